Background: an optimization exercise with open tools, aiming at small area. Do not read the settings as production practice. Function was checked by simulation only, so behaviour that the tests miss may differ from the original. The runs stand in the order in which they began. Some may have run side by side, so a run need not build on the results above it, and the first need not be the original design. The series may have gaps, and a smaller design here may also do less where the tests do not look. Power and IR drop assume default switching activity.

==> run.sh <==
#!/bin/bash
# synth_recipe.tcl (not shown) runs the flow's synth.tcl, then flattens the netlist and writes it again
# the make line also repeats each setting of config.mk as NAME=value (left out here)
make -C /OpenROAD-flow-scripts/flow DESIGN_CONFIG=/design/flow/config.mk WORK_HOME=/design/flow/orfs CLKGATE_MAP_FILE= SYNTH_SCRIPT=/design/flow/synth_recipe.tcl finish
==> config.mk <==
export PLATFORM = sky130hd
export DESIGN_NAME = pdp11
export DESIGN_NICKNAME = pdp11
export VERILOG_FILES = /design/flow/design.v
export SDC_FILE = /design/flow/constraint.sdc
export NUM_CORES = 4
export LEC_CHECK = 0
export CAP_MARGIN = 35
export CORE_MARGIN = 2
export CORE_UTILIZATION = 30
export SLEW_MARGIN = 35
==> constraint.sdc <==
create_clock -name core_clock -period 14.0 [get_ports {clk}]
set_input_delay 2.8000 -clock core_clock [delete_from_list [all_inputs] [get_ports {clk}]]
set_output_delay 2.8000 -clock core_clock [all_outputs]
set_load 0.01 [all_outputs]
==> design.v <==
module pdp11(clk, reset, initial_pc, halted, waited, trapped, soft_reset,
	     bus_addr, bus_data_out, bus_data_in,
	     bus_rd, bus_wr, bus_byte_op,
	     bus_arbitrate, bus_ack, bus_error,
	     bus_i_access, bus_d_access, bus_cpu_cm,
	     mmu_fetch_va, mmu_valid_incdec,
	     mmu_trap_odd, mmu_abort, mmu_trap, mmu_wr_inhibit, mmu_incdec,
	     bus_int, bus_int_ipl, bus_int_vector, interrupt_ack_ipl, 
	     pc, psw, psw_io_wr);
   input clk, reset;
   input [15:0] initial_pc;
   output 	halted;
   output 	waited;
   output 	trapped;
   output 	soft_reset;
   output [15:0] bus_addr;
   reg [15:0] 	 bus_addr;
   input [15:0]  bus_data_in;
   output [15:0] bus_data_out;
   reg [15:0] 	 bus_data_out;
   output 	 bus_rd, bus_wr, bus_byte_op;
   reg 		 bus_rd, bus_wr, bus_byte_op;
   output 	 bus_arbitrate;
   input 	 bus_ack, bus_error;
   input 	 bus_int;
   input [7:0] 	 bus_int_ipl, bus_int_vector;
   output [7:0]  interrupt_ack_ipl;
   reg [7:0] 	 interrupt_ack_ipl;
   output [15:0] psw;
   output [15:0] pc;
   input 	 psw_io_wr;
   output 	 bus_i_access;
   output 	 bus_d_access;
   output [1:0]  bus_cpu_cm;
   output 	 mmu_fetch_va;
   output 	 mmu_valid_incdec;
   output 	 mmu_trap_odd;
   output 	 mmu_wr_inhibit;
   output [15:0] mmu_incdec;
   input 	 mmu_abort;
   input 	 mmu_trap;
   reg 		 interrupt;
   wire [15:0] 	 bus_addr_mux;
   wire [15:0] 	 bus_data_out_mux;
   wire 	 bus_rd_r, bus_wr_r, bus_byte_op_r;
   reg 		halted;
   reg 		waited;
   wire 	trap;
   reg 		trap_bpt;
   reg 		trap_iot;
   reg 		trap_emt;
   reg 		trap_trap;
   reg 		trap_odd;
   reg 		trap_oflo;
   reg 		trap_bus;
   reg 		trap_ill;
   reg 		trap_res;
   reg 		trap_priv;
   reg 		trap_abort;
   reg 		trace_inhibit;
   reg [7:0] 	vector;
   wire 	trace;
   wire 	odd_fetch;
   wire 	odd_pc;
   wire 	waiting;
   wire 	bus_req;
   reg [15:0] 	psw;
   wire 	cc_n, cc_z, cc_v, cc_c;
   wire [2:0] 	ipl;
   reg [15:0] 	r0, r1, r2, r3, r4, r5;
   reg [15:0] 	r6[0:3];
   reg [15:0] 	pc;
   reg [15:0] 	trap_pc;
   reg [15:0] 	trap_psw;
   wire [15:0] 	sp;
   wire 	assert_wait;
   wire 	assert_halt;
   wire 	assert_reset;
   wire 	assert_bpt;
   wire 	assert_iot;
   wire 	assert_trap_odd;
   wire 	assert_trap_oflo;
   wire 	assert_trap_ill;
   wire 	assert_trap_res;
   wire 	assert_trap_priv;
   wire 	assert_trap_emt;
   wire 	assert_trap_trap;
   wire 	assert_trap_bus;
   wire 	assert_trap_abort;
   wire 	assert_trace_inhibit;
   wire 	deassert_wait;
   wire [3:0] 	isn_15_12;
   wire [6:0] 	isn_15_9;
   wire [9:0] 	isn_15_6;
   wire [8:0] 	isn_14_6;
   wire [5:0] 	isn_11_6;
   wire [2:0] 	isn_11_9;
   wire [5:0] 	isn_5_0;
   wire 	is_isn_rss;
   wire 	is_isn_rdd;
   wire 	is_isn_rxx;
   wire 	is_isn_r32;
   wire 	is_isn_byte;
   wire 	is_isn_mfpx;
   wire 	is_isn_mtpx;
   wire 	is_isn_mfps;
   wire 	is_illegal;
   wire 	is_reserved;
   wire 	no_operand;
   wire 	store_result;
   wire 	store_result32;
   wire 	store_ss_reg;
   wire 	need_srcspec_dd_word,
		need_srcspec_dd_byte,
		need_srcspec_dd;
   wire 	need_destspec_dd_word,
		need_destspec_dd_byte,
		need_destspec_dd,
		need_pop_reg,
		need_pop_pc_psw,
		need_push_state,
		need_dest_data,
		need_src_data;
   wire 	need_s1,
		need_s2,
		need_s4,
		need_d1,
		need_d2,
		need_d4;
   wire [15:0] 	dd_ea_mux;
   wire [15:0] 	ss_ea_mux;
   wire [15:0] 	new_pc;
   wire 	latch_pc;
   wire 	latch_sp;
   wire 	new_cc_n, new_cc_z, new_cc_v, new_cc_c;
   wire 	latch_cc;
   wire [3:0] 	new_psw_cc;
   wire [2:0] 	new_psw_prio;
   wire 	latch_psw_prio;
   wire [15:0] 	new_psw_rti_kernel;
   wire [15:0] 	new_psw_rti_user;
   reg [15:0] 	isn;
   reg [15:0] 	dd_ea;
   reg [15:0] 	ss_ea;
   wire [2:0] 	dd_mode, dd_reg;
   wire 	dd_dest_mem,
		dd_dest_reg,
		dd_ea_ind,
		dd_post_incr,
		dd_pre_dec;
   wire [15:0] 	new_dd_reg_post_incr;
   wire [15:0] 	new_dd_reg_pre_decr;
   wire [15:0] 	new_dd_reg_incdec;
   wire [15:0] 	new_ss_reg_post_incr;
   wire [15:0] 	new_ss_reg_pre_decr;
   wire [15:0] 	new_ss_reg_incdec;
   wire [2:0] 	ss_mode, ss_reg;
   wire [15:0] 	ss_reg_value;	 
   wire [15:0] 	ss_rego1_value;	 
   wire [15:0] 	dd_reg_value;	 
   reg [15:0] 	ss_data;	 
   reg [15:0] 	dd_data;	 
   reg [15:0] 	e1_data;	 
   reg [15:0] 	e32_data;	 
   wire 	ss_ea_ind,
		ss_post_incr,
		ss_pre_dec;
   wire [15:0] 	pc_mux;
   wire [15:0] 	sp_mux;
   wire [15:0] 	ss_data_mux;
   wire [15:0] 	dd_data_mux;
   wire [15:0] 	e1_data_mux;
   wire [15:0] 	e1_result;
   wire [15:0] 	e32_result;
   wire 	e1_advance;
   wire 	ok_to_assert_trap;
   wire 	ok_to_reset_trap;
   wire 	ok_to_reset_trace_inhibit;
   parameter 	mode_kernel = 2'b00;
   parameter 	mode_super  = 2'b01;
   parameter 	mode_undef  = 2'b10;
   parameter 	mode_user   = 2'b11;
   wire [1:0] 	current_mode;
   wire [1:0] 	previous_mode;
   parameter
       h1 = 5'b00000,
       f1 = 5'b00001,
       c1 = 5'b00010,
       s1 = 5'b00011,
       s2 = 5'b00100,
       s3 = 5'b00101,
       s4 = 5'b00110,
       d1 = 5'b00111,
       d2 = 5'b01000,
       d3 = 5'b01001,
       d4 = 5'b01010,
       e1 = 5'b01011,
       w1 = 5'b01100,
       o1 = 5'b01101,
       o2 = 5'b01110,
       o3 = 5'b01111,
       p1 = 5'b10001,
       t0 = 5'b10010,
       t1 = 5'b10011,
       t2 = 5'b10100,
       t3 = 5'b10101,
       t4 = 5'b10110,
       i1 = 5'b10111;
   wire [4:0] 	new_istate;
   reg [4:0] 	istate;
   wire        enable_execute;
   assign      enable_execute = istate == e1 &&
				~is_illegal && ~is_reserved &&
				~trap_odd && ~trap_abort 
&& ~trap_bus;
wire        enable_d1;
assign      enable_d1 = istate == d1 && ~trap_abort && ~trap_bus;
wire        enable_s1;
assign      enable_s1 = istate == s1 && ~trap_abort && ~trap_bus;
   execute exec(.clk(clk), .reset(reset),
		 .enable(enable_execute),
		 .pc(pc), .psw(psw),
		 .ss_data(ss_data), .dd_data(dd_data),
		 .cc_n(cc_n), .cc_z(cc_z), .cc_v(cc_v), .cc_c(cc_c),
		 .current_mode(current_mode),
		 .dd_ea(dd_ea),
		 .ss_reg(ss_reg),
		 .ss_reg_value(ss_reg_value),
		 .ss_rego1_value(ss_rego1_value),
		 .isn(isn),  .r5(r5),
		 .assert_halt(assert_halt),
		 .assert_wait(assert_wait),
		 .assert_trap_priv(assert_trap_priv),
		 .assert_trap_emt(assert_trap_emt), 
		 .assert_trap_trap(assert_trap_trap),
		 .assert_bpt(assert_bpt),
		 .assert_iot(assert_iot),
		 .assert_reset(assert_reset),
		 .assert_trace_inhibit(assert_trace_inhibit),
		 .e1_result(e1_result), .e32_result(e32_result),
		 .e1_advance(e1_advance),
		 .new_pc(new_pc), .latch_pc(latch_pc), .latch_sp(latch_sp),
		 .new_cc_n(new_cc_n), .new_cc_z(new_cc_z), 
		 .new_cc_v(new_cc_v), .new_cc_c(new_cc_c),
		 .latch_cc(latch_cc),
		 .latch_psw_prio(latch_psw_prio),
		 .new_psw_prio(new_psw_prio));
   assign ss_ea_mux =
     (istate == c1 || istate == s1) ?
		     (ss_mode == 0 ? ss_reg_value :
		      ss_mode == 1 ? ss_reg_value :
		      ss_mode == 2 ? ss_reg_value :
		      ss_mode == 3 ? ss_reg_value :
		      ss_mode == 4 ? (ss_reg_value -
      		       		((is_isn_byte && ss_reg < 6) ? 16'd1 : 16'd2)) :
		      ss_mode == 5 ? (ss_reg_value -
      		       		((is_isn_byte && ss_reg < 6) ? 16'd1 : 16'd2)) :
		      ss_mode == 6 ? pc :
		      ss_mode == 7 ? pc :
		      16'b0) :
     istate == s2 ?
		     (ss_mode == 3 ? bus_data_in :
		      ss_mode == 5 ? bus_data_in :
		      ss_mode == 6 ? (bus_data_in + ss_reg_value) :
		      ss_mode == 7 ? (bus_data_in + ss_reg_value) :
		      ss_ea) :
     istate == s3 ? bus_data_in :
     istate == t0 ? ((odd_pc |
		      trap_odd | trap_oflo | trap_bus | trap_res) ? 16'o4 :
		     trap_ill ? 16'o10 :
		     trap_priv ? 16'o10 :
		     (trap_bpt | (trace && ~trap_iot)) ? 16'o14 :
		     trap_iot ? 16'o20 :
		     trap_emt ? 16'o30 :
		     trap_trap ? 16'o34 :
		     trap_abort ? 16'o250 :
 		     interrupt ? { 8'b0, vector } :
		     16'd0) :
     istate == t1 ? ss_ea + 16'd2 :
		     16'd0;
   assign dd_ea_mux = (istate == c1 || istate == d1) ?
		      (dd_mode == 0 ? dd_reg_value :
		       dd_mode == 1 ? dd_reg_value :
		       dd_mode == 2 ? dd_reg_value :
		       dd_mode == 3 ? dd_reg_value :
		       dd_mode == 4 ? (dd_reg_value -
		       		((is_isn_byte && dd_reg < 6) ? 16'd1 : 16'd2)) :
		       dd_mode == 5 ? (dd_reg_value -
				((is_isn_byte && dd_reg < 6) ? 16'd1 : 16'd2)) :
		       dd_mode == 6 ? pc :
		       dd_mode == 7 ? pc :
		       16'b0) :
		      istate == d2 ?
		      (dd_mode == 3 ? bus_data_in :
		       dd_mode == 5 ? bus_data_in :
		       dd_mode == 6 ? (bus_data_in + dd_reg_value) :
		       dd_mode == 7 ? (bus_data_in + dd_reg_value) :
		       dd_ea) :
		      istate == d3 ? bus_data_in :
		      dd_ea;
   assign ss_data_mux =
	       (istate == c1 && (ss_mode == 0 || is_isn_rxx)) ? ss_reg_value :
	       (istate == s4) ? bus_data_in :
	       16'b0;
   assign dd_data_mux =
	       (istate == c1 && is_isn_mfps) ? {8'b0, psw[7:0]} :  
	       (istate == c1 && dd_mode == 0) ? dd_reg_value :
	       (istate == d4) ? bus_data_in :
	       16'b0;
   assign e1_data_mux =
	       (istate == e1) ? e1_result :
	       (istate == o3) ? bus_data_in :
 	       16'b0;
   wire trap_or_int = trap || interrupt || trace || odd_pc;
   assign pc_mux =
	  (istate == f1 && !trap_or_int                  ) ? pc + 16'd2 :
	  (istate == s1 && (ss_mode == 6 || ss_mode == 7)) ? pc + 16'd2 :
	  (istate == d1 && (dd_mode == 6 || dd_mode == 7)) ? pc + 16'd2 :
	  (istate == e1 && latch_pc                      ) ? new_pc :
	  (istate == o1 || istate == t1                  ) ? bus_data_in :
	  pc;
   assign sp_mux =
		  (istate == o1 || istate == o2 || istate == o3) ? sp + 16'd2 :
		  (istate == e1 && latch_sp) ? e1_result :
		  (istate == p1 ) ? sp - 16'd2 :
		  (istate == t3 ) ? sp - 16'd2 :
		  (istate == t4 ) ? sp - 16'd2 :
		  r6[current_mode];
   assign cc_n = psw[3];
   assign cc_z = psw[2];
   assign cc_v = psw[1];
   assign cc_c = psw[0];
   assign ipl  = psw[7:5];
   assign sp = r6[current_mode];
   assign current_mode = psw[15:14];
   assign previous_mode = psw[13:12];
   assign new_psw_cc = {new_cc_n, new_cc_z, new_cc_v, new_cc_c};
   assign new_psw_rti_kernel = { bus_data_in[15:5],
				 bus_data_in[4] | psw[4],
				 bus_data_in[3:0] };
   assign new_psw_rti_user = { 4'b1111, 7'b0,
			       bus_data_in[4] | psw[4],
			       bus_data_in[3:0] };
   wire [15:0] new_psw_wr;
   wire [15:0] new_psw_wr_kernel;
   wire [15:0] new_psw_wr_user;
   assign new_psw_wr = new_psw_wr_kernel;
   assign new_psw_wr_kernel = { bus_data_out_mux[15:5],
				bus_data_in[4] | psw[4],
				bus_data_out_mux[3:0] };
   assign new_psw_wr_user = { psw[15:12] | bus_data_out_mux[15:12],
			      7'b0,
			      bus_data_out_mux[4] | psw[4],
			      bus_data_out_mux[3:0] };
   always @(posedge clk)
     if (reset)
	  psw <= 16'o0340;
     else
       if (~waiting)
       begin
	  case (istate)
	    e1:
	      psw <= { psw[15:8], 
		       latch_psw_prio ? new_psw_prio : psw[7:5],
		       psw[4],
		       latch_cc ? new_psw_cc : psw[3:0]};
	    o2:
	      psw <= current_mode != mode_user ?
		     new_psw_rti_kernel : new_psw_rti_user;
            t2:
	      psw <= { bus_data_in[15:14], psw[15:14], bus_data_in[11:0] };
	    w1:
	      if (psw_io_wr)
		begin
		   if (~bus_byte_op_r)
		     psw <= new_psw_wr;
		   else
		     if (bus_addr_mux[0])
		       psw <= {new_psw_wr[15:8], psw[7:0]};
		     else
		       psw <= {psw[15:8], new_psw_wr[7:0]};
		end
	    default:
	      psw <= psw;
	  endcase
       end
   assign isn_15_12 = isn[15:12];
   assign isn_15_9  = isn[15:9];
   assign isn_15_6  = isn[15:6];
   assign isn_14_6  = isn[14:6];
   assign isn_11_6  = isn[11:6];
   assign isn_11_9  = isn[11:9];
   assign isn_5_0   = isn[5:0];
   assign need_destspec_dd_word =
	(isn_15_6 == 10'o0001) ||				 
	(isn_15_6 == 10'o0003) ||				 
	(isn_15_12 == 0 && (isn_11_6 >= 6'o40 && isn_11_6 <= 6'o63))|| 
	(isn_15_12 == 0 && (isn_11_6 >= 6'o65 && isn_11_6 <= 6'o67))|| 
	(isn_15_12 >= 4'o01 && isn_15_12 <= 4'o06) ||		 
	(isn_15_9 >= 7'o070 && isn_15_9 <= 7'o074) || 		 
	(isn_15_12 == 4'o10 &&
	 (isn_11_6 >= 6'o65 && isn_11_6 <= 6'o66))||		 
	(isn_15_12 == 4'o16);					 
   assign need_destspec_dd_byte =				 
	(isn_15_12 == 4'o10 && (isn_11_6 >= 6'o50 && isn_11_6 <= 6'o64))||
	(isn_15_12 == 4'o10 && (isn_11_6 == 6'o67)) ||		 
	(isn_15_12 >= 4'o11 && isn_15_12 < 4'o16);		 
   assign need_destspec_dd = need_destspec_dd_word | need_destspec_dd_byte;
   assign need_srcspec_dd_word = 
	 (isn_15_12 >= 4'o01 && isn_15_12 <= 4'o06) ||		 
	 (isn_15_12 == 4'o16);					 
   assign need_srcspec_dd_byte = 
	 (isn_15_12 >= 4'o11 && isn_15_12 <= 4'o15);		 
   assign need_srcspec_dd = need_srcspec_dd_word | need_srcspec_dd_byte;
   assign no_operand =
	(isn_15_6 == 10'o0000 && isn_5_0 < 6'o10) ||
	(isn_15_6 == 10'o0002 && (isn_5_0 >= 6'o30 )) ||
	(isn_15_12 == 0 && (isn_11_6 >= 6'o04 && isn_11_6 <= 6'o37)) ||
	(isn_15_9 == 7'o104) ||					 
	0;
   assign is_illegal =
	(isn_15_6 == 10'o0000 && isn_5_0 > 6'o07) ||
	(isn_15_6 == 10'o0000 && isn_5_0 == 6'o07) ||		 
	(isn_15_6 == 10'o0002 && (isn_5_0 >= 6'o10 && isn_5_0 <= 6'o27)) ||
	(isn_15_12 == 4'o07 && (isn_11_9 == 5 || isn_11_9 == 6)) ||
	(isn_15_12 == 4'o17);
   assign is_reserved =
	(isn_15_6 == 10'o0001 && isn[5:3] == 3'b000) ||		 
   	(isn_15_9 == 7'o004 && isn[5:3] == 3'b000);		 
   assign need_pop_reg =					 
			(isn_15_6 == 10'o0002 && (isn_5_0 < 6'o10)) ||
			(isn_15_6 == 10'o0064) ||		 
			(isn_15_6 == 10'o0070) ||		 
			(isn_14_6 == 9'o066);			 
   assign need_pop_pc_psw =					 
	(isn_15_6 == 0 && (isn_5_0 == 6'o02 || isn_5_0 == 6'o06));
   assign need_push_state =
			   (isn_15_9 == 7'o004) ||		 
			   (isn_14_6 == 9'o065);		 
   assign assert_trap_ill = is_illegal;
   assign assert_trap_res = is_reserved;
   assign odd_pc = pc[0];
   assign odd_fetch = (bus_rd_r || bus_wr_r) && bus_addr_mux[0] && ~bus_byte_op_r;
   assign assert_trap_odd = odd_fetch;			 
   reg [1:0] trap_count;
   assign assert_trap_oflo = 				 
			     (istate == s1 && ss_pre_dec &&
			      ss_reg == 6 && new_ss_reg_pre_decr < 16'o0400) ||
			     (istate == d1 && dd_pre_dec &&
			      dd_reg == 6 && new_dd_reg_pre_decr < 16'o0400) ||
			     (trap && (sp - 16'd2) < 16'o0400) ||
	     ((istate == t3 || istate == t4) && trap_count < 2 && (sp - 16'd2) < 16'o0400) ||
			     (interrupt && (sp - 16'd2) < 16'o0400);
   always @(posedge clk)
     if (reset)
       trap_count <= 0;
     else
       if (istate == f1 && ~trap)
	 trap_count <= 0;
       else
	 if (istate == t0 && trap)
	   trap_count <= trap_count + 1;
   assign assert_trap_bus = bus_error;
   assign assert_trap_abort = mmu_abort || mmu_trap;
   assign trace = psw[4] && !trace_inhibit;			 
   assign store_result32 =
			  (isn_15_9 == 7'o070) ||		 
			  (isn_15_9 == 7'o071) ||		 
			  (isn_15_9 == 7'o073);			 
   assign store_result =
		!no_operand &&
		!store_result32 &&
		!(isn_15_9 == 7'o004) &&			 
		!(isn_15_9 == 7'o072) &&			 
		!(isn_15_9 == 7'o077) &&			 
		!(isn_15_6 == 10'o0001) &&			 
		!(isn_15_6 == 10'o0057) &&
		!(isn_15_6 == 10'o1057) &&			 
		!(isn_14_6 == 9'o064) &&			 
		!(isn_14_6 == 9'o065) &&			 
		!(isn_15_12 == 4'o02) &&
		!(isn_15_12 == 4'o12) &&			 
		!(isn_15_12 == 4'o03) &&
		!(isn_15_12 == 4'o13) &&			 
		!((isn_15_6 >= 10'o1000) && (isn_15_6 <= 10'o1037)) && 
		!((isn_15_6 >= 10'o0004) && (isn_15_6 <= 10'o0034));   
   assign need_dest_data = 
		   !(isn_15_12 == 4'o01) &&			 
		   !(isn_15_12 == 4'o11) &&			 
		   !(isn_15_9 == 7'o04) &&			 
		   !((isn_15_6 == 10'o0050) ||
		     (isn_15_6 == 10'o1050)) && 		 
		   !(isn_15_6 == 10'o0001);			 
   assign is_isn_byte = isn[15] &&
			!(isn_15_12 == 4'o16) && 		 
			!is_isn_mtpx && 			 
			!is_isn_mfpx;		 		 
   assign is_isn_rdd = 
		       (isn_15_9 == 7'o004) ||			 
		       (isn_15_9 == 7'o074) ||			 
		       (isn_15_9 == 7'o077);			 
   assign is_isn_rss = 
		       (isn_15_9 == 7'o070) ||			 
		       (isn_15_9 == 7'o071) ||			 
		       (isn_15_9 == 7'o072) ||			 
		       (isn_15_9 == 7'o073);			 
   assign is_isn_rxx = is_isn_rdd || is_isn_rss;
   assign is_isn_r32 = (isn_15_9 == 7'o071);			 
   assign is_isn_mfpx = (isn_14_6 == 9'o065);			 
   assign is_isn_mtpx = (isn_14_6 == 9'o066);			 
   assign is_isn_mfps = (isn_15_6 == 10'o1067);			 
   assign need_src_data =
			 !((isn_15_6 == 10'o0050) ||
			   (isn_15_6 == 10'o1050));		 
   assign ss_mode = isn[11:9];
   assign ss_reg = (isn_15_6 == 10'o0064) ? 3'd5 : isn[8:6];
   assign ss_ea_ind = ss_mode == 7;
   assign store_ss_reg = (isn_15_9 == 004 && ss_reg != 7) ||	 
			 (isn_15_9 == 7'o072) ||		 
			 (isn_15_9 == 7'o077) ||		 
			 (isn_15_6 == 10'o0064);		 
   assign ss_post_incr = need_srcspec_dd &&
			 (ss_mode == 2 || ss_mode == 3);
   assign ss_pre_dec = need_srcspec_dd &&
		       (ss_mode == 4 || ss_mode == 5);
   assign dd_mode = isn[5:3];
   assign dd_reg = isn[2:0];
   assign dd_dest_mem = dd_mode != 0;
   assign dd_dest_reg = dd_mode == 0;
   assign dd_ea_ind = dd_mode == 7;
   assign dd_post_incr = need_destspec_dd &&
			 (dd_mode == 2 || dd_mode == 3);
   assign dd_pre_dec = need_destspec_dd &&
		       (dd_mode == 4 || dd_mode == 5);
   assign new_dd_reg_post_incr = dd_reg_value +
				 ((need_destspec_dd_byte &&
				   dd_reg < 6 && dd_mode == 2) ?
				  16'd1 : 16'd2);
   assign new_dd_reg_pre_decr = dd_reg_value - 
				((need_destspec_dd_byte &&
				  dd_reg < 6 && dd_mode == 4) ?
				 16'd1 : 16'd2);
   assign new_dd_reg_incdec = dd_post_incr ? new_dd_reg_post_incr :
			      new_dd_reg_pre_decr;
   assign new_ss_reg_post_incr = ss_reg_value +
				 ((need_destspec_dd_byte &&
				   ss_reg < 6 && ss_mode == 2) ?
				  16'd1 : 16'd2);
   assign new_ss_reg_pre_decr = ss_reg_value - 
				((need_destspec_dd_byte &&
				  ss_reg < 6 && ss_mode == 4) ?
				 16'd1 : 16'd2);
   assign new_ss_reg_incdec = ss_post_incr ? new_ss_reg_post_incr :
			      new_ss_reg_pre_decr;
   assign ss_reg_value = ss_reg == 0 ? r0 :
			 ss_reg == 1 ? r1 :
			 ss_reg == 2 ? r2 :
			 ss_reg == 3 ? r3 :
			 ss_reg == 4 ? r4 :
			 ss_reg == 5 ? r5 :
			 ss_reg == 6 ? r6[current_mode] :
			 pc;
   assign ss_rego1_value = (ss_reg == 3'd0 || ss_reg == 3'd1) ? r1 :
			   (ss_reg == 3'd2 || ss_reg == 3'd3) ? r3 :
			   (ss_reg == 3'd4 || ss_reg == 3'd5) ? r5 :
			   pc;
   assign dd_reg_value = dd_reg == 0 ? r0 :
			 dd_reg == 1 ? r1 :
			 dd_reg == 2 ? r2 :
			 dd_reg == 3 ? r3 :
			 dd_reg == 4 ? r4 :
			 dd_reg == 5 ? r5 :
			 dd_reg == 6 ? (is_isn_mfpx ?		 
					r6[previous_mode] : r6[current_mode]) :
			 pc;
   assign need_s1 = need_srcspec_dd;
   assign need_d1 = need_destspec_dd;
   assign need_s2 = need_srcspec_dd && (ss_mode == 3 || ss_mode >= 5);
   assign need_d2 = need_destspec_dd && (dd_mode == 3 || dd_mode >= 5);
   assign need_s4 = need_srcspec_dd && ss_mode != 0 && need_src_data;
   assign need_d4 = need_destspec_dd && dd_mode != 0 && need_dest_data;
   assign bus_rd_r =
		  istate == f1 ||
		  (istate == s2 || istate == s3 || istate == s4) ||
		  (istate == d2 || istate == d3 || istate == d4) ||
		  (istate == o1 || istate == o2 || istate == o3) ||
		  (istate == t1 || istate == t2);
   assign bus_wr_r =
		  (istate == w1 && store_result && dd_dest_mem) ||
		  istate == p1 ||
		  (istate == t3 || istate == t4);
   assign bus_data_out_mux =
		  istate == w1 ? e1_data :
		  istate == p1 ? (is_isn_mfpx ?			 
				  dd_data : ss_reg_value) :
		  istate == t3 ? trap_psw :
   		  istate == t4 ? trap_pc :
		  16'b0;
   assign bus_addr_mux =
		    istate == f1 ? pc :
		    istate == s2 ? ss_ea :
		    istate == s3 ? ss_ea :
		    istate == s4 ? ss_ea :
		    istate == d2 ? dd_ea :
    		    istate == d3 ? dd_ea :
    		    istate == d4 ? dd_ea :
		    istate == w1 ? dd_ea :
		    istate == o1 ? sp :
		    istate == o2 ? sp :
		    istate == o3 ? sp :
		    istate == p1 ? sp - 16'd2 :
		    istate == t1 ? ss_ea :
		    istate == t2 ? ss_ea :
		    istate == t3 ? sp - 16'd2 :
		    istate == t4 ? sp - 16'd2 :
		    16'b0;
   always @(posedge clk)
     if (reset)
       begin
	  bus_rd <= 0;
	  bus_wr <= 0;
	  bus_byte_op <= 0;
       end
     else
       begin
	  if ((bus_rd || bus_wr) && bus_ack)
	    begin
	       bus_rd <= 0;
	       bus_wr <= 0;
	       bus_byte_op <= 0;
	    end
	  else
	    if (bus_rd_r)
	      begin
		 bus_byte_op <= bus_byte_op_r;
		 bus_rd <= bus_rd_r;
	      end
	    else
	      if (bus_wr_r)
		begin
		   bus_byte_op <= bus_byte_op_r;
		   bus_wr <= bus_wr_r;
		end
       end
   wire   bus_addr_valid;
   assign bus_addr_valid = bus_rd_r || bus_wr_r;
   always @(posedge clk)
     if (reset)
       begin
	  bus_addr <= initial_pc;
	  bus_data_out <= 0;
       end
     else
       if (bus_addr_valid)
	 begin
	    bus_addr <= bus_addr_mux;
	    bus_data_out <= bus_data_out_mux;
	 end
   assign bus_byte_op_r = (istate == w1 || istate == s4 || istate == d4) ?
			  is_isn_byte: 1'b0;
   assign bus_i_access = istate == f1 ||
			 (istate == s1 && (ss_mode == 6 || ss_mode == 7)) ||
			 (istate == d1 && (dd_mode == 6 || dd_mode == 7));
   assign bus_d_access = (istate == d1 && (dd_mode != 6 && dd_mode != 7)) ||
			  (istate == w1);
   wire force_previous_mode;
   wire force_kernel_mode;
   assign force_kernel_mode = (istate == t1 || istate == t2);
   assign force_previous_mode =
	(is_isn_mfpx && (istate == d2 || istate == d3 || istate == d4)) ||
	(is_isn_mtpx && (istate == d4 || istate == w1));
   assign bus_cpu_cm = force_kernel_mode ? 2'b0 :
		       force_previous_mode ? previous_mode :
		       current_mode;
   assign mmu_fetch_va = istate == f1 && ~trap && ~waiting;
   assign mmu_trap_odd = assert_trap_odd;
   assign mmu_wr_inhibit = (trap_abort || mmu_abort) && istate == w1;
   always @(posedge clk)
     if (reset)
       begin
	  r0 <= 0;
	  r1 <= 0;
	  r2 <= 0;
	  r3 <= 0;
	  r4 <= 0;
	  r5 <= 0;
	  r6[0] <= 0;
	  r6[1] <= 0;
	  r6[2] <= 0;
	  r6[3] <= 0;
	  pc <= initial_pc;
	  trap_pc <= 0;
	  trap_psw <= 0;
	  isn <= 0;
       end
     else
       if (~waiting )
       begin
	  if (istate != w1)
	    pc <= pc_mux; 			 
	  if (istate != w1 && istate != s1 && istate != d1)
	    begin
	       r6[current_mode] <= sp_mux;	 
	    end
	  case (istate)
	    f1:
	    begin
	       isn <= bus_data_in;
	    end
	  c1:
	    begin
	    end
	  s1:
	    begin
	       if (ss_post_incr || ss_pre_dec)
		 case (ss_reg)
		   0: r0 <= new_ss_reg_incdec;
		   1: r1 <= new_ss_reg_incdec;
		   2: r2 <= new_ss_reg_incdec;
		   3: r3 <= new_ss_reg_incdec;
		   4: r4 <= new_ss_reg_incdec;
		   5: r5 <= new_ss_reg_incdec;
		   6: r6[current_mode] <= new_ss_reg_incdec;
		   7: pc <= new_ss_reg_incdec;
		 endcase
	    end  
	  s2:
	    begin
	    end
	  s3:
	    begin
	    end
	  s4:
	    begin
	    end
	  d1:
	    begin
	       if ((dd_post_incr || dd_pre_dec) && enable_d1)
		 case (dd_reg)
		   0: r0 <= new_dd_reg_incdec;
		   1: r1 <= new_dd_reg_incdec;
		   2: r2 <= new_dd_reg_incdec;
		   3: r3 <= new_dd_reg_incdec;
		   4: r4 <= new_dd_reg_incdec;
		   5: r5 <= new_dd_reg_incdec;
		   6: r6[current_mode] <= new_dd_reg_incdec;
		   7: pc <= new_dd_reg_incdec;
		 endcase
	    end
	  d2:
	    begin
	    end
	  d3:
	    begin
	    end
	  d4:
	    begin
	    end
	  e1:
	    begin
	    end
	  w1:
	    begin
	       if (store_result && dd_dest_mem)
		 begin
		 end
	       else
		 if (store_result && dd_dest_reg)
		   begin
		      case (dd_reg)
			0: r0 <= e1_data;
			1: r1 <= e1_data;
			2: r2 <= e1_data;
			3: r3 <= e1_data;
			4: r4 <= e1_data;
			5: r5 <= e1_data;
			6:
			  begin
			     if (is_isn_mtpx)			 
			       r6[previous_mode] <= e1_data;
			     else
			       r6[current_mode] <= e1_data;
			  end
			7: pc <= e1_data;
		      endcase
		   end
		 else
		   if (store_ss_reg)
		     begin
			case (ss_reg)
			  0: r0 <= e1_data;
			  1: r1 <= e1_data;
			  2: r2 <= e1_data;
			  3: r3 <= e1_data;
			  4: r4 <= e1_data;
			  5: r5 <= e1_data;
			  6: r6[current_mode] <= e1_data;
			  7: pc <= e1_data;
			endcase
		     end
		   else
		     if (store_result32)
		       begin
			  case (ss_reg)
			    0: begin r0 <= e32_data; r1 <= e1_data; end
			    1: r1 <= e1_data;
			    2: begin r2 <= e32_data; r3 <= e1_data; end
			    3: r3 <= e1_data;
			    4: begin r4 <= e32_data; r5 <= e1_data; end
			    5: r5 <= e1_data;
			    6: begin
			       r6[current_mode] <= e32_data;
			       pc <= e1_data;
			    end
			    7: pc <= e1_data;
			  endcase
		       end
	    end  
	  o1:
	    begin
	    end
	  o2:
	    begin
	    end
	  o3:
	    begin
	    end
	  p1:
	    begin
	    end
	  t0:
	    begin
	       trap_pc <= pc;
	       trap_psw <= psw;
	    end
	  t1:
	    begin
	    end
	  t2:
	    begin
	    end
	  t3:
	    begin
	    end
	  t4:
	    begin
	    end
	  i1:
	    begin
	    end
	 default:
	    begin
	    end
	endcase  
       end
   assign ok_to_assert_trap =
			     istate == f1 || istate == c1 || istate == e1 ||
			     istate == s4 || istate == d4 || istate == w1 ||
			     istate == t3 || istate == t4 ||
			     istate == s1 || istate == d1;
   assign ok_to_reset_trap = istate == t1;
   assign ok_to_reset_trace_inhibit = istate == f1;
   assign trapped = trap;
   assign trap =
            trap_bpt || trap_iot || trap_emt || trap_trap ||
	    trap_res || trap_ill || trap_odd || trap_oflo ||
	    trap_priv || trap_bus || trap_abort;
   assign soft_reset = (istate == e1 || istate == w1) && assert_reset;
   always @(posedge clk)
     if (reset)
       begin
	  trap_bpt <= 0;
	  trap_iot <= 0;
	  trap_emt <= 0;
	  trap_trap <= 0;
	  trap_res <= 0;
	  trap_ill <= 0;
	  trap_odd <= 0;
	  trap_oflo <= 0;
	  trap_priv <= 0;
	  trap_bus <= 0;
	  trap_abort <= 0;
	  trace_inhibit <= 0;
       end
   else
     begin
	if (ok_to_reset_trap)
	  begin
	     trap_odd <= 0;
	     if (~trap_odd && ~trap_ill && ~trap_res &&
		 ~trap_priv && ~trap_bpt && ~trap_iot &&
		 ~trap_emt && ~trap_trap && ~trap_bus &&
		 ~trap_abort)
	       trap_oflo <= 0;
	     trap_ill <= 0;
	     trap_res <= 0;
	     trap_priv <= 0;
	     trap_bpt <= 0;
	     trap_iot <= 0;
	     trap_emt <= 0;
	     trap_trap <= 0;
	     trap_bus <= 0;
	     trap_abort <= 0;
	  end
	else
	  if (ok_to_assert_trap)
	    begin
	       if (assert_trap_odd)
		    trap_odd <= 1;
	       if (assert_trap_oflo)
		    trap_oflo <= 1;
	       if (assert_trap_bus)
		    trap_bus <= 1;
	       if (assert_trap_abort)
		    trap_abort <= 1;
	       if (istate == c1)
		 begin
		    if (assert_trap_ill)
		      trap_ill <= 1;
		    if (assert_trap_res)
		      trap_res <= 1;
		 end
               if (istate == e1)
		 begin
		    if (assert_trap_priv)
                      trap_priv <= 1;
		    if (assert_bpt)
                      trap_bpt <= 1;
		    if (assert_iot)
                      trap_iot <= 1;
		    if (assert_trap_emt)
                      trap_emt <= 1;
		    if (assert_trap_trap)
                      trap_trap <= 1;
		    if (assert_trace_inhibit)
		      trace_inhibit <= 1;
		 end
	    end  
	if (ok_to_reset_trace_inhibit)
	  trace_inhibit <= 0;
     end
   assign deassert_wait =   istate == i1;
   always @(posedge clk)
     if (reset)
       begin
	  halted <= 0;
	  waited <= 0;
       end
     else
       begin
	  if (istate == e1)
	    begin
	       if (assert_halt)
		 begin
		    halted <= 1;
		 end
	       if (assert_wait)
		 begin
		    waited <= 1;
		 end
	    end  
	  else
	    if (deassert_wait)
	      begin
		 waited <= 0;
	      end
       end
   wire ok_to_assert_int;
   assign ok_to_assert_int = istate == f1 || istate == i1 ||
			     istate == s4 || istate == d4 || istate == w1;
   wire ipl_below;
   wire [7:0] ipl_winner;
   ipl_below ibf(clk, reset, ipl, bus_int_ipl, ipl_below, ipl_winner);
   always @(posedge clk)
     if (reset)
       begin
	  interrupt <= 0;
	  interrupt_ack_ipl <= 0;
       end
     else
       if (ok_to_assert_int)
	 begin
	    if (bus_int & ipl_below && ~interrupt)
	    begin
               interrupt <= 1;
	       interrupt_ack_ipl <= ipl_winner ;
               vector <= bus_int_vector;
            end
	  else
	    begin
	       interrupt_ack_ipl <= 0;
	    end
       end
     else
       if (istate == t4)
	 begin
	    interrupt <= 0;
	    interrupt_ack_ipl <= 0;
	    vector <= 0;
	 end
   wire do_push_state;
   assign do_push_state = need_push_state && !(assert_trap_bus || trap_bus);
   assign new_istate =
		      istate == f1 ? ((trap||interrupt||trace||odd_pc) ? t0 :
        			      c1) :
		       istate == c1 ? ((is_illegal || is_reserved) ? f1 :
        			       no_operand ? e1 :
        			       need_s1 ? s1 :
        			       need_d1 ? d1 :
				       e1):
		       istate == s1 ? (need_s2 ? s2 :
				       need_s4 ? s4 :
				       d1) :
		       istate == s2 ? (ss_ea_ind ? s3 :
        			       need_s4 ? s4 :
				       d1) :
		       istate == s3 ? s4 :
		       istate == s4 ? d1 :
		       istate == d1 ? (need_d2 ? d2 : 
        			       need_d4 ? d4 :
        			       do_push_state ? p1 :
        			       e1) :
		       istate == d2 ? (dd_ea_ind ? d3 :
        			       need_d4 ? d4 :
        			       do_push_state ? p1 :
        			       e1) :
		       istate == d3 ? (need_d4 ? d4 :
        			       do_push_state ? p1 :
        			       e1) :
		       istate == d4 ? (do_push_state ? p1 :
        			       e1) :
		       istate == e1 ? (~e1_advance ? e1 :
				       need_pop_reg ? o3 :
				       need_pop_pc_psw ? o1 :
        			       w1) :
		       istate == w1 ? (halted ? h1 :
				       waited ? i1 :
				       f1) :
		       istate == o1 ? o2 :
		       istate == o2 ? f1 :
		       istate == o3 ? w1 :
		       istate == p1 ? e1 :
		       istate == t0 ? t1 :		       
		       istate == t1 ? t2 :
		       istate == t2 ? t3 :
		       istate == t3 ? t4 :
		       istate == t4 ? f1 :
		       istate == i1 ? (interrupt ? f1 : i1) :
		       istate == h1 ? h1 :
		       istate;
   assign bus_req = bus_rd_r || bus_wr_r;
   assign waiting = bus_req && !bus_ack;
   assign bus_arbitrate = istate == f1;
   always @(posedge clk)
     if (reset)
       istate <= f1;
     else
       istate <= waiting ? istate : new_istate;
   always @(posedge clk)
     if (reset)
       begin
	  ss_data <= 0;
	  dd_data <= 0;
	  ss_ea <= 0;
	  dd_ea <= 0;
	  e1_data <= 0;
	  e32_data <= 0;
       end
     else
       if (~waiting )
       begin
	  ss_ea <= (istate == c1 ||
		    istate == s1 ||
		    istate == s2 ||
		    istate == s3 ||
		    istate == t0 ||
		    istate == t1) ?
		   ss_ea_mux : ss_ea;
	  dd_ea <= (istate == c1 ||
		    istate == d1 ||
		    istate == d2 ||
		    istate == d3) ?
		   dd_ea_mux : dd_ea;
	  if (istate == c1 || istate == s4)
	       ss_data <= ss_data_mux;
	  if (istate == c1 || istate == d4)
	       dd_data <= dd_data_mux;
	  if (istate == e1 || istate == o3)
	    e1_data <= e1_data_mux;
	  if (istate == e1)
	    e32_data <= e32_result;
       end
   reg [15:0] reg_incdec;
   reg 	      reg_valid_incdec;
   wire [4:0] ss_reg_delta, dd_reg_delta;
   wire ss_reg_delta_1, dd_reg_delta_1;
   assign dd_reg_delta_1 = (need_destspec_dd_byte && dd_reg < 6 && dd_mode == 2);
   assign ss_reg_delta_1 = (is_isn_byte  && ss_reg < 6 && ss_mode == 2);
   assign dd_reg_delta = dd_post_incr ?
			 (dd_reg_delta_1 ? 5'b00001 : 5'b00010) :
			 (dd_reg_delta_1 ? 5'b11111 : 5'b11110);   
   assign ss_reg_delta = ss_post_incr ?
			 (ss_reg_delta_1 ? 5'b00001 : 5'b00010) :
			 (ss_reg_delta_1 ? 5'b11111 : 5'b11110);   
   assign mmu_incdec = reg_incdec;
   assign mmu_valid_incdec = reg_valid_incdec;
   always @(posedge clk)
     if (reset)
       reg_valid_incdec <= 0;
     else
       reg_valid_incdec <= (istate == s1) || (istate == d1);
   always @(posedge clk)
     if (reset)
       reg_incdec <= 0;
     else
       begin
	  if ((ss_post_incr || ss_pre_dec) && istate == s1)
	    reg_incdec <= { reg_incdec[15:8], ss_reg_delta, ss_reg };
	  if ((dd_post_incr || dd_pre_dec) && istate == d1)
	    reg_incdec <= { dd_reg_delta, dd_reg, reg_incdec[7:0] };
       end
endmodule
module execute(clk, reset, enable,
	       pc, psw,
	       ss_data, dd_data,
	       cc_n, cc_z, cc_v, cc_c,
	       current_mode,
	       dd_ea, ss_reg, ss_reg_value, ss_rego1_value,
	       isn, r5,
	       assert_halt, assert_wait, assert_trap_priv, assert_trap_emt, 
	       assert_trap_trap, assert_bpt, assert_iot, assert_reset,
	       assert_trace_inhibit,
	       e1_result, e32_result, e1_advance,
	       new_pc, latch_pc, latch_sp,
	       new_cc_n, new_cc_z, new_cc_v, new_cc_c,
	       latch_cc, latch_psw_prio, new_psw_prio);
   input clk;
   input reset;
   input enable;
   input [15:0] pc, psw;
   input [15:0] ss_data, dd_data;
   input 	cc_n, cc_z, cc_v, cc_c;
   input [1:0] 	current_mode;
   input [15:0] dd_ea;
   input [15:0] isn;
   input [15:0] r5;
   input [2:0] 	ss_reg;
   input [15:0]	ss_reg_value, ss_rego1_value;
   output 	assert_halt, assert_wait, assert_trap_priv, assert_trap_emt, 
		assert_trap_trap, assert_bpt, assert_iot, assert_reset;
   output 	assert_trace_inhibit;
   output [15:0] e1_result ;
   output [15:0] new_pc;
   output [15:0] e32_result ;
   output 	 e1_advance;
   output 	 latch_pc;
   output 	 latch_sp;
   output 	 new_cc_n, new_cc_z, new_cc_v, new_cc_c;
   output 	 latch_cc, latch_psw_prio;
   output [2:0]  new_psw_prio;
   wire [15:0] 	 div_result;
   wire [15:0] 	 div_remainder;
   wire [31:0] 	 mul_result;
   wire [31:0] 	 shift_result;
   reg 		assert_halt, assert_wait, assert_trap_priv, assert_trap_emt, 
		assert_trap_trap, assert_bpt, assert_iot, assert_reset;
   reg 		assert_trace_inhibit;
   reg [15:0] e1_result, new_pc;
   reg [15:0] e32_result;
   reg 	      latch_pc;
   reg 	      latch_sp;
   reg 	      new_cc_n, new_cc_z, new_cc_v, new_cc_c;
   reg 	      latch_cc, latch_psw_prio;
   reg [2:0]  new_psw_prio;
   reg [5:0]  shift;
   wire       e32_result_sign, e32_result_zero;
   wire       e1_result_sign, e1_result_byte_sign;
   wire       e1_result_zero, e1_result_byte_zero;
   wire       dd_data_sign, dd_data_zero, ss_data_sign;
   assign e32_result_sign = e32_result[15];
   assign e32_result_zero = e1_result == 16'b0 && e32_result == 16'b0;
   assign e1_result_sign = e1_result[15];
   assign e1_result_byte_sign = e1_result[7];
   assign e1_result_zero = e1_result == 16'b0;
   assign e1_result_byte_zero = e1_result[7:0] == 8'b0;
   assign dd_data_sign = dd_data[15];
   assign dd_data_zero = dd_data == 16'b0;
   assign ss_data_sign = ss_data[15];
   wire [7:0] pc_offset;
   wire [15:0] new_pc_w, new_pc_b, new_pc_sob;
   add8 add8_pc(pc_offset, isn[7:0], isn[7:0]);
   assign new_pc_w = pc + { 8'b0, pc_offset};
   assign new_pc_b = pc + { 8'hff, pc_offset };
   assign new_pc_sob = pc - {9'b0, isn[5:0], 1'b0};
   parameter 	mode_kernel = 2'b00;
   parameter 	mode_super  = 2'b01;
   parameter 	mode_undef  = 2'b10;
   parameter 	mode_user   = 2'b11;
   wire   mul_done;
   wire   div_done;
   wire   shift_done;
   reg 	  mul_ready;
   reg 	  div_ready;
   reg 	  shift_ready;
   reg   div_abort;
   wire   shift_out;
   wire   sign_change16;
   wire   sign_change32;
   wire   div_overflow;
   wire   mul_overflow;
   wire   e1_advance;
   wire   is_isn_muldiv;
   mul1616 mul1616_box(.clk(clk), .reset(reset),
		       .ready(mul_ready),
		       .done(mul_done),
		       .multiplier(ss_data),
		       .multiplicand(dd_data),
		       .product(mul_result),
		       .overflow(mul_overflow));
   div3216 div3216_box(.clk(clk), .reset(reset),
		       .ready(div_ready),
		       .done(div_done),
		       .dividend({ss_reg_value, ss_rego1_value}),
		       .divider(dd_data),
		       .quotient(div_result),
   		       .remainder(div_remainder),
		       .overflow(div_overflow));
   wire [31:0] shift_in;
   wire shift_sign_change16, shift_sign_change32;
   shift32 shift32_box(.clk(clk), .reset(reset),
		       .ready(shift_ready),
		       .done(shift_done),
		       .in(shift_in),
		       .out(shift_result),
		       .shift(shift),
		       .last_bit(shift_out),
		       .sign_change16(shift_sign_change16),
		       .sign_change32(shift_sign_change32));
   wire   is_ash, is_ashc, is_ashx;
   assign is_ash = (isn[15:9] == 7'o072) ? 1'b1 : 1'b0;		 
   assign is_ashc = (isn[15:9] == 7'o073) ? 1'b1 : 1'b0;	 
   assign is_ashx = is_ash | is_ashc;
   assign shift_in = is_ash ?
		     {ss_data[15] ? 16'hffff : 16'b0,ss_data} :	 
		     {ss_reg_value, ss_rego1_value};		 
   assign is_isn_muldiv =
			 (isn[15:9] == 7'o070) ||		 
			 (isn[15:9] == 7'o071);			 
   assign e1_advance = is_isn_muldiv ? (mul_done || div_done || div_abort) :
		       is_ashx ? (shift_done) : 1'b1;
   always @( enable or isn or pc or psw or ss_data or dd_data or
	    ss_reg or ss_reg_value or ss_rego1_value or
	    dd_ea or
	    cc_n or cc_z or cc_v or cc_c or isn or
	    e32_result or e32_result_sign or e32_result_zero or
	    e1_result or e1_result_sign or e1_result_zero or
	    e1_result_byte_sign or e1_result_byte_zero or
	    mul_result or div_result or div_remainder or
	    div_overflow or mul_overflow or
	    dd_data_sign or dd_data_zero or ss_data_sign or
	    pc_offset or new_pc_w or new_pc_b or new_pc_sob or
	    current_mode or r5 or
	    shift_result or shift_out or
	    shift_sign_change16 or shift_sign_change32
           )
     if (~enable) begin
	assert_halt = 0;
	assert_wait = 0;
	assert_trap_priv = 0;
	assert_trap_emt = 0;
	assert_trap_trap = 0;
	assert_bpt = 0;
	assert_iot = 0;
	assert_reset = 0;
	assert_trace_inhibit = 0;
	e1_result = 0;
	e32_result = 0;
	new_pc = 0;
	latch_pc = 0;
	latch_sp = 0;
	new_cc_n = 0;
	new_cc_z = 0;
	new_cc_v = 0;
	new_cc_c = 0;
	latch_cc = 0;
	latch_psw_prio = 0;
	new_psw_prio = 0;
	mul_ready = 0;
	div_ready = 0;
	div_abort = 0;
	shift_ready = 0;
	shift = 0;
     end
     else
       begin
	assert_halt = 0;
	assert_wait = 0;
	assert_trap_priv = 0;
	assert_trap_emt = 0;
	assert_trap_trap = 0;
	assert_bpt = 0;
	assert_iot = 0;
	assert_reset = 0;
	assert_trace_inhibit = 0;
	e1_result = 0;
	e32_result = 0;
	new_pc = 0;
	latch_pc = 0;
	latch_sp = 0;
	new_cc_n = cc_n;
	new_cc_z = cc_z;
	new_cc_v = cc_v;
	new_cc_c = cc_c;
	latch_cc = 0;
	latch_psw_prio = 0;
	new_psw_prio = 0;
	mul_ready = 0;
	div_ready = 0;
	div_abort = 0;
	shift_ready = 0;
	shift = 0;
	if (isn[15:12] == 0)
	  begin
	     if (isn[11:6] == 6'o00 && isn[5:0] < 6'o10)
	       begin
		  case (isn[2:0])
		    0:					     
		      begin
			   assert_halt = 1;
		      end
		    1:					     
		      begin
		      end
		    3:					     
		      begin
			 assert_bpt = 1;
		      end
		    4:					     
		      begin
			 assert_iot = 1;
			 assert_trace_inhibit = 1;
		      end
		    5:					     
		      begin
			 if (current_mode == mode_kernel)
			   assert_reset = 1;
		      end
		    2:					     
		      begin
			 if (0) $display("e: RTI");
		      end
		    6:					     
		      begin
			 assert_trace_inhibit = 1;
		      end
		    7:					     
		      e1_result = 16'h1234;
		  endcase  
	       end  
	     else
	       begin
		  if (0) $display("e: pc & cc %o", isn[11:6]);
		  case (isn[11:6])
		    6'o01:					     
		      begin
			 if (0) $display("e: JMP; dest_ea %o", dd_ea);
			 new_pc = dd_ea;
			 latch_pc = isn[5:3] != 3'b000;
		      end
		    6'o02:					     
		      case (isn[5:0])
			6'o00, 6'o01, 6'o02, 6'o03,
			  6'o04, 6'o05, 6'o06, 6'o07:
			    begin
			       if (0) $display("e: RTS");
			       new_pc = dd_data;
			       latch_pc = 1;
			    end
			6'o30:				    	     
			  begin
			     new_psw_prio = isn[2:0];
			     latch_psw_prio = 1;
			  end
			6'o40, 6'o41, 6'o42, 6'o43,
			  6'o44, 6'o45, 6'o46, 6'o47,
			  6'o50, 6'o51, 6'o52, 6'o53,
			  6'o54, 6'o55, 6'o56, 6'o57:
			    begin
			       if (isn[3]) new_cc_n = 0;
			       if (isn[2]) new_cc_z = 0;
			       if (isn[1]) new_cc_v = 0;
			       if (isn[0]) new_cc_c = 0;
			       latch_cc = 1;
			    end
			6'o60, 6'o61, 6'o62, 6'o63,
			  6'o64, 6'o65, 6'o66, 6'o67,
			  6'o70, 6'o71, 6'o72, 6'o73,
			  6'o74, 6'o75, 6'o76, 6'o77:
			    begin
			       if (isn[3]) new_cc_n = 1;
			       if (isn[2]) new_cc_z = 1;
			       if (isn[1]) new_cc_v = 1;
			       if (isn[0]) new_cc_c = 1;
			       latch_cc = 1;
			    end
			default:
			  begin
			  end
		      endcase  
		    6'o03:					     
		      begin
			 if (0) $display("e: SWAB");
			 e1_result = {dd_data[7:0],dd_data[15:8]};
			 new_cc_n = e1_result_byte_sign;
			 new_cc_z = e1_result_byte_zero;
			 new_cc_v = 0;
			 new_cc_c = 0;
			 latch_cc = 1;
		      end
		    6'o04, 6'o05:				     
		      begin
			 new_pc = new_pc_w;
			 latch_pc = 1;
			 if (0) $display("e: br; isn %o, pc %o, new_pc %o",
					 isn, pc, new_pc);
		      end
		    6'o06, 6'o07:				     
		      begin
			 new_pc = new_pc_b;
			 latch_pc = 1;
		      end
		    6'o10, 6'o11:				     
		      begin
			 new_pc = new_pc_w;
			 latch_pc = ~cc_z;
		      end
		    6'o12, 6'o13:				     
		      begin
			 new_pc = new_pc_b;
			 latch_pc = ~cc_z;
		      end
		    6'o14, 6'o15:				     
		      begin
			 new_pc = new_pc_w;
			 latch_pc = cc_z;
		      end
		    6'o16, 6'o17:				     
		      begin
			 new_pc = new_pc_b;
			 latch_pc = cc_z;
		      end
		    6'o20, 6'o21:				     
		      begin
			 new_pc = new_pc_w;
			 latch_pc = (cc_n ^ cc_v) ? 1'b0 : 1'b1;
		      end
		    6'o22, 6'o23:				     
		      begin
			 new_pc = new_pc_b;
			 latch_pc = (cc_n ^ cc_v) ? 1'b0 : 1'b1;
		      end
		    6'o24, 6'o25:				     
		      begin
			 new_pc = new_pc_w;
			 latch_pc = (cc_n ^ cc_v);
		      end
		    6'o26, 6'o27:				     
		      begin
			 new_pc = new_pc_b;
			 latch_pc = (cc_n ^ cc_v);
		      end
		    6'o30, 6'o31:				     
		      begin
			 new_pc = new_pc_w;
			 latch_pc = (cc_z || cc_n ^ cc_v) ? 1'b0 : 1'b1;
		      end
		    6'o32, 6'o33:				     
		      begin
			 new_pc = new_pc_b;
			 latch_pc = (cc_z || cc_n ^ cc_v) ? 1'b0 : 1'b1;
		      end
		    6'o34, 6'o35:				     
		      begin
			 new_pc = new_pc_w;
			 latch_pc = (cc_z || cc_n ^ cc_v);
		      end
		    6'o36, 6'o37:				     
		      begin
			 new_pc = new_pc_b;
			 latch_pc = (cc_z || cc_n ^ cc_v);
		      end
		    6'o40, 6'o41, 6'o42, 6'o43,	     
		      6'o44, 6'o45, 6'o46, 6'o47:
			begin
			   if (0) $display("e: JSR r%d; dd_data %o, dd_ea %o",
					   ss_reg, dd_data, dd_ea);
			   e1_result = pc;
			   new_pc = dd_ea;
			   latch_pc = isn[5:3] != 3'b000;
			end
		    6'o50:					     
		      begin
			 new_cc_n = 0;
			 new_cc_v = 0;
			 new_cc_c = 0;
			 new_cc_z = 1;
			 latch_cc = 1;
			 e1_result = 0;
		      end
		    6'o51:					     
		      begin
			 e1_result = ~dd_data;
			 new_cc_n = e1_result_sign;
			 new_cc_z = e1_result_zero;
			 new_cc_v = 0;
			 new_cc_c = 1;
			 latch_cc = 1;
		      end
		    6'o52:					     
		      begin
			 e1_result = dd_data + 16'd1;
			 new_cc_n = e1_result_sign;
			 new_cc_z = e1_result_zero;
			 new_cc_v = (e1_result == 16'o100000);
			 latch_cc = 1;
		      end
		    6'o53:					     
		      begin
			 e1_result = dd_data - 16'd1;
			 new_cc_n = e1_result_sign;
			 new_cc_z = e1_result_zero;
			 new_cc_v = (e1_result == 16'o77777);
			 latch_cc = 1;
		      end
		    6'o54:					     
		      begin
			 e1_result = -dd_data;
			 new_cc_n = e1_result_sign;
			 new_cc_z = e1_result_zero;
			 new_cc_v = (e1_result == 16'o100000);
			 new_cc_c = new_cc_z ^ 1'b1;
			 latch_cc = 1;
		      end
		    6'o55:					     
		      begin
			 e1_result = dd_data + {15'b0, cc_c};
			 new_cc_n = e1_result_sign;
			 new_cc_z = e1_result_zero;
			 new_cc_v = (cc_c && (e1_result == 16'o100000));
			 new_cc_c = cc_c & new_cc_z;
			 latch_cc = 1;
		      end
		    6'o56:					     
		      begin
			 e1_result = dd_data - {15'b0, cc_c};
			 new_cc_n = e1_result_sign;
			 new_cc_z = e1_result_zero;
			 new_cc_v = (cc_c && (e1_result == 16'o77777));
			 new_cc_c = (cc_c && (e1_result == 16'o177777));
			 latch_cc = 1;
		      end
		    6'o57:					     
		      begin
			 e1_result = dd_data;
			 new_cc_n = e1_result_sign;
			 new_cc_z = e1_result_zero;
			 new_cc_v = 0;
			 new_cc_c = 0;
			 latch_cc = 1;
		      end
		    6'o60:					     
		      begin
			 e1_result = {cc_c, dd_data[15:1]};
			 new_cc_n = e1_result_sign;
			 new_cc_z = e1_result_zero;
			 new_cc_c = dd_data[0];
			 new_cc_v = new_cc_n ^ new_cc_c;
			 latch_cc = 1;
		      end
		    6'o61:					     
		      begin
			 e1_result = {dd_data[14:0], cc_c};
			 new_cc_n = e1_result_sign;
			 new_cc_z = e1_result_zero;
			 new_cc_c = dd_data_sign;
			 new_cc_v = new_cc_n ^ new_cc_c;
			 latch_cc = 1;
		      end
		    6'o62:					     
		      begin
			 e1_result = {dd_data[15], dd_data[15:1]};
			 new_cc_n = e1_result_sign;
			 new_cc_z = e1_result_zero;
			 new_cc_c = dd_data[0];
			 new_cc_v = new_cc_n ^ new_cc_c;
			 latch_cc = 1;
		      end
		    6'o63:					     
		      begin
			 e1_result = {dd_data[14:0], 1'b0};
			 new_cc_n = e1_result_sign;
			 new_cc_z = e1_result_zero;
			 new_cc_c = dd_data[15];
			 new_cc_v = new_cc_n ^ new_cc_c;
			 latch_cc = 1;
		      end
		    6'o64:					     
		      begin
			 e1_result = new_pc_w;
			 latch_sp = 1;
			 new_pc = r5;
			 latch_pc = 1;
		      end
		    6'o65:					     
		      begin
			 new_cc_n = dd_data_sign;
			 new_cc_z = dd_data_zero;
			 new_cc_v = 0;
			 latch_cc = 1;
		      end
		    6'o66:					     
		      begin
			 new_cc_n = dd_data_sign;
			 new_cc_z = dd_data_zero;
			 new_cc_v = 0;
			 latch_cc = 1;
		      end
		    6'o67:					     
		      begin
			 e1_result = cc_n ? 16'hffff : 16'b0;
			 new_cc_z = cc_n ^ 1'b1;
			 new_cc_v = 0;
			 latch_cc = 1;
		      end
		    6'o70,					     
		      6'o72,					     
		      6'o73:					     
			begin
			end
		    default:
		      begin
		      end
		  endcase  
	       end  
	  end  
	else
	  begin
	     if (0) $display("e: isn[15:12] != 0 (%o)", isn[15:12]);
	     case (isn[15:12])
	       4'o00:
		 begin
		 end
	       4'o01:					     
		 begin
		    e1_result = ss_data;
		    new_cc_n = e1_result_sign;
		    new_cc_z = e1_result_zero;
		    new_cc_v = 0;
		    latch_cc = 1;
		    if (0) $display("e: mov ss_data %o, e1_result %o",
				    ss_data, e1_result);
		 end
	       4'o02:					     
		 begin
		    e1_result = ss_data - dd_data;
		    new_cc_n = e1_result_sign;
		    new_cc_z = e1_result_zero;
		    new_cc_v = (ss_data[15] ^ dd_data[15]) &
			       (~dd_data[15] ^ e1_result[15]);
		    new_cc_c = ss_data < dd_data;
		    latch_cc = 1;
		 end
	       4'o03:					     
		 begin
		    e1_result = ss_data & dd_data;
		    new_cc_n = e1_result_sign;
		    new_cc_z = e1_result_zero;
		    new_cc_v = 0;
		    latch_cc = 1;
		 end
	       4'o04:					     
		 begin
		    e1_result = ~ss_data & dd_data;
		    new_cc_n = e1_result_sign;
		    new_cc_z = e1_result_zero;
		    new_cc_v = 0;
		    latch_cc = 1;
		 end
	       4'o05:					     
		 begin
		    e1_result = ss_data | dd_data;
		    new_cc_n = e1_result_sign;
		    new_cc_z = e1_result_zero;
		    new_cc_v = 0;
		    latch_cc = 1;
		 end
	       4'o06:					     
		 begin
		    e1_result = ss_data + dd_data;
		    new_cc_n = e1_result_sign;
		    new_cc_z = e1_result_zero;
		    new_cc_v = (~ss_data[15] ^ dd_data[15]) &
			       (ss_data[15] ^ e1_result[15]);
		    new_cc_c = (e1_result < ss_data);
		    latch_cc = 1;
		    if (0) $display("e: add, new_cc_z %o", new_cc_z);
		 end
	       04'o7:
		 case (isn[11:9]) 
		   0:					     
		     begin
			if (0) $display("e: MUL %o %o %o",
					ss_data, dd_data, mul_result);
			mul_ready = 1;
			e32_result = mul_result[31:16];
			e1_result = mul_result[15:0];
			new_cc_n = e32_result_sign;
			new_cc_z = e32_result_zero;
			new_cc_v = 0;
			new_cc_c = mul_overflow;
			latch_cc = 1;
		     end
		   1:					     
		     begin
			if (dd_data == 0)
			  begin
			     e32_result = ss_reg_value;
			     e1_result = ss_rego1_value;
			     new_cc_n = 0;
			     new_cc_z = 1;
			     new_cc_v = 1;
			     new_cc_c = 1;
			     latch_cc = 1;
			     div_abort = 1;
			  end
			else if ((ss_reg_value == 16'h8000 &&
				  ss_rego1_value == 0) &&
				 (dd_data == 16'o177777))
			  begin
			     e32_result = ss_reg_value;
			     e1_result = ss_rego1_value;
			     new_cc_v = 1;
			     new_cc_z = 1;
			     new_cc_n = 1;
			     new_cc_c = 1;
			     latch_cc = 1;
			     div_abort = 1;
			  end
			else begin
			   div_ready = 1;
			   e32_result = div_result;
			   e1_result = div_remainder;
			   if (div_overflow)
			     begin
				e32_result = ss_reg_value;
				e1_result = ss_rego1_value;
				new_cc_n = e32_result_sign;
				new_cc_z = 0;
				new_cc_v = 1;
				new_cc_c = 0;
			     end else begin
				new_cc_n = e32_result_sign;
				new_cc_z = e32_result == 16'b0;
				new_cc_v = 0;
				new_cc_c = 0;
			     end
			   latch_cc = 1;
			end
		     end  
		   2:					     
		     begin
			shift = dd_data[5:0];
			shift_ready = 1;
			e1_result = shift_result[15:0];
			new_cc_n = e1_result_sign;
			new_cc_z = e1_result_zero;
			new_cc_v = shift == 0 ? 1'b0 : shift_sign_change16;
			new_cc_c = shift[5] ? shift_out : shift_result[16];
			latch_cc = 1;
		     end  
		   3:					     
		     begin
			shift = dd_data[5:0];
			shift_ready = 1;
			e32_result = shift_result[31:16];
			e1_result = shift_result[15:0];
			new_cc_n = e32_result_sign;
			new_cc_z = e32_result_zero;
			new_cc_v = shift == 0 ? 1'b0 : shift_sign_change32;
			new_cc_c = shift_out;
			latch_cc = 1;
		     end
		   4:					     
		     begin
			e1_result = ss_data ^ dd_data;
			new_cc_n = e1_result_sign;
			new_cc_z = e1_result_zero;
			new_cc_v = 0;
			latch_cc = 1;
		     end
		   5:					     
		     begin
		     end
		   6:					     
		     begin
		     end
		   7:					     
		     begin
			e1_result = ss_data - 16'd1;
			new_pc = new_pc_sob;
			latch_pc = ~e1_result_zero;
		     end
		 endcase  
	       4'o10:
		 begin
		    if (0) $display("e: 010 isn[11:6] %o", isn[11:6]);
		 case (isn[11:6])
		   6'o00, 6'o01:				 
		     begin
			new_pc = new_pc_w;
			latch_pc = ~cc_n;
		     end
		   6'o02, 6'o03:				 
		     begin
			new_pc = new_pc_b;
			latch_pc = ~cc_n;
		     end
		   6'o04, 6'o05:				 
		     begin
			new_pc = new_pc_w;
			latch_pc = cc_n;
		     end
		   6'o06, 6'o07:				 
		     begin
			new_pc = new_pc_b;
			latch_pc = cc_n;
		     end
		   6'o10, 6'o11:				 
		     begin
			new_pc = new_pc_w;
			latch_pc = ~(cc_c | cc_z);
		     end
		   6'o12, 6'o13:				 
		     begin
			new_pc = new_pc_b;
			latch_pc = ~(cc_c | cc_z);
		     end
		   6'o14, 6'o15:				 
		     begin
			new_pc = new_pc_w;
			latch_pc = (cc_c | cc_z);
		     end
		   6'o16, 6'o17:				 
		     begin
			new_pc = new_pc_b;
			latch_pc = (cc_c | cc_z);
		     end
		   6'o20, 6'o21:				 
		     begin
			new_pc = new_pc_w;
			latch_pc = ~cc_v;
		     end
		   6'o22, 6'o23:				 
		     begin
			new_pc = new_pc_b;
			latch_pc = ~cc_v;
		     end
		   6'o24, 6'o25:				 
		     begin
			new_pc = new_pc_w;
			latch_pc = cc_v;
		     end
		   6'o26, 6'o27:				 
		     begin
			new_pc = new_pc_b;
			latch_pc = cc_v;
		     end
		   6'o30, 6'o31:				 
		     begin
			new_pc = new_pc_w;
			latch_pc = ~cc_c;
		     end
		   6'o32, 6'o33:				 
		     begin
			new_pc = new_pc_b;
			latch_pc = ~cc_c;
		     end
		   6'o34, 6'o35:				 
		     begin
			new_pc = new_pc_w;
			latch_pc = cc_c;
		     end
		   6'o36, 6'o37:				 
		     begin
			new_pc = new_pc_b;
			latch_pc = cc_c;
		     end
		   6'o40, 6'o41, 6'o42, 6'o43:	 
		     begin
			assert_trap_emt = 1;
		     end
		   6'o44, 6'o45, 6'o46, 6'o47:	 
		     begin
			assert_trap_trap = 1;
		     end
		   6'o50:				 
		     begin
			e1_result = {dd_data[15:8], 8'b0};
			new_cc_n = 0;
			new_cc_v = 0;
			new_cc_c = 0;
			new_cc_z = 1;
			latch_cc = 1;
		     end
		   6'o51:				 
		     begin
			e1_result = {8'b0, ~dd_data[7:0]};
			new_cc_n = e1_result_byte_sign;
			new_cc_z = e1_result_byte_zero;
			new_cc_v = 0;
			new_cc_c = 1;
			latch_cc = 1;
		     end
		   6'o52:				 
		     begin
			e1_result = {dd_data[15:8], (dd_data[7:0] + 8'd1)};
			new_cc_n = e1_result_byte_sign;
			new_cc_z = e1_result_byte_zero;
			new_cc_v = 0;
			latch_cc = 1;
		     end
		   6'o53:				 
		     begin
			e1_result = {dd_data[15:8], (dd_data[7:0] - 8'd1)};
			new_cc_n = e1_result_byte_sign;
			new_cc_z = e1_result_byte_zero;
			new_cc_v = e1_result[7:0] == 8'o177;
			latch_cc = 1;
		     end
		   6'o54:				 
		     begin
			e1_result = {dd_data[15:8], -dd_data[7:0]};
			new_cc_n = e1_result_byte_sign;
			new_cc_z = e1_result_byte_zero;
			new_cc_v = e1_result[7:0] == 8'o200;
			new_cc_c = new_cc_z ^ 1'b1;
			latch_cc = 1;
		     end
		   6'o55:				 
		     begin
			e1_result = {
				     dd_data[15:8],
				     dd_data[7:0] + {7'b0, cc_c}
				     };
			new_cc_n = e1_result_byte_sign;
			new_cc_z = e1_result_byte_zero;
			new_cc_v = cc_c && (e1_result[7:0] == 8'o200);
			new_cc_c = cc_c & new_cc_z;
			latch_cc = 1;
		     end
		   6'o56:				 
		     begin
			e1_result = {
				     dd_data[15:8],
				     dd_data[7:0] - {7'b0, cc_c}
				     };
			new_cc_n = e1_result_byte_sign;
			new_cc_z = e1_result_byte_zero;
			new_cc_v = cc_c && (e1_result[7:0] == 8'o177);
			new_cc_c = cc_c && (e1_result[7:0] == 8'o377);
			latch_cc = 1;
		     end
		   6'o57:				 
		     begin
			e1_result = {8'b0, dd_data[7:0]};
			new_cc_n = e1_result_byte_sign;
			new_cc_z = e1_result_byte_zero;
			new_cc_v = 0;
			new_cc_c = 0;
			latch_cc = 1;
		     end
		   6'o60:				 
		     begin
			e1_result = {dd_data[15:8], cc_c, dd_data[7:1]};
			new_cc_n = e1_result_byte_sign;
			new_cc_z = e1_result_byte_zero;
			new_cc_c = dd_data[0];
			new_cc_v = new_cc_n ^ new_cc_c;
			latch_cc = 1;
		     end
		   6'o61:				 
		     begin
			e1_result = {dd_data[15:8], dd_data[6:0], cc_c};
			new_cc_n = e1_result_byte_sign;
			new_cc_z = e1_result_byte_zero;
			new_cc_c = dd_data[7];
			new_cc_v = new_cc_n ^ new_cc_c;
			latch_cc = 1;
		     end
		   6'o62:				 
		     begin
			e1_result = {dd_data[15:8], dd_data[7], dd_data[7:1]};
			new_cc_n = e1_result_byte_sign;
			new_cc_z = e1_result_byte_zero;
			new_cc_c = dd_data[0];
			new_cc_v = new_cc_n ^ new_cc_c;
			latch_cc = 1;
		     end
		   6'o63:				 
		     begin
			e1_result = {dd_data[15:8], dd_data[6:0], 1'b0};
			new_cc_n = e1_result_byte_sign;
			new_cc_z = e1_result_byte_zero;
			new_cc_c = dd_data[7];
			new_cc_v = new_cc_n ^ new_cc_c;
			latch_cc = 1;
		     end
		   6'o64:				 
		     begin
			new_psw_prio = dd_data[7:5];
			latch_psw_prio = 1;
			new_cc_n = dd_data[3];
			new_cc_z = dd_data[2];
			new_cc_v = dd_data[1];
			new_cc_c = dd_data[0];
			latch_cc = 1;
		     end
		   6'o65:				 
		     begin
			new_cc_n = dd_data_sign;
			new_cc_z = dd_data_zero;
			new_cc_v = 0;
			latch_cc = 1;
		     end
		   6'o66:				 
		     begin
			new_cc_n = dd_data_sign;
			new_cc_z = dd_data_zero;
			new_cc_v = 0;
			latch_cc = 1;
		     end
		   6'o67:				 
		     begin
			new_cc_n = e1_result_sign;
			new_cc_z = e1_result_zero;
			new_cc_v = 0;
			latch_cc = 1;
			e1_result = psw[7] ? (16'o177400 | psw) : psw;
		     end
		   default:
		     begin
		     end
		 endcase  
		 end
	       4'o11:					     
		 begin
		    e1_result = {ss_data[7] ? 8'hff : 8'b0, ss_data[7:0]};
		    new_cc_n = e1_result_byte_sign;
		    new_cc_z = e1_result_byte_zero;
		    new_cc_v = 0;
		    latch_cc = 1;
		 end
	       4'o12:					     
		 begin
		    e1_result = {8'b0, ss_data[7:0] - dd_data [7:0]};
		    new_cc_n = e1_result_byte_sign;
		    new_cc_z = e1_result_byte_zero;
		    new_cc_v = (ss_data[7] ^ dd_data[7]) &
			       (~dd_data[7] ^ e1_result[7]);
		    new_cc_c = ss_data[7:0] < dd_data[7:0];
		    latch_cc = 1;
		 end
	       4'o13:					     
		 begin
		    e1_result = {dd_data[15:8], ss_data[7:0] & dd_data[7:0]};
		    new_cc_n = e1_result_byte_sign;
		    new_cc_z = e1_result_zero;
		    new_cc_v = 0;
		    latch_cc = 1;
		 end
	       4'o14:					     
		 begin
		    e1_result = {dd_data[15:8], ~ss_data[7:0] & dd_data[7:0]};
		    new_cc_n = e1_result_byte_sign;
		    new_cc_z = e1_result_zero;
		    new_cc_v = 0;
		    latch_cc = 1;
		 end
	       4'o15:					     
		 begin
		    e1_result = {dd_data[15:8], ss_data[7:0] | dd_data[7:0]};
		    new_cc_n = e1_result_byte_sign;
		    new_cc_z = e1_result_zero;
		    new_cc_v = 0;
		    latch_cc = 1;
		 end
	       4'o16:					     
		 begin
		    if (0) $display("e: SUB %o %o", ss_data, dd_data);
		    e1_result = dd_data - ss_data;
		    new_cc_n = e1_result_sign;
		    new_cc_z = e1_result_zero;
		    new_cc_v = ((ss_data[15] ^ dd_data[15]) &
				(~ss_data[15] ^ e1_result[15]));
		    new_cc_c = dd_data < ss_data;
		    latch_cc = 1;
		 end  
	       4'o17:
		 begin
		 end
	     endcase  
	  end  
     end  
endmodule  
module mul1616(clk, reset, ready, done, multiplier, multiplicand,
	       product, overflow); 
   input         clk;
   input 	 reset;
   input 	 ready;
   input [15:0]  multiplier, multiplicand;
   output 	 done;
   output [31:0] product;
   output 	 overflow;
   reg [31:0]    product, product_temp;
   reg [15:0]    multiplier_copy;
   reg [31:0]    multiplicand_copy;
   reg           negative_output;
   reg [4:0]     bitnum; 
   reg [1:0] 	 state;
   wire [1:0] 	 next_state;
   parameter 	 idle = 2'd0;
   parameter 	 running = 2'd1;
   parameter 	 last = 2'd2;
   assign 	 done = state == last;
   assign overflow = ($signed(product) > 32'sh00007fff) ||
		     ($signed(product) < 32'shffff8000);
   always @(posedge clk)
     if (reset)
       state <= idle;
     else
       state <= next_state;
   assign next_state = (state == idle && ready) ? running :
		       (state == running) ? (bitnum == 5'd1 ? last : running) :
		       (state == last) ? (ready ? last : idle) : idle;
   always @(posedge clk)
     if (reset)
       begin
	  bitnum <= 0;
	  negative_output <= 0;
	  product <= 0;
	  product_temp <= 0;
	  multiplicand_copy <= 0;
	  multiplier_copy <= 0;
       end
   else
     if (state == idle)
       begin
          bitnum            <= 5'd16;
          product           <= 0;
          product_temp      <= 0;
          multiplicand_copy <= !multiplicand[15] ? 
                               { 16'd0, multiplicand } : 
                               { 16'd0, ~multiplicand + 16'b1};
          multiplier_copy   <= !multiplier[15] ?
                              multiplier : ~multiplier + 16'b1; 
	  negative_output <= multiplier[15] ^ multiplicand[15];
       end 
     else
       if (bitnum != 0)
	 begin
            if (multiplier_copy[0] == 1'b1)
	      product_temp <= product_temp + multiplicand_copy;
            product <= !negative_output ? 
		       product_temp : ~product_temp + 32'b1;
            multiplier_copy <= multiplier_copy >> 1;
            multiplicand_copy <= multiplicand_copy << 1;
            bitnum <= bitnum - 5'b1;
	 end
endmodule
module div3216(clk, reset, ready, done,
	       dividend, divider, quotient, remainder, overflow);
   input         clk;
   input 	 reset;
   input 	 ready;
   input [31:0]  dividend;
   input [15:0]  divider;
   output [15:0] quotient;
   output [15:0] remainder;
   output 	 done;
   output 	 overflow;
   reg [31:0]    quotient_temp;
   reg [63:0] 	 dividend_copy, divider_copy;
   reg           negative_output;
   wire [63:0] 	 diff;
   reg [5:0]     bitnum; 
   reg [1:0] 	 state;
   wire [1:0] 	 next_state;
   parameter 	 idle = 2'd0;
   parameter 	 running = 2'd1;
   parameter 	 last = 2'd2;
   assign 	 done = state == last;
   always @(posedge clk)
     if (reset)
       state <= idle;
     else
       state <= next_state;
   assign next_state = (state == idle && ready) ? running :
		       (state == running) ? (bitnum == 6'd1 ? last : running) :
		       (state == last) ? (ready ? last : idle) : idle;
   assign diff = dividend_copy - divider_copy;
   assign quotient = ~negative_output ?
		     quotient_temp[15:0] : ~quotient_temp[15:0] + 16'b1;
   assign remainder = ~dividend[31]  ?
		      dividend_copy[15:0] : ~dividend_copy[15:0] + 16'b1;
   assign overflow = ($signed(quotient_temp) > 32'sh00008000) ||
		     ($signed(quotient_temp) < 32'shffff8000);
   always @(posedge clk) 
     if (reset)
       begin
	  bitnum <= 0;
	  negative_output <= 0;
	  quotient_temp <= 0;
	  dividend_copy <= 0;
	  divider_copy <= 0;
       end
     else
       if (state == idle)
	 begin
            bitnum <= 6'd32;
            quotient_temp <= 0;
            dividend_copy <= !dividend[31] ? 
                             {32'd0, dividend} : 
                             {32'd0, ~dividend + 32'b1};
            divider_copy <= !divider[15] ? 
			    {17'b0, divider, 31'd0} : 
			    {17'b0, ~divider + 16'b1, 31'd0};
            negative_output <= (divider[15] && !dividend[31]) ||
			       (!divider[15] && dividend[31]);
	 end 
       else
	 if (bitnum != 0)
	   begin
              quotient_temp <= { quotient_temp[30:0], diff[63] ? 1'b0 : 1'b1 };
	      if (~diff[63])
		dividend_copy <= diff;
              divider_copy <= { 1'b0, divider_copy[63:1] };
              bitnum <= bitnum - 6'b1;
	   end
endmodule
module shift32(clk, reset, ready, done, in, out, shift,
	       last_bit, sign_change16, sign_change32); 
   input         clk;
   input 	 reset;
   input 	 ready;
   input [31:0]  in;
   input [5:0] 	 shift;
   output 	 done;
   output [31:0] out;
   reg [31:0] 	 out;
   output 	 last_bit;
   reg 		 last_bit;
   output 	 sign_change16;
   reg 		 sign_change16;
   output 	 sign_change32;
   reg 		 sign_change32;
   reg [5:0] 	 count; 
   wire 	 final_bit;
   reg [1:0] 	 state;
   wire [1:0] 	 next_state;
   wire 	 up;
   wire 	 sign_different16, sign_different32;
   parameter 	 idle    = 2'b00;
   parameter 	 running = 2'b01;
   parameter 	 last    = 2'b10;
   assign 	 done = state == last;
   assign 	 up = ~shift[5];
   always @(posedge clk)
     if (reset)
       state <= idle;
     else
       state <= next_state;
   assign next_state = (state == idle && ready) ? (shift==6'd0 ? last:running) :
		       (state == running) ? (final_bit ? last : running) :
			 (state == last) ? (ready ? last : idle) :
				 idle;
   assign final_bit = up ? (count == 6'd1) : (count == -6'd1);
   assign sign_different16 = out[15] ^ out[14];
   assign sign_different32 = out[31] ^ out[30];
   always @(posedge clk)
     if (reset)
       begin
	  count <= 0;
	  out <= 0;
	  last_bit <= 0;
       end
   else
     if (state == idle)
       begin
          count <= shift;
	  out <= in;
	  sign_change16 <= 0;
	  sign_change32 <= 0;
	  last_bit <= 0;
       end 
     else
       if (state == running)
	 if (up)
	   begin
	      last_bit <= out[31];
	      out <= { out[30:0], 1'b0 };
	      count <= count - 6'b1;
	      if (sign_different16)
		sign_change16 <= 1'b1;
	      if (sign_different32)
		sign_change32 <= 1'b1;
	   end
	 else
	   begin
	      last_bit <= out[0];
	      out <= { in[31], out[31:1] };
	      count <= count + 6'b1;
	   end
endmodule
module add8(result, arg1, arg2);
   input [7:0] arg1, arg2;
   output [7:0] result;
   assign result = arg1 + arg2;
endmodule
module ipl_below(clk, reset, ipl, asserting, result, winner);
   input clk;
   input reset;
   input [2:0] ipl;
   input [7:0] asserting;
   output      result;
   reg 	       result;
   output [7:0] winner;
   always @(ipl or asserting)
     begin
	case (ipl)
	  0: result = |asserting[7:1];
	  1: result = |asserting[7:2];
	  2: result = |asserting[7:3];
	  3: result = |asserting[7:4];
	  4: result = |asserting[7:5];
	  5: result = |asserting[7:6];
	  6: result = |asserting[7];
	  7: result = 0;
	endcase  
     end
   wire [7:0] mask, hot;
   assign mask =
		ipl == 0 ? 8'hfe :
		ipl == 1 ? 8'hfc :
		ipl == 2 ? 8'hf8 :
		ipl == 3 ? 8'hf0 :
		ipl == 4 ? 8'he0 :
		ipl == 5 ? 8'hc0 :
		ipl == 6 ? 8'h80 :
		0;
   assign hot = asserting & mask;
   assign winner =
   		  hot[7] ? 8'h80 :
		  hot[6] ? 8'h40 :
		  hot[5] ? 8'h20 :
		  hot[4] ? 8'h10 :
		  hot[3] ? 8'h08 :
		  hot[2] ? 8'h04 :
		  hot[1] ? 8'h02 :
		  hot[0] ? 8'h01 :
		  0;
endmodule
==> impl_results.md, run 1 <==
* Post-synth cell types at 118
* Slew Viols, Final at 0
* Clock Tree Buf Depth at 3
* Io pins at 160
* Cell depth of the worst setup path at 14
* Worst hold slack at 0.4571 ns
* Post-Synthesis Cells at 8633
* Biggest regs: r6: 64 flops, exec.div3216_box.dividend_copy: 63 flops, exec.div3216_box.divider_copy: 47 flops
* Filler cells at 21980
* GRT Util Overall at 37.75%
* Final hold violations at 0
* Worst reg2reg path depth at 19
* Reg-to-reg setup timing slack at 4.71 ns
* Max FFs per register at 64
* Max-cap check violation count at 0
* Synthesis Warnings at 6
* Crit-path most repeated cell: buf_4
* Clk_skew at 0.04862 ns
* CP startpoint: isn[7]
* Reg2Reg Capture Point: pc[7]
* CP max stage cell: nand2_1
* Die W at 460.2 um
* # DRC at 0
* Port Buf Inserts at 156
* Crit. End Element: primary output
* Final setup fails at 0
* Critical Path Sink: mmu_fetch_va
* Worst path top cell family by delay: buffers and inverters
* Async SR Flop Fraction at 0%
* Fraction of the cycle the final worst path needs at 69.03%
* Initial drt markers at 12470
* H-tree depth at 3
* Reg2reg start: isn[8]
* Syn_area_per_cell at 7.231 um2
* Final nets at 8824
* Num CTS Buffers at 97
* Status: no timing/DRC/antenna violations
* Tmin final at 9.664 ns
* Post-synth top flop: dfxtp_1
* Routability Congestion at 1.145
* CTS clk-pin slew, worst paths at 0.06 ns
* P&R area growth vs syn at 14.41%
* DP HPWL at 305900 um
* Die height at 460.2 um
* Peak supply drop at 0.2592 mV
* Fin area at 71420 um2
* Largest Register: r6
* Die footprint at 211700 um2
* Initial antenna violation count at 54
* Routed len/inst at 36.37 um
* Worst path cell trace: buf_4, buf_4, nor2_1, buf_4, a22oi_1, o21ai_1, a221oi_1, buf_2, a311o_1, buf_4, nand2b_1, nand2_1, nor2_1, clkdlybuf4s50_1
* Maximum clock rate at 103.5 MHz
* Most common library cell in the layout ignoring fill and taps: nand2_1
* Count of hold-fix buffers inserted at cts at 0
* Vias in the first global route at 68160
* Routed Wire Length at 415400 um
* CP Launch Type: flip-flop
* Hold WC Path Type: flip-flop to flip-flop
* Initial Utilization at 30.15%
* Post-synthesis sequential area ratio at 25.33%
* Core ar. at 207100 um2
* Worst Max-Slew Pin Slew at 1.249 ns
* Most frequent cells in the layout: nand2_1, nor2_1, a21oi_1
* First-pass iteration count of the detailed router at 9
* Rows at 167
* Synthesized area at 62420 um2
* Placed cell area at 67650 um2
* Vias per Instance at 6.627
* Clock root buffer: clkbuf_16
* Max incr delay on CP at 0.81 ns
* TritonCTS clock tree: built
* Grt total ovfl at 0
* CP bufs+invs at 6
* Crit Path Category: flip-flop to primary output
* Leakage power at 25.13 nW
* Share of cells above drive strength 1 at 9.502%
* Synthesized flop and latch total at 737
* CTS sink count at 737
* Setup TNS at 0 ns
* Post-CTS Setup Bufs at 0
* Worst-Skew Late Latency at 0.84 ns
* Post-DRT Antenna Nets at 0
* Worst rel slew slack at 15.85%
* CP Max Fanout at 39
* Post-synth EDFFs at 106
* Post_cts resized at 0
* DR vias at 75690
* Data arrival, critical path at 6.86 ns
* First-pass GRT wire length at 563900 um
* RSZ-0062 raised after global routing: no
* Worst path required time at 11.20 ns
* Pwr dens at 268.1 nW/um2
* Largest net degree at the start of global routing at 177
[worst min-delay path by stage]
stage,from,endpoint,cells after the start
after global routing,trap_psw[2],trap_psw[2],2
after detailed placement,trap_psw[15],trap_psw[15],2
after CTS,trap_psw[15],trap_psw[15],2
final,exec.div3216_box.dividend_copy[35],exec.div3216_box.dividend_copy[35],2
after floorplan,exec.mul1616_box.product[0],exec.mul1616_box.product[0],2
after global placement,trap_psw[1],trap_psw[1],2
[worst min-delay path, cell delays in order, from the launching register on]
cell and delay (ns):
dfxtp_1 0.31, nand2_1 0.05, a21oi_1 0.05
[layer usage]
metal	wire length, um	GRT usage [%]	part of all wire, %
met2	163000	52.17	39
met4	37250	28.32	9.0
met3	56440	14.24	14
met5	267	0	0.064
met1	158400	47.14	38
[Yosys cell counts (all sizes together), types with 111 or more instances]
cell    instances  area [um2]
clkbuf        597        2242
dfxtp         631       12630
a211oi        283        2130
o21ai         488        2446
buf           129       638.1
mux2i         117        1171
ha            237        2965
xnor2         240        2102
a21oi         810        4080
a22oi         113       848.3
xor2          115        1007
inv           271        1017
nand2        1219        4578
nor3          229        1167
a31oi         111       694.4
nor2          997        3750
a311oi        117        1025
nand3         164       820.8
[metrics by stage]
step / utilization [%] / total power, mW / worst slack (ns) / std cells
2_1_floorplan: - / 9.618 / 7.653 / 8634
3_3_place_gp: 32.59 / 15.20 / 5.423 / 11200
3_5_place_dp: 32.67 / 15.29 / 5.562 / 11200
4_1_cts: 34.35 / 18.12 / 4.742 / 11380
5_1_grt: 34.45 / 19.33 / 4.490 / 11390
6_report: 34.49 / 19.15 / 4.336 / 11420
[layout make-up]
type / count / area, um2 / area share [%]
Timing Repair Buffer: 509 / 4257 / 5.960
Clock buffer: 125 / 2706 / 3.789
Tap cell: 2788 / 3488 / 4.884
Inverter: 285 / 1070 / 1.498
Clock inverter: 56 / 775.7 / 1.086
Multi-Input combinational cell: 6886 / 43190 / 60.47
Antenna cell: 35 / 87.58 / 0.1226
Sequential cell: 737 / 15850 / 22.19
[report_power, final]
part	total, mW	switching [mW]	internal [mW]
Combinational	13.1	9.40	3.68
Sequential	3.27	0.683	2.58
Clock	2.80	1.18	1.62
[cells by family (layout without fill, tap and decap cells)]
family | count (synthesis) | after routing | synth area share [%]
AO/OA/AOI/OAI | 2827 | 2827 | 30.27
XOR/XNOR | 355 | 355 | 4.981
adder cells (fa/ha/maj) | 252 | 252 | 5.231
buffers and inverters | 1011 | 975 | 6.328
flip-flops | 737 | 737 | 25.33
multiplexers | 195 | 195 | 4.257
other | 1 | 37 | 0.006007
AND/OR/NAND/NOR | 3255 | 3255 | 23.60
==> run 2, diff against run 1 <==
--- a/design.v
+++ b/design.v
@@ -1208,5 +1208,5 @@
    wire   sign_change32;
    wire   div_overflow;
-   wire   mul_overflow;
+   wire   mul_flag_n, mul_flag_z, mul_flag_c;
    wire   e1_advance;
    wire   is_isn_muldiv;
@@ -1217,5 +1217,6 @@
 		       .multiplicand(dd_data),
 		       .product(mul_result),
-		       .overflow(mul_overflow));
+		       .flag_n(mul_flag_n), .flag_z(mul_flag_z),
+		       .flag_c(mul_flag_c));
    div3216 div3216_box(.clk(clk), .reset(reset),
 		       .ready(div_ready),
@@ -1257,5 +1258,5 @@
 	    e1_result_byte_sign or e1_result_byte_zero or
 	    mul_result or div_result or div_remainder or
-	    div_overflow or mul_overflow or
+	    div_overflow or mul_flag_n or mul_flag_z or mul_flag_c or
 	    dd_data_sign or dd_data_zero or ss_data_sign or
 	    pc_offset or new_pc_w or new_pc_b or new_pc_sob or
@@ -1715,8 +1716,8 @@
 			e32_result = mul_result[31:16];
 			e1_result = mul_result[15:0];
-			new_cc_n = e32_result_sign;
-			new_cc_z = e32_result_zero;
+			new_cc_n = mul_flag_n;
+			new_cc_z = mul_flag_z;
 			new_cc_v = 0;
-			new_cc_c = mul_overflow;
+			new_cc_c = mul_flag_c;
 			latch_cc = 1;
 		     end
@@ -2114,5 +2115,5 @@
 endmodule  
 module mul1616(clk, reset, ready, done, multiplier, multiplicand,
-	       product, overflow); 
+	       product, flag_n, flag_z, flag_c);
    input         clk;
    input 	 reset;
@@ -2121,10 +2122,7 @@
    output 	 done;
    output [31:0] product;
-   output 	 overflow;
-   reg [31:0]    product, product_temp;
-   reg [15:0]    multiplier_copy;
-   reg [31:0]    multiplicand_copy;
-   reg           negative_output;
-   reg [4:0]     bitnum; 
+   output 	 flag_n, flag_z, flag_c;
+   reg [31:0] 	 p;
+   reg [4:0] 	 bitnum;
    reg [1:0] 	 state;
    wire [1:0] 	 next_state;
@@ -2133,6 +2131,4 @@
    parameter 	 last = 2'd2;
    assign 	 done = state == last;
-   assign overflow = ($signed(product) > 32'sh00007fff) ||
-		     ($signed(product) < 32'shffff8000);
    always @(posedge clk)
      if (reset)
@@ -2143,38 +2139,45 @@
 		       (state == running) ? (bitnum == 5'd1 ? last : running) :
 		       (state == last) ? (ready ? last : idle) : idle;
+   wire [15:0] mp = multiplier[15] ? (~multiplier + 16'd1) : multiplier;
+   wire [15:0] mc = multiplicand[15] ? (~multiplicand + 16'd1) : multiplicand;
+   wire        negative_output = multiplier[15] ^ multiplicand[15];
+   wire [16:0] sum = {1'b0, p[31:16]} + {1'b0, p[0] ? mc : 16'd0};
    always @(posedge clk)
-     if (reset)
-       begin
-	  bitnum <= 0;
-	  negative_output <= 0;
-	  product <= 0;
-	  product_temp <= 0;
-	  multiplicand_copy <= 0;
-	  multiplier_copy <= 0;
-       end
-   else
      if (state == idle)
        begin
-          bitnum            <= 5'd16;
-          product           <= 0;
-          product_temp      <= 0;
-          multiplicand_copy <= !multiplicand[15] ? 
-                               { 16'd0, multiplicand } : 
-                               { 16'd0, ~multiplicand + 16'b1};
-          multiplier_copy   <= !multiplier[15] ?
-                              multiplier : ~multiplier + 16'b1; 
-	  negative_output <= multiplier[15] ^ multiplicand[15];
-       end 
+	  bitnum <= 5'd16;
+	  p <= {16'd0, mp};
+       end
      else
-       if (bitnum != 0)
+       if (state == running)
 	 begin
-            if (multiplier_copy[0] == 1'b1)
-	      product_temp <= product_temp + multiplicand_copy;
-            product <= !negative_output ? 
-		       product_temp : ~product_temp + 32'b1;
-            multiplier_copy <= multiplier_copy >> 1;
-            multiplicand_copy <= multiplicand_copy << 1;
-            bitnum <= bitnum - 5'b1;
+	    if (~bitnum[4])
+	      p <= {sum, p[15:1]};
+	    bitnum <= bitnum - 5'd1;
 	 end
+   wire [31:0] pt = {1'b0, p[31:1]};
+   assign product = negative_output ? (~pt + 32'd1) : pt;
+   reg 	       any, ge, other;
+   integer     b;
+   always @(*)
+     begin
+	any = 1'b0;
+	ge = 1'b0;
+	other = 1'b0;
+	for (b = 1; b < 32; b = b + 1)
+	  if (b > bitnum)
+	    begin
+	       any = any | p[b];
+	       if (b >= bitnum + 16)
+		 ge = ge | p[b];
+	       if (b != bitnum + 16)
+		 other = other | p[b];
+	    end
+     end
+   wire        at15 = p[{1'b1, bitnum[3:0]}];
+   wire        gt = ge & (~at15 | other);
+   assign flag_z = ~any;
+   assign flag_n = negative_output & any;
+   assign flag_c = negative_output ? gt : ge;
 endmodule
 module div3216(clk, reset, ready, done,
@@ -2189,9 +2192,8 @@
    output 	 done;
    output 	 overflow;
-   reg [31:0]    quotient_temp;
-   reg [63:0] 	 dividend_copy, divider_copy;
-   reg           negative_output;
-   wire [63:0] 	 diff;
-   reg [5:0]     bitnum; 
+   reg [14:0] 	 r;
+   reg [15:0] 	 q;
+   reg 		 q_big;
+   reg [5:0]     bitnum;
    reg [1:0] 	 state;
    wire [1:0] 	 next_state;
@@ -2208,43 +2210,30 @@
 		       (state == running) ? (bitnum == 6'd1 ? last : running) :
 		       (state == last) ? (ready ? last : idle) : idle;
-   assign diff = dividend_copy - divider_copy;
-   assign quotient = ~negative_output ?
-		     quotient_temp[15:0] : ~quotient_temp[15:0] + 16'b1;
-   assign remainder = ~dividend[31]  ?
-		      dividend_copy[15:0] : ~dividend_copy[15:0] + 16'b1;
-   assign overflow = ($signed(quotient_temp) > 32'sh00008000) ||
-		     ($signed(quotient_temp) < 32'shffff8000);
-   always @(posedge clk) 
-     if (reset)
+   wire [31:0] 	 dividend_abs = dividend[31] ? (~dividend + 32'd1) : dividend;
+   wire [15:0] 	 d = divider[15] ? (~divider + 16'd1) : divider;
+   wire 	 negative_output = divider[15] ^ dividend[31];
+   wire [4:0] 	 idx = bitnum[4:0] - 5'd1;
+   wire [15:0] 	 trial = {r, dividend_abs[idx]};
+   wire [16:0] 	 diff = {1'b0, trial} - {1'b0, d};
+   wire 	 fits = ~diff[16];
+   always @(posedge clk)
+     if (state == idle)
        begin
-	  bitnum <= 0;
-	  negative_output <= 0;
-	  quotient_temp <= 0;
-	  dividend_copy <= 0;
-	  divider_copy <= 0;
+          bitnum <= 6'd32;
+	  r <= 15'd0;
+	  q <= 16'd0;
+	  q_big <= 1'b0;
        end
      else
-       if (state == idle)
+       if (state == running)
 	 begin
-            bitnum <= 6'd32;
-            quotient_temp <= 0;
-            dividend_copy <= !dividend[31] ? 
-                             {32'd0, dividend} : 
-                             {32'd0, ~dividend + 32'b1};
-            divider_copy <= !divider[15] ? 
-			    {17'b0, divider, 31'd0} : 
-			    {17'b0, ~divider + 16'b1, 31'd0};
-            negative_output <= (divider[15] && !dividend[31]) ||
-			       (!divider[15] && dividend[31]);
-	 end 
-       else
-	 if (bitnum != 0)
-	   begin
-              quotient_temp <= { quotient_temp[30:0], diff[63] ? 1'b0 : 1'b1 };
-	      if (~diff[63])
-		dividend_copy <= diff;
-              divider_copy <= { 1'b0, divider_copy[63:1] };
-              bitnum <= bitnum - 6'b1;
-	   end
+	    r <= fits ? diff[14:0] : trial[14:0];
+	    q <= {q[14:0], fits};
+	    q_big <= q_big | q[15];
+            bitnum <= bitnum - 6'b1;
+	 end
+   assign quotient = ~negative_output ? q : ~q + 16'b1;
+   assign remainder = ~dividend[31] ? {1'b0, r} : ~{1'b0, r} + 16'b1;
+   assign overflow = q_big || (q[15] && q[14:0] != 15'd0);
 endmodule
 module shift32(clk, reset, ready, done, in, out, shift,
==> impl_results.md, run 2 <==
* Status: no timing/DRC/antenna violations (unchanged)
* Slew Viols, Final at 0 (unchanged)
* Worst Hold End: trap_psw[12] (was exec.div3216_box.dividend_copy[35])
* Worst path required time at 11.20 ns (about the same)
* Clock power share at 12.5% (was 14.6%)
* TritonCTS clock tree: built (unchanged)
* Logic gate share of total power at 71.7% (was 68.3%)
* Post-synth EDFFs at 122 (was 106)
* Grt total ovfl at 0 (unchanged)
* Die footprint at 181200 um2 (was 211700 um2)
* Most numerous cell in the Yosys netlist: nand2_1 (unchanged)
* Initial antenna violation count at 37 (was 54)
* Die height at 425.7 um (was 460.2 um)
* Max FFs per register at 64 (unchanged)
* GRT Util Overall at 40.17% (was 37.75%)
* Most common library cell in the layout ignoring fill and taps: nand2_1 (unchanged)
* Crit. End Element: primary output (unchanged)
* Reg-to-reg setup timing slack at 4.31 ns (was 4.71 ns)
* Hold WC Path Type: flip-flop to flip-flop (unchanged)
* Worst Hold Depth at 2 (unchanged)
* Io pins at 160 (unchanged)
* Maximum clock rate at 99.52 MHz (was 103.5 MHz)
* Data arrival, critical path at 7.25 ns (was 6.86 ns)
* CP Max Fanout at 38 (was 39)
* P_sw at 10.30 mW (was 11.26 mW)
* Pwr dens at 277.0 nW/um2 (was 268.1 nW/um2)
* Clock Tree Buf Depth at 3 (unchanged)
* CP Launch Type: flip-flop (unchanged)
* Crit Path Category: flip-flop to primary output (unchanged)
* Final setup fails at 0 (unchanged)
* Leakage power at 21.37 nW (was 25.13 nW)
* Clk_skew at 0.04635 ns (was 0.04862 ns)
* Die W at 425.7 um (was 460.2 um)
* Routed len/inst at 39.01 um (was 36.37 um)
* # DRC at 0 (unchanged)
* H-tree depth at 3 (unchanged)
* Rows at 154 (was 167)
* Largest Register: r6 (unchanged)
* Crit-path most repeated cell: buf_4 (unchanged)
* CTS clk-pin slew, worst paths at 0.06 ns (about the same)
* CTS sink count at 545 (was 737)
* Synthesis Warnings at 6 (unchanged)
* Final nets at 7582 (was 8824)
* Core ar. at 176500 um2 (was 207100 um2)
* Final Util at 34.62% (was 34.49%)
* Initial drt markers at 11750 (was 12470)
* Final worst slack at 3.951 ns (was 4.336 ns)
* Num CTS Buffers at 75 (was 97)
* Worst Max-Slew Pin Slew at 1.218 ns (was 1.249 ns)
* Leading post-synthesis cells by cell area: dfxtp_1, edfxtp_1, nand2_1 (was dfxtp_1, nand2_1, a21oi_1)
* Total power at 16.93 mW (was 19.15 mW)
* DP HPWL at 281600 um (was 305900 um)
* Post-synth top flop: dfxtp_1 (unchanged)
* Fraction of the cycle the final worst path needs at 71.78% (was 69.03%)
* Post-synth cell types at 109 (was 118)
* Sw Share at 60.86% (was 58.80%)
* Post-synthesis sequential area ratio at 22.74% (was 25.33%)
* Max incr delay on CP at 0.79 ns (was 0.81 ns)
* Max-cap check violation count at 0 (unchanged)
* Synthesized area at 53340 um2 (was 62420 um2)
* Reg2Reg Capture Point: exec.div3216_box.r[4] (was pc[7])
* Share of cells above drive strength 1 at 10.32% (was 9.502%)
* Worst reg2reg path depth at 37 (was 19)
* Final hold violations at 0 (unchanged)
* Syn_area_per_cell at 7.194 um2 (was 7.231 um2)
* Reg2reg start: isn[6] (was isn[8])
* Vias per Instance at 6.840 (was 6.627)
* Most frequent cells in the layout: nand2_1, nor2_1, a21oi_1 (unchanged)
* Top cell type's share of synthesized area at 15.87% (was 20.24%)
* Synth top cells by count: nand2_1, nor2_1, a21oi_1 (unchanged)
* Post-Synthesis Cells at 7415 (was 8633)
* Worst-Skew Late Latency at 0.75 ns (was 0.84 ns)
* Count of hold-fix buffers inserted at cts at 0 (unchanged)
* Hold wc startpoint: trap_psw[12] (was exec.div3216_box.dividend_copy[35])
* Largest net degree at the start of global routing at 139 (was 177)
* Power Internal at 6.627 mW (was 7.889 mW)
* First-pass iteration count of the detailed router at 13 (was 9)
* Clock root buffer: clkbuf_16 (unchanged)
* Post-DRT Antenna Nets at 0 (unchanged)
* Cell taking the most area after synthesis: dfxtp_1 (unchanged)
* Sequential share of power at 15.8% (was 17.1%)
* Port Buf Inserts at 156 (unchanged)
* Tmin final at 10.05 ns (was 9.664 ns)
* Worst path cell trace: buf_4, inv_2, buf_4, nand2_1, buf_4, o31ai_1, o211a_1, o221ai_1, o21a_1, o22ai_1, a211o_1, buf_4, nor3b_1, clkdlybuf4s50_1 (was buf_4, buf_4, nor2_1, buf_4, a22oi_1, o21ai_1, a221oi_1, buf_2, a311o_1, buf_4, nand2b_1, nand2_1, nor2_1, clkdlybuf4s50_1)
* Synthesized flop and latch total at 545 (was 737)
* Filler cells at 19000 (was 21980)
* Peak supply drop at 0.1976 mV (was 0.2592 mV)
* First-pass GRT wire length at 509900 um (was 563900 um)
* Biggest regs: r6: 64 flops, exec.mul1616_box.p: 32 flops, exec.shift32_box.out: 32 flops (was r6: 64 flops, exec.div3216_box.dividend_copy: 63 flops, exec.div3216_box.divider_copy: 47 flops)
* DR vias at 66610 (was 75690)
* Routability Congestion at 1.101 (was 1.145)
* Setup TNS at 0 ns (unchanged)
* Pre-CTS setup slack at 4.620 ns (was 5.562 ns)
* Vias in the first global route at 60080 (was 68160)
* Routed Wire Length at 379900 um (was 415400 um)
* P&R area growth vs syn at 14.56% (was 14.41%)
* Initial Utilization at 30.22% (was 30.15%)
* RSZ-0062 raised after global routing: no (unchanged)
* Async SR Flop Fraction at 0% (unchanged)
* Worst rel slew slack at 17.96% (was 15.85%)
* Post_cts resized at 0 (unchanged)
* Post-CTS Setup Bufs at 0 (unchanged)
* CP max stage cell: o31ai_1 (was nand2_1)
run 2: changes by cell type after synthesis, moves of 27 or more:
cell      delta
a211oi_1    -41
mux2i_1     +37
clkbuf_1    -36
nand2_1    -337
a21oi_1    -178
inv_1       -66
ha_1        -44
a221oi_1    +38
dfxtp_1    -208
or3_1       -27
nor2_1     -154
a311oi_1    -67
xor2_1      -28
o21ai_0     +81
run 2: worst max-delay path: cells and delay by family, from the launching register on:
kind                   cells  cell delay, ns
buffers and inverters      6            2.58
AO/OA/AOI/OAI              6            2.44
AND/OR/NAND/NOR            2            0.83
flip-flops                 1            0.51
run 2: metrics by stage:
step                      cell area, um2  std cells  hold WS, ns
after floorplan                    53350       7416       0.4324
after global placement             58030       9573       0.4417
after detailed placement           58290       9578       0.4484
after CTS                          60900       9714       0.4566
after global routing               61060       9719       0.4730
final                              61110       9739       0.4555
run 2: power groups by stage:
stage	Sequential (mW)	Combinational, mW	Clock (mW)
global route	2.67	12.2	2.18
floorplan	2.33	6.14	0
detailed placement	2.65	11.2	0
finish	2.68	12.1	2.12
CTS	2.62	11.3	2.13
global placement	2.64	11.1	0
run 2: layout make-up:
cell class                 instances  area, um2  area share (%)
antenna                           22      55.05         0.09008
inverter                         213      802.0           1.312
timing repair buffer             499       4214           6.896
tap                             2340       2928           4.791
clock inverter                    36      460.4          0.7534
sequential                       545      12150           19.89
multi-input combinational       5984      38340           62.74
clock buffer                     100       2155           3.526
run 2: how the worst max path moves through the flow:
stage / from / endpoint / slack (ns)
4_1_cts: isn[11] / mmu_trap_odd / 4.33
6_report: isn[11] / mmu_trap_odd / 3.95
3_3_place_gp: isn[8] / exec.div3216_box.r[0] / 3.91
3_5_place_dp: isn[8] / exec.div3216_box.r[1] / 4.62
2_1_floorplan: isn[7] / exec.div3216_box.r[0] / 6.12
5_1_grt: isn[6] / exec.div3216_box.r[3] / 3.81
run 2: kinds of logic after synthesis:
family	Yosys count	synth area share, %
fa+ha+maj	209	5.108
simple gates	2665	22.77
buf+inv	887	6.499
flops	545	22.74
compound gates	2538	31.47
xor+xnor	326	5.352
other cells	1	0.007030
mux	244	6.056
run 2: metal layers:
metal | wire, um | vias up | track usage (%)
met5 | 333 | - | 0.7937
met4 | 39050 | 24 | 33.16
met3 | 50960 | 1595 | 14.34
met2 | 151100 | 5574 | 56.62
met1 | 138400 | 32160 | 48.60
li1 | - | 27260 | -
==> run 3, diff against run 2 <==
--- a/design.v
+++ b/design.v
@@ -71,6 +71,4 @@
    reg [15:0] 	r6[0:3];
    reg [15:0] 	pc;
-   reg [15:0] 	trap_pc;
-   reg [15:0] 	trap_psw;
    wire [15:0] 	sp;
    wire 	assert_wait;
@@ -128,6 +126,4 @@
 		need_d2,
 		need_d4;
-   wire [15:0] 	dd_ea_mux;
-   wire [15:0] 	ss_ea_mux;
    wire [15:0] 	new_pc;
    wire 	latch_pc;
@@ -141,6 +137,7 @@
    wire [15:0] 	new_psw_rti_user;
    reg [15:0] 	isn;
-   reg [15:0] 	dd_ea;
-   reg [15:0] 	ss_ea;
+   reg [15:0] 	ea;
+   wire [15:0] 	dd_ea = ea;
+   wire [15:0] 	ss_ea = ea;
    wire [2:0] 	dd_mode, dd_reg;
    wire 	dd_dest_mem,
@@ -149,10 +146,4 @@
 		dd_post_incr,
 		dd_pre_dec;
-   wire [15:0] 	new_dd_reg_post_incr;
-   wire [15:0] 	new_dd_reg_pre_decr;
-   wire [15:0] 	new_dd_reg_incdec;
-   wire [15:0] 	new_ss_reg_post_incr;
-   wire [15:0] 	new_ss_reg_pre_decr;
-   wire [15:0] 	new_ss_reg_incdec;
    wire [2:0] 	ss_mode, ss_reg;
    wire [15:0] 	ss_reg_value;	 
@@ -161,6 +152,8 @@
    reg [15:0] 	ss_data;	 
    reg [15:0] 	dd_data;	 
-   reg [15:0] 	e1_data;	 
-   reg [15:0] 	e32_data;	 
+   wire [15:0] 	e1_data = dd_data;	 
+   wire [15:0] 	e32_data = ss_data;	 
+   wire [15:0] 	trap_pc = dd_data;
+   wire [15:0] 	trap_psw = ss_data;
    wire 	ss_ea_ind,
 		ss_post_incr,
@@ -246,57 +239,56 @@
 		 .latch_psw_prio(latch_psw_prio),
 		 .new_psw_prio(new_psw_prio));
-   assign ss_ea_mux =
-     (istate == c1 || istate == s1) ?
-		     (ss_mode == 0 ? ss_reg_value :
-		      ss_mode == 1 ? ss_reg_value :
-		      ss_mode == 2 ? ss_reg_value :
-		      ss_mode == 3 ? ss_reg_value :
-		      ss_mode == 4 ? (ss_reg_value -
-      		       		((is_isn_byte && ss_reg < 6) ? 16'd1 : 16'd2)) :
-		      ss_mode == 5 ? (ss_reg_value -
-      		       		((is_isn_byte && ss_reg < 6) ? 16'd1 : 16'd2)) :
-		      ss_mode == 6 ? pc :
-		      ss_mode == 7 ? pc :
-		      16'b0) :
-     istate == s2 ?
-		     (ss_mode == 3 ? bus_data_in :
-		      ss_mode == 5 ? bus_data_in :
-		      ss_mode == 6 ? (bus_data_in + ss_reg_value) :
-		      ss_mode == 7 ? (bus_data_in + ss_reg_value) :
-		      ss_ea) :
-     istate == s3 ? bus_data_in :
-     istate == t0 ? ((odd_pc |
-		      trap_odd | trap_oflo | trap_bus | trap_res) ? 16'o4 :
-		     trap_ill ? 16'o10 :
-		     trap_priv ? 16'o10 :
-		     (trap_bpt | (trace && ~trap_iot)) ? 16'o14 :
-		     trap_iot ? 16'o20 :
-		     trap_emt ? 16'o30 :
-		     trap_trap ? 16'o34 :
-		     trap_abort ? 16'o250 :
- 		     interrupt ? { 8'b0, vector } :
-		     16'd0) :
-     istate == t1 ? ss_ea + 16'd2 :
-		     16'd0;
-   assign dd_ea_mux = (istate == c1 || istate == d1) ?
-		      (dd_mode == 0 ? dd_reg_value :
-		       dd_mode == 1 ? dd_reg_value :
-		       dd_mode == 2 ? dd_reg_value :
-		       dd_mode == 3 ? dd_reg_value :
-		       dd_mode == 4 ? (dd_reg_value -
-		       		((is_isn_byte && dd_reg < 6) ? 16'd1 : 16'd2)) :
-		       dd_mode == 5 ? (dd_reg_value -
-				((is_isn_byte && dd_reg < 6) ? 16'd1 : 16'd2)) :
-		       dd_mode == 6 ? pc :
-		       dd_mode == 7 ? pc :
-		       16'b0) :
-		      istate == d2 ?
-		      (dd_mode == 3 ? bus_data_in :
-		       dd_mode == 5 ? bus_data_in :
-		       dd_mode == 6 ? (bus_data_in + dd_reg_value) :
-		       dd_mode == 7 ? (bus_data_in + dd_reg_value) :
-		       dd_ea) :
-		      istate == d3 ? bus_data_in :
-		      dd_ea;
+   wire        ea_s = (istate == s1 || istate == s2);
+   wire [2:0]  ea_mode = ea_s ? ss_mode : dd_mode;
+   wire [2:0]  ea_reg = ea_s ? ss_reg : dd_reg;
+   wire [15:0] ea_rv = ea_s ? ss_reg_value : dd_reg_value;
+   wire        ea_in2 = (istate == s2 || istate == d2);
+   wire [15:0] ea_addend = ea_in2 ? bus_data_in :
+	       ((is_isn_byte && ea_reg < 6) ? 16'hffff : 16'hfffe);
+   wire [15:0] ea_sum;
+   wire        ea_co;
+   radd #(16) ea_add(.a(ea_rv), .b(ea_addend), .ci(1'b0), .s(ea_sum), .co(ea_co));
+   wire [15:0] ea_mux =
+	       (istate == s3 || istate == d3) ? bus_data_in :
+	       ea_in2 ?
+	       ((ea_mode == 3 || ea_mode == 5) ? bus_data_in :
+		(ea_mode == 6 || ea_mode == 7) ? ea_sum :
+		ea) :
+	       (ea_mode == 4 || ea_mode == 5) ? ea_sum :
+	       (ea_mode == 6 || ea_mode == 7) ? pc :
+	       ea_rv;
+   wire [15:0] trap_vector_mux =
+	       ((odd_pc |
+		 trap_odd | trap_oflo | trap_bus | trap_res) ? 16'o4 :
+		trap_ill ? 16'o10 :
+		trap_priv ? 16'o10 :
+		(trap_bpt | (trace && ~trap_iot)) ? 16'o14 :
+		trap_iot ? 16'o20 :
+		trap_emt ? 16'o30 :
+		trap_trap ? 16'o34 :
+		trap_abort ? 16'o250 :
+		interrupt ? { 8'b0, vector } :
+		16'd0);
+   wire        id_post = ea_s ? ss_post_incr : dd_post_incr;
+   wire        id_1 = need_destspec_dd_byte && ea_reg < 6 &&
+	       (id_post ? ea_mode == 2 : ea_mode == 4);
+   wire [15:0] new_reg_incdec;
+   wire        id_co;
+   radd #(16) id_add(.a(ea_rv), .b(id_post ? (id_1 ? 16'd1 : 16'd2) :
+				 (id_1 ? 16'hffff : 16'hfffe)),
+		     .ci(1'b0), .s(new_reg_incdec), .co(id_co));
+   wire [15:0] sp_adj;
+   wire        sp_co;
+   radd #(16) sp_add(.a(sp), .b((istate == o1 || istate == o2 || istate == o3) ?
+				16'd2 : 16'hfffe),
+		     .ci(1'b0), .s(sp_adj), .co(sp_co));
+   wire [15:0] pc_plus2;
+   wire        pc_co;
+   radd #(15) pc_add(.a(pc[15:1]), .b(15'd1), .ci(1'b0), .s(pc_plus2[15:1]), .co(pc_co));
+   assign pc_plus2[0] = pc[0];
+   wire [15:0] ss_ea_plus2;
+   wire        ss_ea_co;
+   radd #(15) ss_ea_add(.a(ss_ea[15:1]), .b(15'd1), .ci(1'b0), .s(ss_ea_plus2[15:1]), .co(ss_ea_co));
+   assign ss_ea_plus2[0] = ss_ea[0];
    assign ss_data_mux =
 	       (istate == c1 && (ss_mode == 0 || is_isn_rxx)) ? ss_reg_value :
@@ -314,17 +306,16 @@
    wire trap_or_int = trap || interrupt || trace || odd_pc;
    assign pc_mux =
-	  (istate == f1 && !trap_or_int                  ) ? pc + 16'd2 :
-	  (istate == s1 && (ss_mode == 6 || ss_mode == 7)) ? pc + 16'd2 :
-	  (istate == d1 && (dd_mode == 6 || dd_mode == 7)) ? pc + 16'd2 :
+	  (istate == f1 && !trap_or_int                  ) ? pc_plus2 :
+	  (istate == s1 && (ss_mode == 6 || ss_mode == 7)) ? pc_plus2 :
+	  (istate == d1 && (dd_mode == 6 || dd_mode == 7)) ? pc_plus2 :
 	  (istate == e1 && latch_pc                      ) ? new_pc :
 	  (istate == o1 || istate == t1                  ) ? bus_data_in :
 	  pc;
    assign sp_mux =
-		  (istate == o1 || istate == o2 || istate == o3) ? sp + 16'd2 :
-		  (istate == e1 && latch_sp) ? e1_result :
-		  (istate == p1 ) ? sp - 16'd2 :
-		  (istate == t3 ) ? sp - 16'd2 :
-		  (istate == t4 ) ? sp - 16'd2 :
-		  r6[current_mode];
+		  (istate == e1) ? e1_result :
+		  sp_adj;
+   wire sp_we = istate == o1 || istate == o2 || istate == o3 ||
+		istate == p1 || istate == t3 || istate == t4 ||
+		(istate == e1 && latch_sp);
    assign cc_n = psw[3];
    assign cc_z = psw[2];
@@ -445,11 +436,10 @@
    reg [1:0] trap_count;
    assign assert_trap_oflo = 				 
-			     (istate == s1 && ss_pre_dec &&
-			      ss_reg == 6 && new_ss_reg_pre_decr < 16'o0400) ||
-			     (istate == d1 && dd_pre_dec &&
-			      dd_reg == 6 && new_dd_reg_pre_decr < 16'o0400) ||
-			     (trap && (sp - 16'd2) < 16'o0400) ||
-	     ((istate == t3 || istate == t4) && trap_count < 2 && (sp - 16'd2) < 16'o0400) ||
-			     (interrupt && (sp - 16'd2) < 16'o0400);
+	     (((istate == s1 && ss_pre_dec && ss_reg == 6) ||
+	       (istate == d1 && dd_pre_dec && dd_reg == 6)) &&
+	      new_reg_incdec[15:8] == 8'd0) ||
+	     (trap && sp_adj[15:8] == 8'd0) ||
+	     ((istate == t3 || istate == t4) && trap_count < 2 && sp_adj[15:8] == 8'd0) ||
+	     (interrupt && sp_adj[15:8] == 8'd0);
    always @(posedge clk)
      if (reset)
@@ -533,24 +523,4 @@
    assign dd_pre_dec = need_destspec_dd &&
 		       (dd_mode == 4 || dd_mode == 5);
-   assign new_dd_reg_post_incr = dd_reg_value +
-				 ((need_destspec_dd_byte &&
-				   dd_reg < 6 && dd_mode == 2) ?
-				  16'd1 : 16'd2);
-   assign new_dd_reg_pre_decr = dd_reg_value - 
-				((need_destspec_dd_byte &&
-				  dd_reg < 6 && dd_mode == 4) ?
-				 16'd1 : 16'd2);
-   assign new_dd_reg_incdec = dd_post_incr ? new_dd_reg_post_incr :
-			      new_dd_reg_pre_decr;
-   assign new_ss_reg_post_incr = ss_reg_value +
-				 ((need_destspec_dd_byte &&
-				   ss_reg < 6 && ss_mode == 2) ?
-				  16'd1 : 16'd2);
-   assign new_ss_reg_pre_decr = ss_reg_value - 
-				((need_destspec_dd_byte &&
-				  ss_reg < 6 && ss_mode == 4) ?
-				 16'd1 : 16'd2);
-   assign new_ss_reg_incdec = ss_post_incr ? new_ss_reg_post_incr :
-			      new_ss_reg_pre_decr;
    assign ss_reg_value = ss_reg == 0 ? r0 :
 			 ss_reg == 1 ? r1 :
@@ -609,9 +579,9 @@
 		    istate == o2 ? sp :
 		    istate == o3 ? sp :
-		    istate == p1 ? sp - 16'd2 :
+		    istate == p1 ? sp_adj :
 		    istate == t1 ? ss_ea :
 		    istate == t2 ? ss_ea :
-		    istate == t3 ? sp - 16'd2 :
-		    istate == t4 ? sp - 16'd2 :
+		    istate == t3 ? sp_adj :
+		    istate == t4 ? sp_adj :
 		    16'b0;
    always @(posedge clk)
@@ -676,4 +646,50 @@
    assign mmu_trap_odd = assert_trap_odd;
    assign mmu_wr_inhibit = (trap_abort || mmu_abort) && istate == w1;
+   reg 	      rf_we;
+   reg [2:0]  rf_wi;
+   reg [15:0] rf_wd;
+   reg 	      rf_w32;
+   reg [1:0]  rf_bank;
+   always @(*)
+     begin
+	rf_we = 1'b0;
+	rf_wi = ss_reg;
+	rf_wd = e1_data;
+	rf_w32 = 1'b0;
+	rf_bank = current_mode;
+	case (istate)
+	  s1:
+	    begin
+	       rf_we = ss_post_incr || ss_pre_dec;
+	       rf_wd = new_reg_incdec;
+	    end
+	  d1:
+	    begin
+	       rf_we = (dd_post_incr || dd_pre_dec) && enable_d1;
+	       rf_wi = dd_reg;
+	       rf_wd = new_reg_incdec;
+	    end
+	  w1:
+	    if (store_result && dd_dest_mem)
+	      ;
+	    else if (store_result && dd_dest_reg)
+	      begin
+		 rf_we = 1'b1;
+		 rf_wi = dd_reg;
+		 if (is_isn_mtpx)
+		   rf_bank = previous_mode;
+	      end
+	    else if (store_ss_reg)
+	      rf_we = 1'b1;
+	    else if (store_result32)
+	      begin
+		 rf_we = 1'b1;
+		 rf_wi = ss_reg | 3'd1;
+		 rf_w32 = ~ss_reg[0];
+	      end
+	  default:
+	    ;
+	endcase
+     end
    always @(posedge clk)
      if (reset)
@@ -690,167 +706,36 @@
 	  r6[3] <= 0;
 	  pc <= initial_pc;
-	  trap_pc <= 0;
-	  trap_psw <= 0;
-	  isn <= 0;
        end
      else
-       if (~waiting )
+       if (~waiting)
+	 begin
+	    if (istate != w1)
+	      pc <= pc_mux;
+	    if (sp_we)
+	      r6[current_mode] <= sp_mux;
+	    if (rf_we)
+	      case (rf_wi)
+		0: r0 <= rf_wd;
+		1: r1 <= rf_wd;
+		2: r2 <= rf_wd;
+		3: r3 <= rf_wd;
+		4: r4 <= rf_wd;
+		5: r5 <= rf_wd;
+		6: r6[rf_bank] <= rf_wd;
+		7: pc <= rf_wd;
+	      endcase
+	    if (rf_w32)
+	      case (ss_reg[2:1])
+		0: r0 <= e32_data;
+		1: r2 <= e32_data;
+		2: r4 <= e32_data;
+		3: r6[current_mode] <= e32_data;
+	      endcase
+	 end
+   always @(posedge clk)
+     if (~waiting)
        begin
-	  if (istate != w1)
-	    pc <= pc_mux; 			 
-	  if (istate != w1 && istate != s1 && istate != d1)
-	    begin
-	       r6[current_mode] <= sp_mux;	 
-	    end
-	  case (istate)
-	    f1:
-	    begin
-	       isn <= bus_data_in;
-	    end
-	  c1:
-	    begin
-	    end
-	  s1:
-	    begin
-	       if (ss_post_incr || ss_pre_dec)
-		 case (ss_reg)
-		   0: r0 <= new_ss_reg_incdec;
-		   1: r1 <= new_ss_reg_incdec;
-		   2: r2 <= new_ss_reg_incdec;
-		   3: r3 <= new_ss_reg_incdec;
-		   4: r4 <= new_ss_reg_incdec;
-		   5: r5 <= new_ss_reg_incdec;
-		   6: r6[current_mode] <= new_ss_reg_incdec;
-		   7: pc <= new_ss_reg_incdec;
-		 endcase
-	    end  
-	  s2:
-	    begin
-	    end
-	  s3:
-	    begin
-	    end
-	  s4:
-	    begin
-	    end
-	  d1:
-	    begin
-	       if ((dd_post_incr || dd_pre_dec) && enable_d1)
-		 case (dd_reg)
-		   0: r0 <= new_dd_reg_incdec;
-		   1: r1 <= new_dd_reg_incdec;
-		   2: r2 <= new_dd_reg_incdec;
-		   3: r3 <= new_dd_reg_incdec;
-		   4: r4 <= new_dd_reg_incdec;
-		   5: r5 <= new_dd_reg_incdec;
-		   6: r6[current_mode] <= new_dd_reg_incdec;
-		   7: pc <= new_dd_reg_incdec;
-		 endcase
-	    end
-	  d2:
-	    begin
-	    end
-	  d3:
-	    begin
-	    end
-	  d4:
-	    begin
-	    end
-	  e1:
-	    begin
-	    end
-	  w1:
-	    begin
-	       if (store_result && dd_dest_mem)
-		 begin
-		 end
-	       else
-		 if (store_result && dd_dest_reg)
-		   begin
-		      case (dd_reg)
-			0: r0 <= e1_data;
-			1: r1 <= e1_data;
-			2: r2 <= e1_data;
-			3: r3 <= e1_data;
-			4: r4 <= e1_data;
-			5: r5 <= e1_data;
-			6:
-			  begin
-			     if (is_isn_mtpx)			 
-			       r6[previous_mode] <= e1_data;
-			     else
-			       r6[current_mode] <= e1_data;
-			  end
-			7: pc <= e1_data;
-		      endcase
-		   end
-		 else
-		   if (store_ss_reg)
-		     begin
-			case (ss_reg)
-			  0: r0 <= e1_data;
-			  1: r1 <= e1_data;
-			  2: r2 <= e1_data;
-			  3: r3 <= e1_data;
-			  4: r4 <= e1_data;
-			  5: r5 <= e1_data;
-			  6: r6[current_mode] <= e1_data;
-			  7: pc <= e1_data;
-			endcase
-		     end
-		   else
-		     if (store_result32)
-		       begin
-			  case (ss_reg)
-			    0: begin r0 <= e32_data; r1 <= e1_data; end
-			    1: r1 <= e1_data;
-			    2: begin r2 <= e32_data; r3 <= e1_data; end
-			    3: r3 <= e1_data;
-			    4: begin r4 <= e32_data; r5 <= e1_data; end
-			    5: r5 <= e1_data;
-			    6: begin
-			       r6[current_mode] <= e32_data;
-			       pc <= e1_data;
-			    end
-			    7: pc <= e1_data;
-			  endcase
-		       end
-	    end  
-	  o1:
-	    begin
-	    end
-	  o2:
-	    begin
-	    end
-	  o3:
-	    begin
-	    end
-	  p1:
-	    begin
-	    end
-	  t0:
-	    begin
-	       trap_pc <= pc;
-	       trap_psw <= psw;
-	    end
-	  t1:
-	    begin
-	    end
-	  t2:
-	    begin
-	    end
-	  t3:
-	    begin
-	    end
-	  t4:
-	    begin
-	    end
-	  i1:
-	    begin
-	    end
-	 default:
-	    begin
-	    end
-	endcase  
+	  if (istate == f1)
+	    isn <= bus_data_in;
        end
    assign ok_to_assert_trap =
@@ -1058,36 +943,25 @@
        istate <= waiting ? istate : new_istate;
    always @(posedge clk)
-     if (reset)
+     if (~waiting)
        begin
-	  ss_data <= 0;
-	  dd_data <= 0;
-	  ss_ea <= 0;
-	  dd_ea <= 0;
-	  e1_data <= 0;
-	  e32_data <= 0;
-       end
-     else
-       if (~waiting )
-       begin
-	  ss_ea <= (istate == c1 ||
-		    istate == s1 ||
-		    istate == s2 ||
-		    istate == s3 ||
-		    istate == t0 ||
-		    istate == t1) ?
-		   ss_ea_mux : ss_ea;
-	  dd_ea <= (istate == c1 ||
-		    istate == d1 ||
-		    istate == d2 ||
-		    istate == d3) ?
-		   dd_ea_mux : dd_ea;
+	  if (istate == s1 || istate == s2 || istate == s3 ||
+	      istate == c1 || istate == d1 || istate == d2 || istate == d3)
+	    ea <= ea_mux;
+	  else if (istate == t0)
+	    ea <= trap_vector_mux;
+	  else if (istate == t1)
+	    ea <= ss_ea_plus2;
 	  if (istate == c1 || istate == s4)
-	       ss_data <= ss_data_mux;
+	    ss_data <= ss_data_mux;
+	  else if (istate == e1 && e1_advance)
+	    ss_data <= e32_result;
+	  else if (istate == t0)
+	    ss_data <= psw;
 	  if (istate == c1 || istate == d4)
-	       dd_data <= dd_data_mux;
-	  if (istate == e1 || istate == o3)
-	    e1_data <= e1_data_mux;
-	  if (istate == e1)
-	    e32_data <= e32_result;
+	    dd_data <= dd_data_mux;
+	  else if ((istate == e1 && e1_advance) || istate == o3)
+	    dd_data <= e1_data_mux;
+	  else if (istate == t0)
+	    dd_data <= pc;
        end
    reg [15:0] reg_incdec;
@@ -1189,8 +1063,51 @@
    wire [7:0] pc_offset;
    wire [15:0] new_pc_w, new_pc_b, new_pc_sob;
-   add8 add8_pc(pc_offset, isn[7:0], isn[7:0]);
-   assign new_pc_w = pc + { 8'b0, pc_offset};
-   assign new_pc_b = pc + { 8'hff, pc_offset };
-   assign new_pc_sob = pc - {9'b0, isn[5:0], 1'b0};
+   wire        is_sob = isn[15:9] == 7'o077;
+   wire [15:0] br_offset = is_sob ? ~{9'b0, isn[5:0], 1'b0} :
+	       {{7{isn[7]}}, isn[7:0], 1'b0};
+   wire [15:0] br_target;
+   wire        br_co;
+   radd #(16) br_add(.a(pc), .b(br_offset), .ci(is_sob), .s(br_target), .co(br_co));
+   assign pc_offset = {isn[6:0], 1'b0};
+   assign new_pc_w = br_target;
+   assign new_pc_b = br_target;
+   assign new_pc_sob = br_target;
+   wire        op_cmp  = isn[15:12] == 4'o02 || isn[15:12] == 4'o12;
+   wire        op_add  = isn[15:12] == 4'o06;
+   wire        op_sub  = isn[15:12] == 4'o16;
+   wire [2:0]  op_unit = isn[8:6];		 
+   wire        a_ss = op_cmp | op_add | is_sob;
+   wire        a_zero = ~a_ss & ~op_sub & (op_unit == 3'd4);
+   wire [15:0] alu_a = a_zero ? 16'd0 : a_ss ? ss_data : dd_data;
+   reg [15:0]  alu_b;
+   reg 	       alu_cin;
+   always @(*)
+     begin
+	alu_b = 16'd0;
+	alu_cin = 1'b0;
+	if (op_cmp)
+	  begin alu_b = ~dd_data; alu_cin = 1'b1; end
+	else if (op_add)
+	  alu_b = dd_data;
+	else if (op_sub)
+	  begin alu_b = ~ss_data; alu_cin = 1'b1; end
+	else if (is_sob)
+	  alu_b = 16'hffff;
+	else
+	  case (op_unit)
+	    3'd2: alu_cin = 1'b1;
+	    3'd3: alu_b = 16'hffff;
+	    3'd4: begin alu_b = ~dd_data; alu_cin = 1'b1; end
+	    3'd5: alu_cin = cc_c;
+	    3'd6: alu_b = {16{cc_c}};
+	    default: ;
+	  endcase
+     end
+   wire [15:0] alu_sum;
+   wire        alu_c8, alu_c16;
+   radd #(8) alu_add_lo(.a(alu_a[7:0]), .b(alu_b[7:0]), .ci(alu_cin),
+			.s(alu_sum[7:0]), .co(alu_c8));
+   radd #(8) alu_add_hi(.a(alu_a[15:8]), .b(alu_b[15:8]), .ci(alu_c8),
+			.s(alu_sum[15:8]), .co(alu_c16));
    parameter 	mode_kernel = 2'b00;
    parameter 	mode_super  = 2'b01;
@@ -1211,31 +1128,28 @@
    wire   e1_advance;
    wire   is_isn_muldiv;
-   mul1616 mul1616_box(.clk(clk), .reset(reset),
-		       .ready(mul_ready),
-		       .done(mul_done),
-		       .multiplier(ss_data),
-		       .multiplicand(dd_data),
-		       .product(mul_result),
-		       .flag_n(mul_flag_n), .flag_z(mul_flag_z),
-		       .flag_c(mul_flag_c));
-   div3216 div3216_box(.clk(clk), .reset(reset),
-		       .ready(div_ready),
-		       .done(div_done),
-		       .dividend({ss_reg_value, ss_rego1_value}),
-		       .divider(dd_data),
-		       .quotient(div_result),
-   		       .remainder(div_remainder),
-		       .overflow(div_overflow));
    wire [31:0] shift_in;
    wire shift_sign_change16, shift_sign_change32;
-   shift32 shift32_box(.clk(clk), .reset(reset),
-		       .ready(shift_ready),
-		       .done(shift_done),
-		       .in(shift_in),
-		       .out(shift_result),
-		       .shift(shift),
-		       .last_bit(shift_out),
-		       .sign_change16(shift_sign_change16),
-		       .sign_change32(shift_sign_change32));
+   wire eis_done;
+   eis_unit eis_box(.clk(clk), .reset(reset),
+		    .op_div(isn[9]), .op_shift(isn[10]),
+		    .ready(mul_ready | div_ready | shift_ready),
+		    .done(eis_done),
+		    .multiplier(ss_data),
+		    .operand(dd_data),
+		    .dividend({ss_reg_value, ss_rego1_value}),
+		    .shift_in(shift_in),
+		    .shift(shift),
+		    .product(mul_result),
+		    .mul_n(mul_flag_n), .mul_z(mul_flag_z), .mul_c(mul_flag_c),
+		    .quotient(div_result),
+		    .remainder(div_remainder),
+		    .div_overflow(div_overflow),
+		    .shift_result(shift_result),
+		    .last_bit(shift_out),
+		    .sign_change16(shift_sign_change16),
+		    .sign_change32(shift_sign_change32));
+   assign mul_done = eis_done;
+   assign div_done = eis_done;
+   assign shift_done = eis_done;
    wire   is_ash, is_ashc, is_ashx;
    assign is_ash = (isn[15:9] == 7'o072) ? 1'b1 : 1'b0;		 
@@ -1260,5 +1174,5 @@
 	    div_overflow or mul_flag_n or mul_flag_z or mul_flag_c or
 	    dd_data_sign or dd_data_zero or ss_data_sign or
-	    pc_offset or new_pc_w or new_pc_b or new_pc_sob or
+	    pc_offset or new_pc_w or new_pc_b or new_pc_sob or alu_sum or alu_c8 or alu_c16 or
 	    current_mode or r5 or
 	    shift_result or shift_out or
@@ -1520,5 +1434,5 @@
 		    6'o52:					     
 		      begin
-			 e1_result = dd_data + 16'd1;
+			 e1_result = alu_sum;
 			 new_cc_n = e1_result_sign;
 			 new_cc_z = e1_result_zero;
@@ -1528,5 +1442,5 @@
 		    6'o53:					     
 		      begin
-			 e1_result = dd_data - 16'd1;
+			 e1_result = alu_sum;
 			 new_cc_n = e1_result_sign;
 			 new_cc_z = e1_result_zero;
@@ -1536,5 +1450,5 @@
 		    6'o54:					     
 		      begin
-			 e1_result = -dd_data;
+			 e1_result = alu_sum;
 			 new_cc_n = e1_result_sign;
 			 new_cc_z = e1_result_zero;
@@ -1545,5 +1459,5 @@
 		    6'o55:					     
 		      begin
-			 e1_result = dd_data + {15'b0, cc_c};
+			 e1_result = alu_sum;
 			 new_cc_n = e1_result_sign;
 			 new_cc_z = e1_result_zero;
@@ -1554,5 +1468,5 @@
 		    6'o56:					     
 		      begin
-			 e1_result = dd_data - {15'b0, cc_c};
+			 e1_result = alu_sum;
 			 new_cc_n = e1_result_sign;
 			 new_cc_z = e1_result_zero;
@@ -1664,10 +1578,10 @@
 	       4'o02:					     
 		 begin
-		    e1_result = ss_data - dd_data;
+		    e1_result = alu_sum;
 		    new_cc_n = e1_result_sign;
 		    new_cc_z = e1_result_zero;
 		    new_cc_v = (ss_data[15] ^ dd_data[15]) &
 			       (~dd_data[15] ^ e1_result[15]);
-		    new_cc_c = ss_data < dd_data;
+		    new_cc_c = ~alu_c16;
 		    latch_cc = 1;
 		 end
@@ -1698,10 +1612,10 @@
 	       4'o06:					     
 		 begin
-		    e1_result = ss_data + dd_data;
+		    e1_result = alu_sum;
 		    new_cc_n = e1_result_sign;
 		    new_cc_z = e1_result_zero;
 		    new_cc_v = (~ss_data[15] ^ dd_data[15]) &
 			       (ss_data[15] ^ e1_result[15]);
-		    new_cc_c = (e1_result < ss_data);
+		    new_cc_c = alu_c16;
 		    latch_cc = 1;
 		    if (0) $display("e: add, new_cc_z %o", new_cc_z);
@@ -1808,5 +1722,5 @@
 		   7:					     
 		     begin
-			e1_result = ss_data - 16'd1;
+			e1_result = alu_sum;
 			new_pc = new_pc_sob;
 			latch_pc = ~e1_result_zero;
@@ -1925,5 +1839,5 @@
 		   6'o52:				 
 		     begin
-			e1_result = {dd_data[15:8], (dd_data[7:0] + 8'd1)};
+			e1_result = {dd_data[15:8], alu_sum[7:0]};
 			new_cc_n = e1_result_byte_sign;
 			new_cc_z = e1_result_byte_zero;
@@ -1933,5 +1847,5 @@
 		   6'o53:				 
 		     begin
-			e1_result = {dd_data[15:8], (dd_data[7:0] - 8'd1)};
+			e1_result = {dd_data[15:8], alu_sum[7:0]};
 			new_cc_n = e1_result_byte_sign;
 			new_cc_z = e1_result_byte_zero;
@@ -1941,5 +1855,5 @@
 		   6'o54:				 
 		     begin
-			e1_result = {dd_data[15:8], -dd_data[7:0]};
+			e1_result = {dd_data[15:8], alu_sum[7:0]};
 			new_cc_n = e1_result_byte_sign;
 			new_cc_z = e1_result_byte_zero;
@@ -1950,8 +1864,5 @@
 		   6'o55:				 
 		     begin
-			e1_result = {
-				     dd_data[15:8],
-				     dd_data[7:0] + {7'b0, cc_c}
-				     };
+			e1_result = {dd_data[15:8], alu_sum[7:0]};
 			new_cc_n = e1_result_byte_sign;
 			new_cc_z = e1_result_byte_zero;
@@ -1962,8 +1873,5 @@
 		   6'o56:				 
 		     begin
-			e1_result = {
-				     dd_data[15:8],
-				     dd_data[7:0] - {7'b0, cc_c}
-				     };
+			e1_result = {dd_data[15:8], alu_sum[7:0]};
 			new_cc_n = e1_result_byte_sign;
 			new_cc_z = e1_result_byte_zero;
@@ -2064,10 +1972,10 @@
 	       4'o12:					     
 		 begin
-		    e1_result = {8'b0, ss_data[7:0] - dd_data [7:0]};
+		    e1_result = {8'b0, alu_sum[7:0]};
 		    new_cc_n = e1_result_byte_sign;
 		    new_cc_z = e1_result_byte_zero;
 		    new_cc_v = (ss_data[7] ^ dd_data[7]) &
 			       (~dd_data[7] ^ e1_result[7]);
-		    new_cc_c = ss_data[7:0] < dd_data[7:0];
+		    new_cc_c = ~alu_c8;
 		    latch_cc = 1;
 		 end
@@ -2099,10 +2007,10 @@
 		 begin
 		    if (0) $display("e: SUB %o %o", ss_data, dd_data);
-		    e1_result = dd_data - ss_data;
+		    e1_result = alu_sum;
 		    new_cc_n = e1_result_sign;
 		    new_cc_z = e1_result_zero;
 		    new_cc_v = ((ss_data[15] ^ dd_data[15]) &
 				(~ss_data[15] ^ e1_result[15]));
-		    new_cc_c = dd_data < ss_data;
+		    new_cc_c = ~alu_c16;
 		    latch_cc = 1;
 		 end  
@@ -2114,15 +2022,29 @@
      end  
 endmodule  
-module mul1616(clk, reset, ready, done, multiplier, multiplicand,
-	       product, flag_n, flag_z, flag_c);
+module eis_unit(clk, reset, op_div, op_shift, ready, done,
+		multiplier, operand, dividend, shift_in, shift,
+		product, mul_n, mul_z, mul_c,
+		quotient, remainder, div_overflow,
+		shift_result, last_bit, sign_change16, sign_change32);
    input         clk;
    input 	 reset;
+   input 	 op_div;		 
+   input 	 op_shift;
    input 	 ready;
-   input [15:0]  multiplier, multiplicand;
    output 	 done;
+   input [15:0]  multiplier;		 
+   input [15:0]  operand;		 
+   input [31:0]  dividend;
+   input [31:0]  shift_in;
+   input [5:0] 	 shift;
    output [31:0] product;
-   output 	 flag_n, flag_z, flag_c;
-   reg [31:0] 	 p;
-   reg [4:0] 	 bitnum;
+   output 	 mul_n, mul_z, mul_c;
+   output [15:0] quotient, remainder;
+   output 	 div_overflow;
+   output [31:0] shift_result;
+   output 	 last_bit, sign_change16, sign_change32;
+   reg [31:0] 	 acc;
+   reg [5:0] 	 cnt;
+   reg 		 last_bit, sign_change16, sign_change32;
    reg [1:0] 	 state;
    wire [1:0] 	 next_state;
@@ -2131,4 +2053,6 @@
    parameter 	 last = 2'd2;
    assign 	 done = state == last;
+   wire 	 up = ~shift[5];
+   wire 	 final_bit = (op_shift & ~up) ? (cnt == 6'd63) : (cnt == 6'd1);
    always @(posedge clk)
      if (reset)
@@ -2136,26 +2060,85 @@
      else
        state <= next_state;
-   assign next_state = (state == idle && ready) ? running :
-		       (state == running) ? (bitnum == 5'd1 ? last : running) :
+   assign next_state = (state == idle && ready) ?
+		       ((op_shift && shift == 6'd0) ? last : running) :
+		       (state == running) ? (final_bit ? last : running) :
 		       (state == last) ? (ready ? last : idle) : idle;
-   wire [15:0] mp = multiplier[15] ? (~multiplier + 16'd1) : multiplier;
-   wire [15:0] mc = multiplicand[15] ? (~multiplicand + 16'd1) : multiplicand;
-   wire        negative_output = multiplier[15] ^ multiplicand[15];
-   wire [16:0] sum = {1'b0, p[31:16]} + {1'b0, p[0] ? mc : 16'd0};
+   wire [15:0] mp, mc;
+   wire [31:0] dividend_abs;
+   wire        mp_co, mc_co, dv_co;
+   radd #(16) mp_abs(.a(multiplier ^ {16{multiplier[15]}}), .b(16'd0),
+		     .ci(multiplier[15]), .s(mp), .co(mp_co));
+   radd #(16) mc_abs(.a(operand ^ {16{operand[15]}}), .b(16'd0),
+		     .ci(operand[15]), .s(mc), .co(mc_co));
+   radd #(32) dv_abs(.a(dividend ^ {32{dividend[31]}}), .b(32'd0),
+		     .ci(dividend[31]), .s(dividend_abs), .co(dv_co));
+   wire [16:0] mul_sum;
+   radd #(16) mul_add(.a(acc[31:16]), .b(acc[0] ? mc : 16'd0), .ci(1'b0),
+		      .s(mul_sum[15:0]), .co(mul_sum[16]));
+   wire [4:0]  idx = cnt[4:0] - 5'd1;
+   wire [15:0] trial = {acc[30:16], dividend_abs[idx]};
+   wire [15:0] diff;
+   wire        diff_co;
+   radd #(16) div_sub(.a(trial), .b(~mc), .ci(1'b1), .s(diff), .co(diff_co));
+   wire        fits = diff_co;
    always @(posedge clk)
      if (state == idle)
        begin
-	  bitnum <= 5'd16;
-	  p <= {16'd0, mp};
+	  sign_change16 <= 1'b0;
+	  sign_change32 <= 1'b0;
+	  last_bit <= 1'b0;
+	  if (op_shift)
+	    begin
+	       cnt <= shift;
+	       acc <= shift_in;
+	    end
+	  else if (op_div)
+	    begin
+	       cnt <= 6'd32;
+	       acc <= 32'd0;
+	    end
+	  else
+	    begin
+	       cnt <= 6'd16;
+	       acc <= {16'd0, mp};
+	    end
        end
      else
        if (state == running)
 	 begin
-	    if (~bitnum[4])
-	      p <= {sum, p[15:1]};
-	    bitnum <= bitnum - 5'd1;
+	    if (op_shift)
+	      begin
+		 if (up)
+		   begin
+		      last_bit <= acc[31];
+		      acc <= {acc[30:0], 1'b0};
+		      cnt <= cnt - 6'd1;
+		      if (acc[15] ^ acc[14])
+			sign_change16 <= 1'b1;
+		      if (acc[31] ^ acc[30])
+			sign_change32 <= 1'b1;
+		   end
+		 else
+		   begin
+		      last_bit <= acc[0];
+		      acc <= {shift_in[31], acc[31:1]};
+		      cnt <= cnt + 6'd1;
+		   end
+	      end
+	    else if (op_div)
+	      begin
+		 acc <= {acc[31] | acc[15],
+			 fits ? diff[14:0] : trial[14:0],
+			 acc[14:0], fits};
+		 cnt <= cnt - 6'd1;
+	      end
+	    else
+	      begin
+		 if (~cnt[4])
+		   acc <= {mul_sum, acc[15:1]};
+		 cnt <= cnt - 6'd1;
+	      end
 	 end
-   wire [31:0] pt = {1'b0, p[31:1]};
-   assign product = negative_output ? (~pt + 32'd1) : pt;
+   assign shift_result = acc;
    reg 	       any, ge, other;
    integer     b;
@@ -2166,153 +2149,59 @@
 	other = 1'b0;
 	for (b = 1; b < 32; b = b + 1)
-	  if (b > bitnum)
+	  if (b > cnt[4:0])
 	    begin
-	       any = any | p[b];
-	       if (b >= bitnum + 16)
-		 ge = ge | p[b];
-	       if (b != bitnum + 16)
-		 other = other | p[b];
+	       any = any | acc[b];
+	       if (b >= cnt[4:0] + 16)
+		 ge = ge | acc[b];
+	       if (b != cnt[4:0] + 16)
+		 other = other | acc[b];
 	    end
      end
-   wire        at15 = p[{1'b1, bitnum[3:0]}];
+   wire        mul_neg = multiplier[15] ^ operand[15];
+   wire        at15 = acc[{1'b1, cnt[3:0]}];
    wire        gt = ge & (~at15 | other);
-   assign flag_z = ~any;
-   assign flag_n = negative_output & any;
-   assign flag_c = negative_output ? gt : ge;
-endmodule
-module div3216(clk, reset, ready, done,
-	       dividend, divider, quotient, remainder, overflow);
-   input         clk;
-   input 	 reset;
-   input 	 ready;
-   input [31:0]  dividend;
-   input [15:0]  divider;
-   output [15:0] quotient;
-   output [15:0] remainder;
-   output 	 done;
-   output 	 overflow;
-   reg [14:0] 	 r;
-   reg [15:0] 	 q;
-   reg 		 q_big;
-   reg [5:0]     bitnum;
-   reg [1:0] 	 state;
-   wire [1:0] 	 next_state;
-   parameter 	 idle = 2'd0;
-   parameter 	 running = 2'd1;
-   parameter 	 last = 2'd2;
-   assign 	 done = state == last;
-   always @(posedge clk)
-     if (reset)
-       state <= idle;
-     else
-       state <= next_state;
-   assign next_state = (state == idle && ready) ? running :
-		       (state == running) ? (bitnum == 6'd1 ? last : running) :
-		       (state == last) ? (ready ? last : idle) : idle;
-   wire [31:0] 	 dividend_abs = dividend[31] ? (~dividend + 32'd1) : dividend;
-   wire [15:0] 	 d = divider[15] ? (~divider + 16'd1) : divider;
-   wire 	 negative_output = divider[15] ^ dividend[31];
-   wire [4:0] 	 idx = bitnum[4:0] - 5'd1;
-   wire [15:0] 	 trial = {r, dividend_abs[idx]};
-   wire [16:0] 	 diff = {1'b0, trial} - {1'b0, d};
-   wire 	 fits = ~diff[16];
-   always @(posedge clk)
-     if (state == idle)
-       begin
-          bitnum <= 6'd32;
-	  r <= 15'd0;
-	  q <= 16'd0;
-	  q_big <= 1'b0;
-       end
-     else
-       if (state == running)
-	 begin
-	    r <= fits ? diff[14:0] : trial[14:0];
-	    q <= {q[14:0], fits};
-	    q_big <= q_big | q[15];
-            bitnum <= bitnum - 6'b1;
-	 end
-   assign quotient = ~negative_output ? q : ~q + 16'b1;
-   assign remainder = ~dividend[31] ? {1'b0, r} : ~{1'b0, r} + 16'b1;
-   assign overflow = q_big || (q[15] && q[14:0] != 15'd0);
-endmodule
-module shift32(clk, reset, ready, done, in, out, shift,
-	       last_bit, sign_change16, sign_change32); 
-   input         clk;
-   input 	 reset;
-   input 	 ready;
-   input [31:0]  in;
-   input [5:0] 	 shift;
-   output 	 done;
-   output [31:0] out;
-   reg [31:0] 	 out;
-   output 	 last_bit;
-   reg 		 last_bit;
-   output 	 sign_change16;
-   reg 		 sign_change16;
-   output 	 sign_change32;
-   reg 		 sign_change32;
-   reg [5:0] 	 count; 
-   wire 	 final_bit;
-   reg [1:0] 	 state;
-   wire [1:0] 	 next_state;
-   wire 	 up;
-   wire 	 sign_different16, sign_different32;
-   parameter 	 idle    = 2'b00;
-   parameter 	 running = 2'b01;
-   parameter 	 last    = 2'b10;
-   assign 	 done = state == last;
-   assign 	 up = ~shift[5];
-   always @(posedge clk)
-     if (reset)
-       state <= idle;
-     else
-       state <= next_state;
-   assign next_state = (state == idle && ready) ? (shift==6'd0 ? last:running) :
-		       (state == running) ? (final_bit ? last : running) :
-			 (state == last) ? (ready ? last : idle) :
-				 idle;
-   assign final_bit = up ? (count == 6'd1) : (count == -6'd1);
-   assign sign_different16 = out[15] ^ out[14];
-   assign sign_different32 = out[31] ^ out[30];
-   always @(posedge clk)
-     if (reset)
-       begin
-	  count <= 0;
-	  out <= 0;
-	  last_bit <= 0;
-       end
-   else
-     if (state == idle)
-       begin
-          count <= shift;
-	  out <= in;
-	  sign_change16 <= 0;
-	  sign_change32 <= 0;
-	  last_bit <= 0;
-       end 
-     else
-       if (state == running)
-	 if (up)
-	   begin
-	      last_bit <= out[31];
-	      out <= { out[30:0], 1'b0 };
-	      count <= count - 6'b1;
-	      if (sign_different16)
-		sign_change16 <= 1'b1;
-	      if (sign_different32)
-		sign_change32 <= 1'b1;
-	   end
-	 else
-	   begin
-	      last_bit <= out[0];
-	      out <= { in[31], out[31:1] };
-	      count <= count + 6'b1;
-	   end
+   assign mul_z = ~any;
+   assign mul_n = mul_neg & any;
+   assign mul_c = mul_neg ? gt : ge;
+   wire        div_neg = operand[15] ^ dividend[31];
+   wire [15:0] lo_in = op_div ? {1'b0, acc[30:16]} : acc[16:1];
+   wire        lo_neg = op_div ? dividend[31] : mul_neg;
+   wire [16:0] lo_out;
+   radd #(16) lo_add(.a(lo_in ^ {16{lo_neg}}), .b(16'd0), .ci(lo_neg),
+		     .s(lo_out[15:0]), .co(lo_out[16]));
+   wire [15:0] hi_in = op_div ? acc[15:0] : {1'b0, acc[31:17]};
+   wire        hi_neg = op_div ? div_neg : mul_neg;
+   wire [15:0] hi_out;
+   wire        hi_co;
+   radd #(16) hi_add(.a(hi_in ^ {16{hi_neg}}), .b(16'd0),
+		     .ci(op_div ? div_neg : lo_out[16]), .s(hi_out), .co(hi_co));
+   assign product = {hi_out, lo_out[15:0]};
+   assign quotient = hi_out;
+   assign remainder = lo_out[15:0];
+   assign div_overflow = acc[31] || (acc[15] && acc[14:0] != 15'd0);
 endmodule
 module add8(result, arg1, arg2);
    input [7:0] arg1, arg2;
    output [7:0] result;
-   assign result = arg1 + arg2;
+   wire 	co;
+   radd #(8) a(.a(arg1), .b(arg2), .ci(1'b0), .s(result), .co(co));
+endmodule
+module radd(a, b, ci, s, co);
+   parameter W = 16;
+   input [W-1:0]  a, b;
+   input 	  ci;
+   output [W-1:0] s;
+   output 	  co;
+   wire [W:0] 	  c;
+   assign c[0] = ci;
+   genvar 	  i;
+   generate
+      for (i = 0; i < W; i = i + 1)
+	begin : bit_
+	   assign s[i] = a[i] ^ b[i] ^ c[i];
+	   assign c[i+1] = (a[i] & b[i]) | (c[i] & (a[i] ^ b[i]));
+	end
+   endgenerate
+   assign co = c[W];
 endmodule
 module ipl_below(clk, reset, ipl, asserting, result, winner);
--- a/config.mk
+++ b/config.mk
@@ -6,6 +6,7 @@
 export NUM_CORES = 4
 export LEC_CHECK = 0
+export ABC_AREA = 1
 export CAP_MARGIN = 35
 export CORE_MARGIN = 2
-export CORE_UTILIZATION = 30
+export CORE_UTILIZATION = 45
 export SLEW_MARGIN = 35
==> impl_results.md, run 3 <==
* Reg2Reg Capture Point: exec.eis_box.acc[27] (was exec.div3216_box.r[4])
* Pwr dens at 297.0 nW/um2 (was 277.0 nW/um2)
* Most frequent cells in the layout: nand2_1, inv_1, o21ai_0 (was nand2_1, nor2_1, a21oi_1)
* Routed len/inst at 37.30 um (was 39.01 um)
* CTS sink count at 386 (was 545)
* Worst reg2reg path depth at 74 (was 37)
* RSZ-0062 raised after global routing: yes (was no)
* Synthesis Warnings at 4 (was 6)
* Cell taking the most area after synthesis: edfxtp_1 (was dfxtp_1)
* Data arrival, critical path at 14.46 ns (was 7.25 ns)
* Hold wc startpoint: reg_incdec[11] (was trap_psw[12])
* Worst-Skew Late Latency at 0.73 ns (was 0.75 ns)
* Fin area at 46120 um2 (was 61110 um2)
* Largest net degree at the start of global routing at 62 (was 139)
* Pre-CTS setup slack at -0.5717 ns (was 4.620 ns)
* Synth top cells by count: nand2_1, inv_1, o21ai_0 (was nand2_1, nor2_1, a21oi_1)
* Worst Hold Depth at 2 (unchanged)
* Post-synth EDFFs at 206 (was 122)
* # DRC at 0 (unchanged)
* Routability Congestion at 1.203 (was 1.101)
* Core ar. at 87160 um2 (was 176500 um2)
* Placed cell area at 43650 um2 (was 58290 um2)
* Synthesized area at 39720 um2 (was 53340 um2)
* Leading post-synthesis cells by cell area: edfxtp_1, nand2_1, dfxtp_1 (was dfxtp_1, edfxtp_1, nand2_1)
* P&R area growth vs syn at 16.12% (was 14.56%)
* Clock Tree Buf Depth at 3 (unchanged)
* Final worst slack at -0.03814 ns (was 3.951 ns)
* Post-synth top flop: edfxtp_1 (was dfxtp_1)
* Failed layout checks: setup timing
* Post-synth cell types at 69 (was 109)
* Worst Max-Slew Pin Slew at 1.164 ns (was 1.218 ns)
* Final setup fails at 4 (was 0)
* Tmin final at 14.04 ns (was 10.05 ns)
* Total power at 13.70 mW (was 16.93 mW)
* Largest Register: r6 (unchanged)
* Initial drt markers at 11770 (was 11750)
* Grt total ovfl at 0 (unchanged)
* Vias per Instance at 7.185 (was 6.840)
* CTS clk-pin slew, worst paths at 0.06 ns (about the same)
* CP Max Fanout at 6 (was 38)
* Post-synthesis sequential area ratio at 24.65% (was 22.74%)
* Max-cap check violation count at 0 (unchanged)
* Die W at 301.1 um (was 425.7 um)
* Peak supply drop at 0.1460 mV (was 0.1976 mV)
* Final hold violations at 0 (unchanged)
* DP HPWL at 205000 um (was 281600 um)
* Most common library cell in the layout ignoring fill and taps: nand2_1 (unchanged)
* Initial Utilization at 45.57% (was 30.22%)
* First-pass GRT wire length at 372500 um (was 509900 um)
* Fraction of the cycle the final worst path needs at 100.3% (was 71.78%)
* # placed instances at 7244 (was 9578)
* Worst hold slack at 0.4664 ns (was 0.4555 ns)
* DR vias at 53270 (was 66610)
* Crit. End Element: flip-flop (was primary output)
* Syn_area_per_cell at 6.606 um2 (was 7.194 um2)
* CP max stage cell: edfxtp_1 (was o31ai_1)
* First-pass iteration count of the detailed router at 13 (unchanged)
* Clock root buffer: clkbuf_16 (unchanged)
* Top cell type's share of synthesized area at 15.57% (was 15.87%)
* Count of hold-fix buffers inserted at cts at 0 (unchanged)
* Port Buf Inserts at 156 (unchanged)
* Maximum clock rate at 71.23 MHz (was 99.52 MHz)
* Hold WC Path Type: flip-flop to flip-flop (unchanged)
* Biggest regs: r6: 64 flops, exec.eis_box.acc: 32 flops (was r6: 64 flops, exec.mul1616_box.p: 32 flops, exec.shift32_box.out: 32 flops)
* Rows at 108 (was 154)
* Most numerous cell in the Yosys netlist: nand2_1 (unchanged)
* Leakage power at 19.26 nW (was 21.37 nW)
* Share of cells above drive strength 1 at 9.153% (was 10.32%)
* Num CTS Buffers at 48 (was 75)
* Worst Hold End: reg_incdec[11] (was trap_psw[12])
* Initial antenna violation count at 52 (was 37)
* Status: complete, but fails checks (was no timing/DRC/antenna violations)
* Die height at 301.1 um (was 425.7 um)
* Max incr delay on CP at 0.44 ns (was 0.79 ns)
* Clk_skew at 0.06134 ns (was 0.04635 ns)
* Crit-path most repeated cell: ha_4 (was buf_4)
* Reg-to-reg setup timing slack at -0.04 ns (was 4.31 ns)
* TritonCTS clock tree: built (unchanged)
* Worst rel slew slack at 21.58% (was 17.96%)
* Worst path required time at 14.42 ns (was 11.20 ns)
* Crit Path Category: flip-flop to flip-flop (was flip-flop to primary output)
* Non-filler cells in the finished layout at 7414 (was 9739)
* Vias in the first global route at 46320 (was 60080)
* Post-DRT Antenna Nets at 0 (unchanged)
* Routed Wire Length at 276600 um (was 379900 um)
* Reg2reg start: isn[7] (was isn[6])
* Async SR Flop Fraction at 0% (unchanged)
* Die footprint at 90660 um2 (was 181200 um2)
* H-tree depth at 2 (was 3)
* Synthesized flop and latch total at 386 (was 545)
* GRT Util Overall at 59.00% (was 40.17%)
* Post-Synthesis Cells at 6013 (was 7415)
* Io pins at 160 (unchanged)
* Slew Viols, Final at 0 (unchanged)
* Max FFs per register at 64 (unchanged)
* Final nets at 6459 (was 7582)
* CP Launch Type: flip-flop (unchanged)
==> run 3: cell types whose count changed in the layout (fill, tap and decap cells not counted), sizes merged, moves of 154 or more <==
cell	before	now
mux2i	154	0
xnor2	239	21
dfxtp	423	180
nor3	233	70
inv	206	754
nor2	842	538
a211oi	241	38
nand2	882	1220
==> run 3: how the worst max path moves through the flow <==
stage | startpoint | end | slack (ns)
after floorplan | isn[6] | exec.eis_box.acc[20] | 0.002
after global placement | isn[7] | exec.eis_box.acc[18] | -0.48
after detailed placement | isn[7] | exec.eis_box.acc[17] | -0.57
after CTS | isn[6] | exec.eis_box.acc[26] | 0.001
after global routing | isn[7] | exec.eis_box.acc[19] | -0.38
final | isn[7] | exec.eis_box.acc[27] | -0.04
==> run 3: kinds of logic (layout without fill, tap and decap cells) <==
logic type,count (synthesis),in the layout,synth area share [%]
compound gates,1967,1967,29.48
xor+xnor,112,112,2.470
fa+ha+maj,248,248,9.683
buf+inv,1150,1331,11.36
flops,386,386,24.65
other cells,1,66,0.009441
simple gates,2149,2149,22.35
==> run 3: power by group <==
part	switching (mW)	internal, mW
Sequential	0.276	1.52
Clock	0.614	0.729
Combinational	7.62	2.94
Total	8.51	5.19
==> run 3: critical path: cells and delay by family (launching register included) <==
family,cells,cell delay [ns]
buf+inv,6,0.67
flops,1,0.44
fa+ha+maj,45,9.72
xor+xnor,1,0.14
compound gates,11,1.69
simple gates,11,1.07
==> run 3: layout make-up <==
| type | instances | area, um2 |
|---|---|---|
| Fill cell | 8734 | 41040 |
| Multi-Input combinational cell | 4478 | 26200 |
| Sequential cell | 386 | 9789 |
| Timing Repair Buffer | 460 | 3973 |
| Inverter | 781 | 2937 |
| Tap cell | 1155 | 1445 |
| Clock buffer | 66 | 1363 |
| Clock inverter | 24 | 257.7 |
| Antenna cell | 64 | 160.2 |
==> run 3: timing repair <==
action                     CTS  global route
setup endpoints to repair   16            16
buffers inserted             5             1
gates resized for setup     45            35
gates cloned                 1             0
pin swaps                    2            12
==> run 3: through the flow <==
stage                TNS, ns  utilization [%]
floorplan                  0                -
global placement      -6.309            50.01
detailed placement    -7.545            50.08
CTS                        0            52.32
global route          -4.681            52.75
finish              -0.06773            52.92
==> run 3: metal layers <==
metal | routed length, um | GRT usage [%] | vias up
met2 | 101600 | 76.02 | 5879
met4 | 30810 | 48.08 | 22
met1 | 92440 | 68.89 | 24340
met5 | 261 | 2.434 | -
li1 | - | - | 21170
met3 | 51470 | 35.20 | 1857
==> run 4, diff against run 3 <==
--- a/design.v
+++ b/design.v
@@ -242,5 +242,5 @@
    wire [2:0]  ea_mode = ea_s ? ss_mode : dd_mode;
    wire [2:0]  ea_reg = ea_s ? ss_reg : dd_reg;
-   wire [15:0] ea_rv = ea_s ? ss_reg_value : dd_reg_value;
+   wire [15:0] ea_rv = reg_b;
    wire        ea_in2 = (istate == s2 || istate == d2);
    wire [15:0] ea_addend = ea_in2 ? bus_data_in :
@@ -292,10 +292,10 @@
    assign ss_ea_plus2[0] = ss_ea[0];
    assign ss_data_mux =
-	       (istate == c1 && (ss_mode == 0 || is_isn_rxx)) ? ss_reg_value :
+	       (istate == c1 && rb_src_c1) ? ss_reg_value :
 	       (istate == s4) ? bus_data_in :
 	       16'b0;
    assign dd_data_mux =
 	       (istate == c1 && is_isn_mfps) ? {8'b0, psw[7:0]} :  
-	       (istate == c1 && dd_mode == 0) ? dd_reg_value :
+	       (istate == c1 && dd_mode == 0 && ~rb_src_c1) ? dd_reg_value :
 	       (istate == d4) ? bus_data_in :
 	       16'b0;
@@ -523,25 +523,25 @@
    assign dd_pre_dec = need_destspec_dd &&
 		       (dd_mode == 4 || dd_mode == 5);
-   assign ss_reg_value = ss_reg == 0 ? r0 :
-			 ss_reg == 1 ? r1 :
-			 ss_reg == 2 ? r2 :
-			 ss_reg == 3 ? r3 :
-			 ss_reg == 4 ? r4 :
-			 ss_reg == 5 ? r5 :
-			 ss_reg == 6 ? r6[current_mode] :
-			 pc;
+   wire        is_isn_ashc = isn_15_9 == 7'o073;
+   wire        rb_src_c1 = is_isn_rxx && ~is_isn_ashc;
+   wire        rb_dd = (istate == c1 && ~rb_src_c1) ||
+	       (istate == d1 && ~(is_isn_ashc && dd_mode == 0)) ||
+	       istate == d2;
+   wire [2:0]  rb_reg = rb_dd ? dd_reg : ss_reg;
+   wire [1:0]  rb_bank = (rb_dd && is_isn_mfpx) ? previous_mode : current_mode;
+   wire [15:0] reg_b = rb_reg == 0 ? r0 :
+	       rb_reg == 1 ? r1 :
+	       rb_reg == 2 ? r2 :
+	       rb_reg == 3 ? r3 :
+	       rb_reg == 4 ? r4 :
+	       rb_reg == 5 ? r5 :
+	       rb_reg == 6 ? r6[rb_bank] :
+	       pc;
+   assign ss_reg_value = reg_b;
    assign ss_rego1_value = (ss_reg == 3'd0 || ss_reg == 3'd1) ? r1 :
 			   (ss_reg == 3'd2 || ss_reg == 3'd3) ? r3 :
 			   (ss_reg == 3'd4 || ss_reg == 3'd5) ? r5 :
 			   pc;
-   assign dd_reg_value = dd_reg == 0 ? r0 :
-			 dd_reg == 1 ? r1 :
-			 dd_reg == 2 ? r2 :
-			 dd_reg == 3 ? r3 :
-			 dd_reg == 4 ? r4 :
-			 dd_reg == 5 ? r5 :
-			 dd_reg == 6 ? (is_isn_mfpx ?		 
-					r6[previous_mode] : r6[current_mode]) :
-			 pc;
+   assign dd_reg_value = reg_b;
    assign need_s1 = need_srcspec_dd;
    assign need_d1 = need_destspec_dd;
@@ -954,4 +954,6 @@
 	  if (istate == c1 || istate == s4)
 	    ss_data <= ss_data_mux;
+	  else if (istate == s1 && ss_mode == 0)
+	    ss_data <= reg_b;
 	  else if (istate == e1 && e1_advance)
 	    ss_data <= e32_result;
@@ -960,4 +962,6 @@
 	  if (istate == c1 || istate == d4)
 	    dd_data <= dd_data_mux;
+	  else if (istate == d1 && rb_src_c1 && dd_mode == 0)
+	    dd_data <= reg_b;
 	  else if ((istate == e1 && e1_advance) || istate == o3)
 	    dd_data <= e1_data_mux;
@@ -2054,4 +2058,5 @@
    assign 	 done = state == last;
    wire 	 up = ~shift[5];
+   wire 	 div_op = op_div & ~op_shift;
    wire 	 final_bit = (op_shift & ~up) ? (cnt == 6'd63) : (cnt == 6'd1);
    always @(posedge clk)
@@ -2064,18 +2069,25 @@
 		       (state == running) ? (final_bit ? last : running) :
 		       (state == last) ? (ready ? last : idle) : idle;
-   wire [15:0] mp, mc;
-   wire [31:0] dividend_abs;
-   wire        mp_co, mc_co, dv_co;
-   radd #(16) mp_abs(.a(multiplier ^ {16{multiplier[15]}}), .b(16'd0),
-		     .ci(multiplier[15]), .s(mp), .co(mp_co));
+   wire [15:0] mc;
+   wire        mc_co;
    radd #(16) mc_abs(.a(operand ^ {16{operand[15]}}), .b(16'd0),
 		     .ci(operand[15]), .s(mc), .co(mc_co));
-   radd #(32) dv_abs(.a(dividend ^ {32{dividend[31]}}), .b(32'd0),
-		     .ci(dividend[31]), .s(dividend_abs), .co(dv_co));
+   wire        mul_bit = acc[0] ^ (multiplier[15] & last_bit);
    wire [16:0] mul_sum;
-   radd #(16) mul_add(.a(acc[31:16]), .b(acc[0] ? mc : 16'd0), .ci(1'b0),
+   radd #(16) mul_add(.a(acc[31:16]),
+		      .b((~op_shift & mul_bit) ? mc : 16'd0), .ci(1'b0),
 		      .s(mul_sum[15:0]), .co(mul_sum[16]));
    wire [4:0]  idx = cnt[4:0] - 5'd1;
-   wire [15:0] trial = {acc[30:16], dividend_abs[idx]};
+   reg 	       lower_nz;
+   integer     k;
+   always @(*)
+     begin
+	lower_nz = 1'b0;
+	for (k = 0; k < 31; k = k + 1)
+	  if (k < idx)
+	    lower_nz = lower_nz | dividend[k];
+     end
+   wire        dividend_bit = dividend[idx] ^ (dividend[31] & lower_nz);
+   wire [15:0] trial = {acc[30:16], dividend_bit};
    wire [15:0] diff;
    wire        diff_co;
@@ -2101,5 +2113,5 @@
 	    begin
 	       cnt <= 6'd16;
-	       acc <= {16'd0, mp};
+	       acc <= {16'd0, multiplier};
 	    end
        end
@@ -2107,36 +2119,21 @@
        if (state == running)
 	 begin
+	    if ((op_shift & ~up) | (~op_shift & ~div_op & ~cnt[4]))
+	      acc <= {op_shift ? acc[31] : mul_sum[16], mul_sum[15:0], acc[15:1]};
+	    if ((op_shift & up) | div_op)
+	      acc <= {div_op ? (acc[31] | acc[15]) : acc[30],
+		      div_op ? (fits ? diff[14:0] : trial[14:0]) : acc[29:15],
+		      acc[14:0], div_op & fits};
+	    cnt <= cnt + ((op_shift & ~up) ? 6'd1 : 6'h3f);
 	    if (op_shift)
 	      begin
-		 if (up)
-		   begin
-		      last_bit <= acc[31];
-		      acc <= {acc[30:0], 1'b0};
-		      cnt <= cnt - 6'd1;
-		      if (acc[15] ^ acc[14])
-			sign_change16 <= 1'b1;
-		      if (acc[31] ^ acc[30])
-			sign_change32 <= 1'b1;
-		   end
-		 else
-		   begin
-		      last_bit <= acc[0];
-		      acc <= {shift_in[31], acc[31:1]};
-		      cnt <= cnt + 6'd1;
-		   end
-	      end
-	    else if (op_div)
-	      begin
-		 acc <= {acc[31] | acc[15],
-			 fits ? diff[14:0] : trial[14:0],
-			 acc[14:0], fits};
-		 cnt <= cnt - 6'd1;
-	      end
-	    else
-	      begin
-		 if (~cnt[4])
-		   acc <= {mul_sum, acc[15:1]};
-		 cnt <= cnt - 6'd1;
+		 last_bit <= up ? acc[31] : acc[0];
+		 if (up & (acc[15] ^ acc[14]))
+		   sign_change16 <= 1'b1;
+		 if (up & (acc[31] ^ acc[30]))
+		   sign_change32 <= 1'b1;
 	      end
+	    else if (~div_op & ~cnt[4])
+	      last_bit <= last_bit | acc[0];
 	 end
    assign shift_result = acc;
--- a/config.mk
+++ b/config.mk
@@ -9,4 +9,6 @@
 export CAP_MARGIN = 35
 export CORE_MARGIN = 2
-export CORE_UTILIZATION = 45
+export CORE_UTILIZATION = 35
+export CTS_CLUSTER_DIAMETER = 100
+export CTS_CLUSTER_SIZE = 24
 export SLEW_MARGIN = 35
==> impl_results.md, run 4 <==
* Initial antenna violation count at 23 (was 52)
* Leading post-synthesis cells by cell area: edfxtp_1, nand2_1, dfxtp_1 (unchanged)
* CTS sink count at 384 (was 386)
* Maximum clock rate at 77.45 MHz (was 71.23 MHz)
* Largest Register: r6 (unchanged)
* Final worst slack at 1.088 ns (was -0.03814 ns)
* Post-synth cell types at 71 (was 69)
* Clock Tree Buf Depth at 3 (unchanged)
* Final nets at 6063 (was 6459)
* Total power at 13.79 mW (was 13.70 mW)
* Synthesis Warnings at 4 (unchanged)
* Vias per Instance at 6.611 (was 7.185)
* Count of hold-fix buffers inserted at cts at 0 (unchanged)
* Crit Path Category: flip-flop to flip-flop (unchanged)
* Routed len/inst at 35.25 um (was 37.30 um)
* Synth top cells by count: nand2_1, o21ai_0, inv_1 (was nand2_1, inv_1, o21ai_0)
* Core ar. at 107400 um2 (was 87160 um2)
* Tmin final at 12.91 ns (was 14.04 ns)
* Crit-path most repeated cell: ha_1 (was ha_4)
* Leakage power at 17.69 nW (was 19.26 nW)
* TritonCTS clock tree: built (unchanged)
* Status: no timing/DRC/antenna violations (was complete, but fails checks)
* Max-cap check violation count at 0 (unchanged)
* Die footprint at 111100 um2 (was 90660 um2)
* Post-synth top flop: edfxtp_1 (unchanged)
* Final hold violations at 0 (unchanged)
* Peak supply drop at 0.3258 mV (was 0.1460 mV)
* Data arrival, critical path at 13.52 ns (was 14.46 ns)
* Largest net degree at the start of global routing at 93 (was 62)
* Share of cells above drive strength 1 at 7.676% (was 9.153%)
* H-tree depth at 1 (was 2)
* Biggest regs: r6: 64 flops, exec.eis_box.acc: 32 flops (unchanged)
* Pre-CTS setup slack at 1.521 ns (was -0.5717 ns)
* Io pins at 160 (unchanged)
* Post_cts resized at 0 (was 45)
* Post-DRT Antenna Nets at 0 (unchanged)
* Worst Max-Slew Pin Slew at 1.071 ns (was 1.164 ns)
* Die height at 333.3 um (was 301.1 um)
* DR vias at 47900 (was 53270)
* Seq. cell area at 9749 um2 (was 9789 um2)
* Max incr delay on CP at 0.60 ns (was 0.44 ns)
* Synthesized area at 37950 um2 (was 39720 um2)
* # DRC at 0 (unchanged)
* CP max stage cell: edfxtp_1 (unchanged)
* Worst-Skew Late Latency at 0.72 ns (was 0.73 ns)
* Non-filler cells in the finished layout at 7246 (was 7414)
* Final setup fails at 0 (was 4)
* Top cell type's share of synthesized area at 16.30% (was 15.57%)
* Worst rel slew slack at 26.73% (was 21.58%)
* Clock root buffer: clkbuf_16 (unchanged)
* CP bufs+invs at 5 (was 6)
* DP HPWL at 193100 um (was 205000 um)
* CTS clk-pin slew, worst paths at 0.09 ns (was 0.06 ns)
* Port Buf Inserts at 156 (unchanged)
* Routed Wire Length at 255400 um (was 276600 um)
* Grt total ovfl at 0 (unchanged)
* Syn_area_per_cell at 6.640 um2 (was 6.606 um2)
* Vias in the first global route at 43020 (was 46320)
* Most numerous cell in the Yosys netlist: nand2_1 (unchanged)
* Setup TNS at 0 ns (was -0.06773 ns)
* Worst path required time at 14.61 ns (was 14.42 ns)
* CP Max Fanout at 19 (was 6)
* Routability Congestion at 1.131 (was 1.203)
* First-pass GRT wire length at 345700 um (was 372500 um)
* Multi-input logic area at 24180 um2 (was 26200 um2)
* Synthesized flop and latch total at 384 (was 386)
* Max FFs per register at 64 (unchanged)
* Fraction of the cycle the final worst path needs at 92.23% (was 100.3%)
* Post-synth EDFFs at 206 (unchanged)
* Worst hold slack at 0.4696 ns (was 0.4664 ns)
* Pwr dens at 321.1 nW/um2 (was 297.0 nW/um2)
* Post-synthesis sequential area ratio at 25.69% (was 24.65%)
* Initial Utilization at 35.35% (was 45.57%)
* RSZ-0062 raised after global routing: no (was yes)
* Post-Synthesis Cells at 5715 (was 6013)
* Most common library cell in the layout ignoring fill and taps: nand2_1 (unchanged)
* # placed instances at 7171 (was 7244)
* Num CTS Buffers at 29 (was 48)
* First-pass iteration count of the detailed router at 10 (was 13)
* Most frequent cells in the layout: nand2_1, inv_1, o21ai_0 (unchanged)
* Async SR Flop Fraction at 0% (unchanged)
* Initial drt markers at 8194 (was 11770)
* Worst path top cell family by delay: adder cells (unchanged)
* GRT Util Overall at 44.04% (was 59.00%)
* Crit. End Element: flip-flop (unchanged)
* Slew Viols, Final at 0 (unchanged)
* Post-CTS Setup Bufs at 0 (was 5)
* Clk_skew at 0.08198 ns (was 0.06134 ns)
* P&R area growth vs syn at 13.18% (was 16.12%)
* CP Launch Type: flip-flop (unchanged)
* Rows at 120 (was 108)
* Hold WC Path Type: flip-flop to flip-flop (unchanged)
* Cell taking the most area after synthesis: edfxtp_1 (unchanged)
* Die W at 333.3 um (was 301.1 um)
* Filler cells at 11560 (was 8734)
-- run 4: path summary, 6_finish.rpt --
| kind | startpoint | to | slack (ns) | depth (start not counted) |
|---|---|---|---|---|
| setup / recovery | isn[11] | psw[2] | 1.09 | 65 |
| hold / removal | interrupt_ack_ipl[4] | interrupt_ack_ipl[4] | 0.47 | 2 |
| setup reg to reg | isn[11] | psw[2] | 1.09 | 65 |
| hold reg to reg | interrupt_ack_ipl[4] | interrupt_ack_ipl[4] | 0.47 | 2 |
-- run 4: layout make-up --
type                    instances  share of cell area [%]
diodes                         20                  0.1165
clock buffers                  35                   1.792
clock inverters                18                  0.7953
inverters                     714                   6.249
multi-input cells            4269                   56.29
flip-flops and latches        384                   22.70
well taps                    1403                   4.087
repair buffers                403                   7.973
-- run 4: kinds of logic after synthesis --
group / Yosys count / synth area share [%]
buf+inv: 1063 / 10.88
xor+xnor: 70 / 1.616
fa+ha+maj: 206 / 8.770
other cells: 1 / 0.009882
flops: 384 / 25.69
simple gates: 2114 / 23.45
compound gates: 1877 / 29.58
-- run 4: routing by layer --
layer | share of wire, % | track usage (%)
met3 | 15 | 17.56
met4 | 8.0 | 28.63
met1 | 37 | 55.58
met5 | 0.17 | 1.520
met2 | 40 | 61.59
-- run 4: stage by stage --
stage | utilization (%) | area, um2
after floorplan | - | 37950
final | 40.01 | 42950
after global routing | 39.97 | 42900
after CTS | 39.92 | 42860
after global placement | 38.83 | 41690
after detailed placement | 38.89 | 41750
-- run 4: worst reg2reg max path: cells and delay by family, from the launching register on --
| kind | cells | cell delay [ns] |
|---|---|---|
| compound gates | 10 | 2.16 |
| flops | 1 | 0.60 |
| buf+inv | 5 | 1.06 |
| simple gates | 20 | 3.10 |
| fa+ha+maj | 30 | 5.90 |
-- run 4: power by group --
group | switching, mW | internal [mW] | total [mW]
clock | 0.573 | 0.457 | 1.03
sequential | 0.349 | 1.54 | 1.89
combinational | 8.01 | 2.87 | 10.9
==> run 5, diff against run 4 <==
--- a/config.mk
+++ b/config.mk
@@ -6,9 +6,6 @@
 export NUM_CORES = 4
 export LEC_CHECK = 0
-export ABC_AREA = 1
 export CAP_MARGIN = 35
 export CORE_MARGIN = 2
-export CORE_UTILIZATION = 35
-export CTS_CLUSTER_DIAMETER = 100
-export CTS_CLUSTER_SIZE = 24
+export CORE_UTILIZATION = 30
 export SLEW_MARGIN = 35
==> impl_results.md, run 5 <==
* Status: no timing/DRC/antenna violations (unchanged)
* Core ar. at 126100 um2 (was 107400 um2)
* Max FFs per register at 64 (unchanged)
* Hold WC Path Type: flip-flop to flip-flop (unchanged)
* P&R area growth vs syn at 16.47% (was 13.18%)
* Most frequent cells in the layout: nand2_1, nor2_1, a21oi_1 (was nand2_1, inv_1, o21ai_0)
* Non-filler cells in the finished layout at 6759 (was 7246)
* Die footprint at 130300 um2 (was 111100 um2)
* Max layer used: met5 (unchanged)
* Final setup fails at 0 (unchanged)
* DR vias at 45960 (was 47900)
* Initial drt markers at 8236 (was 8194)
* CTS clk-pin slew, worst paths at 0.08 ns (was 0.09 ns)
* Worst reg2reg path depth at 42 (was 65)
* Routed metal-1 wirelength at 96870 um (was 95320 um)
* Fraction of the cycle the final worst path needs at 94.82% (was 92.23%)
* Post-synth cell types at 107 (was 71)
* Pwr dens at 295.4 nW/um2 (was 321.1 nW/um2)
* Top cell type's share of synthesized area at 16.18% (was 16.30%)
* Post-synth top flop: edfxtp_1 (unchanged)
* Vias per Instance at 6.800 (was 6.611)
* Critical Path Sink: pc[3] (was psw[2])
* Worst Max-Slew Pin Slew at 1.067 ns (was 1.071 ns)
* Reg-to-reg setup timing slack at 0.73 ns (was 1.09 ns)
* RSZ-0062 raised after global routing: no (unchanged)
* Worst Hold Depth at 2 (unchanged)
* Crit. End Element: flip-flop (unchanged)
* Final nets at 5312 (was 6063)
* Die height at 361.0 um (was 333.3 um)
* Crit Path Category: flip-flop to flip-flop (unchanged)
* Post-synth EDFFs at 206 (unchanged)
* CP Max Fanout at 36 (was 19)
* Routed Wire Length at 255400 um (about the same)
* Post-Synthesis Cells at 4976 (was 5715)
* Post_cts resized at 0 (unchanged)
* Port Buf Inserts at 156 (unchanged)
* H-tree depth at 2 (was 1)
* Async SR Flop Fraction at 0% (unchanged)
* # placed instances at 6644 (was 7171)
* Max incr delay on CP at 0.68 ns (was 0.60 ns)
* Io pins at 160 (unchanged)
* Logic gate share of total power at 75.1% (was 78.9%)
* Crit-path most repeated cell: fa_1 (was ha_1)
* Sequential share of power at 14.5% (was 13.7%)
* Syn_area_per_cell at 7.682 um2 (was 6.640 um2)
* Synthesized flop and latch total at 384 (unchanged)
* Count of hold-fix buffers inserted at cts at 0 (unchanged)
* CP Launch Type: flip-flop (unchanged)
* Maximum clock rate at 75.33 MHz (was 77.45 MHz)
* Grt total ovfl at 0 (unchanged)
* CP startpoint: isn[15] (was isn[11])
* Num CTS Buffers at 49 (was 29)
* First-pass iteration count of the detailed router at 12 (was 10)
* Data arrival, critical path at 13.69 ns (was 13.52 ns)
* Routed len/inst at 37.79 um (was 35.25 um)
* WL met3 at 37360 um (was 38160 um)
* Synthesis Warnings at 4 (unchanged)
* Clock power share at 10.4% (was 7.5%)
* Cell taking the most area after synthesis: edfxtp_1 (unchanged)
* Rows at 130 (was 120)
* Synth top cells by count: nor2_1, nand2_1, a21oi_1 (was nand2_1, o21ai_0, inv_1)
* P_sw at 7.943 mW (was 8.933 mW)
* Share of cells above drive strength 1 at 12.06% (was 7.676%)
* # DRC at 0 (unchanged)
* Routability Congestion at 1.092 (was 1.131)
* Clock Tree Buf Depth at 3 (unchanged)
* Worst rel slew slack at 28.33% (was 26.73%)
* Reg2Reg Capture Point: pc[3] (was psw[2])
* Biggest regs: r6: 64 flops, exec.eis_box.acc: 32 flops (unchanged)
* Final hold violations at 0 (unchanged)
* GRT Util Overall at 37.70% (was 44.04%)
* TritonCTS clock tree: built (unchanged)
* DP HPWL at 189600 um (was 193100 um)
* Post-DRT Antenna Nets at 0 (unchanged)
* Die W at 361.0 um (was 333.3 um)
* WL met2 at 98160 um (was 101200 um)
* Largest Register: r6 (unchanged)
* Worst path required time at 14.42 ns (was 14.61 ns)
* Largest net degree at the start of global routing at 81 (was 93)
* Synthesized area at 38220 um2 (was 37950 um2)
* Leading post-synthesis cells by cell area: edfxtp_1, dfxtp_1, a21oi_1 (was edfxtp_1, nand2_1, dfxtp_1)
* Vias in the first global route at 41740 (was 43020)
* Leakage power at 16.53 nW (was 17.69 nW)
* CP max stage cell: nor4b_2 (was edfxtp_1)
* Slew Viols, Final at 0 (unchanged)
* Max-cap check violation count at 0 (unchanged)
* Post-synthesis sequential area ratio at 25.51% (was 25.69%)
* Peak supply drop at 0.2220 mV (was 0.3258 mV)
* Post-CTS Setup Bufs at 0 (unchanged)
* Worst-Skew Late Latency at 0.73 ns (was 0.72 ns)
* Sw Share at 60.40% (was 64.76%)
* CTS sink count at 384 (unchanged)
* Clk_skew at 0.06877 ns (was 0.08198 ns)
* Most numerous cell in the Yosys netlist: nor2_1 (was nand2_1)
* Reg2reg start: isn[15] (was isn[11])
* Tmin final at 13.27 ns (was 12.91 ns)
* Most common library cell in the layout ignoring fill and taps: nand2_1 (unchanged)
* Initial antenna violation count at 27 (was 23)
* Clock root buffer: clkbuf_16 (unchanged)
* Initial Utilization at 30.32% (was 35.35%)
* First-pass GRT wire length at 346500 um (was 345700 um)
* Setup TNS at 0 ns (unchanged)
* Power Internal at 5.208 mW (was 4.860 mW)
[run 5: cell types whose count changed in the layout (fill, tap and decap cells not counted), moves of 48 or more]
cell,delta
inv_1,-518
nand2_1,-463
nand3_1,-137
mux2i_1,+213
and3_1,+48
o211ai_1,-99
o21ai_0,-219
buf_4,+72
a21oi_1,-75
[run 5: kinds of logic after synthesis]
group	count (synthesis)	synth area share [%]
compound gates	1702	28.53
mux	279	8.818
flops	384	25.51
simple gates	1705	19.95
buf+inv	608	6.396
other cells	1	0.009811
xor+xnor	90	2.062
fa+ha+maj	207	8.733
[run 5: through the flow]
| step | cell area, um2 | hold WS, ns | utilization [%] | setup slack [ns] | power (mW) |
|---|---|---|---|---|---|
| floorplan | 38230 | 0.4366 | - | 2.311 | 6.633 |
| global placement | 42620 | 0.4444 | 33.81 | 1.436 | 11.00 |
| detailed placement | 42710 | 0.4638 | 33.88 | 1.340 | 11.03 |
| CTS | 44380 | 0.4737 | 35.21 | 1.264 | 12.44 |
| global route | 44470 | 0.4973 | 35.28 | 0.6538 | 13.34 |
| finish | 44520 | 0.4672 | 35.32 | 0.7257 | 13.15 |
[run 5: area by class of cell]
cell class / count / area [um2]
Tap cell: 1650 / 2064
Multi-Input combinational cell: 3985 / 26380
Inverter: 149 / 559.3
Fill cell: 13310 / 81540
Timing Repair Buffer: 481 / 4044
Clock buffer: 68 / 1454
Sequential cell: 384 / 9749
Antenna cell: 18 / 45.04
Clock inverter: 24 / 222.7
[run 5: worst min path at each step]
stage,startpoint,end,slack [ns]
final,interrupt_ack_ipl[6],interrupt_ack_ipl[6],0.47
after global routing,bus_byte_op,bus_byte_op,0.50
after CTS,bus_byte_op,bus_byte_op,0.47
after detailed placement,interrupt_ack_ipl[6],interrupt_ack_ipl[6],0.46
after global placement,interrupt_ack_ipl[6],interrupt_ack_ipl[6],0.44
after floorplan,exec.eis_box.sign_change16,exec.eis_box.sign_change16,0.44
[run 5: power by group through the flow]
stage / Clock (mW) / Sequential, mW / Combinational [mW]
3_5_place_dp: 0 / 1.90 / 9.13
3_3_place_gp: 0 / 1.90 / 9.10
6_report: 1.37 / 1.91 / 9.87
2_1_floorplan: 0 / 1.74 / 4.90
4_1_cts: 1.37 / 1.88 / 9.18
5_1_grt: 1.42 / 1.91 / 10.0
[run 5: metal layers]
layer  up-vias  global-route usage (%)
li1      18560                       -
met1     22410                   47.99
met2      3930                   50.87
met4        29                   27.19
met5         -                   1.850
met3      1033                   15.05
[run 5: critical path: cells and delay by family, from the launching register on]
family,cells,cell delay [ns]
adder cells (fa/ha/maj),16,6.30
buffers and inverters,11,2.19
AND/OR/NAND/NOR,10,1.98
flip-flops,1,0.66
AO/OA/AOI/OAI,5,1.76
==> run 6, diff against run 5 <==
--- a/design.v
+++ b/design.v
@@ -238,4 +238,5 @@
 		 .latch_cc(latch_cc),
 		 .latch_psw_prio(latch_psw_prio),
+		 .div_keep(div_keep),
 		 .new_psw_prio(new_psw_prio));
    wire        ea_s = (istate == s1 || istate == s2);
@@ -249,12 +250,13 @@
    wire        ea_co;
    radd #(16) ea_add(.a(ea_rv), .b(ea_addend), .ci(1'b0), .s(ea_sum), .co(ea_co));
-   wire [15:0] ea_mux =
-	       (istate == s3 || istate == d3) ? bus_data_in :
-	       ea_in2 ?
-	       ((ea_mode == 3 || ea_mode == 5) ? bus_data_in :
-		(ea_mode == 6 || ea_mode == 7) ? ea_sum :
-		ea) :
-	       (ea_mode == 4 || ea_mode == 5) ? ea_sum :
-	       (ea_mode == 6 || ea_mode == 7) ? pc :
+   wire        ea_s3 = (istate == s3 || istate == d3);
+   wire        ea_bus = ea_s3 || (ea_in2 && (ea_mode == 3 || ea_mode == 5));
+   wire        ea_sel_add = ea_in2 ? ea_mode[2:1] == 2'b11 : ea_mode[2:1] == 2'b10;
+   wire        ea_pc = ~ea_in2 && ea_mode[2:1] == 2'b11;
+   wire        ea_load = istate == c1 || istate == s1 || istate == d1 || ea_s3 ||
+	       (ea_in2 && (ea_mode == 3 || ea_mode[2]));
+   wire [15:0] ea_mux = ea_bus ? bus_data_in :
+	       ea_sel_add ? ea_sum :
+	       ea_pc ? pc :
 	       ea_rv;
    wire [15:0] trap_vector_mux =
@@ -291,8 +293,5 @@
    radd #(15) ss_ea_add(.a(ss_ea[15:1]), .b(15'd1), .ci(1'b0), .s(ss_ea_plus2[15:1]), .co(ss_ea_co));
    assign ss_ea_plus2[0] = ss_ea[0];
-   assign ss_data_mux =
-	       (istate == c1 && rb_src_c1) ? ss_reg_value :
-	       (istate == s4) ? bus_data_in :
-	       16'b0;
+   assign ss_data_mux = (istate == s4) ? bus_data_in : ss_reg_value;
    assign dd_data_mux =
 	       (istate == c1 && is_isn_mfps) ? {8'b0, psw[7:0]} :  
@@ -528,5 +527,5 @@
 	       (istate == d1 && ~(is_isn_ashc && dd_mode == 0)) ||
 	       istate == d2;
-   wire [2:0]  rb_reg = rb_dd ? dd_reg : ss_reg;
+   wire [2:0]  rb_reg = (istate == t0) ? 3'd7 : rb_dd ? dd_reg : ss_reg;
    wire [1:0]  rb_bank = (rb_dd && is_isn_mfpx) ? previous_mode : current_mode;
    wire [15:0] reg_b = rb_reg == 0 ? r0 :
@@ -682,5 +681,5 @@
 	    else if (store_ss_reg)
 	      rf_we = 1'b1;
-	    else if (store_result32)
+	    else if (store_result32 && ~div_keep_r)
 	      begin
 		 rf_we = 1'b1;
@@ -733,4 +732,9 @@
 	      endcase
 	 end
+   wire       div_keep;
+   reg 	      div_keep_r;
+   always @(posedge clk)
+     if (istate == e1)
+       div_keep_r <= div_keep;
    always @(posedge clk)
      if (~waiting)
@@ -882,5 +886,4 @@
 	    interrupt <= 0;
 	    interrupt_ack_ipl <= 0;
-	    vector <= 0;
 	 end
    wire do_push_state;
@@ -945,6 +948,5 @@
      if (~waiting)
        begin
-	  if (istate == s1 || istate == s2 || istate == s3 ||
-	      istate == c1 || istate == d1 || istate == d2 || istate == d3)
+	  if (ea_load)
 	    ea <= ea_mux;
 	  else if (istate == t0)
@@ -967,5 +969,5 @@
 	    dd_data <= e1_data_mux;
 	  else if (istate == t0)
-	    dd_data <= pc;
+	    dd_data <= reg_b;	 
        end
    reg [15:0] reg_incdec;
@@ -1012,7 +1014,9 @@
 	       new_pc, latch_pc, latch_sp,
 	       new_cc_n, new_cc_z, new_cc_v, new_cc_c,
-	       latch_cc, latch_psw_prio, new_psw_prio);
+	       latch_cc, latch_psw_prio, new_psw_prio, div_keep);
    input clk;
    input reset;
+   output div_keep;		 
+   reg 	  div_keep;
    input enable;
    input [15:0] pc, psw;
@@ -1142,5 +1146,4 @@
 		    .operand(dd_data),
 		    .dividend({ss_reg_value, ss_rego1_value}),
-		    .shift_in(shift_in),
 		    .shift(shift),
 		    .product(mul_result),
@@ -1208,4 +1211,5 @@
 	div_ready = 0;
 	div_abort = 0;
+	div_keep = 0;
 	shift_ready = 0;
 	shift = 0;
@@ -1237,4 +1241,5 @@
 	div_ready = 0;
 	div_abort = 0;
+	div_keep = 0;
 	shift_ready = 0;
 	shift = 0;
@@ -1642,8 +1647,8 @@
 		   1:					     
 		     begin
+			e32_result = div_result;
+			e1_result = div_remainder;
 			if (dd_data == 0)
 			  begin
-			     e32_result = ss_reg_value;
-			     e1_result = ss_rego1_value;
 			     new_cc_n = 0;
 			     new_cc_z = 1;
@@ -1652,4 +1657,5 @@
 			     latch_cc = 1;
 			     div_abort = 1;
+			     div_keep = 1;
 			  end
 			else if ((ss_reg_value == 16'h8000 &&
@@ -1657,6 +1663,4 @@
 				 (dd_data == 16'o177777))
 			  begin
-			     e32_result = ss_reg_value;
-			     e1_result = ss_rego1_value;
 			     new_cc_v = 1;
 			     new_cc_z = 1;
@@ -1665,17 +1669,15 @@
 			     latch_cc = 1;
 			     div_abort = 1;
+			     div_keep = 1;
 			  end
 			else begin
 			   div_ready = 1;
-			   e32_result = div_result;
-			   e1_result = div_remainder;
 			   if (div_overflow)
 			     begin
-				e32_result = ss_reg_value;
-				e1_result = ss_rego1_value;
-				new_cc_n = e32_result_sign;
+				new_cc_n = ss_reg_value[15];
 				new_cc_z = 0;
 				new_cc_v = 1;
 				new_cc_c = 0;
+				div_keep = 1;
 			     end else begin
 				new_cc_n = e32_result_sign;
@@ -2027,5 +2029,5 @@
 endmodule  
 module eis_unit(clk, reset, op_div, op_shift, ready, done,
-		multiplier, operand, dividend, shift_in, shift,
+		multiplier, operand, dividend, shift,
 		product, mul_n, mul_z, mul_c,
 		quotient, remainder, div_overflow,
@@ -2040,5 +2042,4 @@
    input [15:0]  operand;		 
    input [31:0]  dividend;
-   input [31:0]  shift_in;
    input [5:0] 	 shift;
    output [31:0] product;
@@ -2099,20 +2100,10 @@
 	  sign_change16 <= 1'b0;
 	  sign_change32 <= 1'b0;
-	  last_bit <= 1'b0;
-	  if (op_shift)
-	    begin
-	       cnt <= shift;
-	       acc <= shift_in;
-	    end
-	  else if (op_div)
-	    begin
-	       cnt <= 6'd32;
-	       acc <= 32'd0;
-	    end
-	  else
-	    begin
-	       cnt <= 6'd16;
-	       acc <= {16'd0, multiplier};
-	    end
+	  last_bit <= div_op & dividend[31];
+	  acc <= {(op_shift & op_div) ? dividend[31:16] :
+		  (op_shift & multiplier[15]) ? 16'hffff : 16'd0,
+		  (op_shift & op_div) ? dividend[15:0] :
+		  div_op ? 16'd0 : multiplier};
+	  cnt <= op_shift ? shift : div_op ? 6'd32 : 6'd16;
        end
      else
@@ -2138,30 +2129,28 @@
 	 end
    assign shift_result = acc;
-   reg 	       any, ge, other;
+   reg 	       below, gt16;
    integer     b;
    always @(*)
      begin
-	any = 1'b0;
-	ge = 1'b0;
-	other = 1'b0;
+	below = 1'b0;
+	gt16 = 1'b0;
 	for (b = 1; b < 32; b = b + 1)
-	  if (b > cnt[4:0])
-	    begin
-	       any = any | acc[b];
-	       if (b >= cnt[4:0] + 16)
-		 ge = ge | acc[b];
-	       if (b != cnt[4:0] + 16)
-		 other = other | acc[b];
-	    end
+	  begin
+	     if (b > cnt[4:0] && b < cnt[4:0] + 16)
+	       below = below | acc[b];
+	     if (b > cnt[4:0] + 16)
+	       gt16 = gt16 | acc[b];
+	  end
      end
    wire        mul_neg = multiplier[15] ^ operand[15];
-   wire        at15 = acc[{1'b1, cnt[3:0]}];
-   wire        gt = ge & (~at15 | other);
-   assign mul_z = ~any;
-   assign mul_n = mul_neg & any;
+   wire        at15 = ~cnt[4] & acc[{1'b1, cnt[3:0]}];
+   wire        ge = at15 | gt16;
+   wire        gt = gt16 | (at15 & below);
+   assign mul_z = ~(ge | below);
+   assign mul_n = mul_neg & (ge | below);
    assign mul_c = mul_neg ? gt : ge;
-   wire        div_neg = operand[15] ^ dividend[31];
+   wire        div_neg = operand[15] ^ last_bit;
    wire [15:0] lo_in = op_div ? {1'b0, acc[30:16]} : acc[16:1];
-   wire        lo_neg = op_div ? dividend[31] : mul_neg;
+   wire        lo_neg = op_div ? last_bit : mul_neg;
    wire [16:0] lo_out;
    radd #(16) lo_add(.a(lo_in ^ {16{lo_neg}}), .b(16'd0), .ci(lo_neg),
@@ -2172,5 +2161,6 @@
    wire        hi_co;
    radd #(16) hi_add(.a(hi_in ^ {16{hi_neg}}), .b(16'd0),
-		     .ci(op_div ? div_neg : lo_out[16]), .s(hi_out), .co(hi_co));
+		     .ci(op_div ? div_neg : (mul_neg & lo_in == 16'd0)),
+		     .s(hi_out), .co(hi_co));
    assign product = {hi_out, lo_out[15:0]};
    assign quotient = hi_out;
--- a/config.mk
+++ b/config.mk
@@ -6,6 +6,9 @@
 export NUM_CORES = 4
 export LEC_CHECK = 0
+export ABC_AREA = 1
 export CAP_MARGIN = 35
 export CORE_MARGIN = 2
-export CORE_UTILIZATION = 30
+export CORE_UTILIZATION = 40
+export CTS_CLUSTER_DIAMETER = 120
+export CTS_CLUSTER_SIZE = 20
 export SLEW_MARGIN = 35
==> impl_results.md, run 6 <==
* Seq. cell area at 9789 um2 (was 9749 um2)
* Worst Max-Slew Pin Slew at 1.078 ns (was 1.067 ns)
* Worst hold slack at 0.4769 ns (was 0.4672 ns)
* Post-synth cell types at 77 (was 107)
* Data arrival, critical path at 13.54 ns (was 13.69 ns)
* Rows at 111 (was 130)
* Initial antenna violation count at 15 (was 27)
* Clock root buffer: clkbuf_16 (unchanged)
* Largest Register: r6 (unchanged)
* Fraction of the cycle the final worst path needs at 93.81% (was 94.82%)
* Most frequent cells in the layout: nand2_1, inv_1, o21ai_0 (was nand2_1, nor2_1, a21oi_1)
* Placed cell area at 40720 um2 (was 42710 um2)
* Maximum clock rate at 76.14 MHz (was 75.33 MHz)
* Post_cts resized at 0 (unchanged)
* Routed Wire Length at 253000 um (was 255400 um)
* Grt total ovfl at 0 (unchanged)
* Async SR Flop Fraction at 0% (unchanged)
* Pwr dens at 303.9 nW/um2 (was 295.4 nW/um2)
* Vias per Instance at 6.803 (was 6.800)
* Initial Utilization at 40.49% (was 30.32%)
* Setup TNS at 0 ns (unchanged)
* GRT Util Overall at 51.22% (was 37.70%)
* CP Launch Type: flip-flop (unchanged)
* Fin area at 41750 um2 (was 44520 um2)
* Post-synthesis sequential area ratio at 26.29% (was 25.51%)
* Leading post-synthesis cells by cell area: edfxtp_1, nand2_1, dfxtp_1 (was edfxtp_1, dfxtp_1, a21oi_1)
* Filler cells at 9804 (was 13310)
* Worst rel slew slack at 27.40% (was 28.33%)
* Worst-Skew Late Latency at 0.70 ns (was 0.73 ns)
* RSZ-0062 raised after global routing: no (unchanged)
* Pre-CTS setup slack at 1.553 ns (was 1.340 ns)
* Post-CTS Setup Bufs at 0 (unchanged)
* Io pins at 160 (unchanged)
* CP max stage cell: edfxtp_1 (was nor4b_2)
* Slew Viols, Final at 0 (unchanged)
* Crit-path most repeated cell: fa_1 (unchanged)
* Synth top cells by count: nand2_1, o21ai_0, inv_1 (was nor2_1, nand2_1, a21oi_1)
* DP HPWL at 195300 um (was 189600 um)
* Multi-input logic area at 23750 um2 (was 26380 um2)
* # placed instances at 6786 (was 6644)
* # DRC at 0 (unchanged)
* P&R area growth vs syn at 12.14% (was 16.47%)
* First-pass GRT wire length at 339100 um (was 346500 um)
* Top cell type's share of synthesized area at 16.78% (was 16.18%)
* Crit. End Element: flip-flop (unchanged)
* Synthesized area at 37230 um2 (was 38220 um2)
* Max incr delay on CP at 0.92 ns (was 0.68 ns)
* Core ar. at 91940 um2 (was 126100 um2)
* Vias in the first global route at 41470 (was 41740)
* Num CTS Buffers at 28 (was 49)
* CTS sink count at 385 (was 384)
* TritonCTS clock tree: built (unchanged)
* Biggest regs: r6: 64 flops, exec.eis_box.acc: 32 flops (unchanged)
* Syn_area_per_cell at 6.757 um2 (was 7.682 um2)
* Crit Path Category: flip-flop to flip-flop (unchanged)
* Final Util at 45.41% (was 35.32%)
* Clk_skew at 0.03817 ns (was 0.06877 ns)
* Status: no timing/DRC/antenna violations (unchanged)
* Max FFs per register at 64 (unchanged)
* Die footprint at 95530 um2 (was 130300 um2)
* H-tree depth at 1 (was 2)
* Synthesized flop and latch total at 385 (was 384)
* Leakage power at 16.85 nW (was 16.53 nW)
* Routability Congestion at 1.118 (was 1.092)
* Post-DRT Antenna Nets at 0 (unchanged)
* Post-synth EDFFs at 208 (was 206)
* Final worst slack at 0.8671 ns (was 0.7257 ns)
* Hold WC Path Type: flip-flop to flip-flop (unchanged)
* First-pass iteration count of the detailed router at 9 (was 12)
* Port Buf Inserts at 156 (unchanged)
* Most common library cell in the layout ignoring fill and taps: nand2_1 (unchanged)
* Share of cells above drive strength 1 at 7.937% (was 12.06%)
* Count of hold-fix buffers inserted at cts at 0 (unchanged)
* DR vias at 46580 (was 45960)
* Die height at 309.1 um (was 361.0 um)
* Max-cap check violation count at 0 (unchanged)
* Die W at 309.1 um (was 361.0 um)
* Routed len/inst at 36.96 um (was 37.79 um)
* Most numerous cell in the Yosys netlist: nand2_1 (was nor2_1)
* Cell taking the most area after synthesis: edfxtp_1 (unchanged)
* Final setup fails at 0 (unchanged)
* Synthesis Warnings at 4 (unchanged)
* CP Max Fanout at 32 (was 36)
* Clock Tree Buf Depth at 3 (unchanged)
* Tmin final at 13.13 ns (was 13.27 ns)
* Peak supply drop at 0.2933 mV (was 0.2220 mV)
* Largest net degree at the start of global routing at 79 (was 81)
* Post-synth top flop: edfxtp_1 (unchanged)
* CTS clk-pin slew, worst paths at 0.09 ns (was 0.08 ns)
* Initial drt markers at 8508 (was 8236)
* Total power at 12.69 mW (was 13.15 mW)
* Final nets at 5836 (was 5312)
* Post-Synthesis Cells at 5510 (was 4976)
* Final hold violations at 0 (unchanged)
* Non-filler cells in the finished layout at 6846 (was 6759)
* Worst path required time at 14.41 ns (was 14.42 ns)
==> run 6: cell count changes after synthesis, sizes merged, moves of 42 or more <==
cell,previous run,this run
inv,143,633
nand2,594,1062
mux2i,214,6
o21ai,454,635
nand3,74,251
clkbuf,363,245
o211ai,46,147
nor2,603,551
a21oi,462,512
and3,48,1
mux4,43,0
a22oi,92,50
==> run 6: final cells by class <==
cell class,count,area share (%)
multi-input cells,4134,56.90
flip-flops and latches,385,23.45
repair buffers,364,7.648
inverters,662,5.967
well taps,1243,3.725
clock buffers,38,1.819
clock inverters,11,0.4406
diodes,9,0.05395
==> run 6: routing by layer <==
layer,wire [um],vias to the layer above,track usage [%]
met5,146,-,0
met4,20520,14,32.76
met3,41230,926,20.51
met2,96610,4106,69.31
met1,94520,22240,66.94
li1,-,19290,-
==> run 6: worst paths after layout <==
check	start	end	slack (ns)	depth (start not counted)
worst max-delay path	isn[7]	pc[0]	0.87	54
worst min-delay path	reg_incdec[10]	reg_incdec[10]	0.48	2
worst max register to register	isn[7]	pc[0]	0.87	54
worst min register to register	reg_incdec[10]	reg_incdec[10]	0.48	2
==> run 6: logic make-up after synthesis <==
kind of cell             after synthesis  synth area share, %
AO/OA/AOI/OAI                       1786                28.62
other                                  1              0.01007
XOR/XNOR                              71                1.670
flip-flops                           385                26.29
adder cells (fa/ha/maj)              205                8.906
AND/OR/NAND/NOR                     2064                23.84
multiplexers                           6               0.1613
buffers and inverters                992                10.50
==> run 6: where the power goes <==
part           switching [mW]  internal, mW  total [mW]
sequential              0.393          1.56        1.95
combinational            7.18          2.61        9.79
clock                   0.529         0.420       0.949
total                    8.10          4.59        12.7
==> run 6: critical path, delay by kind of cell, from the launching register on <==
kind	cells	cell delay [ns]
compound gates	10	1.39
fa+ha+maj	16	6.16
buf+inv	12	1.94
flops	1	0.92
simple gates	16	2.39
==> run 7, diff against run 6 <==
--- a/design.v
+++ b/design.v
@@ -2070,13 +2070,8 @@
 		       (state == running) ? (final_bit ? last : running) :
 		       (state == last) ? (ready ? last : idle) : idle;
-   wire [15:0] mc;
-   wire        mc_co;
-   radd #(16) mc_abs(.a(operand ^ {16{operand[15]}}), .b(16'd0),
-		     .ci(operand[15]), .s(mc), .co(mc_co));
    wire        mul_bit = acc[0] ^ (multiplier[15] & last_bit);
    wire [16:0] mul_sum;
-   radd #(16) mul_add(.a(acc[31:16]),
-		      .b((~op_shift & mul_bit) ? mc : 16'd0), .ci(1'b0),
-		      .s(mul_sum[15:0]), .co(mul_sum[16]));
+   wire [15:0] diff;
+   wire        diff_co;
    wire [4:0]  idx = cnt[4:0] - 5'd1;
    reg 	       lower_nz;
@@ -2091,7 +2086,15 @@
    wire        dividend_bit = dividend[idx] ^ (dividend[31] & lower_nz);
    wire [15:0] trial = {acc[30:16], dividend_bit};
-   wire [15:0] diff;
-   wire        diff_co;
-   radd #(16) div_sub(.a(trial), .b(~mc), .ci(1'b1), .s(diff), .co(diff_co));
+   wire        add_op = div_op | (~op_shift & mul_bit);
+   wire [15:0] op_x = operand ^ {16{div_op ^ operand[15]}};
+   wire [15:0] add_s;
+   wire        add_co;
+   radd #(16) eis_add(.a(div_op ? trial : acc[31:16]),
+		      .b(add_op ? op_x : 16'd0),
+		      .ci(add_op & (div_op ^ operand[15])),
+		      .s(add_s), .co(add_co));
+   assign mul_sum = {add_co, add_s};
+   assign diff = add_s;
+   assign diff_co = add_co;
    wire        fits = diff_co;
    always @(posedge clk)
==> impl_results.md, run 7 <==
* Core ar. at 91520 um2 (was 91940 um2)
* Leakage power at 16.39 nW (was 16.85 nW)
* Most frequent cells in the layout: nand2_1, o21ai_0, inv_1 (was nand2_1, inv_1, o21ai_0)
* Async SR Flop Fraction at 0% (unchanged)
* Post_cts resized at 0 (unchanged)
* Post-synth cell types at 81 (was 77)
* Die W at 307.8 um (was 309.1 um)
* Synthesized area at 36910 um2 (was 37230 um2)
* # DRC at 0 (unchanged)
* Final hold violations at 0 (unchanged)
* # placed instances at 6718 (was 6786)
* P&R area growth vs syn at 12.28% (was 12.14%)
* Routability Congestion at 1.108 (was 1.118)
* Post-CTS Setup Bufs at 0 (unchanged)
* Clock power share at 6.8% (was 7.5%)
* Num CTS Buffers at 28 (unchanged)
* M1 GR Usage at 65.49% (was 66.94%)
* Filler cells at 9644 (was 9804)
* Routed Wire Length at 256200 um (was 253000 um)
* Pre-CTS setup slack at 1.508 ns (was 1.553 ns)
* Cell taking the most area after synthesis: edfxtp_1 (unchanged)
* CP Max Fanout at 19 (was 32)
* Worst Max-Slew Pin Slew at 1.061 ns (was 1.078 ns)
* Final worst slack at 0.9532 ns (was 0.8671 ns)
* Routed len/inst at 37.76 um (was 36.96 um)
* Post-synthesis sequential area ratio at 26.52% (was 26.29%)
* GRT Util Overall at 52.36% (was 51.22%)
* Status: no timing/DRC/antenna violations (unchanged)
* Largest net degree at the start of global routing at 118 (was 79)
* Final Util at 45.28% (was 45.41%)
* Total power at 13.71 mW (was 12.69 mW)
* Data arrival, critical path at 13.58 ns (was 13.54 ns)
* CTS sink count at 385 (unchanged)
* Sw Share at 64.68% (was 63.85%)
* Logic gate share of total power at 79.0% (was 77.1%)
* Pwr dens at 330.7 nW/um2 (was 303.9 nW/um2)
* Io pins at 160 (unchanged)
* Grt met3 use at 20.04% (was 20.51%)
* Most common library cell in the layout ignoring fill and taps: nand2_1 (unchanged)
* Leading post-synthesis cells by cell area: edfxtp_1, nand2_1, dfxtp_1 (unchanged)
* Crit. End Element: flip-flop (unchanged)
* Final nets at 5790 (was 5836)
* Worst rel slew slack at 29.28% (was 27.40%)
* TritonCTS clock tree: built (unchanged)
* Max FFs per register at 64 (unchanged)
* Clock root buffer: clkbuf_16 (unchanged)
* Worst path required time at 14.54 ns (was 14.41 ns)
* RSZ-0062 raised after global routing: no (unchanged)
* Largest Register: r6 (unchanged)
* Most numerous cell in the Yosys netlist: nand2_1 (unchanged)
* Power Internal at 4.842 mW (was 4.587 mW)
* Post-synth EDFFs at 208 (unchanged)
* First-pass GRT wire length at 342900 um (was 339100 um)
* Maximum clock rate at 76.65 MHz (was 76.14 MHz)
* Max incr delay on CP at 0.70 ns (was 0.92 ns)
* Tmin final at 13.05 ns (was 13.13 ns)
* Die footprint at 94720 um2 (was 95530 um2)
* Grt total ovfl at 0 (unchanged)
* Slew Viols, Final at 0 (unchanged)
* Synthesis Warnings at 4 (unchanged)
* Worst hold slack at 0.4720 ns (was 0.4769 ns)
* DR vias at 46430 (was 46580)
* Vias in the first global route at 41920 (was 41470)
* Port Buf Inserts at 156 (unchanged)
* Crit Path Category: flip-flop to flip-flop (unchanged)
* Share of cells above drive strength 1 at 8.907% (was 7.937%)
* Hold WC Path Type: flip-flop to flip-flop (unchanged)
* Initial drt markers at 8853 (was 8508)
* Initial antenna violation count at 22 (was 15)
* H-tree depth at 1 (unchanged)
* Sequential share of power at 14.2% (was 15.4%)
* CTS clk-pin slew, worst paths at 0.09 ns (about the same)
* Busiest layer in global routing: met2 (unchanged)
* Top cell type's share of synthesized area at 16.92% (was 16.78%)
* Die height at 307.8 um (was 309.1 um)
* Setup TNS at 0 ns (unchanged)
* Final setup fails at 0 (unchanged)
* Clk_skew at 0.02799 ns (was 0.03817 ns)
* Clock Tree Buf Depth at 3 (unchanged)
* Worst-Skew Late Latency at 0.68 ns (was 0.70 ns)
* Syn_area_per_cell at 6.749 um2 (was 6.757 um2)
* P_sw at 8.864 mW (was 8.102 mW)
* Post-Synthesis Cells at 5469 (was 5510)
* Vias per Instance at 6.843 (was 6.803)
* Count of hold-fix buffers inserted at cts at 0 (unchanged)
* First-pass iteration count of the detailed router at 10 (was 9)
* Fin area at 41440 um2 (was 41750 um2)
* Rows at 111 (unchanged)
* Post-DRT Antenna Nets at 0 (unchanged)
* Fraction of the cycle the final worst path needs at 93.19% (was 93.81%)
* Synth top cells by count: nand2_1, o21ai_0, nor2_1 (was nand2_1, o21ai_0, inv_1)
* Biggest regs: r6: 64 flops, exec.eis_box.acc: 32 flops (unchanged)
* DP HPWL at 195300 um (about the same)
* Initial Utilization at 40.33% (was 40.49%)
* GRT met2 Usage at 71.75% (was 69.31%)
* Crit-path most repeated cell: fa_1 (unchanged)
* Max-cap check violation count at 0 (unchanged)
* CP Launch Type: flip-flop (unchanged)
* Synthesized flop and latch total at 385 (unchanged)
* Post-synth top flop: edfxtp_1 (unchanged)
* Peak supply drop at 0.2407 mV (was 0.2933 mV)
* CP max stage cell: edfxtp_1 (unchanged)
* Placed cell area at 40460 um2 (was 40720 um2)
* Non-filler cells in the finished layout at 6785 (was 6846)
==> run 7: worst paths after layout <==
| check | startpoint | endpoint | slack (ns) | cells past startpoint |
|---|---|---|---|---|
| setup / recovery | isn[7] | pc[2] | 0.95 | 39 |
| hold / removal | exec.eis_box.sign_change16 | exec.eis_box.sign_change16 | 0.47 | 2 |
| setup reg to reg | isn[7] | pc[2] | 0.95 | 39 |
| hold reg to reg | exec.eis_box.sign_change16 | exec.eis_box.sign_change16 | 0.47 | 2 |
==> run 7: critical path, delay by kind of cell (launching register included) <==
kind	cells	cell delay, ns
flip-flops	1	0.70
AO/OA/AOI/OAI	6	2.03
adder cells (fa/ha/maj)	16	6.22
buffers and inverters	6	0.94
AND/OR/NAND/NOR	11	2.98
==> run 7: cell families (layout without fill, tap and decap cells) <==
group                      Yosys count  after routing  share of synthesized area, %
and+or+nand+nor                   2156           2156                         25.17
AOI/OAI and AO/OA                 1734           1734                         28.33
buffers and inverters              940           1050                         10.41
DFF                                385            385                         26.52
adders and majority gates          172            172                         7.600
xor gates and xnor gates            71             71                         1.685
muxes                               10             10                        0.2712
other                                1             21                       0.01016
==> run 7: final cells by class <==
class	count	area, um2	area share, %
diodes	19	47.55	0.1147
clock buffers	37	755.7	1.824
clock inverters	11	153.9	0.3713
inverters	597	2248	5.425
multi-input cells	4145	23510	56.72
flip-flops and latches	385	9789	23.62
well taps	1186	1484	3.581
repair buffers	405	3458	8.345
==> run 7: metal layers <==
metal / routed length, um / part of all wire [%]
met5: 182 / 0.071
met4: 24640 / 9.6
met3: 39670 / 15
met2: 98870 / 39
met1: 92870 / 36
==> run 7: power by group through the flow <==
stage                     Clock [mW]  Sequential [mW]  Combinational (mW)
after floorplan                    0             1.77                5.31
after global placement             0             1.93                9.97
after detailed placement           0             1.94                9.99
after global routing           0.951             1.94                11.0
after CTS                      0.915             1.91                10.0
final                          0.929             1.95                10.8
==> run 8, diff against run 7 <==
--- a/design.v
+++ b/design.v
@@ -211,4 +211,9 @@
 wire        enable_s1;
 assign      enable_s1 = istate == s1 && ~trap_abort && ~trap_bus;
+   wire        eis_acc_we;
+   wire [31:0] eis_acc_d;
+   wire        eis_load = ~waiting && istate != e1 && new_istate == e1 &&
+	       isn_15_12 == 4'o07 && ~isn[11];
+   wire        div_keep;
    execute exec(.clk(clk), .reset(reset),
 		 .enable(enable_execute),
@@ -239,4 +244,6 @@
 		 .latch_psw_prio(latch_psw_prio),
 		 .div_keep(div_keep),
+		 .eis_load(eis_load), .eis_acc({ss_data, ea}),
+		 .eis_acc_we(eis_acc_we), .eis_acc_d(eis_acc_d),
 		 .new_psw_prio(new_psw_prio));
    wire        ea_s = (istate == s1 || istate == s2);
@@ -732,5 +739,4 @@
 	      endcase
 	 end
-   wire       div_keep;
    reg 	      div_keep_r;
    always @(posedge clk)
@@ -948,5 +954,7 @@
      if (~waiting)
        begin
-	  if (ea_load)
+	  if (eis_acc_we)
+	    ea <= eis_acc_d[15:0];
+	  else if (ea_load)
 	    ea <= ea_mux;
 	  else if (istate == t0)
@@ -954,5 +962,7 @@
 	  else if (istate == t1)
 	    ea <= ss_ea_plus2;
-	  if (istate == c1 || istate == s4)
+	  if (eis_acc_we)
+	    ss_data <= eis_acc_d[31:16];
+	  else if (istate == c1 || istate == s4)
 	    ss_data <= ss_data_mux;
 	  else if (istate == s1 && ss_mode == 0)
@@ -1014,8 +1024,13 @@
 	       new_pc, latch_pc, latch_sp,
 	       new_cc_n, new_cc_z, new_cc_v, new_cc_c,
-	       latch_cc, latch_psw_prio, new_psw_prio, div_keep);
+	       latch_cc, latch_psw_prio, new_psw_prio, div_keep,
+	       eis_load, eis_acc, eis_acc_we, eis_acc_d);
    input clk;
    input reset;
    output div_keep;		 
+   input  eis_load;
+   input [31:0] eis_acc;
+   output 	eis_acc_we;
+   output [31:0] eis_acc_d;
    reg 	  div_keep;
    input enable;
@@ -1143,4 +1158,6 @@
 		    .ready(mul_ready | div_ready | shift_ready),
 		    .done(eis_done),
+		    .load(eis_load),
+		    .acc(eis_acc), .acc_we(eis_acc_we), .acc_d(eis_acc_d),
 		    .multiplier(ss_data),
 		    .operand(dd_data),
@@ -1730,5 +1747,5 @@
 			e1_result = alu_sum;
 			new_pc = new_pc_sob;
-			latch_pc = ~e1_result_zero;
+			latch_pc = ss_data != 16'd1;	 
 		     end
 		 endcase  
@@ -2028,5 +2045,6 @@
      end  
 endmodule  
-module eis_unit(clk, reset, op_div, op_shift, ready, done,
+module eis_unit(clk, reset, op_div, op_shift, ready, done, load,
+		acc, acc_we, acc_d,
 		multiplier, operand, dividend, shift,
 		product, mul_n, mul_z, mul_c,
@@ -2039,4 +2057,8 @@
    input 	 ready;
    output 	 done;
+   input 	 load;			 
+   input [31:0]  acc;
+   output 	 acc_we;
+   output [31:0] acc_d;
    input [15:0]  multiplier;		 
    input [15:0]  operand;		 
@@ -2049,7 +2071,7 @@
    output [31:0] shift_result;
    output 	 last_bit, sign_change16, sign_change32;
-   reg [31:0] 	 acc;
    reg [5:0] 	 cnt;
    reg 		 last_bit, sign_change16, sign_change32;
+   reg 		 msign;			 
    reg [1:0] 	 state;
    wire [1:0] 	 next_state;
@@ -2070,5 +2092,5 @@
 		       (state == running) ? (final_bit ? last : running) :
 		       (state == last) ? (ready ? last : idle) : idle;
-   wire        mul_bit = acc[0] ^ (multiplier[15] & last_bit);
+   wire        mul_bit = acc[0] ^ (msign & last_bit);
    wire [16:0] mul_sum;
    wire [15:0] diff;
@@ -2104,8 +2126,4 @@
 	  sign_change32 <= 1'b0;
 	  last_bit <= div_op & dividend[31];
-	  acc <= {(op_shift & op_div) ? dividend[31:16] :
-		  (op_shift & multiplier[15]) ? 16'hffff : 16'd0,
-		  (op_shift & op_div) ? dividend[15:0] :
-		  div_op ? 16'd0 : multiplier};
 	  cnt <= op_shift ? shift : div_op ? 6'd32 : 6'd16;
        end
@@ -2113,10 +2131,4 @@
        if (state == running)
 	 begin
-	    if ((op_shift & ~up) | (~op_shift & ~div_op & ~cnt[4]))
-	      acc <= {op_shift ? acc[31] : mul_sum[16], mul_sum[15:0], acc[15:1]};
-	    if ((op_shift & up) | div_op)
-	      acc <= {div_op ? (acc[31] | acc[15]) : acc[30],
-		      div_op ? (fits ? diff[14:0] : trial[14:0]) : acc[29:15],
-		      acc[14:0], div_op & fits};
 	    cnt <= cnt + ((op_shift & ~up) ? 6'd1 : 6'h3f);
 	    if (op_shift)
@@ -2131,4 +2143,21 @@
 	      last_bit <= last_bit | acc[0];
 	 end
+   always @(posedge clk)
+     if (load)
+       msign <= multiplier[15];
+   wire        run = state == running;
+   wire        acc_right = run & ((op_shift & ~up) | (~op_shift & ~div_op & ~cnt[4]));
+   wire        acc_left = run & ((op_shift & up) | div_op);
+   assign acc_we = load | acc_right | acc_left;
+   assign acc_d = load ?
+		  {(op_shift & op_div) ? dividend[31:16] :
+		   (op_shift & multiplier[15]) ? 16'hffff : 16'd0,
+		   (op_shift & op_div) ? dividend[15:0] :
+		   div_op ? 16'd0 : multiplier} :
+		  acc_right ?
+		  {op_shift ? acc[31] : mul_sum[16], mul_sum[15:0], acc[15:1]} :
+		  {div_op ? (acc[31] | acc[15]) : acc[30],
+		   div_op ? (fits ? diff[14:0] : trial[14:0]) : acc[29:15],
+		   acc[14:0], div_op & fits};
    assign shift_result = acc;
    reg 	       below, gt16;
@@ -2146,5 +2175,5 @@
 	  end
      end
-   wire        mul_neg = multiplier[15] ^ operand[15];
+   wire        mul_neg = msign ^ operand[15];
    wire        at15 = ~cnt[4] & acc[{1'b1, cnt[3:0]}];
    wire        ge = at15 | gt16;
==> impl_results.md, run 8 <==
* Status: no timing/DRC/antenna violations (unchanged)
* Fraction of the cycle the final worst path needs at 93.68% (was 93.19%)
* Setup TNS at 0 ns (unchanged)
* Slew Viols, Final at 0 (unchanged)
* Maximum clock rate at 76.24 MHz (was 76.65 MHz)
* Worst path required time at 14.41 ns (was 14.54 ns)
* Grt total ovfl at 0 (unchanged)
* Leakage power at 16.29 nW (was 16.39 nW)
* Post-synthesis sequential area ratio at 24.65% (was 26.52%)
* Worst rel slew slack at 25.64% (was 29.28%)
* DR vias at 47800 (was 46430)
* P_sw at 8.578 mW (was 8.864 mW)
* Rows at 109 (was 111)
* H-tree depth at 1 (unchanged)
* CP startpoint: isn[6] (was isn[7])
* Power Internal at 4.565 mW (was 4.842 mW)
* Total power at 13.14 mW (was 13.71 mW)
* Most common library cell in the layout ignoring fill and taps: nand2_1 (unchanged)
* Leading post-synthesis cells by cell area: edfxtp_1, nand2_1, dfxtp_1 (unchanged)
* Port Buf Inserts at 156 (unchanged)
* Data arrival, critical path at 13.53 ns (was 13.58 ns)
* Post_cts resized at 0 (unchanged)
* Vias per Instance at 6.980 (was 6.843)
* First-pass GRT wire length at 342500 um (was 342900 um)
* CTS sink count at 354 (was 385)
* DP HPWL at 193800 um (was 195300 um)
* Post-synth top flop: edfxtp_1 (unchanged)
* Io pins at 160 (unchanged)
* Clock Tree Buf Depth at 3 (unchanged)
* Worst reg2reg path depth at 58 (was 39)
* Die footprint at 92260 um2 (was 94720 um2)
* Synthesis Warnings at 4 (unchanged)
* Logic gate share of total power at 80.4% (was 79.0%)
* Count of hold-fix buffers inserted at cts at 0 (unchanged)
* Top cell type's share of synthesized area at 14.79% (was 16.92%)
* CP Launch Type: flip-flop (unchanged)
* Worst hold slack at 0.4697 ns (was 0.4720 ns)
* Max incr delay on CP at 0.53 ns (was 0.70 ns)
* Num CTS Buffers at 26 (was 28)
* Crit. End Element: flip-flop (unchanged)
* Peak supply drop at 0.1785 mV (was 0.2407 mV)
* P&R area growth vs syn at 12.50% (was 12.28%)
* Vias in the first global route at 41720 (was 41920)
* Sw Share at 65.27% (was 64.68%)
* CTS clk-pin slew, worst paths at 0.10 ns (was 0.09 ns)
* Synth top cells by count: nand2_1, o21ai_0, inv_1 (was nand2_1, o21ai_0, nor2_1)
* Clock power share at 6.6% (was 6.8%)
* Post-synth cell types at 73 (was 81)
* Most frequent cells in the layout: nand2_1, o21ai_0, inv_1 (unchanged)
* Final Util at 45.61% (was 45.28%)
* Die height at 303.7 um (was 307.8 um)
* Die W at 303.7 um (was 307.8 um)
* Routability Congestion at 1.167 (was 1.108)
* CP bufs+invs at 8 (was 6)
* Cell taking the most area after synthesis: edfxtp_1 (unchanged)
* Max FFs per register at 64 (unchanged)
* Crit-path most repeated cell: nand2_1 (was fa_1)
* Final setup fails at 0 (unchanged)
* Core ar. at 88650 um2 (was 91520 um2)
* Pre-CTS setup slack at 1.235 ns (was 1.508 ns)
* Post-CTS Setup Bufs at 0 (unchanged)
* Tmin final at 13.12 ns (was 13.05 ns)
* Worst Max-Slew Pin Slew at 1.104 ns (was 1.061 ns)
* Pwr dens at 325.1 nW/um2 (was 330.7 nW/um2)
* Synthesized flop and latch total at 354 (was 385)
* Largest net degree at the start of global routing at 84 (was 118)
* First-pass iteration count of the detailed router at 12 (was 10)
* Worst-Skew Late Latency at 0.68 ns (about the same)
* Hold WC Path Type: flip-flop to flip-flop (unchanged)
* Clk_skew at 0.05730 ns (was 0.02799 ns)
* RSZ-0062 raised after global routing: no (unchanged)
* GRT Util Overall at 53.04% (was 52.36%)
* Routed len/inst at 37.47 um (was 37.76 um)
* Post-Synthesis Cells at 5539 (was 5469)
* # DRC at 0 (unchanged)
* Post-DRT Antenna Nets at 0 (unchanged)
* Most numerous cell in the Yosys netlist: nand2_1 (unchanged)
* Worst path top cell family by delay: adder cells (unchanged)
* Routed Wire Length at 256600 um (was 256200 um)
* Initial antenna violation count at 41 (was 22)
* Final nets at 5858 (was 5790)
* CP Max Fanout at 28 (was 19)
* Clock root buffer: clkbuf_16 (unchanged)
* Reg2reg start: isn[6] (was isn[7])
* Synthesized area at 35940 um2 (was 36910 um2)
* Sequential share of power at 13.0% (was 14.2%)
* Final worst slack at 0.8843 ns (was 0.9532 ns)
* Max-cap check violation count at 0 (unchanged)
* CP max stage cell: nor2_1 (was edfxtp_1)
* Share of cells above drive strength 1 at 7.296% (was 8.907%)
* Final hold violations at 0 (unchanged)
* Crit Path Category: flip-flop to flip-flop (unchanged)
* Cell depth of the worst setup path at 58 (was 39)
* Hold wc startpoint: r3[4] (was exec.eis_box.sign_change16)
* Syn_area_per_cell at 6.488 um2 (was 6.749 um2)
* Worst Hold Depth at 2 (unchanged)
* Post-synth EDFFs at 177 (was 208)
* Async SR Flop Fraction at 0% (unchanged)
* Initial drt markers at 8810 (was 8853)
* TritonCTS clock tree: built (unchanged)
* Initial Utilization at 40.54% (was 40.33%)
* Largest Register: r6 (unchanged)
[run 8: changes by cell type in the layout (fill, tap and decap cells not counted), sizes merged, moves of 27 or more]
cell and change:
o21ai +96, inv +78, nand2 -41, a21oi +33, edfxtp -31, o221ai +27
[run 8: path summary, 6_finish.rpt]
check | end | slack [ns]
worst max register to register | ss_data[10] | 0.88
worst min register to register | r3[4] | 0.47
worst max-delay path | ss_data[10] | 0.88
worst min-delay path | r3[4] | 0.47
[run 8: worst min-delay path, cell delays in order (launching register included)]
cell,delay (ns)
dfxtp_1,0.33
inv_1,0.05
a21oi_1,0.05
[run 8: through the flow]
step | area (um2) | std cells
floorplan | 35940 | 5540
global placement | 39400 | 6762
detailed placement | 39450 | 6763
CTS | 40290 | 6809
global route | 40360 | 6820
finish | 40430 | 6848
[run 8: logic make-up after synthesis]
family,count (synthesis),synth area share [%]
compound gates,1856,30.51
simple gates,2079,24.40
flops,354,24.65
fa+ha+maj,173,7.840
mux,2,0.05918
buf+inv,1009,10.95
other cells,1,0.01043
xor+xnor,65,1.584
[run 8: layout make-up]
class | count | area, um2
Clock buffer | 35 | 684.4
Inverter | 672 | 2530
Multi-Input combinational cell | 4177 | 23220
Sequential cell | 354 | 8859
Tap cell | 1165 | 1458
Clock inverter | 11 | 156.4
Fill cell | 9644 | 48220
Timing Repair Buffer | 398 | 3431
Antenna cell | 36 | 90.09
[run 8: routing by layer]
layer / share of wire (%) / track usage, % / vias up
li1: - / - / 19460
met1: 35 / 65.38 / 22460
met2: 37 / 70.22 / 4612
met3: 17 / 25.47 / 1247
met4: 9.8 / 40.26 / 20
met5: 0.051 / 2.067 / -
[run 8: power by group through the flow]
stage,logic (mW),registers (mW),clock network (mW)
after global routing,10.7,1.70,0.885
after detailed placement,9.65,1.69,0
final,10.6,1.70,0.867
after global placement,9.64,1.69,0
after CTS,9.71,1.67,0.858
after floorplan,5.15,1.59,0

re-timing with driven ports:
How much do the figures lean on ideal ports? The routed layouts below were timed once more, with nothing changed but the port constraints. Step 1, drivers: a clkbuf_16 drives clk and a buf_2 each remaining input, both assumed. Step 2 also shifts input and output timing later by t, the mid clock arrival at the registers, as if the neighbouring blocks saw the same clock. Three values: ideal ports, drivers, drivers and shift; two values: the first two.
run | t, ns | setup slack, ns | pins driven straight from the clock port
run 1 | 0.895 | 4.336 / 4.254 / 4.709 | 1
run 2 | 0.811 | 3.951 / 3.864 / 4.312 | 1
run 3 | 0.782 | -0.038 / -0.038 / -0.038 | 1
run 4 | 0.758 | 1.088 / 1.088 / 1.088 | 1
run 5 | 0.776 | 0.726 / 0.726 / 0.726 | 1
run 6 | 0.760 | 0.867 / 0.867 / 0.867 | 1
run 7 | 0.741 | 0.953 / 0.953 / 0.953 | 1
run 8 | 0.719 | 0.884 / 0.884 / 0.884 | 1
